Context: an optimization exercise on an open-source flow, tuned for small area, a short achievable clock period and few clock cycles. The choices shown serve that exercise and are no tape-out recipe.
Where RTL was checked, it was by simulation tests only, not by an equivalence proof against the original.
Runs are listed by start time; runs that overlapped did not see each other's results, and the first one shown may already differ from the original design.
The series may have gaps, and a smaller design here may also do less where the tests do not look.
For runs 5, 6, 8, 9, 16, 23, 25 and 26, only the layout was checked, not whether the RTL still works.
Power and IR drop assume default switching activity.

==> flow/design.v <==
`timescale 1ns/10ps
module  ATCONV(
	input		clk,
	input		reset,
	output	reg	busy,	
	input		ready,	
	output reg	[11:0]	iaddr,
	input signed [12:0]	idata,
	output	reg 	cwr,
	output  reg	[11:0]	caddr_wr,
	output reg 	[12:0] 	cdata_wr,
	output	reg 	crd,
	output reg	[11:0] 	caddr_rd,
	input 	[12:0] 	cdata_rd,
	output reg 	csel
	);
localparam Padding = 0;
localparam Atrous_conv = 2;
localparam ReLU = 3;
localparam Readmem1 = 4;
localparam Stop = 5;
localparam Row_major = 6;
localparam Maxpooling = 7;
localparam Readmem2 = 8;
localparam Maxpooling_addr = 9;
localparam Writemem = 10;
localparam Max = 11;
localparam Writemem2 = 12;
reg [4:0] state;
reg [4:0] nextstate;
reg [6:0] i,j,i_begin,j_begin;
reg [6:0] ii,jj,k,right,down;
reg [12:0] temp,times,data,now,out1,out2,mem_addr,mem_addr2;
reg [12:0] kernel [8:0];
reg [12:0] bias;
reg [12:0] maxpooling_matrix [3:0];
reg [1:0] maxpooling_index,sel;
always @(*)begin
	nextstate = state;
	case(state)
		Padding:begin
			if(right == 2)
				nextstate = Padding;
			else
				nextstate = Row_major;
		end
		Row_major:begin
			nextstate = Readmem1;
		end
		Readmem1:begin
			nextstate = Atrous_conv;
		end
		Atrous_conv:begin
			if(k == 8)begin
				nextstate = ReLU;
			end
			else
				nextstate = Padding;
		end
		ReLU:begin
			nextstate = Writemem;
		end
		Writemem:begin
			if(times == 4095)
				nextstate = Maxpooling_addr;
			else
				nextstate = Padding;
		end
		Maxpooling_addr:begin
			nextstate = Readmem2;
		end
		Readmem2:begin
			if(maxpooling_index == 3) begin
				nextstate = Maxpooling;
			end
			else
				nextstate = Maxpooling_addr;
		end
		Maxpooling:begin
			nextstate = Max;
		end
		Max:begin
			nextstate = Writemem2;
		end
		Writemem2:begin
			if(now ==4030)
				nextstate = Stop;
			else
				nextstate = Maxpooling_addr;
		end
		default:begin
		end
	endcase
end
always @(posedge clk)begin
	if(reset)
		state <= Padding;
	else
		state <= nextstate;
end
always @(posedge clk)begin
	if(reset)begin
	kernel[0] <=13'h1FFF;
	kernel[1] <=13'h1FFE;
	kernel[2] <=13'h1FFF;
	kernel[3] <=13'h1FFC;
	kernel[4] <=13'h0010;
	kernel[5] <=13'h1FFC;
	kernel[6] <=13'h1FFF;
	kernel[7] <=13'h1FFE;
	kernel[8] <=13'h1FFF;
	bias <= 13'h1FF4;
	maxpooling_matrix[0] <= 0;
	maxpooling_matrix[1] <= 0;
	maxpooling_matrix[2] <= 0;
	maxpooling_matrix[3] <= 0;
	busy <= 0;
	i <= 0;
	j <= 0;
	k <= 0;
	ii <= 0;
	jj <= 0;
	temp <= 0;
	right <= 0;
	down <= 0;
	mem_addr <= 0;
	mem_addr2 <= 0;
	i_begin <= 0;
	j_begin <= 0;
	times <= 0;
	maxpooling_index <= 0;
	now <= 0;
	sel <= 0;
	cwr <= 0;
	crd <= 0;
	csel <= 0;
	iaddr <= 0;
	end
	else begin
		if(ready == 1)
			busy <= 1;
		case(state)
			Padding:begin
				cwr <= 0;
				csel <= 0;
				if(down < 3)begin
					if(right < 3)begin
						if (i < 2) 
							ii <= 0;
						else if (i-2 >= 63)
							ii <= 63;
						else
							ii <= i - 2;
						if (j < 2) 
							jj <= 0;
						else if (j-2 >= 63) 
							jj <= 63;
						else
							jj <= j-2;
						right <= right + 1;
						j <= j + 2;
					end
					else begin
						down <= down + 1;
						right <= 0;
						i <= i + 2;
						j <= j_begin;
					end
				end
				else begin
					right <= 0;
					down <= 0;
				end
			end
			Row_major:begin
				iaddr <= ii * 64 + jj;
			end
			Readmem1:begin
				data <= idata>>4;
			end
			Atrous_conv:begin
				if(k == 8) begin
					temp <= temp + data * kernel[k] + bias;
					k <= 0;
				end
				else begin
					temp <= temp + data * kernel[k];
					k <= k + 1;
				end
			end
			ReLU:begin
				if(j_begin == 63) begin
					i_begin <= i_begin + 1;
					j_begin <= 0;
					end
				else 
					j_begin <= j_begin + 1;
				caddr_wr <= mem_addr;
				mem_addr <= mem_addr + 1;
				down <= 0;
				right <= 0;
				if(temp >= 4096)
					cdata_wr <= 0;
				else
					cdata_wr <= temp;
			end
			Writemem:begin
				cwr <= 1;
				csel <= 0;
				i <= i_begin;
				j <= j_begin;
				if(times == 4095) begin
					times <= 0;
				end
				else begin
					times <= times+1;
					temp <= 0;
				end
			end
			Maxpooling_addr:begin
				cwr <= 0;
				csel <= 0;
				crd <= 1;
				times <= times+1;
				case(sel)
					0:caddr_rd <= now;
					1:caddr_rd <= now+1;
					2:caddr_rd <= now+64;
					3:caddr_rd <= now+65;
				endcase
				sel <= sel+1;
			end
			Readmem2:begin
				maxpooling_matrix[maxpooling_index] <= cdata_rd;
				maxpooling_index <= maxpooling_index + 1;
			end
			Maxpooling:begin
				if(maxpooling_matrix[maxpooling_index]<maxpooling_matrix[maxpooling_index+1])
					out1 <= maxpooling_matrix[maxpooling_index+1];
				else
					out1 <= maxpooling_matrix[maxpooling_index];
				if(maxpooling_matrix[maxpooling_index+2]<maxpooling_matrix[maxpooling_index+3])
					out2 <= maxpooling_matrix[maxpooling_index+3];
				else
					out2 <= maxpooling_matrix[maxpooling_index+2];	
				caddr_wr <=  mem_addr2;
				mem_addr2 <= mem_addr2 + 1;
			end
			Max:begin
				cwr <= 1;
				csel <= 1;
				if(out1<out2) begin
					if(out2<<9 >= 13'b0001000000000)begin
						cdata_wr <=((out2>>4)+1)<<4;
					end
					else begin
						cdata_wr <= (out2>>4)<<4;
					end
				end
				else begin
					if(out1<<9 >= 13'b0001000000000)begin
						cdata_wr <= ((out1>>4)+1)<<4;
					end
					else begin
						cdata_wr <= (out1>>4)<<4;
					end
				end
			end
			Writemem2:begin
				if(mem_addr2%32==0 && now!=0)
					now <= now + 66;
				else
					now <= now + 2;
			end
			Stop:begin
				busy <= 0;
			end
			default:begin
			end
		endcase
	end
end
endmodule
==> flow/run.sh <==
#!/bin/bash
# synth_recipe.tcl (not shown) runs the flow's synth.tcl, then flattens the netlist and writes it again
# the make line also repeats each setting of config.mk as NAME=value (left out here)
make -C /OpenROAD-flow-scripts/flow DESIGN_CONFIG=/design/flow/config.mk WORK_HOME=/design/flow/orfs CLKGATE_MAP_FILE= SYNTH_SCRIPT=/design/flow/synth_recipe.tcl finish
==> flow/config.mk <==
export PLATFORM = sky130hd
export DESIGN_NAME = ATCONV
export DESIGN_NICKNAME = ATCONV
export VERILOG_FILES = /design/flow/design.v
export SDC_FILE = /design/flow/constraint.sdc
export NUM_CORES = 4
export LEC_CHECK = 0
export CAP_MARGIN = 20
export CORE_MARGIN = 2
export CORE_UTILIZATION = 40
export SLEW_MARGIN = 20
==> flow/constraint.sdc <==
create_clock -name core_clock -period 8.0 [get_ports {clk}]
set_input_delay 1.6000 -clock core_clock [delete_from_list [all_inputs] [get_ports {clk}]]
set_output_delay 1.6000 -clock core_clock [all_outputs]
set_load 0.01 [all_outputs]
==> results of run 1 <==
==> state kept, by name, indices dropped and copies added, names as in the netlist, 13 cells and up, named ones only <==
signal             flops
times                 13
temp                  13
cdata_wr              13
out2                  13
maxpooling_matrix     52
out1                  13
==> worst max-delay path by stage <==
stage / to / depth (start not counted) / slack [ns] / startpoint
3_5_place_dp: temp[12] / 22 / 1.52 / k[0]
6_report: temp[12] / 22 / 1.49 / k[0]
3_3_place_gp: temp[12] / 22 / 1.57 / k[0]
5_1_grt: temp[12] / 22 / 1.07 / k[0]
2_1_floorplan: temp[12] / 24 / 2.28 / k[1]
4_1_cts: temp[12] / 22 / 1.47 / k[0]
==> metal layers <==
metal / wire, um / GRT usage / vias to the layer above
met1: 19300 / 0.225 / 6572
li1: - / - / 6861
met2: 19900 / 0.290 / 222
met4: 1050 / 0.0473 / 0
met5: 0 / 0 / -
met3: 1420 / 0.0215 / 67
==> cells in the final DEF, fill, tap and decap left out, drive strengths merged, types with 18 or more instances in the layout <==
cell type,Yosys,routed
inv,193,195
and3,20,20
mux2i,28,28
a21oi,106,106
nand2b,19,19
a211oi,24,24
nor2,171,171
dfxtp,150,150
buf,27,20
nand3,32,32
clkbuf,66,50
o21ai,107,107
nor3,39,39
xnor2,68,68
nand2,191,191
mux4,26,26
clkdlybuf4s50,0,76
edfxtp,124,124
and2,70,70
fa,91,91
ha,132,132
xor2,49,49
o31ai,29,29
nand4,18,18
o41ai,26,26
==> critical path, delay by kind of cell, from the launching register on <==
kind / cells / cell delay (ns)
flip-flops: 1 / 0.35
XOR/XNOR: 1 / 0.14
buffers and inverters: 4 / 0.29
AND/OR/NAND/NOR: 1 / 0.25
adder cells (fa/ha/maj): 7 / 2.74
AO/OA/AOI/OAI: 9 / 2.55
==> cell usage after synthesis (5+ instances only) <==
cell type and count:
a211o_1 5, a211oi_1 24, a21o_1 15, a21oi_1 106, a22oi_1 14, a31oi_1 8
and2_1 70, and3_1 20, buf_1 5, buf_2 20, clkbuf_1 66, dfxtp_1 150
edfxtp_1 124, fa_1 91, ha_1 132, inv_1 189, mux2_2 15, mux2i_1 28
mux4_2 26, nand2_1 191, nand2b_1 19, nand3_1 32, nand3b_1 9, nand4_1 18
nor2_1 170, nor2b_1 8, nor3_1 37, nor3b_1 11, nor4_1 7, o21ai_0 77
o21ai_1 30, o21bai_1 6, o31ai_1 15, o31ai_2 14, o41ai_2 22, or3_1 11
xnor2_1 67, xor2_1 48
==> metrics by stage <==
stage | util | setup slack [ns] | std cells | cell area [um^2]
global route | 0.456 | 1.07 | 2630 | 21300
finish | 0.456 | 1.49 | 2630 | 21300
CTS | 0.456 | 1.47 | 2630 | 21300
detailed placement | 0.435 | 1.52 | 2573 | 20300
floorplan | - | 2.28 | 1963 | 19000
global placement | 0.434 | 1.57 | 2573 | 20300
==> logic make-up after synthesis <==
| logic type | share of synthesized area |
|---|---|
| and+or+nand+nor | 0.157 |
| AOI/OAI and AO/OA | 0.134 |
| buffers and inverters | 0.0588 |
| DFF | 0.355 |
| adders and majority gates | 0.184 |
| xor gates and xnor gates | 0.0572 |
| muxes | 0.0546 |
==> final cells by class <==
class	instances	area, um^2	area share
sequential	274	6730	0.316
multi-input combinational	1403	11200	0.524
clock buffer	50	958	0.0450
timing repair buffer	96	911	0.0428
clock inverter	7	42.5	0.00200
inverter	193	724	0.0340
tap	607	759	0.0357
==> run notes, run 1 <==
synth top area cells=edfxtp_1 (20%), dfxtp_1 (16%), fa_1 (9.6%); Congestion Overflow GR=0; ys flop type=dfxtp_1; die height=222 um; WS Path Type=flop to flop; Synth Register Bits=274; clk slew on worst S/H paths=0.06 ns; Core Box Area=0.0467 mm^2; EDFF count, synth=124; Cell Chain, Critical Path=inv_1 -> ha_1 -> inv_1 -> o21ai_1 -> o21bai_1 -> and2_1 -> fa_1 -> ha_1 -> ha_1 -> inv_1 -> fa_1 -> inv_1 -> fa_1 -> fa_1 -> a21o_1 -> a21oi_1 -> o21ai_1 -> a31oi_1 -> o21ai_0 -> xnor2_1 -> a22oi_1 -> a21oi_1; antenna violations before repair=0; crit start category=flop; FF-to-FF End=temp[12]; TritonCTS Buffers=31; Worst R2R Start=k[0]; Final Hold Slack=0.449 ns; Crit path arrival time=6.91 ns; minimum clock period after layout=6.51 ns; Hold-fix buffers, CTS=0; CTS sink cnt=274; die width=222 um; CP required=8.40 ns; RSZ-0062 raised after global routing=false; Rel. slew slack=0.288; Critical Path Max Stage Delay=0.73 ns; CTS tree=done; largest net degree at the start of global routing=99; asr flop ratio synth=0; worst min-delay path category=flop to flop; Post-DP HPWL=31300 um; Min-Delay Endpoint=iaddr[1]; worst skew pair latency=0.57 ns; antenna cells=0; register area share after synthesis=0.355; synth unique cells=70; Final Hold Fails=0; Synth top area share=0.196; vias in the first global route=13654; number of max-cap violations=0; Slew @ Worst Pin=1.06 ns; Die Area=0.0491 mm^2; Synth Cell Area=0.0190 mm^2; FF-to-FF path depth=22; final setup fails=0; Cell Rows=79; Critical Path End Type=flop; Hold Path Cell Cnt=2; Slowest-stage cell, CP=o21ai_1; Net Count, Synth=2215; first-pass GRT wire length=69300 um; first-pass iteration count of the detailed router=16; Yosys warning count=2; Initial Util=0.406; clk root buf=clkbuf_16; fillers=4455; setup slack, reg-to-reg=1.49 ns; Wirelength per Cell=15.8 um; Fin Setup TNS=0 ns; I/O Pins=82; drc violations=0; HP Start=jj[1]; leading area contributor after synthesis=edfxtp_1; Setup Skew=0.0132 ns; Total GRT Usage=0.169; Vias=13722; Area Overhead vs Synth=12.3%; DRT iter0 DRCs=683; H-tree lvl count=1; worst-case clock buffer depth=3; layout cells sized above 1=0.0850; Max Freq=0.154 GHz; mean post-synth cell area=9.65 um^2; RD Place Congestion=0.827; Worst Path Max Fanout=10; final wirelength=41600 um; port bufs=77; status=complete, no violations; Layout Nets=2251; Post-CTS Setup Bufs=0; fin crit share=0.814; CTS resizes=0; synthesized instance count=1963; Final Slew Violations=0; Post-DRT Antenna Nets=0; Vias/cell=5.22
Testbench counts, summed over its fixed seeds: cycles 2,150,412.
Power of run 1 is not shown: default switching activity piles up to over one toggle a cycle in this logic, so the estimate is an artifact.
==> run 2: changes to the inputs <==
==> flow/design.v (replaced) <==
`timescale 1ns/10ps
module  ATCONV(
	input		clk,
	input		reset,
	output	reg	busy,
	input		ready,
	output reg	[11:0]	iaddr,
	input signed [12:0]	idata,
	output	reg 	cwr,
	output  	[11:0]	caddr_wr,
	output reg 	[12:0] 	cdata_wr,
	output	reg 	crd,
	output  	[11:0] 	caddr_rd,
	input 	[12:0] 	cdata_rd,
	output reg 	csel
	);
localparam [12:0] BIAS = 13'h1FF4;
reg [6:0] r;         
reg [1:0] ph;        
reg       half;      
reg       fin;
wire [5:0] x = iaddr[5:0];
reg [9:0]  A;        
reg [8:0]  M;        
reg        vld;      
reg        spA;      
reg [12:0] Xa, Xb;   
reg [5:0]  ro, xo;   
wire [8:0] d = idata[12:4];
reg [5:0] x_n;
reg       half_n;
reg [6:0] r_n;
always @(*) begin
	x_n = x; half_n = half; r_n = r;
	if (!half) begin
		if (x == 6'd62) begin x_n = 6'd63; half_n = 1'b1; end
		else x_n = x + 6'd2;
	end else if (x == 6'd1) x_n = 6'd0;
	else if (x == 6'd0) begin half_n = 1'b0; r_n = r + 7'd1; end
	else x_n = x - 6'd2;
end
wire [6:0] rt_n = (r_n < 7'd2) ? 7'd0 : r_n - 7'd2;
wire [6:0] rb   = (r > 7'd61) ? 7'd63 : r + 7'd2;
wire [12:0] P  = 13'd0 - {3'b0, A} - {2'b0, M, 2'b0};
wire [12:0] Q  = {M, 4'b0} - {2'b0, A, 1'b0};
wire [12:0] so = Xa + P;
wire [12:0] l0 = so[12] ? 13'd0 : so;
reg [5:0] xo_n, ro_n;
always @(*) begin
	xo_n = xo; ro_n = ro;
	if (!xo[0]) xo_n = (xo == 6'd62) ? 6'd63 : xo + 6'd2;
	else if (xo == 6'd1) begin xo_n = 6'd0; ro_n = ro + 6'd1; end
	else xo_n = xo - 6'd2;
end
wire [12:0] mx = (cdata_rd > cdata_wr) ? cdata_rd : cdata_wr;
wire [12:0] mr = (mx[3:0] == 4'd0) ? mx : {mx[12:4] + 9'd1, 4'd0};
assign caddr_wr = csel ? {2'b00, ro[5:1], xo[5:1]} : {ro, xo};
assign caddr_rd = csel ? {2'b00, ro[5:1], xo[5:1]} : {ro[5:1], 1'b0, xo};
always @(posedge clk) begin
	if (reset) begin
		busy <= 1'b0;
		fin <= 1'b0;
		r <= 7'd0;
		ph <= 2'd0;
		half <= 1'b0;
		iaddr <= 12'd0;
		vld <= 1'b0;
		ro <= 6'h3f;
		xo <= 6'd1;
		cwr <= 1'b0;
		crd <= 1'b0;
		csel <= 1'b0;
	end else if (!fin) begin
		if (ready) busy <= 1'b1;
		case (ph)
		2'd0: begin
			A <= {1'b0, d};
			iaddr[11:6] <= rb[5:0];
			ph <= 2'd1;
			Xa <= (spA ? P : Xb) + Q + BIAS;
			Xb <= P;
			if (vld) begin
				cdata_wr <= l0;
				cwr <= 1'b1;
				csel <= 1'b0;
				crd <= ro_n[0];
				ro <= ro_n;
				xo <= xo_n;
			end else begin
				cwr <= 1'b0;
				crd <= 1'b0;
			end
			if (r[6] && !half && x == 6'd2) begin
				busy <= 1'b0;
				fin <= 1'b1;
				cwr <= 1'b0;
			end
		end
		2'd1: begin
			A <= A + {1'b0, d};
			iaddr[11:6] <= r[5:0];
			ph <= 2'd2;
			if (crd) begin
				cdata_wr <= mx;
				csel <= 1'b1;
				cwr <= ~xo[0];
				crd <= xo[0];
			end else
				cwr <= 1'b0;
		end
		default: begin
			M <= d;
			iaddr <= {rt_n[5:0], x_n};
			half <= half_n;
			r <= r_n;
			ph <= 2'd0;
			vld <= !(x == 6'd0 && !half) && !r[6];
			spA <= (x == 6'd0 && !half) || (x == 6'd63 && half);
			if (crd) begin
				cdata_wr <= mr;
				cwr <= 1'b1;
			end else
				cwr <= 1'b0;
			crd <= 1'b0;
		end
		endcase
	end
end
endmodule
==> run notes, run 2 <==
status=complete, no violations; power per cell area=213 mW/mm^2; synthesized instance count=881; most frequent cells in the layout=nor2_1 (90), nand2_1 (82), ha_1 (80); RSZ-0062 raised after global routing=false; most common cell after layout, fill and taps aside=nor2_1; largest family of logic cells by synthesized area=simple AND/OR/NAND/NOR gates; Post-CTS Setup Bufs=0; FF-to-FF End=cdata_wr[9]; clk slew on worst S/H paths=0.08 ns; Rel. slew slack=0.331; leak pwr=3.59 nW; Crit path arrival time=4.98 ns; asr flop ratio synth=0; CTS tree=done; setup slack, reg-to-reg=3.07 ns; leading area contributor after synthesis=edfxtp_1; final setup fails=0; xor/xnor cell area share of the yosys netlist=0.0808; Slew @ Worst Pin=1.00 ns; Placed Instances=1179; Synth Area in Adders=0.159; Core Box Area=0.0193 mm^2; RD Place Congestion=0.824; Post-DP HPWL=13400 um; CP required=8.05 ns; clk root buf=clkbuf_16; Hold-fix buffers, CTS=0; minimum clock period after layout=4.93 ns; Final Hold Fails=0; Yosys warning count=1; mean post-synth cell area=8.85 um^2; Min-Delay Endpoint=iaddr[7]; synth top area cells=edfxtp_1 (23%), ha_1 (13%), dfxtp_1 (10%); Area Overhead vs Synth=15.6%; Wirelength per Cell=14.7 um; post-route insts no fill=1195; largest net degree at the start of global routing=31; WS Path Type=flop to flop; Gate power share=0.423; Fin Setup TNS=0 ns; Congestion Overflow GR=0; Cell Chain, Critical Path=inv_1 -> ha_1 -> nand3_1 -> nor3_1 -> xnor2_1 -> ha_1 -> o21ai_0 -> nand2b_1 -> o41ai_1 -> a31oi_1 -> xor2_1 -> ha_1 -> a21oi_1 -> nand2_1 -> o21ai_0 -> o21ai_0 -> xnor2_1 -> nand2b_1 -> o221ai_1; clock group share of total power=0.228; VDD IR max=0.121 mV; TritonCTS Buffers=9; Post-DRT Antenna Nets=0; worst skew pair latency=0.35 ns; Synth Cell Area=0.00779 mm^2; critical path's top delay family=compound AO/OA/AOI/OAI gates; CTS sink cnt=99; Worst R2R Start=A[0]; I/O Pins=82; first-pass GRT wire length=28800 um; Core Util, Final=0.467; Vias/cell=5.21; layout cells sized above 1=0.0591; synth unique cells=67; post-synthesis simple-gate area fraction=0.173; Final Slew Violations=0; DRT iter0 DRCs=314; CTS resizes=0; switch share=0.361; sequential fraction of design power=0.348; Slowest-stage cell, CP=edfxtp_1; Worst Path Max Fanout=10; Synth top area share=0.227; post-synthesis mux area share=0.0430; Critical Path Max Stage Delay=0.50 ns; antenna violations before repair=0; CP Buf/Inv Count=1; die height=144 um; Critical Path End Type=flop; Initial Util=0.404; Die Area=0.0206 mm^2; Net Count, Synth=1002; port bufs=77; Vias=6229; FF-to-FF path depth=19; worst-case clock buffer depth=2; Switch Pwr=0.693 mW; number of max-cap violations=0; vias in the first global route=5864; Commonest cells post-synth=nor2_1 (90), nand2_1 (82), ha_1 (80), inv_1 (73), edfxtp_1 (59); Synth Register Bits=99; post-synthesis compound-gate area fraction=0.149; worst min-delay path category=flop to flop; drc violations=0; H-tree lvl count=3; Total GRT Usage=0.174; HP Start=iaddr[7]; Cell Rows=51; Top Registers=Xa (13), Xb (13), cdata_wr (13); final wirelength=17500 um; die width=144 um; crit start category=flop; EDFF count, synth=59; antenna cells=0; Setup Skew=0.00790 ns; Layout Nets=1046; fin crit share=0.616; most common cell in the netlist=nor2_1; ys flop type=edfxtp_1; register area share after synthesis=0.330; first-pass iteration count of the detailed router=5; Max Freq=0.203 GHz; Pint=1.23 mW; Hold Path Cell Cnt=2
run 2: cell count changes after synthesis, sizes merged, moves of 26 or more:
| cell | previous run | this run |
|---|---|---|
| inv | 193 | 73 |
| dfxtp | 150 | 40 |
| nand2 | 191 | 82 |
| nor2 | 171 | 90 |
| fa | 91 | 12 |
| and2 | 70 | 4 |
| edfxtp | 124 | 59 |
| o21ai | 107 | 53 |
| a21oi | 106 | 54 |
| ha | 132 | 80 |
| clkbuf | 66 | 30 |
| xnor2 | 68 | 41 |
| mux4 | 26 | 0 |
run 2: logic make-up (layout without fill, tap and decap cells):
kind of cell | Yosys count | after routing
muxes | 31 | 31
DFF | 99 | 99
xor gates and xnor gates | 71 | 71
and+or+nand+nor | 281 | 281
buffers and inverters | 121 | 170
adders and majority gates | 92 | 92
AOI/OAI and AO/OA | 186 | 186
run 2: power by group through the flow:
| stage | combinational [mW] | sequential [mW] | clock [mW] |
|---|---|---|---|
| after global routing | 0.927 | 0.678 | 0.467 |
| after floorplan | 0.627 | 0.668 | 0 |
| after global placement | 0.812 | 0.679 | 0 |
| after detailed placement | 0.822 | 0.682 | 0 |
| after CTS | 0.830 | 0.670 | 0.450 |
| final | 0.814 | 0.669 | 0.439 |
run 2: stage by stage:
| step | setup WS (ns) | cell area [um^2] | hold WS [ns] | power, mW |
|---|---|---|---|---|
| finish | 3.07 | 9010 | 0.476 | 1.92 |
| global route | 2.56 | 9010 | 0.523 | 2.07 |
| CTS | 2.92 | 9000 | 0.481 | 1.95 |
| detailed placement | 2.79 | 8710 | 0.466 | 1.50 |
| global placement | 2.81 | 8710 | 0.467 | 1.49 |
| floorplan | 3.56 | 7790 | 0.468 | 1.29 |
run 2: worst max path at each step:
stage	start	endpoint	slack, ns	cells after the start
floorplan	cdata_rd[2]	cdata_wr[10]	3.56	14
global placement	cdata_rd[2]	cdata_wr[10]	2.81	14
detailed placement	cdata_rd[2]	cdata_wr[10]	2.79	14
CTS	A[0]	cdata_wr[9]	2.92	19
global route	A[0]	cdata_wr[9]	2.56	19
finish	A[0]	cdata_wr[9]	3.07	19
run 2: final cells by class:
cell class                      count  area, um^2
Fill cell                        1889       10300
Multi-Input combinational cell    661        4740
Sequential cell                    99        2570
Timing Repair Buffer               81         801
Tap cell                          265         332
Inverter                           73         274
Clock buffer                       10         250
Clock inverter                      6        42.5
run 2: layer usage:
| metal | routed length [um] | vias to the layer above | track usage |
|---|---|---|---|
| met2 | 8130 | 99 | 0.287 |
| met3 | 797 | 10 | 0.0310 |
| met4 | 177 | 0 | 0.0444 |
| li1 | - | 3186 | - |
| met5 | 0 | - | 0 |
| met1 | 8440 | 2934 | 0.236 |
run 2: worst register-to-register path, stage by stage (launching register included):
cell      delay [ns]
edfxtp_1        0.50
inv_1           0.16
ha_1            0.24
nand3_1         0.16
nor3_1          0.24
xnor2_1         0.11
ha_1            0.36
o21ai_0         0.14
nand2b_1        0.09
o41ai_1         0.06
a31oi_1         0.23
xor2_1          0.40
ha_1            0.34
a21oi_1         0.18
nand2_1         0.06
o21ai_0         0.28
o21ai_0         0.17
xnor2_1         0.31
nand2b_1        0.41
o221ai_1        0.19
Testbench counts for the RTL of run 2, summed over its fixed seeds: cycles 149,808.
==> run 3: changes to the inputs <==
==> flow/design.v (replaced) <==
`timescale 1ns/10ps
module  ATCONV(
	input		clk,
	input		reset,
	output	reg	busy,
	input		ready,
	output  	[11:0]	iaddr,
	input signed [12:0]	idata,
	output	reg 	cwr,
	output  	[11:0]	caddr_wr,
	output reg 	[12:0] 	cdata_wr,
	output	reg 	crd,
	output  	[11:0] 	caddr_rd,
	input 	[12:0] 	cdata_rd,
	output reg 	csel
	);
reg        fin;
reg [1:0]  ph;         
reg [6:0]  r;          
reg [6:0]  n;          
reg [5:0]  irow;       
reg [8:0]  D;          
reg [11:0] T;          
reg [12:0] U;          
reg [12:0] Xa;         
reg [11:0] Xb;         
reg        colv;       
reg        colsp;      
reg [11:0] pos;        
reg        pw;         
reg [12:0] RD;         
wire [5:0] x  = {n[4:0] ^ {5{n[5]}}, n[5]};
assign iaddr  = {irow, x};
wire [5:0] ro = pos[11:6];
wire [5:0] o  = pos[5:0];
wire [4:0] oc = o[4:0] ^ {5{o[5]}};           
assign caddr_wr = csel ? {2'b00, ro[5:1], oc} : {ro, oc, o[5]};
assign caddr_rd = csel ? {2'b00, ro[5:1], oc - 5'd1} : {ro[5:1], 1'b0, oc, o[5]};
wire       nlast = (n == 7'd64);
wire [6:0] r_n   = r + {6'd0, nlast};
wire [5:0] rtop  = (r < 7'd2) ? 6'd0 : r[5:0] - 6'd2;
wire [5:0] rbot  = (r > 7'd61) ? 6'd63 : r[5:0] + 6'd2;
wire [12:0] so  = Xa + ~{1'b0, T};
wire [12:0] l0  = so[12] ? 13'd0 : so;
wire [11:0] sel = colsp ? T : Xb;
wire [12:0] mx  = (RD > cdata_wr) ? RD : cdata_wr;
wire [12:0] mr  = (mx[3:0] == 4'd0) ? mx : {mx[12:4] + 9'd1, 4'd0};
always @(posedge clk) begin
	D  <= idata[12:4];
	RD <= cdata_rd;
	if (reset) begin
		busy <= 1'b0;
		fin <= 1'b0;
		ph <= 2'd0;
		r <= 7'd0;
		n <= 7'd0;
		irow <= 6'd0;
		colv <= 1'b0;
		pos <= 12'hfff;
		pw <= 1'b0;
		cwr <= 1'b0;
		crd <= 1'b0;
		csel <= 1'b0;
	end else if (!fin) begin
		if (ready) busy <= 1'b1;
		case (ph)
		2'd0: begin
			T <= T + {3'd0, D};
			U <= U + {4'b1111, ~D};
			irow <= rtop;
			ph <= 2'd1;
			if (pw) cdata_wr <= o[5] ? mr : mx;
			cwr <= pw;
			csel <= 1'b1;
			crd <= colv & ro[0] & o[5] & (o != 6'd63);
		end
		2'd1: begin
			T <= {1'b0, D, 2'b11};
			U <= {1'b0, D, 3'b000};
			irow <= rbot;
			ph <= 2'd2;
			Xa <= {U[11:0], 1'b0} + ~{1'b0, sel};
			Xb <= T;
			colv <= (n != 7'd0) && !r[6];
			colsp <= (n == 7'd0) || (n == 7'd32);
			if (colv & ro[0] & (o == 6'd31))
				RD <= cdata_wr;
			if (colv) begin
				cdata_wr <= l0;
				pos <= pos + 12'd1;
			end
			cwr <= colv;
			csel <= 1'b0;
			crd <= colv & (ro[0] ^ (o == 6'd63));
			pw <= colv & (ro[0] ^ (o == 6'd63));
			if (r[6] && n == 7'd1) begin
				busy <= 1'b0;
				fin <= 1'b1;
				cwr <= 1'b0;
				crd <= 1'b0;
			end
		end
		default: begin
			T <= T + {3'd0, D};
			U <= U + {4'b1111, ~D};
			irow <= r_n[5:0];
			r <= r_n;
			n <= nlast ? 7'd0 : n + 7'd1;
			ph <= 2'd0;
			if (pw & o[5]) cdata_wr <= mx;
			cwr <= 1'b0;
			crd <= 1'b0;
		end
		endcase
	end
end
endmodule
==> run notes, run 3 <==
Synth Register Bits=126; final setup fails=0; clk root buf=clkbuf_16; H-tree lvl count=4; Final Slew Violations=0; Yosys warning count=1; fillers=1923; Crit path arrival time=3.30 ns; Die Area=0.0216 mm^2; Slew @ Worst Pin=0.915 ns; Post-DP HPWL=12400 um; Wirelength per Cell=13.9 um; register area share after synthesis=0.385; ys flop type=edfxtp_1; Fin Setup TNS=0 ns; Rel. slew slack=0.389; Area Overhead vs Synth=19.6%; Worst Path Max Fanout=23; Cell Chain, Critical Path=inv_1 -> ha_1 -> nand2b_1 -> o22ai_1 -> a2111oi_0 -> clkdlybuf4s50_1; Core Util, Final=0.486; worst skew pair latency=0.42 ns; Congestion Overflow GR=0; fin crit share=0.612; FF-to-FF path depth=15; layout cells sized above 1=0.0766; antenna cells=0; vias in the first global route=5806; Min-Delay Endpoint=irow[4]; Commonest cells post-synth=nor2_1 (79), nand2_1 (76), a21oi_1 (70), ha_1 (70); number of max-cap violations=0; worst-case clock buffer depth=2; mean post-synth cell area=9.19 um^2; first-pass GRT wire length=28400 um; Worst R2R Start=cdata_wr[3]; FF/Latch Area=0.00315 mm^2; synth unique cells=64; leak pwr=3.97 nW; leading area contributor after synthesis=edfxtp_1; status=complete, no violations; HP Start=irow[4]; Critical Path End Type=primary output; setup slack, reg-to-reg=4.42 ns; most frequent cells in the layout=nor2_1 (77), clkdlybuf4s50_1 (77), nand2_1 (76); asr flop ratio synth=0; Post-DRT Antenna Nets=0; die width=147 um; power per cell area=234 mW/mm^2; synthesized instance count=892; EDFF count, synth=63; CTS tree=done; Post-CTS Setup Bufs=0; RSZ-0062 raised after global routing=false; crit start category=flop; port bufs=77; Max Freq=0.204 GHz; VDD IR max=0.147 mV; WS Path Type=flop to primary output; synth top area cells=edfxtp_1 (23%), dfxtp_1 (15%), ha_1 (11%); CP required=6.40 ns; Core Box Area=0.0202 mm^2; TritonCTS Buffers=17; RD Place Congestion=0.816; Vias/cell=5.12; Critical Path Max Stage Delay=0.92 ns; clk slew on worst S/H paths=0.06 ns; Initial Util=0.406; minimum clock period after layout=4.90 ns; Placed Instances=1204; dpl ws=3.56 ns; DRT iter0 DRCs=269; most common cell in the netlist=nor2_1; Total GRT Usage=0.161; largest net degree at the start of global routing=41; Top Registers=RD (13), Xa (13), cdata_wr (13); die height=147 um; post-route insts no fill=1236; Final Hold Fails=0; drc violations=0; worst setup margin=3.10 ns; area of the multi-input gates=0.00465 mm^2; Hold Path Cell Cnt=2; post-route cell area=0.00980 mm^2; CTS sink cnt=126; FF-to-FF End=cdata_wr[10]; worst min-delay path category=flop to flop; antenna violations before repair=0; placed instance area=0.00918 mm^2; final wirelength=17200 um; Cell Rows=52; Slowest-stage cell, CP=dfxtp_1; first-pass iteration count of the detailed router=4; Vias=6327; Layout Nets=1056; Setup Skew=0.0104 ns; Synth top area share=0.231; Synth Cell Area=0.00820 mm^2; CTS resizes=0; Hold-fix buffers, CTS=0; I/O Pins=82; Net Count, Synth=995
==> run 3: cell types whose count changed after synthesis, sizes merged, moves of 8 or more <==
cell and delta:
inv -14, mux2i +16, nor2 -11, ha -10, dfxtp +23, a21oi +17, fa -8
==> run 3: report_power, final <==
| group | switching (mW) | internal, mW |
|---|---|---|
| registers | 0.0623 | 0.777 |
| logic | 0.341 | 0.315 |
| clock network | 0.290 | 0.508 |
==> run 3: layout make-up <==
| type | instances | share of cell area |
|---|---|---|
| sequential | 126 | 0.322 |
| tap | 270 | 0.0345 |
| timing repair buffer | 85 | 0.0847 |
| clock buffer | 20 | 0.0466 |
| multi-input combinational | 664 | 0.474 |
| inverter | 59 | 0.0226 |
| clock inverter | 12 | 0.0162 |
==> run 3: cell families (layout without fill, tap and decap cells) <==
logic type | Yosys count | in the layout | share of synthesized area
muxes | 49 | 49 | 0.0632
and+or+nand+nor | 272 | 272 | 0.158
xor gates and xnor gates | 73 | 73 | 0.0780
buffers and inverters | 102 | 176 | 0.0514
AOI/OAI and AO/OA | 196 | 196 | 0.148
DFF | 126 | 126 | 0.385
adders and majority gates | 74 | 74 | 0.117
==> run 3: metal layers <==
layer	global-route usage	wire [um]	vias up
met1	0.221	8660	2913
met5	0	0	-
met2	0.256	7690	107
met4	0.0490	244	0
met3	0.0348	612	16
li1	-	-	3291
==> run 3: worst max-delay path, delay by kind of cell (launching register included) <==
family | cells | cell delay [ns]
fa+ha+maj | 1 | 0.44
compound gates | 2 | 0.49
buf+inv | 2 | 0.88
simple gates | 1 | 0.14
flops | 1 | 0.92
==> run 3: worst max path at each step <==
| stage | cells after the start | start | to |
|---|---|---|---|
| detailed placement | 6 | pos[5] | caddr_rd[4] |
| floorplan | 8 | pos[5] | caddr_rd[4] |
| global route | 6 | pos[5] | caddr_rd[4] |
| global placement | 6 | pos[5] | caddr_rd[4] |
| CTS | 6 | pos[5] | caddr_rd[4] |
| finish | 6 | pos[5] | caddr_rd[4] |
==> run 3: through the flow <==
step | total power, mW | hold WS [ns]
finish | 2.29 | 0.462
global route | 2.43 | 0.503
CTS | 2.32 | 0.461
detailed placement | 1.51 | 0.452
global placement | 1.50 | 0.452
floorplan | 1.35 | 0.450
Testbench counts for the RTL of run 3, summed over its fixed seeds: cycles 149,820.
==> run 4: changes to the inputs <==
--- a/flow/config.mk
+++ b/flow/config.mk
@@ -5,7 +5,9 @@
 export SDC_FILE = /design/flow/constraint.sdc
 export NUM_CORES = 4
 export LEC_CHECK = 0
+export ABC_CLOCK_PERIOD_IN_PS = 2500
 export CAP_MARGIN = 20
 export CORE_MARGIN = 2
 export CORE_UTILIZATION = 40
+export SETUP_SLACK_MARGIN = 4.5
 export SLEW_MARGIN = 20
==> run notes, run 4 <==
Wirelength per Cell=14.2 um; CTS tree=done; crit start category=flop; Post-DRT Antenna Nets=0; DRT iter0 DRCs=330; final wirelength=17900 um; mean post-synth cell area=9.19 um^2; most common cell after layout, fill and taps aside=nor2_1; Yosys warning count=1; Critical Path Max Stage Delay=0.43 ns; Hold-fix buffers, CTS=0; final setup fails=0; TritonCTS Buffers=17; leak pwr=4.11 nW; RD Place Congestion=0.814; Cell Rows=52; leading area contributor after synthesis=edfxtp_1; setup slack, reg-to-reg=4.69 ns; Rel. slew slack=0.464; Hold Path Cell Cnt=2; H-tree lvl count=4; synth unique cells=64; largest net degree at the start of global routing=41; synth top area cells=edfxtp_1 (23%), dfxtp_1 (15%), ha_1 (11%); asr flop ratio synth=0; worst min-delay path category=flop to flop; power per cell area=224 mW/mm^2; most common cell in the netlist=nor2_1; Net Count, Synth=995; Initial Util=0.406; most frequent cells in the layout=nor2_1 (77), nand2_1 (76), a21oi_1 (69); worst skew pair latency=0.43 ns; Max Freq=0.280 GHz; CP required=6.40 ns; first-pass GRT wire length=29600 um; worst-case clock buffer depth=2; ys flop type=edfxtp_1; VDD IR max=0.159 mV; Vias/cell=5.13; Total GRT Usage=0.169; FF-to-FF End=cdata_wr[10]; minimum clock period after layout=3.57 ns; Post-DP HPWL=12500 um; Core Util, Final=0.498; antenna cells=0; layout cells sized above 1=0.116; clk root buf=clkbuf_16; Synth Register Bits=126; Synth top area share=0.231; Final Hold Fails=0; clk slew on worst S/H paths=0.05 ns; register area share after synthesis=0.385; status=complete, no violations; Vias=6436; CTS sink cnt=126; Slew @ Worst Pin=0.803 ns; Setup Skew=0.0117 ns; Cell Chain, Critical Path=clkinvlp_4 -> ha_4 -> nand2b_4 -> o22ai_1 -> a2111oi_2 -> buf_2; Final Slew Violations=0; die height=147 um; fin crit share=0.447; Slowest-stage cell, CP=dfxtp_4; drc violations=0; Critical Path End Type=primary output; Fin Setup TNS=0 ns; Top Registers=RD (13), Xa (13), cdata_wr (13); EDFF count, synth=63; FF-to-FF path depth=16; Synth Cell Area=0.00820 mm^2; Congestion Overflow GR=0; HP Start=irow[4]; Worst Path Max Fanout=5; RSZ-0062 raised after global routing=true; I/O Pins=82; Layout Nets=1075; die width=147 um; antenna violations before repair=0; synthesized instance count=892; vias in the first global route=6052; number of max-cap violations=0; Min-Delay Endpoint=irow[4]; Core Box Area=0.0202 mm^2; port bufs=77; Worst R2R Start=cdata_wr[3]; Area Overhead vs Synth=22.6%; Die Area=0.0216 mm^2; Crit path arrival time=1.97 ns; first-pass iteration count of the detailed router=4; WS Path Type=flop to primary output; Commonest cells post-synth=nor2_1 (79), nand2_1 (76), a21oi_1 (70), ha_1 (70)
run 4: cell counts after synthesis:
No cell type changed its count.
run 4: how the worst max path moves through the flow:
stage / startpoint / end / slack (ns) / cells after the start
2_1_floorplan: pos[5] / caddr_rd[4] / 4.55 / 8
3_3_place_gp: pos[5] / caddr_rd[4] / 3.59 / 6
3_5_place_dp: pos[5] / caddr_rd[4] / 3.55 / 6
4_1_cts: pos[5] / caddr_wr[4] / 4.38 / 5
5_1_grt: pos[5] / caddr_rd[4] / 4.32 / 7
6_report: pos[5] / caddr_rd[4] / 4.43 / 6
run 4: cell type report:
class / instances / area (um^2)
fillers: 1905 / 10100
well taps: 270 / 338
clock buffers: 23 / 500
flip-flops and latches: 126 / 3170
clock inverters: 9 / 85.1
repair buffers: 104 / 970
inverters: 59 / 225
multi-input cells: 664 / 4760
run 4: critical path, delay by kind of cell, from the launching register on:
family	cells	cell delay [ns]
buf+inv	2	0.32
flops	1	0.43
simple gates	1	0.12
compound gates	2	0.36
fa+ha+maj	1	0.31
run 4: metrics by stage:
step           power, mW  setup slack [ns]  hold WS, ns  instances  area [um^2]
4_1_cts             2.27              4.38        0.461       1240         9850
6_report            2.26              4.43        0.459       1255        10000
5_1_grt             2.39              4.32        0.489       1255        10000
2_1_floorplan       1.35              4.55        0.450        892         8210
3_3_place_gp        1.49              3.59        0.452       1204         9190
3_5_place_dp        1.51              3.55        0.453       1204         9190
run 4: layer usage:
layer / GRT usage / up-vias / wire length (um) / part of all wire
met4: 0.0543 / 0 / 244 / 0.014
li1: - / 3328 / - / -
met5: 0 / - / 0 / 0
met3: 0.0401 / 18 / 578 / 0.032
met2: 0.271 / 96 / 8240 / 0.46
met1: 0.228 / 2994 / 8800 / 0.49
run 4: logic make-up (layout without fill, tap and decap cells):
logic type,count (synthesis),in the layout,synth area share
adder cells (fa/ha/maj),74,74,0.117
flip-flops,126,126,0.385
buffers and inverters,102,195,0.0514
AO/OA/AOI/OAI,196,196,0.148
AND/OR/NAND/NOR,272,272,0.158
XOR/XNOR,73,73,0.0780
multiplexers,49,49,0.0632
run 4: what timing repair did:
action	in CTS	in global routing
endpoints found under the setup margin	27	12
pin swaps	0	8
gates resized for setup	26	22
setup buffers	4	15
run 4: where the power goes:
part	internal, mW	total, mW	leakage, nW	switching (mW)
combinational	0.316	0.659	2.72	0.342
clock	0.471	0.759	0.279	0.288
sequential	0.777	0.837	1.11	0.0608
==> run 5: changes to the inputs <==
==> flow/design.v (replaced) <==
`timescale 1ns/10ps
module  ATCONV(
	input		clk,
	input		reset,
	output	reg	busy,
	input		ready,
	output reg	[11:0]	iaddr,
	input signed [12:0]	idata,
	output	reg 	cwr,
	output reg	[11:0]	caddr_wr,
	output reg 	[12:0] 	cdata_wr,
	output	reg 	crd,
	output reg	[11:0] 	caddr_rd,
	input 	[12:0] 	cdata_rd,
	output reg 	csel
	);
reg        fin;
reg [1:0]  ph;         
reg [6:0]  r;          
reg        ex;         
reg [8:0]  D;          
reg [11:0] T;          
reg [12:0] U;          
reg [12:0] Xa;         
reg [11:0] Xb;         
reg        colv;       
reg        colsp;      
reg [11:0] pos;        
reg        pw;         
reg [12:0] RD;         
wire [5:0] x  = iaddr[5:0];
wire [5:0] n  = {x[0], x[5:1] ^ {5{x[0]}}};
wire       n0 = (x == 6'd0) & ~ex;
wire [5:0] n1 = n + 6'd1;
wire       wrap = (x == 6'd1);           
wire [5:0] xn = ex ? 6'd0 : wrap ? 6'd0 : {n1[4:0] ^ {5{n1[5]}}, n1[5]};
wire [6:0] r_n = r + {6'd0, ex};
wire [5:0] rtop = (r < 7'd2) ? 6'd0 : r[5:0] - 6'd2;
wire [5:0] rbot = (r > 7'd61) ? 6'd63 : r[5:0] + 6'd2;
wire [5:0]  ro = pos[11:6];
wire [5:0]  o  = pos[5:0];
wire [11:0] pn = pos + 12'd1;
wire [4:0]  cn = pn[4:0] ^ {5{pn[5]}};
wire [4:0]  co = o[4:0] ^ {5{o[5]}};
wire [12:0] so  = Xa + ~{1'b0, T};
wire [12:0] l0  = so[12] ? 13'd0 : so;
wire [11:0] sel = colsp ? T : Xb;
wire        gt  = RD > cdata_wr;
wire [12:0] mx  = gt ? RD : cdata_wr;
wire [12:0] rr  = (RD[3:0] == 4'd0) ? RD : {RD[12:4] + 9'd1, 4'd0};
wire [12:0] rc  = (cdata_wr[3:0] == 4'd0) ? cdata_wr : {cdata_wr[12:4] + 9'd1, 4'd0};
wire [12:0] mr  = gt ? rr : rc;
always @(posedge clk) begin
	D  <= idata[12:4];
	RD <= cdata_rd;
	if (reset) begin
		busy <= 1'b0;
		fin <= 1'b0;
		ph <= 2'd0;
		r <= 7'd0;
		ex <= 1'b0;
		iaddr <= 12'd0;
		colv <= 1'b0;
		pos <= 12'hfff;
		pw <= 1'b0;
		cwr <= 1'b0;
		crd <= 1'b0;
		csel <= 1'b0;
	end else if (!fin) begin
		if (ready) busy <= 1'b1;
		case (ph)
		2'd0: begin
			T <= T + {3'd0, D};
			U <= U + {4'b1111, ~D};
			iaddr[11:6] <= rtop;
			ph <= 2'd1;
			if (pw) cdata_wr <= o[5] ? mr : mx;
			cwr <= pw;
			csel <= 1'b1;
			crd <= 1'b0;
			caddr_wr <= {2'b00, ro[5:1], co};
		end
		2'd1: begin
			T <= {1'b0, D, 2'b11};
			U <= {1'b0, D, 3'b000};
			iaddr[11:6] <= rbot;
			ph <= 2'd2;
			Xa <= {U[11:0], 1'b0} + ~{1'b0, sel};
			Xb <= T;
			colv <= !n0 && !r[6];
			colsp <= n0 || (x == 6'd63);
			if (colv & ro[0] & (o == 6'd31))
				RD <= cdata_wr;
			if (colv) begin
				cdata_wr <= l0;
				pos <= pn;
			end
			caddr_wr <= {pn[11:6], cn, pn[5]};
			caddr_rd <= {pn[11:7], 1'b0, cn, pn[5]};
			cwr <= colv;
			csel <= 1'b0;
			crd <= colv & pn[6];
			pw <= colv & pn[6];
			if (r[6] && !ex && x == 6'd2) begin
				busy <= 1'b0;
				fin <= 1'b1;
				cwr <= 1'b0;
				crd <= 1'b0;
			end
		end
		default: begin
			T <= T + {3'd0, D};
			U <= U + {4'b1111, ~D};
			iaddr <= {r_n[5:0], xn};
			ex <= wrap;
			r <= r_n;
			ph <= 2'd0;
			if (pw & o[5]) cdata_wr <= mx;
			cwr <= 1'b0;
			csel <= 1'b1;
			crd <= pw & o[5] & (o != 6'd63);
			caddr_rd <= {2'b00, ro[5:1], cn};
		end
		endcase
	end
end
endmodule
--- a/flow/config.mk
+++ b/flow/config.mk
@@ -9,5 +9,5 @@
 export CAP_MARGIN = 20
 export CORE_MARGIN = 2
 export CORE_UTILIZATION = 40
-export SETUP_SLACK_MARGIN = 4.5
+export SETUP_SLACK_MARGIN = 5
 export SLEW_MARGIN = 20
==> run notes, run 5 <==
worst-case clock buffer depth=2; Yosys warning count=1; RSZ-0062 raised after global routing=false; asr flop ratio synth=0; Min-Delay Endpoint=iaddr[8]; Crit path arrival time=1.36 ns; Vias=7460; layout cells sized above 1=0.104; worst skew pair latency=0.43 ns; post-route insts no fill=1387; Total GRT Usage=0.190; setup slack, reg-to-reg=5.18 ns; Critical Path Max Stage Delay=0.56 ns; synth top area cells=edfxtp_1 (28%), dfxtp_1 (13%), ha_1 (9.2%); most common cell in the netlist=edfxtp_1; synthesized instance count=981; clock group share of total power=0.320; FF-to-FF path depth=9; VDD IR max=0.113 mV; FF-to-FF End=cdata_wr[0]; Pint=1.70 mW; fin crit share=0.369; clk slew on worst S/H paths=0.06 ns; CTS tree=done; drc violations=0; RD Place Congestion=0.845; final setup fails=0; I/O Pins=82; first-pass GRT wire length=37200 um; CP required=6.40 ns; Final Slew Violations=0; Worst R2R Start=T[0]; Vias/cell=5.38; H-tree lvl count=4; final wirelength=22400 um; Critical Path End Type=primary output; CP Buf/Inv Count=1; most common cell after layout, fill and taps aside=edfxtp_1; minimum clock period after layout=2.96 ns; Gate power share=0.287; placed instance area=0.0105 mm^2; Hold Path Cell Cnt=2; clk root buf=clkbuf_16; Placed Instances=1338; antenna cells=0; port bufs=77; Slew @ Worst Pin=0.955 ns; Worst Path Max Fanout=2; Core Box Area=0.0233 mm^2; Net Count, Synth=1083; power per cell area=221 mW/mm^2; Synth Cell Area=0.00937 mm^2; first-pass iteration count of the detailed router=5; Post-DP HPWL=15400 um; mean post-synth cell area=9.55 um^2; ys flop type=edfxtp_1; CTS sink cnt=150; DRT iter0 DRCs=344; Cell Chain, Critical Path=clkdlybuf4s50_1; most frequent cells in the layout=edfxtp_1 (87), nand2_1 (76), a21oi_1 (71); fillers=2233; Wirelength per Cell=16.1 um; TritonCTS Buffers=17; register area share after synthesis=0.413; status=complete, no violations; Synth Register Bits=150; Cell Rows=56; WS Path Type=flop to primary output; die height=157 um; Rel. slew slack=0.362; Fin Setup TNS=0 ns; number of max-cap violations=0; die width=157 um; Max Freq=0.338 GHz; Final Hold Fails=0; worst min-delay path category=flop to flop; Initial Util=0.403; largest net degree at the start of global routing=52; crit start category=flop; EDFF count, synth=87; antenna violations before repair=0; Post-DRT Antenna Nets=0; Die Area=0.0247 mm^2; vias in the first global route=7324; Commonest cells post-synth=edfxtp_1 (87), nand2_1 (76), a21oi_1 (71), ha_1 (69), nor2_1 (67); Slowest-stage cell, CP=clkdlybuf4s50_1; leak pwr=4.54 nW; synth unique cells=68; Area Overhead vs Synth=20.2%; Synth top area share=0.279; Congestion Overflow GR=0; leading area contributor after synthesis=edfxtp_1; Layout Nets=1157; post-route cell area=0.0113 mm^2; Top Registers=RD (13), Xa (13), cdata_wr (13); switch share=0.315; Switch Pwr=0.784 mW; sequential fraction of design power=0.393; critical path's top delay family=buffers and inverters; Setup Skew=0.0124 ns; HP Start=iaddr[8]
## run 5: how the worst max path moves through the flow
stage	end	from	slack, ns	cells after the start
after floorplan	cdata_wr[0]	reset	4.93	4
after global placement	cdata_wr[2]	reset	4.22	5
after detailed placement	cdata_wr[1]	reset	4.21	5
after CTS	iaddr[0]	iaddr[0]	4.83	1
after global routing	cdata_wr[5]	T[0]	5.00	9
final	cdata_wr[6]	cdata_wr[6]	5.04	1
## run 5: logic make-up (layout without fill, tap and decap cells)
group,count (synthesis),count (layout),share of synthesized area
AND/OR/NAND/NOR,288,289,0.153
AO/OA/AOI/OAI,244,244,0.168
flip-flops,150,150,0.413
buffers and inverters,104,190,0.0433
XOR/XNOR,80,80,0.0748
adder cells (fa/ha/maj),73,73,0.101
multiplexers,42,42,0.0470
## run 5: what timing repair did
action / 4_1_cts / 5_1_grt
pin swaps: 2 / 0
gates cloned: 1 / 0
resized for setup: 15 / 16
hold buffers: 0 / 0
buffers inserted: 14 / 1
endpoints found under the setup margin: 69 / 23
endpoints found under the hold margin: 0 / 0
## run 5: layout make-up
type	count	area, um^2	area share
repair buffers	98	955	0.0848
multi-input cells	728	5210	0.462
flip-flops and latches	150	3890	0.346
inverters	60	229	0.0203
well taps	319	399	0.0354
clock buffers	22	485	0.0431
clock inverters	10	93.8	0.00833
## run 5: stage by stage
| stage | power [mW] | worst slack, ns | utilization | hold WS, ns |
|---|---|---|---|---|
| global route | 2.64 | 5.00 | 0.484 | 0.499 |
| finish | 2.49 | 5.04 | 0.484 | 0.465 |
| floorplan | 1.51 | 4.93 | - | 0.473 |
| CTS | 2.49 | 4.83 | 0.481 | 0.468 |
| detailed placement | 1.69 | 4.21 | 0.450 | 0.458 |
| global placement | 1.68 | 4.22 | 0.450 | 0.460 |
## run 5: power groups by stage
stage | sequential (mW) | clock [mW] | combinational (mW)
final | 0.978 | 0.797 | 0.713
after CTS | 0.981 | 0.815 | 0.697
after global placement | 0.999 | 0 | 0.677
after global routing | 0.989 | 0.843 | 0.811
after detailed placement | 0.999 | 0 | 0.687
after floorplan | 0.977 | 0 | 0.533
## run 5: layer usage
layer | vias to the layer above | GRT usage | routed length [um]
met5 | - | 0 | 0
met4 | 0 | 0.0636 | 493
met3 | 33 | 0.0352 | 836
met2 | 153 | 0.315 | 10500
met1 | 3540 | 0.250 | 10500
li1 | 3734 | - | -
==> run 6: changes to the inputs <==
--- a/flow/config.mk
+++ b/flow/config.mk
@@ -5,7 +5,7 @@
 export SDC_FILE = /design/flow/constraint.sdc
 export NUM_CORES = 4
 export LEC_CHECK = 0
-export ABC_CLOCK_PERIOD_IN_PS = 2500
+export ABC_AREA = 1
 export CAP_MARGIN = 20
 export CORE_MARGIN = 2
 export CORE_UTILIZATION = 40
==> run notes, run 6 <==
Wirelength per Cell=14.9 um; fin crit share=0.372; Initial Util=0.407; clk root buf=clkbuf_16; worst-case clock buffer depth=2; layout cells sized above 1=0.0669; Max Freq=0.336 GHz; total power=2.61 mW; FF-to-FF path depth=15; largest net degree at the start of global routing=45; die height=159 um; Synth Area in Adders=0.0988; antenna violations before repair=0; Critical Path Max Stage Delay=0.56 ns; H-tree lvl count=4; CTS tree=done; xor/xnor cell area share of the yosys netlist=0.0486; Critical Path Start=cdata_wr[0]; post-synthesis compound-gate area fraction=0.126; worst skew pair latency=0.43 ns; Total GRT Usage=0.201; DRT iter0 DRCs=529; met2 global-route usage=0.333; Rel. slew slack=0.391; most common cell in the netlist=nand2_1; Synth Register Bits=150; post-synthesis simple-gate area fraction=0.242; Net Count, Synth=1336; final wirelength=24600 um; post-route cell area=0.0115 mm^2; Cell Chain, Critical Path=clkdlybuf4s50_1; Commonest cells post-synth=nand2_1 (311), inv_1 (145), nand3_1 (115), o21ai_0 (96), edfxtp_1 (87); synth top area cells=edfxtp_1 (27%), dfxtp_1 (13%), nand2_1 (12%); synthesized instance count=1234; status=complete, no violations; Layout Nets=1420; crit start category=flop; port bufs=77; register area share after synthesis=0.406; Cell Rows=56; asr flop ratio synth=0; Core Util, Final=0.490; GRT Max-Usage Layer=met2; post-route insts no fill=1650; number of max-cap violations=0; Critical Path End=cdata_wr[0]; Slew @ Worst Pin=0.910 ns; worst min-delay path category=flop to flop; Global Route met3 Usage=0.0422; drc violations=0; mean post-synth cell area=7.74 um^2; Final Hold Fails=0; Synth top area share=0.274; antenna cells=0; RSZ-0062 raised after global routing=true; first-pass GRT wire length=39300 um; critical path depth in cells=1; most frequent cells in the layout=nand2_1 (310), inv_1 (144), nand3_1 (114); Slowest-stage cell, CP=clkdlybuf4s50_1; Area Overhead vs Synth=20.4%; area of the multi-input gates=0.00507 mm^2; ys flop type=edfxtp_1; RD Place Congestion=0.868; GR Layer Usage met1=0.269; critical path's top delay family=buffers and inverters; Die Area=0.0251 mm^2; Fin Setup TNS=0 ns; Synth Cell Area=0.00955 mm^2; fillers=2310; clk slew on worst S/H paths=0.06 ns; most common cell after layout, fill and taps aside=nand2_1; Vias/cell=5.05; setup slack, reg-to-reg=5.17 ns; Worst Path Max Fanout=2; CP required=6.40 ns; FF-to-FF End=cdata_wr[8]; leak pwr=5.32 nW; CTS sink cnt=150; first-pass iteration count of the detailed router=6; VDD IR max=0.102 mV; Worst R2R Start=cdata_wr[4]; FF/Latch Area=0.00388 mm^2; post-synthesis mux area share=0.00223; placed instance area=0.0106 mm^2; Post-DP HPWL=17600 um; EDFF count, synth=87; minimum clock period after layout=2.98 ns; Top Registers=RD (13), Xa (13), cdata_wr (13); Vias=8332; vias in the first global route=7857; Yosys warning count=1; synth unique cells=44; Critical Path End Type=primary output; TritonCTS Buffers=17; leading area contributor after synthesis=edfxtp_1; I/O Pins=82; Setup Skew=0.0152 ns; die width=159 um; Crit path arrival time=1.38 ns; largest family of logic cells by synthesized area=simple AND/OR/NAND/NOR gates; Congestion Overflow GR=0; final setup fails=0; power per cell area=227 mW/mm^2; Post-DRT Antenna Nets=0; Placed Instances=1598; Hold-fix buffers, CTS=0; WS Path Type=flop to primary output; CP Buf/Inv Count=1; Final Slew Violations=0; Core Box Area=0.0235 mm^2
run 6: worst min path at each step:
stage	start	to	cells past startpoint
final	T[11]	Xb[11]	0
after global placement	T[11]	Xb[11]	0
after detailed placement	T[11]	Xb[11]	0
after floorplan	T[11]	Xb[11]	0
after CTS	T[11]	Xb[11]	0
after global routing	T[11]	Xb[11]	0
run 6: logic make-up (layout without fill, tap and decap cells):
family          Yosys count  count (layout)
compound gates          221             221
simple gates            550             553
buf+inv                 185             279
flops                   150             150
xor+xnor                 53              53
mux                       2               2
fa+ha+maj                73              73
run 6: metal layers:
layer,wire (um),part of all wire,vias to the layer above
met3,1300,0.053,25
met4,321,0.013,0
li1,-,-,4299
met1,11500,0.47,3797
met2,11500,0.47,211
met5,0,0,-
run 6: layout make-up:
cell class / count / share of cell area
multi-input combinational: 902 / 0.441
timing repair buffer: 99 / 0.0858
tap: 319 / 0.0347
clock buffer: 20 / 0.0398
inverter: 148 / 0.0487
sequential: 150 / 0.338
clock inverter: 12 / 0.0122
run 6: power by group:
part           total (mW)  switching [mW]  internal, mW  leakage [nW]
Clock               0.826           0.341         0.484         0.297
Combinational       0.797           0.486         0.311          3.68
Sequential          0.990          0.0594         0.931          1.34
Total                2.61           0.887          1.73          5.32
run 6: what timing repair did:
| item | in CTS | in global routing |
|---|---|---|
| pin swaps | 3 | 2 |
| setup buffers | 11 | 6 |
| hold endpoints to repair | 0 | 0 |
| resized for setup | 22 | 20 |
| endpoints found under the setup margin | 54 | 38 |
| gates cloned | 1 | 2 |
run 6: per-stage QoR:
stage	hold WS (ns)	worst slack, ns
finish	0.450	5.02
global route	0.471	4.98
CTS	0.453	5.01
detailed placement	0.437	3.77
global placement	0.429	3.80
floorplan	0.426	4.87
==> run 7: changes to the inputs <==
--- a/flow/design.v
+++ b/flow/design.v
@@ -10,7 +10,7 @@
 	output reg	[11:0]	caddr_wr,
 	output reg 	[12:0] 	cdata_wr,
 	output	reg 	crd,
-	output reg	[11:0] 	caddr_rd,
+	output  	[11:0] 	caddr_rd,
 	input 	[12:0] 	cdata_rd,
 	output reg 	csel
 	);
@@ -28,6 +28,8 @@
 reg [11:0] pos;        
 reg        pw;         
 reg [12:0] RD;         
+reg        cr6;        
+assign caddr_rd = {caddr_wr[11:7], cr6, caddr_wr[5:0]};
 wire [5:0] x  = iaddr[5:0];
 wire [5:0] n  = {x[0], x[5:1] ^ {5{x[0]}}};
 wire       n0 = (x == 6'd0) & ~ex;
@@ -96,7 +98,7 @@
 				pos <= pn;
 			end
 			caddr_wr <= {pn[11:6], cn, pn[5]};
-			caddr_rd <= {pn[11:7], 1'b0, cn, pn[5]};
+			cr6 <= 1'b0;
 			cwr <= colv;
 			csel <= 1'b0;
 			crd <= colv & pn[6];
@@ -119,7 +121,8 @@
 			cwr <= 1'b0;
 			csel <= 1'b1;
 			crd <= pw & o[5] & (o != 6'd63);
-			caddr_rd <= {2'b00, ro[5:1], cn};
+			caddr_wr <= {2'b00, ro[5:1], cn};
+			cr6 <= ro[2];
 		end
 		endcase
 	end
--- a/flow/config.mk
+++ b/flow/config.mk
@@ -5,7 +5,7 @@
 export SDC_FILE = /design/flow/constraint.sdc
 export NUM_CORES = 4
 export LEC_CHECK = 0
-export ABC_AREA = 1
+export ABC_CLOCK_PERIOD_IN_PS = 2500
 export CAP_MARGIN = 20
 export CORE_MARGIN = 2
 export CORE_UTILIZATION = 40
==> run notes, run 7 <==
drc violations=0; worst-case clock buffer depth=2; number of max-cap violations=0; TritonCTS Buffers=17; Vias/cell=5.30; Max Freq=0.337 GHz; dpl ws=4.61 ns; post-synthesis compound-gate area fraction=0.165; worst setup margin=5.03 ns; Setup Skew=0.00811 ns; Commonest cells post-synth=nor2_1 (83), a21oi_1 (80), edfxtp_1 (76), ha_1 (69), nand2_1 (64); Yosys warning count=1; most common cell in the netlist=nor2_1; area of the multi-input gates=0.00482 mm^2; fillers=2012; synth unique cells=64; Hold-fix buffers, CTS=0; Die Area=0.0230 mm^2; final wirelength=20300 um; crit start category=flop; post-route insts no fill=1290; Final Hold Fails=0; Wirelength per Cell=15.7 um; RD Place Congestion=0.819; Cell Rows=53; Initial Util=0.410; Area Overhead vs Synth=21.2%; synthesized instance count=924; power per cell area=230 mW/mm^2; Synth Register Bits=139; Post-DP HPWL=14300 um; CTS tree=done; Synth Area in Adders=0.108; largest family of logic cells by synthesized area=compound AO/OA/AOI/OAI gates; Net Count, Synth=1026; layout cells sized above 1=0.104; Placed Instances=1234; die width=152 um; antenna cells=0; minimum clock period after layout=2.97 ns; Synth Cell Area=0.00871 mm^2; first-pass GRT wire length=32700 um; xor/xnor cell area share of the yosys netlist=0.0825; most common cell after layout, fill and taps aside=nor2_1; Crit path arrival time=3.13 ns; post-route cell area=0.0106 mm^2; VDD IR max=0.135 mV; clk slew on worst S/H paths=0.06 ns; synth top area cells=edfxtp_1 (26%), dfxtp_1 (14%), ha_1 (9.9%); Fin Setup TNS=0 ns; post-synthesis mux area share=0.0471; post-synthesis simple-gate area fraction=0.140; RSZ-0062 raised after global routing=true; vias in the first global route=6507; fin crit share=0.371; register area share after synthesis=0.407; asr flop ratio synth=0; leak pwr=4.32 nW; leading area contributor after synthesis=edfxtp_1; Post-DRT Antenna Nets=0; die height=152 um; Final Hold Slack=0.481 ns; Total GRT Usage=0.181; Vias=6835; Congestion Overflow GR=0; Slew @ Worst Pin=1.07 ns; Rel. slew slack=0.284; Top Registers=RD (13), Xa (13), cdata_wr (13); first-pass iteration count of the detailed router=5; worst min-delay path category=flop to flop; I/O Pins=82; antenna violations before repair=0; mean post-synth cell area=9.43 um^2; Final Slew Violations=0; CP required=8.16 ns; H-tree lvl count=4; total power=2.43 mW; port bufs=77; status=complete, no violations; Critical Path End Type=flop; placed instance area=0.00967 mm^2; Worst Path Max Fanout=3; Core Util, Final=0.498; clk root buf=clkbuf_16; worst skew pair latency=0.42 ns; final setup fails=0; Layout Nets=1104; DRT iter0 DRCs=465; EDFF count, synth=76; largest net degree at the start of global routing=47; Synth top area share=0.262; CTS sink cnt=139; FF/Latch Area=0.00355 mm^2; ys flop type=edfxtp_1; Core Box Area=0.0212 mm^2; most frequent cells in the layout=nor2_1 (79), a21oi_1 (78), edfxtp_1 (76); WS Path Type=flop to flop
[run 7: cell types whose count changed in the layout (fill, tap and decap cells not counted), sizes merged, moves of 10 or more]
| cell | before | now |
|---|---|---|
| edfxtp | 87 | 76 |
| nand3 | 116 | 28 |
| inv | 152 | 58 |
| nor3 | 12 | 22 |
| xnor2 | 12 | 48 |
| nand2 | 315 | 65 |
| o21ai | 99 | 53 |
| mux2i | 1 | 23 |
| mux2 | 1 | 16 |
[run 7: final timing paths]
kind                            startpoint  endpoint  slack [ns]  cells after the start
worst max register to register       colsp    Xa[12]        5.03                      9
worst max-delay path                 colsp    Xa[12]        5.03                      9
worst min register to register        csel      csel        0.48                      2
worst min-delay path                  csel      csel        0.48                      2
[run 7: area by class of cell]
| cell class | count | share of cell area |
|---|---|---|
| clock buffers | 17 | 0.0403 |
| clock inverters | 15 | 0.0166 |
| inverters | 59 | 0.0210 |
| multi-input cells | 681 | 0.457 |
| flip-flops and latches | 139 | 0.336 |
| well taps | 275 | 0.0326 |
| repair buffers | 104 | 0.0964 |
[run 7: timing repair]
item                       CTS  global route
buffers inserted            13             9
pin swaps                    1            12
resized for setup           15            24
setup endpoints to repair   35            30
cloned                       0             1
[run 7: cell families (layout without fill, tap and decap cells)]
logic type                 Yosys count  count (layout)
DFF                                139             139
and+or+nand+nor                    258             259
buffers and inverters              105             195
adders and majority gates           73              73
AOI/OAI and AO/OA                  228             228
muxes                               39              39
xor gates and xnor gates            82              82
[run 7: routing by layer]
metal / part of all wire / up-vias / GRT usage
met3: 0.047 / 27 / 0.0290
met2: 0.45 / 173 / 0.291
met4: 0.019 / 0 / 0.0565
li1: - / 3483 / -
met1: 0.48 / 3152 / 0.250
met5: 0 / - / 0
[run 7: where the power goes]
part           internal, mW  total [mW]  switching (mW)
Sequential            0.855       0.917          0.0620
Combinational         0.325       0.711           0.386
Clock                 0.489       0.803           0.313
Total                  1.67        2.43           0.762
[run 7: critical path, stage by stage (launching register included)]
cell       delay (ns)
edfxtp_1         0.51
mux2i_2          0.31
ha_1             0.27
a21o_1           0.16
a21o_1           0.21
a2111oi_4        0.36
nor4b_2          0.09
a2111o_1         0.41
o31ai_2          0.29
xor2_1           0.11
Testbench counts for the RTL of run 7, summed over its fixed seeds: cycles 149,820.
==> run 8: changes to the inputs <==
==> flow/design.v (replaced) <==
`timescale 1ns/10ps
module  ATCONV(
	input		clk,
	input		reset,
	output	reg	busy,
	input		ready,
	output reg	[11:0]	iaddr,
	input signed [12:0]	idata,
	output	reg 	cwr,
	output reg	[11:0]	caddr_wr,
	output reg 	[12:0] 	cdata_wr,
	output	reg 	crd,
	output reg	[11:0] 	caddr_rd,
	input 	[12:0] 	cdata_rd,
	output reg 	csel
	);
reg        fin;
reg [1:0]  ph;         
reg [5:0]  B;          
reg        ex;         
reg        dup;        
reg [8:0]  D;          
reg [11:0] Ta, Tb;     
reg [12:0] Va, Vb;     
reg [12:0] Xa, Xb;     
reg        colv;       
reg [10:0] pos;        
reg        ov;         
reg [12:0] RD;         
wire ph0 = (ph == 2'd0);
wire ph1 = (ph == 2'd1);
wire ph2 = (ph == 2'd2);
wire ph3 = (ph == 2'd3);
wire [5:0] x  = iaddr[5:0];
wire [5:0] n  = {x[0], x[5:1] ^ {5{x[0]}}};
wire       n0 = (x == 6'd0) & ~ex;
wire [5:0] n1 = n + 6'd1;
wire       wrap = (x == 6'd1) & ~dup;
wire [5:0] xn = (ex | wrap) ? 6'd0 : dup ? x : {n1[4:0] ^ {5{n1[5]}}, n1[5]};
wire       dupn = ex | ((x == 6'd62) & ~dup);
wire       cv = !n0 && !((x == 6'd63) && !dup) && !B[5];
wire [5:0] B_n = B + {5'd0, ex};
wire [3:0] q   = B[4:1];
wire       p   = B[0];
wire [3:0] qn  = B_n[4:1];
wire [5:0] rtopn = (qn == 4'd0) ? 6'd0 : {qn - 4'd1, 1'b1, B_n[0]};
wire [5:0] rbot  = (q == 4'd15) ? 6'd63 : {q + 4'd1, 1'b0, p};
wire [4:0]  pq = pos[10:7];
wire        pp = pos[6];
wire [5:0]  o  = pos[5:0];
wire [10:0] pn = pos + 11'd1;
wire [4:0]  co = o[4:0] ^ {5{o[5]}};
wire [4:0]  cn = pn[4:0] ^ {5{pn[5]}};
wire        pool = pp | o[5];
wire [11:0] tw = {3'd0, D};
wire [11:0] t4 = {1'b0, D, 2'b00};
wire [12:0] vw = {3'b111, ~D, 1'b0};
wire [12:0] v8 = {D, 4'b0000};
wire [11:0] Ta_n = (ph1 ? 12'd3 : Ta) + (ph2 ? t4 : tw);
wire [12:0] Va_n = (ph1 ? ~{1'b0, Ta} : Va) + (ph2 ? v8 : vw);
wire [11:0] Tb_n = (ph2 ? 12'd3 : Tb) + (ph3 ? t4 : tw);
wire [12:0] Vb_n = (ph2 ? ~{1'b0, Tb} : Vb) + (ph3 ? v8 : vw);
wire [12:0] so  = ph0 ? Xa + ~{1'b0, Ta} : Xb + ~{1'b0, Tb};
wire [12:0] l0  = so[12] ? 13'd0 : so;
wire        gt  = RD > cdata_wr;
wire [12:0] mx  = gt ? RD : cdata_wr;
wire [12:0] rr  = (RD[3:0] == 4'd0) ? RD : {RD[12:4] + 9'd1, 4'd0};
wire [12:0] rc  = (cdata_wr[3:0] == 4'd0) ? cdata_wr : {cdata_wr[12:4] + 9'd1, 4'd0};
wire [12:0] mr  = gt ? rr : rc;
wire [12:0] mg  = (pp & o[5]) ? mr : mx;
always @(posedge clk) begin
	D  <= idata[12:4];
	RD <= cdata_rd;
	if (!ph0) Ta <= Ta_n;
	Va <= Va_n;
	if (!ph1) begin
		Tb <= Tb_n;
		Vb <= Vb_n;
	end
	if (ph0) Xa <= Va;
	if (ph2) Xb <= Vb;
	if (reset) begin
		busy <= 1'b0;
		fin <= 1'b0;
		ph <= 2'd0;
		B <= 6'd0;
		ex <= 1'b0;
		dup <= 1'b1;
		iaddr <= 12'd0;
		colv <= 1'b0;
		ov <= 1'b0;
		pos <= 11'h7ff;
		cwr <= 1'b0;
		crd <= 1'b0;
		csel <= 1'b0;
	end else if (!fin) begin
		if (ready) busy <= 1'b1;
		ph <= ph + 2'd1;
		case (ph)
		2'd0: begin
			iaddr[11:6] <= {q, 1'b0, p};
			ov <= colv;
			if (colv) begin
				cdata_wr <= l0;
				pos <= pn;
			end
			cwr <= colv;
			csel <= 1'b0;
			caddr_wr <= {pn[10:7], 1'b0, pn[6], cn, pn[5]};
			crd <= colv & ~pn[6] & pn[5];
			caddr_rd <= {pn[10:7], 1'b1, pn[6], cn, 1'b0};
			if (B[5] && n0 && !dup) begin
				busy <= 1'b0;
				fin <= 1'b1;
				cwr <= 1'b0;
				crd <= 1'b0;
			end
		end
		2'd1: begin
			iaddr[11:6] <= {q, 1'b1, p};
			if (ov & pool) cdata_wr <= mg;
			cwr <= ov & pool;
			csel <= 1'b1;
			caddr_wr <= {2'b00, pq, 1'b0, co};
			crd <= ov & pp;
			caddr_rd <= {2'b00, pq, 1'b1, co};
		end
		2'd2: begin
			colv <= cv;
			iaddr[11:6] <= rbot;
			if (ov) cdata_wr <= l0;
			cwr <= ov;
			csel <= 1'b0;
			caddr_wr <= {pq, 1'b1, pp, co, o[5]};
			crd <= cv & ~pn[6] & pn[5];
			caddr_rd <= {pn[10:7], 1'b0, pn[6], cn, 1'b0};
		end
		default: begin
			iaddr <= {rtopn, xn};
			ex <= wrap;
			dup <= dupn;
			B <= B_n;
			if (ov & pool) cdata_wr <= mg;
			cwr <= ov & pool;
			csel <= 1'b1;
			caddr_wr <= {2'b00, pq, 1'b1, co};
			crd <= cv & pn[6];
			caddr_rd <= {2'b00, pn[10:7], 1'b0, cn};
		end
		endcase
	end
end
endmodule
==> run notes, run 8 <==
antenna violations before repair=0; clock group share of total power=0.174; Vias=9612; sequential fraction of design power=0.309; Placed Instances=1648; Net Count, Synth=1374; Gate power share=0.517; post-route cell area=0.0141 mm^2; number of max-cap violations=0; most frequent cells in the layout=nor2_1 (131), edfxtp_1 (101), a21oi_1 (101); fin crit share=0.386; most common cell after layout, fill and taps aside=nor2_1; CTS tree=done; RSZ-0062 raised after global routing=true; Layout Nets=1481; leak pwr=5.80 nW; total power=4.40 mW; TritonCTS Buffers=17; Congestion Overflow GR=0; Commonest cells post-synth=nor2_1 (134), a21oi_1 (117), edfxtp_1 (101), ha_1 (98), nand2_1 (83); Synth Cell Area=0.0114 mm^2; ys flop type=edfxtp_1; Synth top area share=0.267; Pint=2.70 mW; switch share=0.388; port bufs=77; Critical Path Max Stage Delay=0.50 ns; Top cell by count, worst path=a21o_1; VDD IR max=0.204 mV; antenna cells=0; asr flop ratio synth=0; area of the multi-input gates=0.00677 mm^2; synthesized instance count=1241; Area Overhead vs Synth=24.0%; FF/Latch Area=0.00453 mm^2; Die Area=0.0298 mm^2; Core Util, Final=0.506; critical path's top delay family=compound AO/OA/AOI/OAI gates; Hold-fix buffers, CTS=0; EDFF count, synth=101; CP Buf/Inv Count=2; clk root buf=clkbuf_16; synth top area cells=edfxtp_1 (27%), dfxtp_1 (13%), ha_1 (11%); placed instance area=0.0126 mm^2; Cell Rows=61; Cell Chain, Critical Path=inv_2 -> ha_4 -> buf_16 -> nor2_1 -> a21oi_2 -> ha_1 -> a21o_1 -> a21o_1 -> a2111oi_4 -> o311ai_4 -> a21o_1 -> a21oi_2 -> xnor2_1; Final Hold Slack=0.421 ns; Final Hold Fails=0; die height=173 um; mean post-synth cell area=9.16 um^2; first-pass iteration count of the detailed router=5; Rel. slew slack=0.382; Critical Path End Type=flop; post-route insts no fill=1739; final wirelength=31100 um; H-tree lvl count=4; worst setup margin=4.91 ns; Post-DRT Antenna Nets=0; Final Slew Violations=0; minimum clock period after layout=3.09 ns; I/O Pins=82; clk slew on worst S/H paths=0.07 ns; Worst Path Max Fanout=19; CP required=8.19 ns; worst min-delay path category=flop to flop; Synth Register Bits=175; Core Box Area=0.0279 mm^2; register area share after synthesis=0.397; Wirelength per Cell=17.9 um; fillers=2545; worst skew pair latency=0.44 ns; vias in the first global route=8991; Post-DP HPWL=20000 um; Slew @ Worst Pin=0.925 ns; final setup fails=0; worst-case clock buffer depth=2; DRT iter0 DRCs=864; synth unique cells=69; Switch Pwr=1.71 mW; Initial Util=0.408; crit start category=flop; drc violations=0; Max Freq=0.323 GHz; Crit path arrival time=3.28 ns; largest net degree at the start of global routing=43; most common cell in the netlist=nor2_1; Slowest-stage cell, CP=a2111oi_4; power per cell area=312 mW/mm^2; first-pass GRT wire length=48800 um; Setup Skew=0.0104 ns; WS Path Type=flop to flop; layout cells sized above 1=0.133; die width=173 um; Total GRT Usage=0.204; dpl ws=4.03 ns; Yosys warning count=1; Vias/cell=5.53; Fin Setup TNS=0 ns; status=complete, no violations; RD Place Congestion=0.838; CTS sink cnt=175; leading area contributor after synthesis=edfxtp_1
run 8: worst paths after layout:
check                           start  endpoint  slack [ns]  cells past startpoint
worst max register to register  ph[0]    Vb[12]        4.91                     13
worst min-delay path            Va[0]     Xa[0]        0.42                      0
worst min register to register  Va[0]     Xa[0]        0.42                      0
worst max-delay path            ph[0]    Vb[12]        4.91                     13
run 8: timing repair:
action,in CTS,in global routing
buffers inserted,32,18
endpoints found under the setup margin,72,52
pin swaps,22,37
gates resized for setup,62,43
cloned,7,2
run 8: routing by layer:
metal | vias up | GRT usage | share of wire
met5 | - | 0 | 0
met4 | 0 | 0.0570 | 0.017
met3 | 37 | 0.0358 | 0.060
met2 | 314 | 0.311 | 0.43
met1 | 4526 | 0.298 | 0.49
li1 | 4735 | - | -
run 8: cells by family after synthesis:
group	Yosys count	synth area share
AOI/OAI and AO/OA	353	0.201
xor gates and xnor gates	97	0.0748
adders and majority gates	104	0.118
buffers and inverters	136	0.0460
DFF	175	0.397
muxes	12	0.0109
and+or+nand+nor	364	0.152
run 8: area by class of cell:
| class | instances | share of cell area |
|---|---|---|
| flip-flops and latches | 175 | 0.322 |
| inverters | 81 | 0.0224 |
| multi-input cells | 932 | 0.480 |
| repair buffers | 140 | 0.105 |
| repair inverters | 1 | 0.000355 |
| clock buffers | 19 | 0.0307 |
| clock inverters | 13 | 0.00639 |
| well taps | 378 | 0.0336 |
run 8: power by group through the flow:
stage,Clock (mW),Sequential (mW),Combinational [mW]
5_1_grt,0.815,1.38,2.51
3_3_place_gp,0,1.38,1.86
6_report,0.766,1.36,2.28
2_1_floorplan,0,1.35,1.50
4_1_cts,0.779,1.36,2.13
3_5_place_dp,0,1.38,1.90
run 8: worst reg2reg max path, delay by kind of cell, from the launching register on:
family | cells | cell delay, ns
xor+xnor | 1 | 0.09
fa+ha+maj | 2 | 0.45
buf+inv | 2 | 0.25
compound gates | 7 | 1.60
flops | 1 | 0.37
simple gates | 1 | 0.10
==> run 9: changes to the inputs <==
==> flow/design.v (replaced) <==
`timescale 1ns/10ps
module  ATCONV(
	input		clk,
	input		reset,
	output	reg	busy,
	input		ready,
	output reg	[11:0]	iaddr,
	input signed [12:0]	idata,
	output	reg 	cwr,
	output reg	[11:0]	caddr_wr,
	output reg 	[12:0] 	cdata_wr,
	output	reg 	crd,
	output  	[11:0] 	caddr_rd,
	input 	[12:0] 	cdata_rd,
	output reg 	csel
	);
reg        fin;
reg [2:0]  ph;         
reg [6:0]  r;          
reg        ex;         
reg        dup;        
reg [8:0]  D;          
reg [11:0] T;          
reg [12:0] V;          
reg [12:0] Xa;         
reg        colv;       
reg [11:0] pos;        
reg        ov;         
reg [12:0] RD;         
assign caddr_rd = caddr_wr;
wire ph0 = ph[0];
wire ph1 = ph[1];
wire ph2 = ph[2];
wire [5:0] x  = iaddr[5:0];
wire [5:0] n  = {x[0], x[5:1] ^ {5{x[0]}}};
wire       n0 = (x == 6'd0) & ~ex;
wire [5:0] n1 = n + 6'd1;
wire       wrap = (x == 6'd1) & ~dup;
wire [5:0] xn = (ex | wrap) ? 6'd0 : dup ? x : {n1[4:0] ^ {5{n1[5]}}, n1[5]};
wire       dupn = ex | ((x == 6'd62) & ~dup);
wire       cv = !n0 && !((x == 6'd63) && !dup) && !r[6];
wire [6:0] r_n = r + {6'd0, ex};
wire [5:0] rtop = (r < 7'd2) ? 6'd0 : r[5:0] - 6'd2;
wire [5:0] rbot = (r > 7'd61) ? 6'd63 : r[5:0] + 6'd2;
wire [5:0]  ro = pos[11:6];
wire [5:0]  o  = pos[5:0];
wire [11:0] pn = pos + 12'd1;
wire [4:0]  co = o[4:0] ^ {5{o[5]}};
wire [4:0]  cn = pn[4:0] ^ {5{pn[5]}};
wire        pool  = ro[0] | o[5];
wire        pooln = pn[6] | pn[5];
wire [11:0] T_n = (ph1 ? 12'd3 : T) + (ph1 ? {1'b0, D, 2'b00} : {3'd0, D});
wire [12:0] V_n = (ph1 ? ~{1'b0, T} : V) + (ph1 ? {D, 4'b0000} : {3'b111, ~D, 1'b0});
wire [12:0] so  = Xa + ~{1'b0, T};
wire [12:0] l0  = so[12] ? 13'd0 : so;
wire        gt  = RD > cdata_wr;
wire [12:0] mx  = gt ? RD : cdata_wr;
wire [12:0] rr  = (RD[3:0] == 4'd0) ? RD : {RD[12:4] + 9'd1, 4'd0};
wire [12:0] rc  = (cdata_wr[3:0] == 4'd0) ? cdata_wr : {cdata_wr[12:4] + 9'd1, 4'd0};
wire [12:0] mr  = gt ? rr : rc;
always @(posedge clk) begin
	D  <= idata[12:4];
	RD <= cdata_rd;
	T  <= T_n;
	V  <= V_n;
	if (ph1) Xa <= V;
	cdata_wr <= ph1 ? l0 : (ro[0] & o[5]) ? mr : mx;
	if (reset) begin
		busy <= 1'b0;
		fin <= 1'b0;
		ph <= 3'b001;
		r <= 7'd0;
		ex <= 1'b0;
		dup <= 1'b1;
		iaddr <= 12'd0;
		colv <= 1'b0;
		ov <= 1'b0;
		pos <= 12'hfff;
		cwr <= 1'b0;
		crd <= 1'b0;
		csel <= 1'b0;
	end else begin
		if (ready && !fin) busy <= 1'b1;
		ph <= {ph[1:0], ph[2]};
		case (1'b1)
		ph0: begin
			iaddr[11:6] <= rtop;
			cwr <= 1'b0;
			crd <= colv & pooln & ~fin;
			csel <= pn[6];
			caddr_wr <= pn[6] ? {2'b00, pn[11:7], cn} : {pn[11:6], cn, 1'b0};
			if (r[6] && n0 && !dup) begin
				busy <= 1'b0;
				fin <= 1'b1;
			end
		end
		ph1: begin
			iaddr[11:6] <= rbot;
			ov <= colv;
			if (colv) pos <= pn;
			cwr <= colv & ~fin;
			crd <= 1'b0;
			csel <= 1'b0;
			caddr_wr <= {pn[11:6], cn, pn[5]};
		end
		default: begin
			iaddr <= {r_n[5:0], xn};
			ex <= wrap;
			dup <= dupn;
			r <= r_n;
			colv <= cv;
			cwr <= ov & pool & ~fin;
			csel <= 1'b1;
			caddr_wr <= {2'b00, ro[5:1], co};
		end
		endcase
	end
end
endmodule
==> run notes, run 9 <==
setup slack, reg-to-reg=5.12 ns; dpl ws=3.23 ns; minimum clock period after layout=2.95 ns; die width=143 um; Crit path arrival time=1.35 ns; Max Freq=0.339 GHz; FF-to-FF path depth=10; TritonCTS Buffers=17; Cell Chain, Critical Path=clkdlybuf4s50_1; Setup Skew=0.00857 ns; antenna violations before repair=0; Post-DP HPWL=12200 um; Wirelength per Cell=14.7 um; post-route insts no fill=1164; clk slew on worst S/H paths=0.06 ns; synthesized instance count=856; CTS tree=done; worst setup margin=5.05 ns; Die Area=0.0203 mm^2; final setup fails=0; Hold Path Cell Cnt=1; Critical Path End Type=primary output; H-tree lvl count=4; layout cells sized above 1=0.0860; first-pass GRT wire length=28800 um; Final Slew Violations=0; Slowest-stage cell, CP=clkdlybuf4s50_1; synth top area cells=dfxtp_1 (23%), edfxtp_1 (15%), ha_1 (9.6%); Vias/cell=5.31; DRT iter0 DRCs=411; die height=143 um; clk root buf=clkbuf_16; Synth Cell Area=0.00768 mm^2; Congestion Overflow GR=0; leading area contributor after synthesis=dfxtp_1; antenna cells=0; Worst R2R Start=ph[1]; Vias=6184; Layout Nets=1008; Fin Setup TNS=0 ns; Area Overhead vs Synth=20.9%; critical path's top delay family=buffers and inverters; synth unique cells=74; Critical Path Max Stage Delay=0.55 ns; RD Place Congestion=0.860; Post-DRT Antenna Nets=0; Net Count, Synth=947; status=complete, no violations; worst-case clock buffer depth=2; EDFF count, synth=39; ys flop type=dfxtp_1; worst min-delay path category=flop to flop; Slew @ Worst Pin=0.759 ns; most frequent cells in the layout=nand2_1 (82), dfxtp_1 (81), nor2_1 (75); Total GRT Usage=0.177; most common cell after layout, fill and taps aside=nand2_1; mean post-synth cell area=8.97 um^2; worst skew pair latency=0.42 ns; Placed Instances=1122; power per cell area=307 mW/mm^2; number of max-cap violations=0; FF-to-FF End=V[11]; Worst Path Max Fanout=3; CTS sink cnt=128; Yosys warning count=1; asr flop ratio synth=0; Synth top area share=0.232; WS Path Type=flop to primary output; Rel. slew slack=0.492; CP Buf/Inv Count=1; Cell Rows=50; port bufs=77; Final Hold Fails=0; Core Box Area=0.0188 mm^2; largest net degree at the start of global routing=49; fin crit share=0.369; VDD IR max=0.146 mV; register area share after synthesis=0.385; RSZ-0062 raised after global routing=false; I/O Pins=82; vias in the first global route=5939; HP Start=ph[2]; CP required=6.40 ns; drc violations=0; crit start category=flop; Commonest cells post-synth=dfxtp_1 (89), nand2_1 (82), nor2_1 (75), ha_1 (59), a21oi_1 (56); final wirelength=17100 um; most common cell in the netlist=dfxtp_1; first-pass iteration count of the detailed router=4; total power=2.85 mW; Min-Delay Endpoint=ph[0]; leak pwr=3.87 nW; Synth Register Bits=128; Initial Util=0.409
[run 9: cell types whose count changed in the layout (fill, tap and decap cells not counted), sizes merged, moves of 9 or more]
cell           delta
o21a             -14
o21ai            -32
dfxtp            +15
a21oi            -61
inv              -34
clkdlybuf4s50     +9
buf              -44
o21bai           -10
xnor2            -19
a21o             -11
ha               -39
and3             -14
edfxtp           -62
nor2             -59
[run 9: how the worst max path moves through the flow]
stage                 from          end  slack [ns]  depth (start not counted)
6_report       cdata_wr[3]  cdata_wr[3]        5.05                          1
5_1_grt        cdata_wr[0]  cdata_wr[0]        5.00                          1
4_1_cts           iaddr[3]     iaddr[3]        5.01                          1
3_5_place_dp         reset     iaddr[4]        3.23                          5
3_3_place_gp         reset     iaddr[4]        3.31                          5
2_1_floorplan        ph[1]        V[11]        5.01                         12
[run 9: metrics by stage]
step	cell area [um^2]	hold WS, ns	util
after floorplan	7700	0.389	-
after global placement	8520	0.392	0.454
after detailed placement	8520	0.392	0.454
after CTS	9220	0.406	0.491
after global routing	9280	0.423	0.495
final	9280	0.405	0.495
[run 9: area by class of cell]
class	count	area, um^2
fill	1750	9480
multi-input combinational	631	4320
sequential	128	2970
timing repair buffer	90	883
clock buffer	24	493
tap	234	293
inverter	49	201
clock inverter	8	124
[run 9: kinds of logic after synthesis]
group,after synthesis,share of synthesized area
flops,128,0.385
mux,19,0.0262
xor+xnor,73,0.0833
compound gates,201,0.177
buf+inv,97,0.0562
simple gates,276,0.169
fa+ha+maj,62,0.104
[run 9: repair_timing]
item                                    4_1_cts  5_1_grt
resized for setup                            19       14
pin swaps                                     0        1
endpoints found under the setup margin       45       30
hold buffers                                  0        0
hold endpoints to repair                      0        0
setup buffers                                 7        3
[run 9: routing by layer]
layer / vias up / track usage / share of wire
met3: 20 / 0.0353 / 0.036
met4: 0 / 0.0584 / 0.013
met2: 124 / 0.276 / 0.45
li1: 3176 / - / -
met5: - / 0 / 0
met1: 2864 / 0.246 / 0.50
[run 9: power by group]
| group | internal, mW | switching, mW | total, mW |
|---|---|---|---|
| combinational | 0.525 | 0.607 | 1.13 |
| clock | 0.526 | 0.282 | 0.807 |
| sequential | 0.828 | 0.0807 | 0.909 |
==> run 10: changes to the inputs <==
==> flow/design.v (replaced) <==
`timescale 1ns/10ps
module  ATCONV(
	input		clk,
	input		reset,
	output	reg	busy,
	input		ready,
	output reg	[11:0]	iaddr,
	input signed [12:0]	idata,
	output	reg 	cwr,
	output reg	[11:0]	caddr_wr,
	output reg 	[12:0] 	cdata_wr,
	output	reg 	crd,
	output reg	[11:0] 	caddr_rd,
	input 	[12:0] 	cdata_rd,
	output reg 	csel
	);
reg        fin;
reg [3:0]  ph;         
reg [5:0]  B;          
reg        ex;         
reg        dup;        
reg [8:0]  D;          
reg [11:0] Ta, Tb;     
reg [12:0] Va, Vb;     
reg [12:0] Xa, Xb;     
reg        colv;       
reg [10:0] pos;        
reg        ov;         
reg [12:0] RD;         
wire ph0 = ph[0];
wire ph1 = ph[1];
wire ph2 = ph[2];
wire ph3 = ph[3];
wire [5:0] x  = iaddr[5:0];
wire [5:0] n  = {x[0], x[5:1] ^ {5{x[0]}}};
wire       n0 = (x == 6'd0) & ~ex;
wire [5:0] n1 = n + 6'd1;
wire       wrap = (x == 6'd1) & ~dup;
wire [5:0] xn = (ex | wrap) ? 6'd0 : dup ? x : {n1[4:0] ^ {5{n1[5]}}, n1[5]};
wire       dupn = ex | ((x == 6'd62) & ~dup);
wire       cv = !n0 && !((x == 6'd63) && !dup) && !B[5];
wire [5:0] B_n = B + {5'd0, ex};
wire [3:0] q   = B[4:1];
wire       p   = B[0];
wire [3:0] qn  = B_n[4:1];
wire [5:0] rtopn = (qn == 4'd0) ? 6'd0 : {qn - 4'd1, 1'b1, B_n[0]};
wire [5:0] rbot  = (q == 4'd15) ? 6'd63 : {q + 4'd1, 1'b0, p};
wire [4:0]  pq = pos[10:7];
wire        pp = pos[6];
wire [5:0]  o  = pos[5:0];
wire [10:0] pn = pos + 11'd1;
wire [4:0]  co = o[4:0] ^ {5{o[5]}};
wire [4:0]  cn = pn[4:0] ^ {5{pn[5]}};
wire        pool = pp | o[5];
wire [11:0] tw = {3'd0, D};
wire [11:0] t4 = {1'b0, D, 2'b00};
wire [12:0] vw = {3'b111, ~D, 1'b0};
wire [12:0] v8 = {D, 4'b0000};
wire [11:0] Ta_n = (ph1 ? 12'd3 : Ta) + (ph2 ? t4 : tw);
wire [12:0] Va_n = (ph0 ? ~{1'b0, Ta} : Va) + (ph0 ? 13'd0 : ph2 ? v8 : vw);
wire [11:0] Tb_n = (ph2 ? 12'd3 : Tb) + (ph3 ? t4 : tw);
wire [12:0] Vb_n = (ph2 ? ~{1'b0, Tb} : Vb) + (ph3 ? v8 : vw);
wire [12:0] so  = ph0 ? Xa + ~{1'b0, Ta} : Xb + ~{1'b0, Tb};
wire [12:0] l0  = so[12] ? 13'd0 : so;
wire        gt  = RD > cdata_wr;
wire [12:0] mx  = gt ? RD : cdata_wr;
wire [12:0] rr  = (RD[3:0] == 4'd0) ? RD : {RD[12:4] + 9'd1, 4'd0};
wire [12:0] rc  = (cdata_wr[3:0] == 4'd0) ? cdata_wr : {cdata_wr[12:4] + 9'd1, 4'd0};
wire [12:0] mr  = gt ? rr : rc;
wire [12:0] mg  = (pp & o[5]) ? mr : mx;
always @(posedge clk) begin
	D  <= idata[12:4];
	RD <= cdata_rd;
	Ta <= Ta_n;
	Va <= Va_n;
	if (!ph1) begin
		Tb <= Tb_n;
		Vb <= Vb_n;
	end
	if (ph0) Xa <= Va;
	if (ph2) Xb <= Vb;
	cdata_wr <= (ph0 | ph2) ? l0 : mg;
	if (reset) begin
		busy <= 1'b0;
		fin <= 1'b0;
		ph <= 4'b0001;
		B <= 6'd0;
		ex <= 1'b0;
		dup <= 1'b1;
		iaddr <= 12'd0;
		colv <= 1'b0;
		ov <= 1'b0;
		pos <= 11'h7ff;
		cwr <= 1'b0;
		crd <= 1'b0;
		csel <= 1'b0;
	end else begin
		if (ready && !fin) busy <= 1'b1;
		ph <= {ph[2:0], ph[3]};
		case (1'b1)
		ph0: begin
			iaddr[11:6] <= {q, 1'b0, p};
			ov <= colv;
			if (colv) pos <= pn;
			cwr <= colv & ~fin;
			csel <= 1'b0;
			caddr_wr <= {pn[10:7], 1'b0, pn[6], cn, pn[5]};
			crd <= colv & ~pn[6] & pn[5];
			caddr_rd <= {pn[10:7], 1'b1, pn[6], cn, 1'b0};
			if (B[5] && n0 && !dup) begin
				busy <= 1'b0;
				fin <= 1'b1;
				cwr <= 1'b0;
				crd <= 1'b0;
			end
		end
		ph1: begin
			iaddr[11:6] <= {q, 1'b1, p};
			cwr <= ov & pool & ~fin;
			csel <= 1'b1;
			caddr_wr <= {2'b00, pq, 1'b0, co};
			crd <= ov & pp;
			caddr_rd <= {2'b00, pq, 1'b1, co};
		end
		ph2: begin
			colv <= cv;
			iaddr[11:6] <= rbot;
			cwr <= ov & ~fin;
			csel <= 1'b0;
			caddr_wr <= {pq, 1'b1, pp, co, o[5]};
			crd <= cv & ~pn[6] & pn[5];
			caddr_rd <= {pn[10:7], 1'b0, pn[6], cn, 1'b0};
		end
		default: begin
			iaddr <= {rtopn, xn};
			ex <= wrap;
			dup <= dupn;
			B <= B_n;
			cwr <= ov & pool & ~fin;
			csel <= 1'b1;
			caddr_wr <= {2'b00, pq, 1'b1, co};
			crd <= cv & pn[6];
			caddr_rd <= {2'b00, pn[10:7], 1'b0, cn};
		end
		endcase
	end
end
endmodule
==> run notes, run 10 <==
Crit path arrival time=1.36 ns; mean post-synth cell area=9.05 um^2; Yosys warning count=1; clk slew on worst S/H paths=0.08 ns; synthesized instance count=1199; power per cell area=321 mW/mm^2; port bufs=77; final setup fails=0; fin crit share=0.370; Vias=8914; DRT iter0 DRCs=638; register area share after synthesis=0.409; ys flop type=edfxtp_1; leak pwr=5.32 nW; worst skew pair latency=0.44 ns; FF-to-FF path depth=14; I/O Pins=82; Vias/cell=5.47; synth unique cells=73; most common cell in the netlist=a21oi_1; CP Buf/Inv Count=1; WS Path Type=flop to primary output; FF/Latch Area=0.00446 mm^2; placed instance area=0.0119 mm^2; die width=169 um; worst min-delay path category=flop to flop; number of max-cap violations=0; H-tree lvl count=4; status=complete, no violations; Core Box Area=0.0268 mm^2; Hold Path Cell Cnt=0; clk root buf=clkbuf_16; Setup Skew=0.0154 ns; setup slack, reg-to-reg=5.05 ns; HP Start=Va[0]; Fin Setup TNS=0 ns; fillers=2548; Congestion Overflow GR=0; Critical Path End Type=primary output; first-pass GRT wire length=44500 um; synth top area cells=edfxtp_1 (25%), dfxtp_1 (16%), ha_1 (11%); Layout Nets=1404; Initial Util=0.405; Final Hold Fails=0; RSZ-0062 raised after global routing=true; worst-case clock buffer depth=2; Max Freq=0.338 GHz; Min-Delay Endpoint=Xa[0]; RD Place Congestion=0.854; Post-DP HPWL=18800 um; Post-DRT Antenna Nets=0; drc violations=0; EDFF count, synth=89; area of the multi-input gates=0.00607 mm^2; Commonest cells post-synth=a21oi_1 (124), nor2_1 (123), nand2_1 (111), ha_1 (93), edfxtp_1 (89); post-route cell area=0.0128 mm^2; Final Slew Violations=0; Synth Register Bits=177; CP required=6.40 ns; asr flop ratio synth=0; FF-to-FF End=Va[11]; Net Count, Synth=1327; Wirelength per Cell=17.1 um; Area Overhead vs Synth=18.4%; Cell Chain, Critical Path=clkdlybuf4s50_1; Rel. slew slack=0.549; Worst Path Max Fanout=3; Synth Cell Area=0.0108 mm^2; Slew @ Worst Pin=0.672 ns; antenna violations before repair=1; TritonCTS Buffers=17; Synth top area share=0.246; most frequent cells in the layout=nor2_1 (123), a21oi_1 (116), nand2_1 (110); Total GRT Usage=0.198; Cell Rows=60; CTS tree=done; critical path's top delay family=buffers and inverters; layout cells sized above 1=0.0861; antenna cells=0; CTS sink cnt=177; minimum clock period after layout=2.96 ns; Die Area=0.0284 mm^2; leading area contributor after synthesis=edfxtp_1; largest net degree at the start of global routing=37; die height=169 um; final wirelength=27900 um; first-pass iteration count of the detailed router=5; VDD IR max=0.155 mV; most common cell after layout, fill and taps aside=nor2_1; Worst R2R Start=ph[0]; Critical Path Max Stage Delay=0.54 ns; crit start category=flop; vias in the first global route=8566; Slowest-stage cell, CP=clkdlybuf4s50_1
run 10: worst max-delay path by stage:
stage	startpoint	endpoint	slack [ns]	cells past startpoint
global route	ph[0]	Va[11]	4.91	14
finish	iaddr[0]	iaddr[0]	5.04	1
CTS	ph[0]	Va[11]	4.96	14
detailed placement	ph[0]	Va[11]	3.93	14
floorplan	ph[0]	Va[11]	4.93	15
global placement	ph[0]	Va[11]	4.01	14
run 10: repair_timing:
| action | in CTS | in global routing |
|---|---|---|
| hold buffers | 0 | 0 |
| endpoints found under the setup margin | 49 | 23 |
| resized for setup | 37 | 25 |
| cloned | 4 | 0 |
| pin swaps | 3 | 7 |
| setup buffers | 14 | 3 |
run 10: layout make-up:
| type | count | area share |
|---|---|---|
| Sequential cell | 177 | 0.347 |
| Clock inverter | 15 | 0.0114 |
| Timing Repair inverter | 2 | 0.000780 |
| Multi-Input combinational cell | 908 | 0.473 |
| Tap cell | 341 | 0.0332 |
| Clock buffer | 17 | 0.0331 |
| Timing Repair Buffer | 103 | 0.0809 |
| Inverter | 67 | 0.0202 |
run 10: routing by layer:
layer / routed length [um] / track usage / vias to the layer above / part of all wire
li1: - / - / 4421 / -
met1: 12700 / 0.261 / 4169 / 0.45
met2: 12700 / 0.323 / 279 / 0.45
met3: 1900 / 0.0449 / 43 / 0.068
met4: 648 / 0.0626 / 2 / 0.023
met5: 12 / 0 / - / 0.00043
run 10: logic make-up (layout without fill, tap and decap cells):
group / after synthesis / in the layout / synth area share
flip-flops: 177 / 177 / 0.409
adder cells (fa/ha/maj): 99 / 99 / 0.118
buffers and inverters: 115 / 204 / 0.0419
AO/OA/AOI/OAI: 317 / 318 / 0.175
XOR/XNOR: 101 / 101 / 0.0816
multiplexers: 13 / 13 / 0.0128
AND/OR/NAND/NOR: 377 / 377 / 0.162
run 10: through the flow:
| stage | util | power [mW] | std cells | hold WS [ns] | worst slack [ns] |
|---|---|---|---|---|---|
| global placement | 0.444 | 3.15 | 1577 | 0.402 | 4.01 |
| detailed placement | 0.444 | 3.19 | 1577 | 0.407 | 3.93 |
| global route | 0.479 | 4.42 | 1630 | 0.438 | 4.91 |
| finish | 0.479 | 4.12 | 1630 | 0.425 | 5.04 |
| floorplan | - | 2.72 | 1199 | 0.400 | 4.93 |
| CTS | 0.475 | 4.07 | 1627 | 0.426 | 4.96 |
run 10: where the power goes:
group	switching (mW)	internal, mW
logic	1.07	0.866
registers	0.119	1.24
clock network	0.405	0.415
Testbench counts for the RTL of run 10, summed over its fixed seeds: cycles 102,972.
==> run 11: changes to the inputs <==
--- a/flow/design.v
+++ b/flow/design.v
@@ -64,9 +64,7 @@
 wire [12:0] l0  = so[12] ? 13'd0 : so;
 wire        gt  = RD > cdata_wr;
 wire [12:0] mx  = gt ? RD : cdata_wr;
-wire [12:0] rr  = (RD[3:0] == 4'd0) ? RD : {RD[12:4] + 9'd1, 4'd0};
-wire [12:0] rc  = (cdata_wr[3:0] == 4'd0) ? cdata_wr : {cdata_wr[12:4] + 9'd1, 4'd0};
-wire [12:0] mr  = gt ? rr : rc;
+wire [12:0] mr  = (mx[3:0] == 4'd0) ? mx : {mx[12:4] + 9'd1, 4'd0};
 wire [12:0] mg  = (pp & o[5]) ? mr : mx;
 always @(posedge clk) begin
 	D  <= idata[12:4];
@@ -93,7 +91,6 @@
 		pos <= 11'h7ff;
 		cwr <= 1'b0;
 		crd <= 1'b0;
-		csel <= 1'b0;
 	end else begin
 		if (ready && !fin) busy <= 1'b1;
 		ph <= {ph[2:0], ph[3]};
@@ -103,10 +100,7 @@
 			ov <= colv;
 			if (colv) pos <= pn;
 			cwr <= colv & ~fin;
-			csel <= 1'b0;
-			caddr_wr <= {pn[10:7], 1'b0, pn[6], cn, pn[5]};
 			crd <= colv & ~pn[6] & pn[5];
-			caddr_rd <= {pn[10:7], 1'b1, pn[6], cn, 1'b0};
 			if (B[5] && n0 && !dup) begin
 				busy <= 1'b0;
 				fin <= 1'b1;
@@ -117,19 +111,13 @@
 		ph1: begin
 			iaddr[11:6] <= {q, 1'b1, p};
 			cwr <= ov & pool & ~fin;
-			csel <= 1'b1;
-			caddr_wr <= {2'b00, pq, 1'b0, co};
 			crd <= ov & pp;
-			caddr_rd <= {2'b00, pq, 1'b1, co};
 		end
 		ph2: begin
 			colv <= cv;
 			iaddr[11:6] <= rbot;
 			cwr <= ov & ~fin;
-			csel <= 1'b0;
-			caddr_wr <= {pq, 1'b1, pp, co, o[5]};
 			crd <= cv & ~pn[6] & pn[5];
-			caddr_rd <= {pn[10:7], 1'b0, pn[6], cn, 1'b0};
 		end
 		default: begin
 			iaddr <= {rtopn, xn};
@@ -137,12 +125,33 @@
 			dup <= dupn;
 			B <= B_n;
 			cwr <= ov & pool & ~fin;
-			csel <= 1'b1;
-			caddr_wr <= {2'b00, pq, 1'b1, co};
 			crd <= cv & pn[6];
-			caddr_rd <= {2'b00, pn[10:7], 1'b0, cn};
 		end
 		endcase
 	end
 end
+always @(posedge clk) begin
+	case (1'b1)
+	ph0: begin
+		csel <= 1'b0;
+		caddr_wr <= {pn[10:7], 1'b0, pn[6], cn, pn[5]};
+		caddr_rd <= {pn[10:7], 1'b1, pn[6], cn, 1'b0};
+	end
+	ph1: begin
+		csel <= 1'b1;
+		caddr_wr <= {2'b00, pq, 1'b0, co};
+		caddr_rd <= {2'b00, pq, 1'b1, co};
+	end
+	ph2: begin
+		csel <= 1'b0;
+		caddr_wr <= {pq, 1'b1, pp, co, o[5]};
+		caddr_rd <= {pn[10:7], 1'b0, pn[6], cn, 1'b0};
+	end
+	default: begin
+		csel <= 1'b1;
+		caddr_wr <= {2'b00, pq, 1'b1, co};
+		caddr_rd <= {2'b00, pn[10:7], 1'b0, cn};
+	end
+	endcase
+end
 endmodule
==> run notes, run 11 <==
most common cell after layout, fill and taps aside=nor2_1; Total GRT Usage=0.195; final wirelength=26900 um; Placed Instances=1580; Net Count, Synth=1334; Final Hold Slack=0.427 ns; Critical Path Start=cdata_wr[6]; most frequent cells in the layout=nor2_1 (141), dfxtp_1 (113), a21oi_1 (113); Commonest cells post-synth=nor2_1 (141), a21oi_1 (126), dfxtp_1 (125), nand2_1 (100), ha_1 (92); most common cell in the netlist=nor2_1; largest family of logic cells by synthesized area=compound AO/OA/AOI/OAI gates; xor/xnor cell area share of the yosys netlist=0.0814; CP required=6.40 ns; met2 global-route usage=0.308; placed instance area=0.0116 mm^2; number of max-cap violations=0; RD Place Congestion=0.850; fillers=2516; post-synthesis mux area share=0.0166; antenna violations before repair=0; port bufs=77; TritonCTS Buffers=17; Slowest-stage cell, CP=clkdlybuf4s50_1; setup slack, reg-to-reg=5.12 ns; RSZ-0062 raised after global routing=true; Post-DP HPWL=18500 um; EDFF count, synth=52; Post-DRT Antenna Nets=0; Worst R2R Start=ph[2]; post-route insts no fill=1626; Initial Util=0.406; Die Area=0.0277 mm^2; post-synthesis simple-gate area fraction=0.174; Critical Path Max Stage Delay=0.54 ns; die height=166 um; largest net degree at the start of global routing=73; Yosys warning count=1; HP Start=Va[1]; Vias/cell=5.43; Core Box Area=0.0260 mm^2; layout cells sized above 1=0.0999; leading area contributor after synthesis=dfxtp_1; antenna cells=0; Wirelength per Cell=16.5 um; Hold-fix buffers, CTS=0; Cell Rows=59; synthesized instance count=1207; Rel. slew slack=0.448; register area share after synthesis=0.385; Final Slew Violations=0; leak pwr=5.22 nW; mean post-synth cell area=8.74 um^2; post-synthesis compound-gate area fraction=0.178; GR Layer Usage met1=0.273; clk slew on worst S/H paths=0.07 ns; minimum clock period after layout=2.97 ns; asr flop ratio synth=0; clk root buf=clkbuf_16; Synth Register Bits=177; Slew @ Worst Pin=0.807 ns; post-route cell area=0.0126 mm^2; Area Overhead vs Synth=19.5%; Crit path arrival time=1.37 ns; Global Route met3 Usage=0.0336; final setup fails=0; crit start category=flop; Congestion Overflow GR=0; Fin Setup TNS=0 ns; CTS sink cnt=177; synth unique cells=76; first-pass iteration count of the detailed router=5; fin crit share=0.372; Layout Nets=1405; die width=166 um; vias in the first global route=8366; Setup Skew=0.0159 ns; first-pass GRT wire length=43800 um; Synth Cell Area=0.0105 mm^2; Worst Path Max Fanout=6; drc violations=0; worst min-delay path category=flop to flop; Synth Area in Adders=0.121; DRT iter0 DRCs=771; synth top area cells=dfxtp_1 (24%), edfxtp_1 (15%), ha_1 (11%); worst-case clock buffer depth=2; critical path's top delay family=buffers and inverters; VDD IR max=0.192 mV; Final Hold Fails=0; Core Util, Final=0.485; power per cell area=324 mW/mm^2; GRT Max-Usage Layer=met2; Critical Path End Type=primary output; worst skew pair latency=0.45 ns; CP Buf/Inv Count=1; ys flop type=dfxtp_1; status=complete, no violations; Vias=8830; WS Path Type=flop to primary output; H-tree lvl count=4; CTS tree=done; I/O Pins=82; Synth top area share=0.237; Max Freq=0.336 GHz; Cell Chain, Critical Path=clkdlybuf4s50_1
[run 11: cell types whose count changed after synthesis, sizes merged, moves of 8 or more]
cell / delta
dfxtp: +37
edfxtp: -37
nor2: +21
nand2: -11
o21ai: -11
nand3: -9
or3: -8
[run 11: cells by family (layout without fill, tap and decap cells)]
| family | Yosys count | after routing |
|---|---|---|
| buf+inv | 119 | 202 |
| flops | 177 | 177 |
| simple gates | 393 | 393 |
| compound gates | 306 | 307 |
| xor+xnor | 98 | 98 |
| mux | 16 | 16 |
| fa+ha+maj | 98 | 98 |
[run 11: final timing paths]
kind	end	depth (start not counted)
max	cdata_wr[6]	1
min	Xa[1]	0
max reg2reg	Tb[10]	13
min reg2reg	Xa[1]	0
[run 11: per-layer routing]
layer,wire [um],vias up,part of all wire
li1,-,4420,-
met1,13000,4150,0.48
met2,12100,225,0.45
met3,1310,35,0.049
met4,483,0,0.018
met5,0,-,0
[run 11: final cells by class]
type	instances	area, um^2	area share
Timing Repair Buffer	98	1020	0.0813
Sequential cell	177	4090	0.324
Tap cell	335	419	0.0332
Multi-Input combinational cell	912	6200	0.492
Clock inverter	15	166	0.0132
Inverter	72	282	0.0223
Clock buffer	17	425	0.0337
[run 11: report_power, final]
part           switching [mW]  internal (mW)  leakage, nW  total (mW)
combinational            1.06          0.850         3.37        1.91
sequential              0.119           1.19         1.55        1.31
clock                   0.395          0.470        0.298       0.866
total                    1.57           2.51         5.22        4.08
[run 11: repair_timing]
action / in CTS / in global routing
setup buffers: 6 / 5
resized for setup: 43 / 29
cloned: 2 / 1
pin swaps: 1 / 7
endpoints found under the setup margin: 37 / 26
[run 11: per-stage QoR]
stage / setup WS [ns] / total power, mW
floorplan: 4.98 / 2.65
global placement: 4.42 / 3.06
detailed placement: 4.42 / 3.10
CTS: 5.00 / 4.03
global route: 4.98 / 4.39
finish: 5.03 / 4.08
Testbench counts for the RTL of run 11, summed over its fixed seeds: cycles 102,972.
==> run 12: changes to the inputs <==
--- a/flow/config.mk
+++ b/flow/config.mk
@@ -8,6 +8,6 @@
 export ABC_CLOCK_PERIOD_IN_PS = 2500
 export CAP_MARGIN = 20
 export CORE_MARGIN = 2
-export CORE_UTILIZATION = 40
+export CORE_UTILIZATION = 60
 export SETUP_SLACK_MARGIN = 5
 export SLEW_MARGIN = 20
==> run notes, run 12 <==
synth unique cells=76; synth top area cells=dfxtp_1 (24%), edfxtp_1 (15%), ha_1 (11%); Initial Util=0.612; antenna cells=0; most frequent cells in the layout=nor2_1 (141), a21oi_1 (117), dfxtp_1 (115); Die Area=0.0187 mm^2; Total GRT Usage=0.271; post-synthesis compound-gate area fraction=0.178; CTS tree=done; CP required=6.40 ns; VDD IR max=0.246 mV; antenna violations before repair=0; Net Count, Synth=1334; number of max-cap violations=0; Fin Setup TNS=0 ns; post-synthesis simple-gate area fraction=0.174; worst setup margin=5.02 ns; Layout Nets=1405; port bufs=77; DRT iter0 DRCs=718; largest family of logic cells by synthesized area=compound AO/OA/AOI/OAI gates; worst skew pair latency=0.45 ns; Post-DRT Antenna Nets=0; layout cells sized above 1=0.0937; Commonest cells post-synth=nor2_1 (141), a21oi_1 (126), dfxtp_1 (125), nand2_1 (100), ha_1 (92); first-pass iteration count of the detailed router=7; fillers=1375; Yosys warning count=1; Core Box Area=0.0172 mm^2; final setup fails=0; most common cell in the netlist=nor2_1; most common cell after layout, fill and taps aside=nor2_1; fin crit share=0.372; Vias=8822; power per cell area=326 mW/mm^2; Rel. slew slack=0.429; die height=137 um; critical path's top delay family=buffers and inverters; Setup Skew=0.0146 ns; Slew @ Worst Pin=0.855 ns; leading area contributor after synthesis=dfxtp_1; Cell Chain, Critical Path=clkdlybuf4s50_1; status=complete, no violations; TritonCTS Buffers=17; Max Freq=0.336 GHz; register area share after synthesis=0.385; CTS sink cnt=177; Cell Rows=48; clk slew on worst S/H paths=0.07 ns; mean post-synth cell area=8.74 um^2; synthesized instance count=1207; worst min-delay path category=flop to flop; Synth Area in Adders=0.121; WS Path Type=flop to primary output; Critical Path Max Stage Delay=0.56 ns; final wirelength=25300 um; Congestion Overflow GR=0; Slowest-stage cell, CP=clkdlybuf4s50_1; Synth Register Bits=177; Worst Path Max Fanout=4; minimum clock period after layout=2.98 ns; xor/xnor cell area share of the yosys netlist=0.0814; vias in the first global route=8047; asr flop ratio synth=0; Wirelength per Cell=16.7 um; CP Buf/Inv Count=1; drc violations=0; EDFF count, synth=52; Area Overhead vs Synth=17.9%; Vias/cell=5.82; ys flop type=dfxtp_1; RSZ-0062 raised after global routing=true; worst-case clock buffer depth=2; Post-DP HPWL=17100 um; die width=137 um; crit start category=flop; Critical Path End Type=primary output; post-synthesis mux area share=0.0166; RD Place Congestion=0.876; Crit path arrival time=1.38 ns; clk root buf=clkbuf_16; leak pwr=5.30 nW; first-pass GRT wire length=39900 um; largest net degree at the start of global routing=78; Synth top area share=0.237; Final Slew Violations=0; dpl ws=4.43 ns; Hold-fix buffers, CTS=0; Synth Cell Area=0.0105 mm^2; Final Hold Fails=0; H-tree lvl count=4; I/O Pins=82
==> run 12: cell counts after synthesis <==
Identical to the previous run, type by type.
==> run 12: layout make-up <==
| class | instances | area, um^2 | area share |
|---|---|---|---|
| clock inverters | 10 | 71.3 | 0.00574 |
| well taps | 225 | 282 | 0.0226 |
| multi-input cells | 912 | 6170 | 0.496 |
| repair buffers | 98 | 1040 | 0.0838 |
| clock buffers | 22 | 507 | 0.0408 |
| inverters | 72 | 278 | 0.0223 |
| flip-flops and latches | 177 | 4080 | 0.329 |
==> run 12: per-layer routing <==
metal	track usage	wire length, um
met1	0.380	11900
met4	0.0822	449
met3	0.0452	1210
met2	0.429	11700
met5	0	0
==> run 12: path summary, 6_finish.rpt <==
check               from     endpoint  slack (ns)  cells past startpoint
max reg2reg        ph[0]       Va[10]        5.09                     11
min                Va[0]        Xa[0]        0.43                      0
max          cdata_wr[4]  cdata_wr[4]        5.02                      1
min reg2reg        Va[0]        Xa[0]        0.43                      0
==> run 12: timing repair <==
action	4_1_cts	5_1_grt
resized for setup	29	39
pin swaps	3	7
cloned	1	2
setup endpoints to repair	37	33
setup buffers	6	5
==> run 12: cell families after synthesis <==
logic type,Yosys count
simple gates,393
fa+ha+maj,98
compound gates,306
flops,177
xor+xnor,98
mux,16
buf+inv,119
==> run 12: metrics by stage <==
stage / util / cell area (um^2) / instances / power [mW] / hold slack (ns)
2_1_floorplan: - / 10600 / 1207 / 2.65 / 0.400
3_3_place_gp: 0.666 / 11500 / 1470 / 3.05 / 0.404
3_5_place_dp: 0.666 / 11500 / 1470 / 3.09 / 0.410
4_1_cts: 0.708 / 12200 / 1509 / 3.97 / 0.430
5_1_grt: 0.721 / 12400 / 1516 / 4.33 / 0.442
6_report: 0.721 / 12400 / 1516 / 4.05 / 0.428
==> run 12: where the power goes <==
| group | internal [mW] | total (mW) | switching (mW) |
|---|---|---|---|
| combinational | 0.858 | 1.92 | 1.07 |
| clock | 0.453 | 0.821 | 0.368 |
| sequential | 1.19 | 1.31 | 0.118 |
| total | 2.50 | 4.05 | 1.55 |
==> run 12: worst register-to-register path, delay by kind of cell (launching register included) <==
kind	cells	cell delay, ns
multiplexers	1	0.29
AND/OR/NAND/NOR	3	0.45
buffers and inverters	2	0.42
flip-flops	1	0.47
XOR/XNOR	1	0.14
AO/OA/AOI/OAI	3	0.73
adder cells (fa/ha/maj)	1	0.33
==> run 13: changes to the inputs <==
--- a/flow/config.mk
+++ b/flow/config.mk
@@ -8,6 +8,7 @@
 export ABC_CLOCK_PERIOD_IN_PS = 2500
 export CAP_MARGIN = 20
 export CORE_MARGIN = 2
-export CORE_UTILIZATION = 60
+export CORE_UTILIZATION = 40
+export CTS_BUF_LIST = sky130_fd_sc_hd__clkbuf_8
 export SETUP_SLACK_MARGIN = 5
 export SLEW_MARGIN = 20
==> run notes, run 13 <==
first-pass GRT wire length=43800 um; vias in the first global route=8349; worst setup margin=5.07 ns; final setup fails=0; Synth Register Bits=177; drc violations=0; Core Util, Final=0.480; worst-case clock buffer depth=2; final wirelength=26700 um; Slew @ Worst Pin=0.792 ns; mean post-synth cell area=8.74 um^2; TritonCTS Buffers=17; Vias/cell=5.40; leak pwr=5.48 nW; die height=166 um; Post-DRT Antenna Nets=0; CP Buf/Inv Count=1; port bufs=77; EDFF count, synth=52; Layout Nets=1408; Final Hold Fails=0; RD Place Congestion=0.850; I/O Pins=82; Initial Util=0.406; Max Freq=0.341 GHz; number of max-cap violations=0; Slowest-stage cell, CP=clkdlybuf4s50_1; H-tree lvl count=4; Vias=8802; clk root buf=clkbuf_8; Core Box Area=0.0260 mm^2; Synth Cell Area=0.0105 mm^2; Hold-fix buffers, CTS=0; first-pass iteration count of the detailed router=9; worst min-delay path category=flop to flop; RSZ-0062 raised after global routing=true; Yosys warning count=1; Rel. slew slack=0.458; Cell Chain, Critical Path=clkdlybuf4s50_1; Synth top area share=0.237; Worst Path Max Fanout=1; Setup Skew=0.0223 ns; Commonest cells post-synth=nor2_1 (141), a21oi_1 (126), dfxtp_1 (125), nand2_1 (100), ha_1 (92); largest net degree at the start of global routing=73; Critical Path Max Stage Delay=0.53 ns; antenna violations before repair=0; most frequent cells in the layout=nor2_1 (141), dfxtp_1 (113), a21oi_1 (113); Post-DP HPWL=18500 um; DRT iter0 DRCs=724; Net Count, Synth=1334; most common cell after layout, fill and taps aside=nor2_1; most common cell in the netlist=nor2_1; minimum clock period after layout=2.93 ns; synth unique cells=76; synthesized instance count=1207; Crit path arrival time=1.33 ns; Critical Path Start=caddr_wr[6]; Fin Setup TNS=0 ns; Die Area=0.0277 mm^2; Critical Path End Type=primary output; layout cells sized above 1=0.102; clk slew on worst S/H paths=0.10 ns; antenna cells=0; WS Path Type=flop to primary output; ys flop type=dfxtp_1; Cell Rows=59; Wirelength per Cell=16.4 um; Congestion Overflow GR=0; fin crit share=0.367; CTS sink cnt=177; worst skew pair latency=0.48 ns; Final Slew Violations=0; Total GRT Usage=0.195; VDD IR max=0.135 mV; crit start category=flop; HP Start=Va[1]; CTS tree=done; fillers=2544; Worst R2R Start=ph[2]; synth top area cells=dfxtp_1 (24%), edfxtp_1 (15%), ha_1 (11%); critical path's top delay family=buffers and inverters; CP required=6.40 ns; leading area contributor after synthesis=dfxtp_1; register area share after synthesis=0.385; asr flop ratio synth=0; power per cell area=309 mW/mm^2; status=complete, no violations; dpl ws=4.42 ns; die width=166 um; Area Overhead vs Synth=18.2%
==> run 13: changes by cell type in the layout (fill, tap and decap cells not counted), moves of 5 or more <==
cell / before / now
clkdlybuf4s50_1: 65 / 39
clkbuf_16: 21 / 0
clkbuf_8: 2 / 17
dlygate4sd2_1: 2 / 15
dlymetal6s2s_1: 10 / 23
inv_6: 0 / 6
dfxtp_4: 3 / 8
==> run 13: worst paths after layout <==
| check | endpoint | slack (ns) | cells after the start |
|---|---|---|---|
| setup / recovery | caddr_wr[6] | 5.07 | 1 |
| hold / removal | Xa[1] | 0.43 | 0 |
| setup reg to reg | Tb[10] | 5.11 | 13 |
| hold reg to reg | Xa[1] | 0.43 | 0 |
==> run 13: repair_timing <==
| action | CTS | global route |
|---|---|---|
| endpoints found under the hold margin | 0 | 0 |
| pin swaps | 1 | 7 |
| buffers inserted | 6 | 9 |
| gates resized for setup | 59 | 47 |
| gates cloned | 2 | 0 |
| endpoints found under the setup margin | 45 | 43 |
==> run 13: stage by stage <==
| stage | instance area (um^2) | total power [mW] | instances | hold slack [ns] |
|---|---|---|---|---|
| 6_report | 12500 | 3.85 | 1629 | 0.431 |
| 5_1_grt | 12500 | 4.16 | 1629 | 0.444 |
| 4_1_cts | 12200 | 3.80 | 1620 | 0.424 |
| 3_5_place_dp | 11600 | 3.10 | 1580 | 0.405 |
| 3_3_place_gp | 11600 | 3.06 | 1580 | 0.403 |
| 2_1_floorplan | 10600 | 2.65 | 1207 | 0.400 |
==> run 13: power by group <==
group | switching [mW] | internal, mW
registers | 0.117 | 1.19
clock network | 0.362 | 0.287
logic | 1.06 | 0.842
==> run 13: final cells by class <==
class | instances | area [um^2] | share of cell area
well taps | 335 | 419 | 0.0336
flip-flops and latches | 177 | 4100 | 0.329
inverters | 72 | 274 | 0.0220
multi-input cells | 912 | 6190 | 0.497
clock buffers | 17 | 234 | 0.0188
repair buffers | 101 | 1080 | 0.0863
clock inverters | 15 | 166 | 0.0134
==> run 13: cells by family after synthesis <==
logic type	synth area share
multiplexers	0.0166
AO/OA/AOI/OAI	0.178
flip-flops	0.385
buffers and inverters	0.0435
adder cells (fa/ha/maj)	0.121
XOR/XNOR	0.0814
AND/OR/NAND/NOR	0.174
==> run 13: routing by layer <==
| layer | GRT usage | wire length (um) | up-vias |
|---|---|---|---|
| li1 | - | - | 4411 |
| met1 | 0.273 | 12900 | 4132 |
| met2 | 0.308 | 12100 | 226 |
| met3 | 0.0327 | 1270 | 33 |
| met4 | 0.0588 | 509 | 0 |
| met5 | 0 | 0 | - |
==> run 14: changes to the inputs <==
==> flow/flow/run.sh (new file) <==
#!/bin/bash
# The standard layout, with plain buf_1 cells as the port buffers
# (buffer_ports otherwise picks a delay buffer of twice the area).
set -euo pipefail
export BUFFER_PORTS_ARGS="-buffer_cell sky130_fd_sc_hd__buf_1"
bash standard.sh "$@" > standard.log 2>&1
==> flow/standard.sh (new file) <==
#!/bin/bash
# synth_recipe.tcl (not shown) runs the flow's synth.tcl, then flattens the netlist and writes it again
# the make line also repeats each setting of config.mk as NAME=value (left out here)
make -C /OpenROAD-flow-scripts/flow DESIGN_CONFIG=/design/flow/config.mk WORK_HOME=/design/flow/orfs CLKGATE_MAP_FILE= SYNTH_SCRIPT=/design/flow/synth_recipe.tcl "${@:-finish}"
--- a/flow/config.mk
+++ b/flow/config.mk
@@ -9,6 +9,5 @@
 export CAP_MARGIN = 20
 export CORE_MARGIN = 2
 export CORE_UTILIZATION = 40
-export CTS_BUF_LIST = sky130_fd_sc_hd__clkbuf_8
 export SETUP_SLACK_MARGIN = 5
 export SLEW_MARGIN = 20
removed: flow/run.sh
==> run notes, run 14 <==
status=complete, no violations; clk root buf=clkbuf_16; Area Overhead vs Synth=15.1%; Fin Setup TNS=0 ns; Congestion Overflow GR=0; largest net degree at the start of global routing=69; register area share after synthesis=0.385; number of max-cap violations=0; synthesized instance count=1207; Core Box Area=0.0260 mm^2; Final Slew Violations=0; Placed Instances=1580; vias in the first global route=8424; fin crit share=0.361; xor/xnor cell area share of the yosys netlist=0.0814; Cell Rows=59; FF-to-FF End=cdata_wr[8]; Synth top area share=0.237; Die Area=0.0277 mm^2; worst-case clock buffer depth=2; Max Freq=0.346 GHz; minimum clock period after layout=2.89 ns; largest family of logic cells by synthesized area=compound AO/OA/AOI/OAI gates; I/O Pins=82; Critical Path Start=cdata_wr[4]; Critical Path End=cdata_wr[8]; WS Path Type=flop to flop; VDD IR max=0.203 mV; Worst R2R Start=cdata_wr[4]; Net Count, Synth=1334; Crit path arrival time=3.23 ns; RSZ-0062 raised after global routing=false; worst min-delay path category=flop to flop; worst skew pair latency=0.44 ns; final setup fails=0; synth top area cells=dfxtp_1 (24%), edfxtp_1 (15%), ha_1 (11%); Yosys warning count=1; Synth Area in Adders=0.121; die width=166 um; leading area contributor after synthesis=dfxtp_1; TritonCTS Buffers=17; most common cell in the netlist=nor2_1; EDFF count, synth=52; crit start category=flop; Synth Register Bits=177; Final Hold Fails=0; drc violations=0; Setup Skew=0.0184 ns; antenna violations before repair=0; post-synthesis mux area share=0.0166; Total GRT Usage=0.190; most frequent cells in the layout=nor2_1 (141), dfxtp_1 (122), a21oi_1 (116); Worst Path Max Fanout=9; RD Place Congestion=0.868; post-synthesis simple-gate area fraction=0.174; leak pwr=4.98 nW; DRT iter0 DRCs=581; first-pass iteration count of the detailed router=5; power per cell area=333 mW/mm^2; Critical Path End Type=flop; Initial Util=0.406; Hold Path Cell Cnt=0; die height=166 um; Rel. slew slack=0.390; synth unique cells=76; Vias/cell=5.37; FF-to-FF path depth=11; Slew @ Worst Pin=0.891 ns; Post-DRT Antenna Nets=0; Layout Nets=1406; port bufs=77; ys flop type=dfxtp_1; setup slack, reg-to-reg=5.11 ns; CTS tree=done; Commonest cells post-synth=nor2_1 (141), a21oi_1 (126), dfxtp_1 (125), nand2_1 (100), ha_1 (92); CP required=8.35 ns; Synth Cell Area=0.0105 mm^2; antenna cells=0; asr flop ratio synth=0; H-tree lvl count=4; Wirelength per Cell=16.3 um; Vias=8738; first-pass GRT wire length=42900 um; layout cells sized above 1=0.0913; Post-DP HPWL=18300 um; most common cell after layout, fill and taps aside=nor2_1; CTS sink cnt=177; final wirelength=26500 um; clk slew on worst S/H paths=0.07 ns; mean post-synth cell area=8.74 um^2; post-route insts no fill=1627; post-synthesis compound-gate area fraction=0.178
## run 14: per-layer routing
layer | global-route usage | vias up | share of wire
met1 | 0.258 | 4067 | 0.48
met5 | 0 | - | 0
li1 | - | 4403 | -
met4 | 0.0540 | 0 | 0.015
met3 | 0.0315 | 35 | 0.045
met2 | 0.313 | 233 | 0.46
## run 14: critical path, cell delays in order (launching register included)
cell      delay, ns
dfxtp_1        0.39
inv_1          0.09
ha_1           0.30
nand4_1        0.21
o221ai_2       0.31
a221oi_4       0.12
a21oi_4        0.24
buf_4          0.24
mux2i_1        0.33
nor3b_2        0.12
a2111o_1       0.40
o31ai_1        0.06
## run 14: logic make-up after synthesis
family,Yosys count
buffers and inverters,119
AOI/OAI and AO/OA,306
xor gates and xnor gates,98
muxes,16
adders and majority gates,98
and+or+nand+nor,393
DFF,177
## run 14: worst min-delay path by stage
stage               startpoint  endpoint  slack [ns]
finish                   Vb[0]     Xb[0]        0.42
CTS                      Vb[0]     Xb[0]        0.43
floorplan                Va[0]     Xa[0]        0.40
global placement         Vb[0]     Xb[0]        0.40
global route             Va[2]     Xa[2]        0.44
detailed placement       Vb[0]     Xb[0]        0.41
## run 14: per-stage QoR
stage	hold WS (ns)	util	power (mW)	setup WS, ns	instance area, um^2
floorplan	0.400	-	2.65	4.98	10600
global placement	0.405	0.429	3.01	4.47	11100
detailed placement	0.410	0.429	3.04	4.45	11100
CTS	0.426	0.462	4.00	5.00	12000
global route	0.437	0.467	4.34	5.00	12100
finish	0.424	0.467	4.04	5.11	12100
## run 14: timing repair
item | in CTS | in global routing
gates cloned | 2 | 1
setup endpoints to repair | 28 | 18
pin swaps | 2 | 4
resized for setup | 30 | 22
hold buffers | 0 | 0
setup buffers | 8 | 4
## run 14: where the power goes
group / total (mW) / internal (mW) / switching, mW
clock network: 0.892 / 0.500 / 0.392
registers: 1.30 / 1.19 / 0.118
logic: 1.85 / 0.798 / 1.05
total: 4.04 / 2.48 / 1.56
## run 14: area by class of cell
class	instances	area (um^2)
fillers	2567	13800
multi-input cells	912	6190
flip-flops and latches	177	4070
repair buffers	99	566
clock buffers	19	464
well taps	335	419
inverters	72	274
clock inverters	13	156
==> run 15: changes to the inputs <==
==> flow/flow/run.sh (replaced) <==
#!/bin/bash
set -euo pipefail
export BUFFER_PORTS_ARGS="-buffer_cell sky130_fd_sc_hd__buf_1"
bash standard.sh SETUP_SLACK_MARGIN=5.3 finish > standard.log 2>&1
==> run notes, run 15 <==
status=complete, no violations; drc violations=0; Area Overhead vs Synth=21.9%; Vias=8932; fin crit share=0.336; synth unique cells=76; Synth Cell Area=0.0105 mm^2; most common cell after layout, fill and taps aside=nor2_1; Final Hold Fails=0; number of max-cap violations=0; Total GRT Usage=0.190; Worst R2R Start=ph[2]; Post-DP HPWL=18200 um; asr flop ratio synth=0; Synth Register Bits=177; vias in the first global route=8268; register area share after synthesis=0.385; Max Freq=0.373 GHz; mean post-synth cell area=8.74 um^2; first-pass GRT wire length=42800 um; minimum clock period after layout=2.68 ns; power per cell area=330 mW/mm^2; Net Count, Synth=1334; Vias/cell=5.36; Wirelength per Cell=16.6 um; Cell Rows=59; worst-case clock buffer depth=2; ys flop type=dfxtp_1; Synth top area share=0.237; layout cells sized above 1=0.165; clk slew on worst S/H paths=0.08 ns; crit start category=flop; clk root buf=clkbuf_16; Hold-fix buffers, CTS=0; first-pass iteration count of the detailed router=5; Post-DRT Antenna Nets=0; final wirelength=27600 um; FF-to-FF End=Vb[11]; RSZ-0062 raised after global routing=true; Core Box Area=0.0260 mm^2; Setup Skew=0.0116 ns; largest net degree at the start of global routing=76; most frequent cells in the layout=nor2_1 (138), a21oi_1 (108), dfxtp_1 (104); synth top area cells=dfxtp_1 (24%), edfxtp_1 (15%), ha_1 (11%); I/O Pins=82; Fin Setup TNS=0 ns; Commonest cells post-synth=nor2_1 (141), a21oi_1 (126), dfxtp_1 (125), nand2_1 (100), ha_1 (92); die width=166 um; Initial Util=0.406; RD Place Congestion=0.836; Congestion Overflow GR=0; Worst Path Max Fanout=13; TritonCTS Buffers=17; setup slack, reg-to-reg=5.32 ns; VDD IR max=0.190 mV; synthesized instance count=1207; EDFF count, synth=52; Critical Path Start=ph[2]; Top cell by count, worst path=a21oi_2; Yosys warning count=1; area of the multi-input gates=0.00648 mm^2; antenna cells=0; worst min-delay path category=flop to flop; CTS sink cnt=177; Critical Path End=Vb[11]; HP Start=Va[6]; DRT iter0 DRCs=627; WS Path Type=flop to flop; Critical Path Max Stage Delay=0.40 ns; FF-to-FF path depth=13; port bufs=77; final setup fails=0; Rel. slew slack=0.490; leading area contributor after synthesis=dfxtp_1; Die Area=0.0277 mm^2; CP required=8.19 ns; Layout Nets=1446; die height=166 um; Final Hold Slack=0.426 ns; fillers=2422; most common cell in the netlist=nor2_1; antenna violations before repair=0; Critical Path End Type=flop; worst skew pair latency=0.43 ns; Slew @ Worst Pin=0.762 ns; Slowest-stage cell, CP=dfxtp_4; FF/Latch Area=0.00410 mm^2; Final Slew Violations=0; H-tree lvl count=4; CTS tree=done; Crit path arrival time=2.88 ns; leak pwr=5.26 nW; Cell Chain, Critical Path=buf_16 -> nor2_1 -> a21oi_1 -> ha_2 -> fa_2 -> a21o_1 -> a21oi_2 -> o21bai_1 -> a21oi_2 -> o21ai_2 -> a21o_1 -> a21oi_2 -> xnor2_1
-- run 15: metrics by stage --
| step | utilization | total power, mW | setup WS [ns] | instance area (um^2) | instances |
|---|---|---|---|---|---|
| global route | 0.495 | 4.53 | 5.20 | 12900 | 1667 |
| floorplan | - | 2.69 | 5.23 | 10800 | 1207 |
| global placement | 0.432 | 3.06 | 4.74 | 11200 | 1579 |
| finish | 0.495 | 4.25 | 5.32 | 12900 | 1667 |
| detailed placement | 0.432 | 3.09 | 4.71 | 11200 | 1579 |
| CTS | 0.471 | 4.08 | 5.29 | 12200 | 1628 |
-- run 15: where the power goes --
part,leakage (nW),switching (mW),total [mW],internal [mW]
clock,0.301,0.381,0.864,0.483
combinational,3.41,1.15,2.07,0.920
sequential,1.55,0.126,1.32,1.19
total,5.26,1.65,4.25,2.60
-- run 15: layout make-up --
| cell class | count | share of cell area |
|---|---|---|
| multi-input cells | 913 | 0.504 |
| flip-flops and latches | 177 | 0.319 |
| repair buffers | 138 | 0.0757 |
| clock buffers | 21 | 0.0383 |
| well taps | 335 | 0.0326 |
| inverters | 72 | 0.0220 |
| clock inverters | 11 | 0.00876 |
-- run 15: logic make-up (layout without fill, tap and decap cells) --
| kind of cell | after synthesis | after routing | share of synthesized area |
|---|---|---|---|
| XOR/XNOR | 98 | 98 | 0.0814 |
| AND/OR/NAND/NOR | 393 | 393 | 0.174 |
| flip-flops | 177 | 177 | 0.385 |
| adder cells (fa/ha/maj) | 98 | 98 | 0.121 |
| multiplexers | 16 | 16 | 0.0166 |
| buffers and inverters | 119 | 242 | 0.0435 |
| AO/OA/AOI/OAI | 306 | 308 | 0.178 |
-- run 15: repair_timing --
action / 4_1_cts / 5_1_grt
pin swaps: 13 / 47
gates cloned: 3 / 6
endpoints found under the setup margin: 46 / 28
resized for setup: 49 / 55
buffers inserted: 14 / 33
-- run 15: per-layer routing --
layer | part of all wire | wire length, um | global-route usage
met5 | 0 | 0 | 0
met4 | 0.019 | 521 | 0.0562
met3 | 0.045 | 1250 | 0.0265
met2 | 0.46 | 12700 | 0.301
met1 | 0.48 | 13200 | 0.270
-- run 15: worst min path at each step --
stage,to,slack [ns],cells past startpoint
floorplan,Xa[0],0.40,0
global route,Xa[0],0.42,0
finish,Xa[6],0.43,0
detailed placement,Xa[6],0.41,0
global placement,Xa[6],0.41,0
CTS,Xa[0],0.42,0
-- run 15: critical path, delay by kind of cell, from the launching register on --
kind | cells | cell delay (ns)
buffers and inverters | 1 | 0.16
xor gates and xnor gates | 1 | 0.07
and+or+nand+nor | 1 | 0.11
DFF | 1 | 0.40
adders and majority gates | 2 | 0.57
AOI/OAI and AO/OA | 8 | 1.13
==> run 16: changes to the inputs <==
--- a/flow/design.v
+++ b/flow/design.v
@@ -19,7 +19,6 @@
 reg [5:0]  B;          
 reg        ex;         
 reg        dup;        
-reg [8:0]  D;          
 reg [11:0] Ta, Tb;     
 reg [12:0] Va, Vb;     
 reg [12:0] Xa, Xb;     
@@ -52,6 +51,7 @@
 wire [4:0]  co = o[4:0] ^ {5{o[5]}};
 wire [4:0]  cn = pn[4:0] ^ {5{pn[5]}};
 wire        pool = pp | o[5];
+wire [8:0]  D  = idata[12:4];
 wire [11:0] tw = {3'd0, D};
 wire [11:0] t4 = {1'b0, D, 2'b00};
 wire [12:0] vw = {3'b111, ~D, 1'b0};
@@ -67,7 +67,6 @@
 wire [12:0] mr  = (mx[3:0] == 4'd0) ? mx : {mx[12:4] + 9'd1, 4'd0};
 wire [12:0] mg  = (pp & o[5]) ? mr : mx;
 always @(posedge clk) begin
-	D  <= idata[12:4];
 	RD <= cdata_rd;
 	Ta <= Ta_n;
 	Va <= Va_n;
@@ -82,9 +81,9 @@
 		busy <= 1'b0;
 		fin <= 1'b0;
 		ph <= 4'b0001;
-		B <= 6'd0;
-		ex <= 1'b0;
-		dup <= 1'b1;
+		B <= 6'h3f;
+		ex <= 1'b1;
+		dup <= 1'b0;
 		iaddr <= 12'd0;
 		colv <= 1'b0;
 		ov <= 1'b0;
@@ -96,12 +95,15 @@
 		ph <= {ph[2:0], ph[3]};
 		case (1'b1)
 		ph0: begin
-			iaddr[11:6] <= {q, 1'b0, p};
+			iaddr <= {rtopn, xn};
+			ex <= wrap;
+			dup <= dupn;
+			B <= B_n;
 			ov <= colv;
 			if (colv) pos <= pn;
 			cwr <= colv & ~fin;
 			crd <= colv & ~pn[6] & pn[5];
-			if (B[5] && n0 && !dup) begin
+			if (B[5] && (x == 6'd0) && dup && !ex) begin
 				busy <= 1'b0;
 				fin <= 1'b1;
 				cwr <= 1'b0;
@@ -109,21 +111,18 @@
 			end
 		end
 		ph1: begin
-			iaddr[11:6] <= {q, 1'b1, p};
+			iaddr[11:6] <= {q, 1'b0, p};
 			cwr <= ov & pool & ~fin;
 			crd <= ov & pp;
 		end
 		ph2: begin
 			colv <= cv;
-			iaddr[11:6] <= rbot;
+			iaddr[11:6] <= {q, 1'b1, p};
 			cwr <= ov & ~fin;
 			crd <= cv & ~pn[6] & pn[5];
 		end
 		default: begin
-			iaddr <= {rtopn, xn};
-			ex <= wrap;
-			dup <= dupn;
-			B <= B_n;
+			iaddr[11:6] <= rbot;
 			cwr <= ov & pool & ~fin;
 			crd <= cv & pn[6];
 		end
==> run notes, run 16 <==
synth unique cells=74; Total GRT Usage=0.198; minimum clock period after layout=3.46 ns; Core Box Area=0.0262 mm^2; CTS sink cnt=168; Final Hold Fails=0; Slew @ Worst Pin=0.783 ns; number of max-cap violations=0; Commonest cells post-synth=nor2_1 (139), a21oi_1 (119), dfxtp_1 (116), ha_1 (92), nand2_1 (85); Synth Register Bits=168; WS Path Type=primary input to flop; first-pass GRT wire length=45000 um; FF-to-FF path depth=13; dpl ws=3.55 ns; fillers=2391; Congestion Overflow GR=0; most frequent cells in the layout=nor2_1 (129), a21oi_1 (95), dfxtp_1 (91); drc violations=0; fin crit share=0.433; die width=168 um; final setup fails=0; antenna cells=0; power per cell area=345 mW/mm^2; port bufs=77; Critical Path End=Tb[10]; Layout Nets=1513; largest net degree at the start of global routing=54; Yosys warning count=1; Synth Cell Area=0.0107 mm^2; Post-DRT Antenna Nets=0; status=complete, no violations; leak pwr=5.53 nW; Fin Setup TNS=0 ns; Area Overhead vs Synth=25.2%; CP required=8.20 ns; layout cells sized above 1=0.219; die height=168 um; crit start category=primary input; Rel. slew slack=0.473; most common cell after layout, fill and taps aside=nor2_1; synthesized instance count=1250; FF-to-FF End=Ta[10]; final wirelength=28300 um; Crit path arrival time=3.66 ns; clk root buf=clkbuf_16; CTS tree=done; worst skew pair latency=0.44 ns; Initial Util=0.409; Vias=9365; ys flop type=dfxtp_1; leading area contributor after synthesis=dfxtp_1; Die Area=0.0281 mm^2; Cell Rows=59; Max Freq=0.289 GHz; Post-DP HPWL=18900 um; H-tree lvl count=4; Net Count, Synth=1377; Critical Path End Type=flop; worst-case clock buffer depth=2; EDFF count, synth=52; Worst Path Max Fanout=4; I/O Pins=82; VDD IR max=0.210 mV; asr flop ratio synth=0; clk slew on worst S/H paths=0.07 ns; worst setup margin=4.54 ns; RD Place Congestion=0.810; TritonCTS Buffers=17; first-pass iteration count of the detailed router=7; Wirelength per Cell=16.3 um; Synth top area share=0.217; register area share after synthesis=0.363; Final Slew Violations=0; DRT iter0 DRCs=541; mean post-synth cell area=8.57 um^2; Worst R2R Start=ph[1]; RSZ-0062 raised after global routing=true; worst min-delay path category=flop to flop; Vias/cell=5.40; most common cell in the netlist=nor2_1; Setup Skew=0.0128 ns; antenna violations before repair=0; Critical Path Start=idata[4]; synth top area cells=dfxtp_1 (22%), edfxtp_1 (15%), ha_1 (11%); setup slack, reg-to-reg=4.68 ns; vias in the first global route=8936
-- run 16: layout make-up --
class | instances | area [um^2] | area share
clock inverters | 15 | 179 | 0.0133
clock buffers | 17 | 425 | 0.0317
flip-flops and latches | 168 | 3920 | 0.293
multi-input cells | 949 | 7040 | 0.525
well taps | 335 | 419 | 0.0313
inverters | 80 | 300 | 0.0224
repair buffers | 170 | 1120 | 0.0834
-- run 16: timing repair --
action	in CTS	in global routing
resized for setup	86	74
endpoints found under the setup margin	63	63
gates cloned	2	0
hold buffers	0	0
pin swaps	74	61
setup buffers	54	27
-- run 16: critical path, cell delays in order --
cell and delay, ns:
buf_12 0.11, nor2b_4 0.13, ha_4 0.18, fa_2 0.35
a21o_1 0.20, a21oi_2 0.15, o21bai_1 0.10, a21oi_2 0.19
o21ai_2 0.08, a21oi_2 0.19, nor3_1 0.07, a311o_1 0.31
-- run 16: where the power goes --
group          internal, mW  leakage, nW  switching [mW]
Combinational          1.15         3.75            1.33
Clock                 0.450        0.296           0.403
Sequential             1.16         1.48           0.130
-- run 16: per-layer routing --
metal  global-route usage  up-vias  routed length [um]
li1                     -     4721                   -
met1                0.264     4423               13400
met2                0.334      192               13400
met3               0.0317       29                1170
met4               0.0552        0                 336
met5                    0        -                   0
-- run 16: cells by family after synthesis --
family,share of synthesized area
simple gates,0.189
xor+xnor,0.0777
mux,0.0147
compound gates,0.188
fa+ha+maj,0.119
buf+inv,0.0486
flops,0.363
-- run 16: worst min-delay path by stage --
stage / startpoint / to / slack [ns] / depth (start not counted)
CTS: Va[0] / Xa[0] / 0.43 / 0
global placement: Va[6] / Xa[6] / 0.40 / 0
global route: Va[0] / Xa[0] / 0.44 / 0
detailed placement: Vb[0] / Xb[0] / 0.41 / 0
finish: Va[0] / Xa[0] / 0.43 / 0
floorplan: Va[0] / Xa[0] / 0.40 / 0
-- run 16: stage by stage --
step	cell area [um^2]	hold slack, ns	std cells	power (mW)	utilization
floorplan	11000	0.400	1250	2.81	-
global placement	11500	0.405	1619	3.22	0.440
detailed placement	11500	0.408	1619	3.26	0.440
CTS	12900	0.433	1707	4.40	0.492
global route	13400	0.445	1734	4.95	0.512
finish	13400	0.430	1734	4.62	0.512
==> run 17: changes to the inputs <==
--- a/flow/design.v
+++ b/flow/design.v
@@ -19,6 +19,7 @@
 reg [5:0]  B;          
 reg        ex;         
 reg        dup;        
+reg [8:0]  D;          
 reg [11:0] Ta, Tb;     
 reg [12:0] Va, Vb;     
 reg [12:0] Xa, Xb;     
@@ -51,7 +52,6 @@
 wire [4:0]  co = o[4:0] ^ {5{o[5]}};
 wire [4:0]  cn = pn[4:0] ^ {5{pn[5]}};
 wire        pool = pp | o[5];
-wire [8:0]  D  = idata[12:4];
 wire [11:0] tw = {3'd0, D};
 wire [11:0] t4 = {1'b0, D, 2'b00};
 wire [12:0] vw = {3'b111, ~D, 1'b0};
@@ -67,6 +67,7 @@
 wire [12:0] mr  = (mx[3:0] == 4'd0) ? mx : {mx[12:4] + 9'd1, 4'd0};
 wire [12:0] mg  = (pp & o[5]) ? mr : mx;
 always @(posedge clk) begin
+	D  <= idata[12:4];
 	RD <= cdata_rd;
 	Ta <= Ta_n;
 	Va <= Va_n;
@@ -81,9 +82,9 @@
 		busy <= 1'b0;
 		fin <= 1'b0;
 		ph <= 4'b0001;
-		B <= 6'h3f;
-		ex <= 1'b1;
-		dup <= 1'b0;
+		B <= 6'd0;
+		ex <= 1'b0;
+		dup <= 1'b1;
 		iaddr <= 12'd0;
 		colv <= 1'b0;
 		ov <= 1'b0;
@@ -95,15 +96,12 @@
 		ph <= {ph[2:0], ph[3]};
 		case (1'b1)
 		ph0: begin
-			iaddr <= {rtopn, xn};
-			ex <= wrap;
-			dup <= dupn;
-			B <= B_n;
+			iaddr[11:6] <= {q, 1'b0, p};
 			ov <= colv;
 			if (colv) pos <= pn;
 			cwr <= colv & ~fin;
 			crd <= colv & ~pn[6] & pn[5];
-			if (B[5] && (x == 6'd0) && dup && !ex) begin
+			if (B[5] && n0 && !dup) begin
 				busy <= 1'b0;
 				fin <= 1'b1;
 				cwr <= 1'b0;
@@ -111,18 +109,21 @@
 			end
 		end
 		ph1: begin
-			iaddr[11:6] <= {q, 1'b0, p};
+			iaddr[11:6] <= {q, 1'b1, p};
 			cwr <= ov & pool & ~fin;
 			crd <= ov & pp;
 		end
 		ph2: begin
 			colv <= cv;
-			iaddr[11:6] <= {q, 1'b1, p};
+			iaddr[11:6] <= rbot;
 			cwr <= ov & ~fin;
 			crd <= cv & ~pn[6] & pn[5];
 		end
 		default: begin
-			iaddr[11:6] <= rbot;
+			iaddr <= {rtopn, xn};
+			ex <= wrap;
+			dup <= dupn;
+			B <= B_n;
 			cwr <= ov & pool & ~fin;
 			crd <= cv & pn[6];
 		end
==> flow/flow/run.sh (replaced) <==
#!/bin/bash
# The standard layout, with plain buf_1 cells as the port buffers
# (buffer_ports otherwise picks a delay buffer of twice the area).
set -euo pipefail
export BUFFER_PORTS_ARGS="-buffer_cell sky130_fd_sc_hd__buf_1"
bash standard.sh "$@" > standard.log 2>&1
--- a/flow/config.mk
+++ b/flow/config.mk
@@ -9,5 +9,6 @@
 export CAP_MARGIN = 20
 export CORE_MARGIN = 2
 export CORE_UTILIZATION = 40
+export CTS_BUF_LIST = sky130_fd_sc_hd__clkbuf_8
 export SETUP_SLACK_MARGIN = 5
 export SLEW_MARGIN = 20
==> run notes, run 17 <==
placed instance area=0.0111 mm^2; Total GRT Usage=0.190; Initial Util=0.406; TritonCTS Buffers=17; Wirelength per Cell=16.3 um; setup slack, reg-to-reg=5.11 ns; Critical Path End Type=flop; antenna cells=0; register area share after synthesis=0.385; worst-case clock buffer depth=2; Post-DRT Antenna Nets=0; Yosys warning count=1; layout cells sized above 1=0.0921; Vias/cell=5.35; Core Box Area=0.0260 mm^2; Vias=8698; CP required=8.39 ns; Final Slew Violations=0; Max Freq=0.346 GHz; ys flop type=dfxtp_1; post-route cell area=0.0120 mm^2; Final Hold Fails=0; number of max-cap violations=0; RD Place Congestion=0.868; final wirelength=26500 um; leading area contributor after synthesis=dfxtp_1; worst min-delay path category=flop to flop; synthesized instance count=1207; asr flop ratio synth=0; port bufs=77; crit start category=flop; Commonest cells post-synth=nor2_1 (141), a21oi_1 (126), dfxtp_1 (125), nand2_1 (100), ha_1 (92); I/O Pins=82; leak pwr=4.90 nW; Crit path arrival time=3.28 ns; antenna violations before repair=0; die height=166 um; dpl ws=4.45 ns; most common cell after layout, fill and taps aside=nor2_1; Net Count, Synth=1334; vias in the first global route=8413; status=complete, no violations; worst setup margin=5.11 ns; worst skew pair latency=0.48 ns; WS Path Type=flop to flop; fin crit share=0.362; RSZ-0062 raised after global routing=false; Layout Nets=1406; Placed Instances=1580; Die Area=0.0277 mm^2; synth unique cells=76; minimum clock period after layout=2.89 ns; Synth Register Bits=177; drc violations=0; Final Hold Slack=0.431 ns; mean post-synth cell area=8.74 um^2; Area Overhead vs Synth=13.3%; VDD IR max=0.135 mV; Worst Path Max Fanout=9; H-tree lvl count=4; Congestion Overflow GR=0; post-route insts no fill=1627; Fin Setup TNS=0 ns; Cell Rows=59; clk root buf=clkbuf_8; final setup fails=0; die width=166 um; Rel. slew slack=0.412; Setup Skew=0.0319 ns; CTS sink cnt=177; Slew @ Worst Pin=0.860 ns; DRT iter0 DRCs=625; largest net degree at the start of global routing=69; first-pass iteration count of the detailed router=5; most frequent cells in the layout=nor2_1 (141), dfxtp_1 (121), a21oi_1 (116); Post-DP HPWL=18300 um; most common cell in the netlist=nor2_1; CTS tree=done; Hold-fix buffers, CTS=0; synth top area cells=dfxtp_1 (24%), edfxtp_1 (15%), ha_1 (11%); Synth Cell Area=0.0105 mm^2; Synth top area share=0.237; fillers=2598; first-pass GRT wire length=42600 um; EDFF count, synth=52; power per cell area=322 mW/mm^2; clk slew on worst S/H paths=0.10 ns
[run 17: cell count changes in the layout (fill, tap and decap cells not counted), moves of 18 or more]
cell      delta
clkbuf_8    +18
a21oi_1     +21
dfxtp_2     -20
buf_6       -20
nand2_1     +20
dfxtp_1     +30
buf_4       -56
[run 17: report_power, final]
group | switching [mW] | internal [mW]
Combinational | 1.05 | 0.797
Clock | 0.368 | 0.329
Sequential | 0.118 | 1.19
[run 17: logic make-up after synthesis]
| kind of cell | after synthesis | share of synthesized area |
|---|---|---|
| AOI/OAI and AO/OA | 306 | 0.178 |
| adders and majority gates | 98 | 0.121 |
| buffers and inverters | 119 | 0.0435 |
| muxes | 16 | 0.0166 |
| and+or+nand+nor | 393 | 0.174 |
| xor gates and xnor gates | 98 | 0.0814 |
| DFF | 177 | 0.385 |
[run 17: worst paths after layout]
path	start	to	cells after the start
min	Vb[0]	Xb[0]	0
max reg2reg	cdata_wr[4]	cdata_wr[8]	11
max	cdata_wr[4]	cdata_wr[8]	11
min reg2reg	Vb[0]	Xb[0]	0
[run 17: per-layer routing]
layer / GRT usage / vias up / share of wire / routed length, um
met1: 0.255 / 4049 / 0.48 / 12700
met2: 0.310 / 207 / 0.46 / 12200
met5: 0 / - / 0 / 0
met3: 0.0336 / 31 / 0.044 / 1160
li1: - / 4411 / - / -
met4: 0.0611 / 0 / 0.017 / 442
[run 17: layout make-up]
class                      instances  area (um^2)  area share
tap                              335          419      0.0351
sequential                       177         4070       0.341
clock buffer                      18          248      0.0207
multi-input combinational        912         6190       0.518
inverter                          72          274      0.0229
clock inverter                    14          186      0.0156
timing repair buffer              99          562      0.0470
[run 17: through the flow]
step,total power [mW],util
global placement,3.01,0.429
CTS,3.79,0.454
floorplan,2.65,-
finish,3.85,0.460
detailed placement,3.04,0.429
global route,4.14,0.460
[run 17: worst max-delay path, cell delays in order (launching register included)]
cell and delay, ns:
dfxtp_1 0.40, inv_1 0.09, ha_1 0.30, nand4_1 0.21, o221ai_2 0.31, a221oi_4 0.12, a21oi_4 0.24, buf_4 0.25
mux2i_1 0.33, nor3b_2 0.12, a2111o_1 0.40, o31ai_1 0.06
[run 17: what timing repair did]
item | 4_1_cts | 5_1_grt
cloned | 2 | 1
endpoints found under the hold margin | 0 | 0
gates resized for setup | 30 | 22
buffers inserted | 8 | 4
pin swaps | 3 | 5
setup endpoints to repair | 28 | 21
Testbench counts for the RTL of run 17, summed over its fixed seeds: cycles 102,972.
==> run 18: changes to the inputs <==
==> flow/flow/run.sh (replaced) <==
#!/bin/bash
set -euo pipefail
export BUFFER_PORTS_ARGS="-buffer_cell sky130_fd_sc_hd__buf_1"
bash standard.sh SETUP_SLACK_MARGIN=5.3 finish > standard.log 2>&1
--- a/flow/config.mk
+++ b/flow/config.mk
@@ -9,6 +9,7 @@
 export CAP_MARGIN = 20
 export CORE_MARGIN = 2
 export CORE_UTILIZATION = 40
-export CTS_BUF_LIST = sky130_fd_sc_hd__clkbuf_8
+export CTS_CLUSTER_DIAMETER = 150
+export CTS_CLUSTER_SIZE = 30
 export SETUP_SLACK_MARGIN = 5
 export SLEW_MARGIN = 20
==> run notes, run 18 <==
status=complete, no violations; H-tree lvl count=4; most common cell after layout, fill and taps aside=nor2_1; switch share=0.389; WS Path Type=flop to flop; TritonCTS Buffers=17; clk slew on worst S/H paths=0.08 ns; Metal-1 WL=13200 um; Pint=2.60 mW; final wirelength=27600 um; Core Util, Final=0.495; largest net degree at the start of global routing=76; Congestion Overflow GR=0; crit start category=flop; RSZ-0062 raised after global routing=true; Vias/cell=5.36; drc violations=0; Final Hold Fails=0; sequential fraction of design power=0.310; fin crit share=0.336; Layout Nets=1446; Setup Skew=0.0116 ns; ys flop type=dfxtp_1; most frequent cells in the layout=nor2_1 (138), a21oi_1 (108), dfxtp_1 (104); Top cell by count, worst path=a21oi_2; vias in the first global route=8268; clk root buf=clkbuf_16; Final Slew Violations=0; fillers=2422; Final Hold Slack=0.426 ns; Synth Cell Area=0.0105 mm^2; worst-case clock buffer depth=2; Synth top area share=0.237; Vias=8932; number of max-cap violations=0; I/O Pins=82; worst setup margin=5.32 ns; DRT iter0 DRCs=627; Slowest-stage cell, CP=dfxtp_4; synth unique cells=76; mean post-synth cell area=8.74 um^2; leak pwr=5.26 nW; Commonest cells post-synth=nor2_1 (141), a21oi_1 (126), dfxtp_1 (125), nand2_1 (100), ha_1 (92); Core Box Area=0.0260 mm^2; worst min-delay path category=flop to flop; antenna cells=0; antenna violations before repair=0; layout cells sized above 1=0.165; Switch Pwr=1.65 mW; CTS tree=done; DR WL met3=1250 um; Yosys warning count=1; leading area contributor after synthesis=dfxtp_1; RD Place Congestion=0.836; first-pass iteration count of the detailed router=5; Crit path arrival time=2.88 ns; Net Count, Synth=1334; Total GRT Usage=0.190; most common cell in the netlist=nor2_1; Slew @ Worst Pin=0.762 ns; Critical Path Max Stage Delay=0.40 ns; Cell Chain, Critical Path=buf_16 -> nor2_1 -> a21oi_1 -> ha_2 -> fa_2 -> a21o_1 -> a21oi_2 -> o21bai_1 -> a21oi_2 -> o21ai_2 -> a21o_1 -> a21oi_2 -> xnor2_1; max layer used=met4; synth top area cells=dfxtp_1 (24%), edfxtp_1 (15%), ha_1 (11%); die height=166 um; total power=4.25 mW; Gate power share=0.486; Post-DRT Antenna Nets=0; CTS sink cnt=177; port bufs=77; Critical Path End Type=flop; Worst Path Max Fanout=13; Routed met2 length=12700 um; Post-DP HPWL=18200 um; CP Buf/Inv Count=1; die width=166 um; power per cell area=330 mW/mm^2; clock group share of total power=0.203; dpl ws=4.71 ns; Fin Setup TNS=0 ns; minimum clock period after layout=2.68 ns; critical path's top delay family=compound AO/OA/AOI/OAI gates; Max Freq=0.373 GHz; Die Area=0.0277 mm^2; Cell Rows=59; CP required=8.19 ns; Rel. slew slack=0.490; VDD IR max=0.190 mV; synthesized instance count=1207; EDFF count, synth=52; asr flop ratio synth=0; Wirelength per Cell=16.6 um; Synth Register Bits=177; final setup fails=0; Initial Util=0.406; Area Overhead vs Synth=21.9%; worst skew pair latency=0.43 ns; register area share after synthesis=0.385; first-pass GRT wire length=42800 um
[run 18: cell families (layout without fill, tap and decap cells)]
logic type               Yosys count  after routing  share of synthesized area
adder cells (fa/ha/maj)           98             98                      0.121
multiplexers                      16             16                     0.0166
AO/OA/AOI/OAI                    306            308                      0.178
buffers and inverters            119            242                     0.0435
XOR/XNOR                          98             98                     0.0814
flip-flops                       177            177                      0.385
AND/OR/NAND/NOR                  393            393                      0.174
[run 18: through the flow]
stage                     area (um^2)  std cells
after floorplan                 10800       1207
after global placement          11200       1579
after detailed placement        11200       1579
after CTS                       12200       1628
after global routing            12900       1667
final                           12900       1667
[run 18: worst paths after layout]
check	slack [ns]	cells past startpoint	endpoint	start
max reg2reg	5.32	13	Vb[11]	ph[2]
min reg2reg	0.43	0	Xa[6]	Va[6]
min	0.43	0	Xa[6]	Va[6]
max	5.32	13	Vb[11]	ph[2]
[run 18: what timing repair did]
item                                   CTS  global route
endpoints found under the hold margin    0             0
hold buffers                             0             0
pin swaps                               13            47
gates cloned                             3             6
setup buffers                           14            33
gates resized for setup                 49            55
setup endpoints to repair               46            28
[run 18: cell type report]
class | count | area (um^2) | share of cell area
Clock buffer | 21 | 493 | 0.0383
Clock inverter | 11 | 113 | 0.00876
Multi-Input combinational cell | 913 | 6480 | 0.504
Sequential cell | 177 | 4100 | 0.319
Tap cell | 335 | 419 | 0.0326
Timing Repair Buffer | 138 | 973 | 0.0757
Inverter | 72 | 283 | 0.0220
[run 18: power by group through the flow]
| stage | registers, mW | logic (mW) | clock network (mW) |
|---|---|---|---|
| global route | 1.34 | 2.28 | 0.914 |
| floorplan | 1.31 | 1.39 | 0 |
| global placement | 1.33 | 1.73 | 0 |
| detailed placement | 1.33 | 1.76 | 0 |
| CTS | 1.31 | 1.89 | 0.877 |
| finish | 1.32 | 2.07 | 0.864 |
[run 18: metal layers]
layer	vias up	GRT usage
li1	4505	-
met1	4161	0.270
met2	233	0.301
met3	33	0.0265
met4	0	0.0562
met5	-	0
==> run 19: changes to the inputs <==
==> flow/flow/run.sh (replaced) <==
#!/bin/bash
set -euo pipefail
export BUFFER_PORTS_ARGS="-buffer_cell sky130_fd_sc_hd__buf_1"
bash standard.sh SETUP_SLACK_MARGIN=5.15 finish > standard.log 2>&1
--- a/flow/config.mk
+++ b/flow/config.mk
@@ -9,7 +9,6 @@
 export CAP_MARGIN = 20
 export CORE_MARGIN = 2
 export CORE_UTILIZATION = 40
-export CTS_CLUSTER_DIAMETER = 150
-export CTS_CLUSTER_SIZE = 30
+export CTS_BUF_LIST = sky130_fd_sc_hd__clkbuf_8
 export SETUP_SLACK_MARGIN = 5
 export SLEW_MARGIN = 20
==> run notes, run 19 <==
synth top area cells=dfxtp_1 (24%), edfxtp_1 (15%), ha_1 (11%); dpl ws=4.44 ns; total power=3.91 mW; Synth Register Bits=177; EDFF count, synth=52; Net Count, Synth=1334; RSZ-0062 raised after global routing=true; Layout Nets=1433; Post-DRT Antenna Nets=0; Commonest cells post-synth=nor2_1 (141), a21oi_1 (126), dfxtp_1 (125), nand2_1 (100), ha_1 (92); RD Place Congestion=0.848; final setup fails=0; synth unique cells=76; DRT iter0 DRCs=636; clk slew on worst S/H paths=0.10 ns; register area share after synthesis=0.385; H-tree lvl count=4; Cell Rows=59; worst min-delay path category=flop to flop; Congestion Overflow GR=0; sequential fraction of design power=0.334; leading area contributor after synthesis=dfxtp_1; met2 global-route usage=0.321; synthesized instance count=1207; die width=166 um; Core Util, Final=0.473; Critical Path End=cdata_wr[7]; most common cell after layout, fill and taps aside=nor2_1; worst skew pair latency=0.48 ns; Area Overhead vs Synth=16.5%; switch share=0.406; VDD IR max=0.135 mV; Rel. slew slack=0.337; asr flop ratio synth=0; largest net degree at the start of global routing=61; I/O Pins=82; Slew @ Worst Pin=0.969 ns; Critical Path Start=Tb[0]; first-pass iteration count of the detailed router=5; CTS tree=done; Synth top area share=0.237; Total GRT Usage=0.192; WS Path Type=flop to flop; fin crit share=0.347; Max Freq=0.360 GHz; clk root buf=clkbuf_8; Fin Setup TNS=0 ns; TritonCTS Buffers=17; Wirelength per Cell=16.6 um; power per cell area=318 mW/mm^2; Synth Cell Area=0.0105 mm^2; mean post-synth cell area=8.74 um^2; Vias/cell=5.38; setup slack, reg-to-reg=5.23 ns; Die Area=0.0277 mm^2; worst-case clock buffer depth=2; Final Hold Fails=0; die height=166 um; CTS sink cnt=177; crit start category=flop; worst setup margin=5.23 ns; Setup Skew=0.0244 ns; status=complete, no violations; CP required=8.35 ns; Global Route met3 Usage=0.0293; final wirelength=27500 um; layout cells sized above 1=0.130; FF-to-FF End=cdata_wr[7]; number of max-cap violations=0; Critical Path End Type=flop; Worst Path Max Fanout=3; Worst R2R Start=Tb[0]; Final Slew Violations=0; clock group share of total power=0.161; most common cell in the netlist=nor2_1; Vias=8903; Gate power share=0.505; Post-DP HPWL=18400 um; Yosys warning count=1; FF-to-FF path depth=12; GR Layer Usage met1=0.260; antenna violations before repair=0; leak pwr=5.04 nW; Crit path arrival time=3.12 ns; port bufs=77; first-pass GRT wire length=43300 um; Core Box Area=0.0260 mm^2; Switch Pwr=1.59 mW; drc violations=0; vias in the first global route=8416; antenna cells=0; Initial Util=0.406; Hold-fix buffers, CTS=0; ys flop type=dfxtp_1; minimum clock period after layout=2.77 ns; Pint=2.32 mW; most frequent cells in the layout=nor2_1 (139), dfxtp_1 (118), a21oi_1 (110); GRT Max-Usage Layer=met2
## run 19: cell counts after synthesis
Identical to the previous run, type by type.
## run 19: per-stage QoR
| step | cell area (um^2) | instances | hold slack (ns) |
|---|---|---|---|
| final | 12300 | 1654 | 0.429 |
| after global routing | 12300 | 1654 | 0.434 |
| after CTS | 11900 | 1630 | 0.432 |
| after detailed placement | 11200 | 1580 | 0.410 |
| after global placement | 11200 | 1580 | 0.406 |
| after floorplan | 10700 | 1207 | 0.400 |
## run 19: repair_timing
item                                    CTS  global route
resized for setup                        36            35
buffers inserted                         15            20
cloned                                    3             4
endpoints found under the setup margin   35            22
pin swaps                                 9            20
## run 19: cell families after synthesis
| logic type | share of synthesized area |
|---|---|
| DFF | 0.385 |
| AOI/OAI and AO/OA | 0.178 |
| xor gates and xnor gates | 0.0814 |
| and+or+nand+nor | 0.174 |
| buffers and inverters | 0.0435 |
| muxes | 0.0166 |
| adders and majority gates | 0.121 |
## run 19: layout make-up
| cell class | count | area, um^2 |
|---|---|---|
| multi-input combinational | 913 | 6310 |
| clock buffer | 18 | 248 |
| sequential | 177 | 4080 |
| fill | 2532 | 13700 |
| timing repair buffer | 125 | 817 |
| clock inverter | 14 | 140 |
| tap | 335 | 419 |
| inverter | 72 | 280 |
## run 19: power by group through the flow
stage / logic, mW / clock network [mW] / registers [mW]
floorplan: 1.36 / 0 / 1.30
global placement: 1.71 / 0 / 1.32
detailed placement: 1.74 / 0 / 1.33
CTS: 1.84 / 0.643 / 1.30
global route: 2.19 / 0.678 / 1.33
finish: 1.97 / 0.629 / 1.31
## run 19: metal layers
layer	wire length (um)	vias to the layer above
li1	-	4460
met1	13100	4201
met2	12700	210
met3	1210	32
met4	567	0
met5	0	-
## run 19: worst max-delay path, stage by stage (launching register included)
cell and delay (ns):
edfxtp_1 0.39, inv_2 0.13, ha_4 0.18, inv_1 0.05, fa_1 0.37, nand2b_2 0.24, a21oi_4 0.20, o211a_1 0.20
nand4b_1 0.16, o311ai_4 0.17, and2_4 0.25, a22oi_1 0.22, o21ai_0 0.11
## run 19: worst min path at each step
stage,startpoint,to,slack (ns),cells past startpoint
after CTS,Vb[0],Xb[0],0.43,0
after global placement,Vb[0],Xb[0],0.41,0
after global routing,Vb[0],Xb[0],0.43,0
after floorplan,Va[0],Xa[0],0.40,0
final,Vb[0],Xb[0],0.43,0
after detailed placement,Vb[0],Xb[0],0.41,0
==> run 20: changes to the inputs <==
==> flow/flow/run.sh (replaced) <==
#!/bin/bash
set -euo pipefail
export BUFFER_PORTS_ARGS="-buffer_cell sky130_fd_sc_hd__buf_1"
bash standard.sh SETUP_SLACK_MARGIN=5.7 finish > standard.log 2>&1
==> run notes, run 20 <==
I/O Pins=82; clk root buf=clkbuf_8; Slowest-stage cell, CP=a2111o_1; Commonest cells post-synth=nor2_1 (141), a21oi_1 (126), dfxtp_1 (125), nand2_1 (100), ha_1 (92); HP Start=Va[6]; Cell Chain, Critical Path=inv_2 -> ha_4 -> nand4_1 -> o221ai_2 -> a221oi_4 -> a21oi_4 -> o21ai_2 -> ha_2 -> buf_6 -> nor3b_4 -> a2111o_1 -> o31ai_1; Post-DP HPWL=18500 um; mean post-synth cell area=8.74 um^2; synth unique cells=76; most common cell after layout, fill and taps aside=nor2_1; synthesized instance count=1207; WS Path Type=flop to flop; final wirelength=30300 um; Setup Skew=0.0129 ns; Die Area=0.0277 mm^2; Gate power share=0.554; register area share after synthesis=0.385; antenna violations before repair=0; switch share=0.391; total power=4.55 mW; sequential fraction of design power=0.291; most common cell in the netlist=nor2_1; Layout Nets=1515; Vias=9432; layout cells sized above 1=0.311; first-pass GRT wire length=47600 um; Synth Register Bits=177; CP required=8.39 ns; CTS sink cnt=177; Hold Path Cell Cnt=0; Critical Path End Type=flop; post-route insts no fill=1736; Final Hold Fails=0; Congestion Overflow GR=0; synth top area cells=dfxtp_1 (24%), edfxtp_1 (15%), ha_1 (11%); fin crit share=0.334; critical path's top delay family=compound AO/OA/AOI/OAI gates; status=complete, no violations; RSZ-0062 raised after global routing=true; drc violations=0; placed instance area=0.0114 mm^2; number of max-cap violations=0; Total GRT Usage=0.213; Min-Delay Endpoint=Xa[6]; vias in the first global route=9128; Vias/cell=5.43; VDD IR max=0.187 mV; die height=166 um; Post-DRT Antenna Nets=0; Net Count, Synth=1334; Wirelength per Cell=17.4 um; worst skew pair latency=0.47 ns; first-pass iteration count of the detailed router=5; Switch Pwr=1.78 mW; Synth top area share=0.237; final setup fails=0; port bufs=77; Yosys warning count=1; Worst R2R Start=cdata_wr[2]; Placed Instances=1580; largest net degree at the start of global routing=64; Worst Path Max Fanout=7; Fin Setup TNS=0 ns; power per cell area=322 mW/mm^2; Area Overhead vs Synth=34.0%; H-tree lvl count=4; crit start category=flop; Rel. slew slack=0.427; FF-to-FF End=cdata_wr[8]; Critical Path Max Stage Delay=0.38 ns; leading area contributor after synthesis=dfxtp_1; CTS tree=done; worst min-delay path category=flop to flop; post-route cell area=0.0141 mm^2; RD Place Congestion=0.841; FF-to-FF path depth=12; Max Freq=0.374 GHz; fillers=2296; Cell Rows=59; Initial Util=0.406; Core Box Area=0.0260 mm^2; asr flop ratio synth=0; ys flop type=dfxtp_1; CP Buf/Inv Count=2; leak pwr=5.97 nW; Slew @ Worst Pin=0.856 ns; Pint=2.77 mW; worst-case clock buffer depth=2; most frequent cells in the layout=nor2_1 (132), a21oi_1 (92), nand2_1 (92); antenna cells=0; setup slack, reg-to-reg=5.33 ns; die width=166 um; Synth Cell Area=0.0105 mm^2; DRT iter0 DRCs=655; clk slew on worst S/H paths=0.10 ns; EDFF count, synth=52; Crit path arrival time=3.06 ns; TritonCTS Buffers=17; clock group share of total power=0.155; minimum clock period after layout=2.67 ns; Final Slew Violations=0
## run 20: area by class of cell
type / instances / area, um^2 / area share
Multi-Input combinational cell: 913 / 6920 / 0.489
Sequential cell: 177 / 4160 / 0.294
Timing Repair Buffer: 207 / 1910 / 0.135
Tap cell: 335 / 419 / 0.0297
Inverter: 72 / 285 / 0.0202
Clock buffer: 17 / 234 / 0.0166
Clock inverter: 15 / 205 / 0.0145
## run 20: layer usage
layer	global-route usage	up-vias	wire (um)	share of wire
li1	-	4629	-	-
met1	0.283	4489	13900	0.46
met2	0.346	247	14100	0.47
met3	0.0324	67	1340	0.044
met4	0.0885	0	903	0.030
met5	0	-	0	0
## run 20: worst max-delay path by stage
stage	startpoint	endpoint	slack [ns]	cells after the start
floorplan	ph[2]	Vb[11]	5.24	14
detailed placement	ph[2]	Vb[12]	4.69	12
global route	cdata_wr[2]	cdata_wr[12]	5.21	13
CTS	Ta[0]	cdata_wr[6]	5.32	11
global placement	ph[2]	Vb[12]	4.70	12
finish	cdata_wr[2]	cdata_wr[8]	5.33	12
## run 20: metrics by stage
step / util / setup WS, ns / hold slack, ns
detailed placement: 0.438 / 4.69 / 0.412
finish: 0.544 / 5.33 / 0.437
floorplan: - / 5.24 / 0.400
global route: 0.544 / 5.21 / 0.452
CTS: 0.517 / 5.32 / 0.436
global placement: 0.438 / 4.70 / 0.403
## run 20: power by group through the flow
stage	sequential, mW	clock (mW)	combinational [mW]
final	1.32	0.703	2.52
after global routing	1.35	0.751	2.74
after CTS	1.32	0.719	2.23
after detailed placement	1.34	0	1.81
after global placement	1.33	0	1.77
after floorplan	1.32	0	1.43
## run 20: kinds of logic (layout without fill, tap and decap cells)
| logic type | after synthesis | in the layout | share of synthesized area |
|---|---|---|---|
| compound gates | 306 | 308 | 0.178 |
| fa+ha+maj | 98 | 98 | 0.121 |
| simple gates | 393 | 393 | 0.174 |
| xor+xnor | 98 | 98 | 0.0814 |
| buf+inv | 119 | 311 | 0.0435 |
| flops | 177 | 177 | 0.385 |
| mux | 16 | 16 | 0.0166 |
## run 20: what timing repair did
item / CTS / global route
setup buffers: 84 / 32
hold endpoints to repair: 0 / 0
gates resized for setup: 210 / 105
gates cloned: 8 / 0
hold buffers: 0 / 0
setup endpoints to repair: 115 / 107
pin swaps: 70 / 57
==> run 21: changes to the inputs <==
==> flow/flow/run.sh (replaced) <==
#!/bin/bash
set -euo pipefail
export BUFFER_PORTS_ARGS="-buffer_cell sky130_fd_sc_hd__buf_1"
bash standard.sh SETUP_SLACK_MARGIN=5.5 finish > standard.log 2>&1
==> run notes, run 21 <==
status=complete, no violations; Post-DRT Antenna Nets=0; Top cell by count, worst path=buf_4; Synth top area share=0.237; antenna cells=0; ys flop type=dfxtp_1; Vias/cell=5.41; Rel. slew slack=0.473; largest net degree at the start of global routing=76; Max Freq=0.366 GHz; Synth Register Bits=177; Total GRT Usage=0.205; H-tree lvl count=4; asr flop ratio synth=0; CP Buf/Inv Count=3; Slew @ Worst Pin=0.788 ns; worst setup margin=5.26 ns; register area share after synthesis=0.385; critical path's top delay family=compound AO/OA/AOI/OAI gates; clk root buf=clkbuf_8; Post-DP HPWL=18200 um; final wirelength=29800 um; Core Box Area=0.0260 mm^2; EDFF count, synth=52; power per cell area=315 mW/mm^2; CTS sink cnt=177; number of max-cap violations=0; DRT iter0 DRCs=652; most frequent cells in the layout=nor2_1 (136), a21oi_1 (100), nand2_1 (96); Commonest cells post-synth=nor2_1 (141), a21oi_1 (126), dfxtp_1 (125), nand2_1 (100), ha_1 (92); Net Count, Synth=1334; synthesized instance count=1207; fin crit share=0.342; worst skew pair latency=0.47 ns; minimum clock period after layout=2.74 ns; WS Path Type=flop to flop; final setup fails=0; Final Hold Fails=0; Layout Nets=1493; Die Area=0.0277 mm^2; Setup Skew=0.0210 ns; clk slew on worst S/H paths=0.10 ns; crit start category=flop; Cell Chain, Critical Path=inv_1 -> ha_1 -> nand4_1 -> buf_4 -> nor4_4 -> a21oi_4 -> o21ai_2 -> ha_4 -> buf_4 -> a311oi_1 -> a2111o_1 -> o31ai_1; drc violations=0; RSZ-0062 raised after global routing=true; leak pwr=5.74 nW; Crit path arrival time=3.11 ns; Congestion Overflow GR=0; die height=166 um; die width=166 um; synth top area cells=dfxtp_1 (24%), edfxtp_1 (15%), ha_1 (11%); RD Place Congestion=0.850; worst-case clock buffer depth=2; Worst Path Max Fanout=6; Wirelength per Cell=17.4 um; synth unique cells=76; first-pass iteration count of the detailed router=6; first-pass GRT wire length=46200 um; Slowest-stage cell, CP=dfxtp_2; total power=4.31 mW; Fin Setup TNS=0 ns; mean post-synth cell area=8.74 um^2; Yosys warning count=1; CTS tree=done; dpl ws=4.70 ns; Final Slew Violations=0; Critical Path End Type=flop; Initial Util=0.406; Cell Rows=59; worst min-delay path category=flop to flop; I/O Pins=82; CP required=8.37 ns; Critical Path Max Stage Delay=0.39 ns; antenna violations before repair=0; VDD IR max=0.184 mV; leading area contributor after synthesis=dfxtp_1; vias in the first global route=8883; Vias=9267; most common cell in the netlist=nor2_1; TritonCTS Buffers=17; Synth Cell Area=0.0105 mm^2; most common cell after layout, fill and taps aside=nor2_1; Area Overhead vs Synth=29.8%; layout cells sized above 1=0.282; Hold-fix buffers, CTS=0; port bufs=77
run 21: cell count changes in the layout (fill, tap and decap cells not counted), sizes merged:
cell	delta
a21oi	-1
buf	-21
clkbuf	+3
bufinv	-3
bufbuf	-1
run 21: area by class of cell:
class	instances	area [um^2]
Clock buffer	19	262
Clock inverter	12	109
Fill cell	2340	12300
Inverter	72	282
Multi-Input combinational cell	912	6730
Sequential cell	177	4170
Tap cell	335	419
Timing Repair Buffer	186	1730
run 21: worst paths after layout:
| kind | end | cells after the start | slack [ns] | start |
|---|---|---|---|---|
| setup / recovery | cdata_wr[8] | 12 | 5.26 | cdata_wr[5] |
| hold / removal | Xa[1] | 0 | 0.43 | Va[1] |
| setup reg to reg | cdata_wr[8] | 12 | 5.26 | cdata_wr[5] |
| hold reg to reg | Xa[1] | 0 | 0.43 | Va[1] |
run 21: stage by stage:
stage / hold slack [ns] / util / cell area, um^2 / std cells
after floorplan: 0.400 / - / 10800 / 1207
after global placement: 0.406 / 0.435 / 11300 / 1580
after global routing: 0.450 / 0.527 / 13700 / 1713
final: 0.430 / 0.527 / 13700 / 1713
after CTS: 0.430 / 0.502 / 13000 / 1681
after detailed placement: 0.412 / 0.435 / 11300 / 1580
run 21: routing by layer:
metal | vias to the layer above | part of all wire | GRT usage
met5 | - | 0 | 0
met4 | 0 | 0.033 | 0.0791
met3 | 65 | 0.043 | 0.0377
met2 | 252 | 0.48 | 0.339
met1 | 4365 | 0.45 | 0.268
li1 | 4585 | - | -
run 21: timing repair:
item                                    4_1_cts  5_1_grt
gates cloned                                  7        1
endpoints found under the setup margin       99       83
setup buffers                                63       31
pin swaps                                    50       63
gates resized for setup                     182      100
run 21: kinds of logic (layout without fill, tap and decap cells):
logic type | count (synthesis) | in the layout | synth area share
AOI/OAI and AO/OA | 306 | 307 | 0.178
xor gates and xnor gates | 98 | 98 | 0.0814
adders and majority gates | 98 | 98 | 0.121
buffers and inverters | 119 | 289 | 0.0435
DFF | 177 | 177 | 0.385
muxes | 16 | 16 | 0.0166
and+or+nand+nor | 393 | 393 | 0.174
run 21: where the power goes:
group          internal, mW  switching, mW
Sequential             1.20          0.130
Combinational          1.14           1.24
Clock                 0.263          0.343
==> run 22: changes to the inputs <==
==> flow/flow/run.sh (replaced) <==
#!/bin/bash
set -euo pipefail
export BUFFER_PORTS_ARGS="-buffer_cell sky130_fd_sc_hd__buf_1"
bash standard.sh SETUP_SLACK_MARGIN=5.3 finish > standard.log 2>&1
==> run notes, run 22 <==
TritonCTS Buffers=17; Cell Chain, Critical Path=buf_4 -> buf_1; synth unique cells=76; most common cell after layout, fill and taps aside=nor2_1; layout cells sized above 1=0.153; Post-DP HPWL=18200 um; post-route cell area=0.0125 mm^2; first-pass iteration count of the detailed router=5; largest net degree at the start of global routing=76; Synth Area in Adders=0.121; port bufs=77; clk slew on worst S/H paths=0.10 ns; post-synthesis mux area share=0.0166; power per cell area=324 mW/mm^2; die height=166 um; H-tree lvl count=4; Setup Skew=0.0195 ns; register area share after synthesis=0.385; I/O Pins=82; Placed Instances=1579; number of max-cap violations=0; worst min-delay path category=flop to flop; crit start category=flop; CP required=6.40 ns; clk root buf=clkbuf_8; Congestion Overflow GR=0; most common cell in the netlist=nor2_1; Layout Nets=1428; synthesized instance count=1207; post-synthesis simple-gate area fraction=0.174; Commonest cells post-synth=nor2_1 (141), a21oi_1 (126), dfxtp_1 (125), nand2_1 (100), ha_1 (92); leading area contributor after synthesis=dfxtp_1; worst skew pair latency=0.47 ns; Total GRT Usage=0.189; leak pwr=5.07 nW; Net Count, Synth=1334; xor/xnor cell area share of the yosys netlist=0.0814; Yosys warning count=1; Die Area=0.0277 mm^2; dpl ws=4.71 ns; vias in the first global route=8196; Fin Setup TNS=0 ns; CTS sink cnt=177; Core Box Area=0.0260 mm^2; Slew @ Worst Pin=0.772 ns; minimum clock period after layout=2.69 ns; placed instance area=0.0112 mm^2; first-pass GRT wire length=42400 um; final setup fails=0; Post-DRT Antenna Nets=0; fin crit share=0.336; antenna violations before repair=0; Critical Path Max Stage Delay=0.37 ns; post-route insts no fill=1649; Max Freq=0.372 GHz; worst setup margin=5.31 ns; EDFF count, synth=52; Vias=8795; Initial Util=0.406; RSZ-0062 raised after global routing=true; drc violations=0; worst-case clock buffer depth=2; fillers=2498; Final Slew Violations=0; Synth Register Bits=177; Final Hold Slack=0.428 ns; Final Hold Fails=0; synth top area cells=dfxtp_1 (24%), edfxtp_1 (15%), ha_1 (11%); asr flop ratio synth=0; Synth top area share=0.237; antenna cells=0; most frequent cells in the layout=nor2_1 (139), a21oi_1 (107), dfxtp_1 (102); mean post-synth cell area=8.74 um^2; Core Util, Final=0.480; Cell Rows=59; status=complete, no violations; ys flop type=dfxtp_1; Rel. slew slack=0.484; RD Place Congestion=0.836; DRT iter0 DRCs=598; Wirelength per Cell=16.1 um; Slowest-stage cell, CP=dfxtp_2; WS Path Type=flop to primary output; total power=4.03 mW; final wirelength=26600 um; VDD IR max=0.145 mV; Area Overhead vs Synth=18.1%; Worst Path Max Fanout=4; Hold-fix buffers, CTS=0; CTS tree=done; largest family of logic cells by synthesized area=compound AO/OA/AOI/OAI gates; Crit path arrival time=1.09 ns; Synth Cell Area=0.0105 mm^2; Vias/cell=5.33; die width=166 um; post-synthesis compound-gate area fraction=0.178; Critical Path End Type=primary output
run 22: power breakdown:
group / switching [mW] / internal [mW]
Combinational: 1.13 / 0.907
Sequential: 0.127 / 1.19
Clock: 0.356 / 0.324
Total: 1.61 / 2.42
run 22: worst paths after layout:
| kind | startpoint | endpoint | slack (ns) | cells after the start |
|---|---|---|---|---|
| setup / recovery | cdata_wr[4] | cdata_wr[4] | 5.31 | 2 |
| hold / removal | Va[0] | Xa[0] | 0.43 | 0 |
| setup reg to reg | ph[2] | Vb[11] | 5.34 | 13 |
| hold reg to reg | Va[0] | Xa[0] | 0.43 | 0 |
run 22: logic make-up (layout without fill, tap and decap cells):
kind of cell	Yosys count	in the layout
buffers and inverters	119	224
flip-flops	177	177
AND/OR/NAND/NOR	393	393
XOR/XNOR	98	98
adder cells (fa/ha/maj)	98	98
multiplexers	16	16
AO/OA/AOI/OAI	306	308
run 22: routing by layer:
layer,part of all wire,up-vias,track usage
met5,0,-,0
met4,0.020,0,0.0570
met3,0.048,29,0.0315
met2,0.45,245,0.293
met1,0.48,4077,0.269
li1,-,4444,-
run 22: final cells by class:
type / count / area [um^2] / area share
inverter: 72 / 279 / 0.0224
clock inverter: 14 / 176 / 0.0142
multi-input combinational: 913 / 6440 / 0.517
tap: 335 / 419 / 0.0336
timing repair buffer: 120 / 779 / 0.0626
sequential: 177 / 4120 / 0.330
clock buffer: 18 / 248 / 0.0199
run 22: critical path, delay by kind of cell, from the launching register on:
family,cells,cell delay (ns)
buffers and inverters,2,0.25
DFF,1,0.37
run 22: what timing repair did:
action,CTS,global route
setup buffers,16,16
cloned,3,3
pin swaps,14,37
endpoints found under the setup margin,51,29
resized for setup,53,52
==> run 23: changes to the inputs <==
--- a/flow/design.v
+++ b/flow/design.v
@@ -64,7 +64,9 @@
 wire [12:0] l0  = so[12] ? 13'd0 : so;
 wire        gt  = RD > cdata_wr;
 wire [12:0] mx  = gt ? RD : cdata_wr;
-wire [12:0] mr  = (mx[3:0] == 4'd0) ? mx : {mx[12:4] + 9'd1, 4'd0};
+wire [12:0] rr  = (RD[3:0] == 4'd0) ? RD : {RD[12:4] + 9'd1, 4'd0};
+wire [12:0] rc  = (cdata_wr[3:0] == 4'd0) ? cdata_wr : {cdata_wr[12:4] + 9'd1, 4'd0};
+wire [12:0] mr  = gt ? rr : rc;       
 wire [12:0] mg  = (pp & o[5]) ? mr : mx;
 always @(posedge clk) begin
 	D  <= idata[12:4];
==> run notes, run 23 <==
status=complete, no violations; Slowest-stage cell, CP=edfxtp_1; Top cell by count, worst path=buf_6; Layout Nets=1479; Net Count, Synth=1363; clk root buf=clkbuf_8; mean post-synth cell area=8.82 um^2; CP required=6.40 ns; worst min-delay path category=flop to flop; Synth top area share=0.206; setup slack, reg-to-reg=5.26 ns; worst setup margin=5.25 ns; most frequent cells in the layout=nor2_1 (130), dfxtp_1 (99), a21oi_1 (98); Slew @ Worst Pin=0.885 ns; FF-to-FF path depth=10; Core Box Area=0.0269 mm^2; Max Freq=0.364 GHz; RSZ-0062 raised after global routing=true; Area Overhead vs Synth=18.9%; sequential fraction of design power=0.320; drc violations=0; Cell Chain, Critical Path=buf_6 -> buf_6; Post-DRT Antenna Nets=0; worst skew pair latency=0.48 ns; Total GRT Usage=0.196; Setup Skew=0.0191 ns; Gate power share=0.533; most common cell in the netlist=nor2_1; first-pass GRT wire length=45300 um; most common cell after layout, fill and taps aside=nor2_1; FF-to-FF End=cdata_wr[4]; RD Place Congestion=0.836; leak pwr=5.34 nW; Worst R2R Start=Xa[0]; synth top area cells=dfxtp_1 (21%), edfxtp_1 (18%), ha_1 (11%); first-pass iteration count of the detailed router=5; Congestion Overflow GR=0; EDFF count, synth=65; synthesized instance count=1235; CTS tree=done; worst-case clock buffer depth=2; Yosys warning count=1; Synth Cell Area=0.0109 mm^2; WS Path Type=flop to primary output; antenna violations before repair=0; Crit path arrival time=1.15 ns; final setup fails=0; total power=4.15 mW; ys flop type=dfxtp_1; Vias/cell=5.43; Post-DP HPWL=18500 um; power per cell area=320 mW/mm^2; synth unique cells=68; Switch Pwr=1.66 mW; port bufs=77; Rel. slew slack=0.410; Synth Register Bits=177; fin crit share=0.343; Cell Rows=60; CTS sink cnt=177; Fin Setup TNS=0 ns; I/O Pins=82; die width=169 um; Die Area=0.0286 mm^2; H-tree lvl count=4; Final Slew Violations=0; Pint=2.49 mW; clk slew on worst S/H paths=0.10 ns; dpl ws=4.49 ns; clock group share of total power=0.147; layout cells sized above 1=0.163; Initial Util=0.405; antenna cells=0; crit start category=flop; leading area contributor after synthesis=dfxtp_1; Final Hold Fails=0; asr flop ratio synth=0; Core Util, Final=0.482; TritonCTS Buffers=17; Wirelength per Cell=16.6 um; Critical Path Max Stage Delay=0.42 ns; switch share=0.401; register area share after synthesis=0.385; DRT iter0 DRCs=795; number of max-cap violations=0; Worst Path Max Fanout=2; Commonest cells post-synth=nor2_1 (132), a21oi_1 (114), dfxtp_1 (112), nand2_1 (98), ha_1 (93); die height=169 um; Critical Path End Type=primary output; vias in the first global route=8833; final wirelength=28400 um; largest net degree at the start of global routing=43; Critical Path End=cdata_wr[4]; Vias=9251; minimum clock period after layout=2.75 ns; VDD IR max=0.125 mV; Critical Path Start=cdata_wr[4]
[run 23: changes by cell type after synthesis, sizes merged, moves of 8 or more]
cell    change
a21oi      -15
nor3        -8
nor2       -12
o21a       +11
dfxtp      -13
clkbuf     +10
nand2b      +8
edfxtp     +13
o221ai      +8
[run 23: cell type report]
type,count,area (um^2)
clock inverters,15,130
multi-input cells,931,6650
repair buffers,148,1000
well taps,341,427
flip-flops and latches,177,4220
fillers,2589,13900
clock buffers,17,234
inverters,76,294
[run 23: logic make-up after synthesis]
group	share of synthesized area
AOI/OAI and AO/OA	0.185
and+or+nand+nor	0.173
adders and majority gates	0.118
buffers and inverters	0.0441
xor gates and xnor gates	0.0787
DFF	0.385
muxes	0.0165
[run 23: critical path: cells and delay by family (launching register included)]
kind	cells	cell delay, ns
buf+inv	2	0.25
flops	1	0.42
[run 23: repair_timing]
action / in CTS / in global routing
setup buffers: 35 / 27
hold buffers: 0 / 0
cloned: 3 / 1
resized for setup: 61 / 61
endpoints found under the setup margin: 76 / 50
pin swaps: 21 / 28
[run 23: power groups by stage]
stage | Sequential (mW) | Clock (mW) | Combinational (mW)
detailed placement | 1.36 | 0 | 1.78
floorplan | 1.34 | 0 | 1.41
CTS | 1.33 | 0.627 | 2.00
global placement | 1.36 | 0 | 1.75
global route | 1.35 | 0.661 | 2.43
finish | 1.33 | 0.610 | 2.21
[run 23: how the worst min path moves through the flow]
stage               startpoint    end  slack (ns)  cells after the start
detailed placement       Va[0]  Xa[0]        0.41                      0
floorplan                Va[0]  Xa[0]        0.40                      0
global route             Va[0]  Xa[0]        0.43                      0
CTS                      Va[0]  Xa[0]        0.42                      0
finish                   Va[0]  Xa[0]        0.42                      0
global placement         Va[0]  Xa[0]        0.40                      0
[run 23: metal layers]
layer  track usage  vias to the layer above  part of all wire
met4        0.0446                        0             0.011
met5             0                        -                 0
li1              -                     4658                 -
met1         0.265                     4354              0.47
met3        0.0255                       21             0.042
met2         0.336                      218              0.48
[run 23: per-stage QoR]
stage	hold WS [ns]	instance area, um^2	instances
finish	0.424	13000	1705
global route	0.431	13000	1705
CTS	0.419	12500	1677
detailed placement	0.406	11500	1607
global placement	0.401	11500	1607
floorplan	0.400	11000	1235
==> run 24: changes to the inputs <==
--- a/flow/design.v
+++ b/flow/design.v
@@ -64,9 +64,7 @@
 wire [12:0] l0  = so[12] ? 13'd0 : so;
 wire        gt  = RD > cdata_wr;
 wire [12:0] mx  = gt ? RD : cdata_wr;
-wire [12:0] rr  = (RD[3:0] == 4'd0) ? RD : {RD[12:4] + 9'd1, 4'd0};
-wire [12:0] rc  = (cdata_wr[3:0] == 4'd0) ? cdata_wr : {cdata_wr[12:4] + 9'd1, 4'd0};
-wire [12:0] mr  = gt ? rr : rc;       
+wire [12:0] mr  = (mx[3:0] == 4'd0) ? mx : {mx[12:4] + 9'd1, 4'd0};
 wire [12:0] mg  = (pp & o[5]) ? mr : mx;
 always @(posedge clk) begin
 	D  <= idata[12:4];
--- a/flow/config.mk
+++ b/flow/config.mk
@@ -5,7 +5,7 @@
 export SDC_FILE = /design/flow/constraint.sdc
 export NUM_CORES = 4
 export LEC_CHECK = 0
-export ABC_CLOCK_PERIOD_IN_PS = 2500
+export ABC_CLOCK_PERIOD_IN_PS = 1500
 export CAP_MARGIN = 20
 export CORE_MARGIN = 2
 export CORE_UTILIZATION = 40
==> run notes, run 24 <==
final setup fails=0; Critical Path Max Stage Delay=0.37 ns; Area Overhead vs Synth=18.1%; die height=166 um; drc violations=0; Synth Area in Adders=0.121; clk slew on worst S/H paths=0.10 ns; first-pass GRT wire length=42400 um; Final Hold Slack=0.428 ns; Rel. slew slack=0.484; Wirelength per Cell=16.1 um; Synth Register Bits=177; leading area contributor after synthesis=dfxtp_1; clock group share of total power=0.168; most common cell after layout, fill and taps aside=nor2_1; HP Start=Va[0]; Placed Instances=1579; CP Buf/Inv Count=2; antenna violations before repair=0; Commonest cells post-synth=nor2_1 (141), a21oi_1 (126), dfxtp_1 (125), nand2_1 (100), ha_1 (92); Critical Path End Type=primary output; final wirelength=26600 um; synth top area cells=dfxtp_1 (24%), edfxtp_1 (15%), ha_1 (11%); DRT iter0 DRCs=598; worst min-delay path category=flop to flop; Post-DRT Antenna Nets=0; EDFF count, synth=52; Synth top area share=0.237; port bufs=77; synth unique cells=76; clk root buf=clkbuf_8; Post-DP HPWL=18200 um; Slew @ Worst Pin=0.772 ns; worst-case clock buffer depth=2; FF-to-FF path depth=13; total power=4.03 mW; RSZ-0062 raised after global routing=true; most common cell in the netlist=nor2_1; sequential fraction of design power=0.326; Die Area=0.0277 mm^2; post-synthesis simple-gate area fraction=0.174; Net Count, Synth=1334; Initial Util=0.406; die width=166 um; xor/xnor cell area share of the yosys netlist=0.0814; post-route insts no fill=1649; I/O Pins=82; Final Hold Fails=0; Yosys warning count=1; setup slack, reg-to-reg=5.34 ns; WS Path Type=flop to primary output; Min-Delay Endpoint=Xa[0]; number of max-cap violations=0; register area share after synthesis=0.385; TritonCTS Buffers=17; vias in the first global route=8196; largest net degree at the start of global routing=76; fillers=2498; post-synthesis mux area share=0.0166; FF/Latch Area=0.00412 mm^2; switch share=0.400; minimum clock period after layout=2.69 ns; Vias=8795; leak pwr=5.07 nW; Vias/cell=5.33; largest family of logic cells by synthesized area=compound AO/OA/AOI/OAI gates; VDD IR max=0.145 mV; H-tree lvl count=4; Hold Path Cell Cnt=0; Congestion Overflow GR=0; Worst R2R Start=ph[2]; most frequent cells in the layout=nor2_1 (139), a21oi_1 (107), dfxtp_1 (102); mean post-synth cell area=8.74 um^2; first-pass iteration count of the detailed router=5; Max Freq=0.372 GHz; Gate power share=0.505; Core Box Area=0.0260 mm^2; Fin Setup TNS=0 ns; Slowest-stage cell, CP=dfxtp_2; layout cells sized above 1=0.153; Crit path arrival time=1.09 ns; crit start category=flop; power per cell area=324 mW/mm^2; asr flop ratio synth=0; RD Place Congestion=0.836; status=complete, no violations; Total GRT Usage=0.189; CP required=6.40 ns; fin crit share=0.336; post-synthesis compound-gate area fraction=0.178; Cell Chain, Critical Path=buf_4 -> buf_1; Switch Pwr=1.61 mW; worst skew pair latency=0.47 ns; antenna cells=0; Layout Nets=1428; CTS sink cnt=177; FF-to-FF End=Vb[11]; critical path depth in cells=2; critical path's top delay family=flip-flops; CTS tree=done; ys flop type=dfxtp_1; Final Slew Violations=0; area of the multi-input gates=0.00644 mm^2; synthesized instance count=1207; Worst Path Max Fanout=4; Setup Skew=0.0195 ns; Pint=2.42 mW; Synth Cell Area=0.0105 mm^2; Cell Rows=59
[run 24: changes by cell type in the layout (fill, tap and decap cells not counted), sizes merged, moves of 11 or more]
| cell | delta |
|---|---|
| a21oi | +17 |
| buf | -25 |
| dfxtp | +13 |
| edfxtp | -13 |
| nor2 | +12 |
| o21a | -11 |
[run 24: repair_timing]
action / CTS / global route
setup endpoints to repair: 51 / 29
pin swaps: 14 / 37
hold buffers: 0 / 0
resized for setup: 53 / 52
buffers inserted: 16 / 16
cloned: 3 / 3
[run 24: final cells by class]
class | instances | share of cell area
timing repair buffer | 120 | 0.0626
inverter | 72 | 0.0224
clock buffer | 18 | 0.0199
multi-input combinational | 913 | 0.517
clock inverter | 14 | 0.0142
sequential | 177 | 0.330
tap | 335 | 0.0336
[run 24: stage by stage]
stage | area [um^2] | util | setup WS [ns]
3_3_place_gp | 11200 | 0.432 | 4.74
2_1_floorplan | 10800 | - | 5.23
5_1_grt | 12500 | 0.480 | 5.18
3_5_place_dp | 11200 | 0.432 | 4.71
4_1_cts | 12100 | 0.464 | 5.29
6_report | 12500 | 0.480 | 5.31
[run 24: how the worst max path moves through the flow]
stage | to | start
floorplan | Vb[11] | ph[2]
global placement | Vb[11] | ph[2]
detailed placement | Va[10] | ph[0]
CTS | Va[10] | ph[0]
global route | Va[11] | ph[0]
finish | cdata_wr[4] | cdata_wr[4]
[run 24: worst register-to-register path, cell delays in order, from the launching register on]
cell      delay, ns
dfxtp_4        0.41
buf_16         0.17
nor2_1         0.11
a21oi_1        0.05
ha_2           0.19
fa_2           0.37
a21o_1         0.18
a21oi_2        0.15
o21bai_1       0.11
a21oi_2        0.21
o21ai_2        0.09
a21o_1         0.18
a21oi_2        0.14
xnor2_1        0.07
[run 24: cell families (layout without fill, tap and decap cells)]
family,Yosys count,count (layout)
XOR/XNOR,98,98
multiplexers,16,16
adder cells (fa/ha/maj),98,98
AND/OR/NAND/NOR,393,393
flip-flops,177,177
buffers and inverters,119,224
AO/OA/AOI/OAI,306,308
[run 24: per-layer routing]
layer	share of wire	routed length, um	global-route usage
met4	0.020	522	0.0570
met5	0	0	0
met1	0.48	12700	0.269
met2	0.45	12100	0.293
met3	0.048	1280	0.0315
[run 24: power groups by stage]
stage,Clock [mW],Sequential [mW],Combinational [mW]
final,0.679,1.32,2.04
after global routing,0.730,1.34,2.25
after CTS,0.694,1.31,1.89
after detailed placement,0,1.33,1.76
after global placement,0,1.33,1.73
after floorplan,0,1.31,1.39
Testbench counts for the RTL of run 24, summed over its fixed seeds: cycles 102,972.
==> run 25: changes to the inputs <==
--- a/flow/design.v
+++ b/flow/design.v
@@ -26,7 +26,7 @@
 reg        colv;       
 reg [10:0] pos;        
 reg        ov;         
-reg [12:0] RD;         
+reg [11:0] RD;         
 wire ph0 = ph[0];
 wire ph1 = ph[1];
 wire ph2 = ph[2];
@@ -58,23 +58,21 @@
 wire [12:0] v8 = {D, 4'b0000};
 wire [11:0] Ta_n = (ph1 ? 12'd3 : Ta) + (ph2 ? t4 : tw);
 wire [12:0] Va_n = (ph0 ? ~{1'b0, Ta} : Va) + (ph0 ? 13'd0 : ph2 ? v8 : vw);
-wire [11:0] Tb_n = (ph2 ? 12'd3 : Tb) + (ph3 ? t4 : tw);
-wire [12:0] Vb_n = (ph2 ? ~{1'b0, Tb} : Vb) + (ph3 ? v8 : vw);
+wire [11:0] Tb_n = (ph2 ? 12'd3 : Tb) + (ph1 ? 12'd0 : ph3 ? t4 : tw);
+wire [12:0] Vb_n = (ph2 ? ~{1'b0, Tb} : Vb) + (ph1 ? 13'd0 : ph3 ? v8 : vw);
 wire [12:0] so  = ph0 ? Xa + ~{1'b0, Ta} : Xb + ~{1'b0, Tb};
 wire [12:0] l0  = so[12] ? 13'd0 : so;
-wire        gt  = RD > cdata_wr;
-wire [12:0] mx  = gt ? RD : cdata_wr;
+wire        gt  = {1'b0, RD} > cdata_wr;
+wire [12:0] mx  = gt ? {1'b0, RD} : cdata_wr;
 wire [12:0] mr  = (mx[3:0] == 4'd0) ? mx : {mx[12:4] + 9'd1, 4'd0};
 wire [12:0] mg  = (pp & o[5]) ? mr : mx;
 always @(posedge clk) begin
 	D  <= idata[12:4];
-	RD <= cdata_rd;
+	RD <= cdata_rd[11:0];
 	Ta <= Ta_n;
 	Va <= Va_n;
-	if (!ph1) begin
-		Tb <= Tb_n;
-		Vb <= Vb_n;
-	end
+	Tb <= Tb_n;
+	Vb <= Vb_n;
 	if (ph0) Xa <= Va;
 	if (ph2) Xb <= Vb;
 	cdata_wr <= (ph0 | ph2) ? l0 : mg;
--- a/flow/config.mk
+++ b/flow/config.mk
@@ -5,7 +5,7 @@
 export SDC_FILE = /design/flow/constraint.sdc
 export NUM_CORES = 4
 export LEC_CHECK = 0
-export ABC_CLOCK_PERIOD_IN_PS = 1500
+export ABC_CLOCK_PERIOD_IN_PS = 2500
 export CAP_MARGIN = 20
 export CORE_MARGIN = 2
 export CORE_UTILIZATION = 40
==> run notes, run 25 <==
clk root buf=clkbuf_8; worst-case clock buffer depth=2; Synth top area share=0.282; CTS sink cnt=176; Switch Pwr=1.62 mW; antenna cells=0; most common cell after layout, fill and taps aside=nor2_1; Hold Path Cell Cnt=0; total power=4.00 mW; final setup fails=0; CP required=8.40 ns; Die Area=0.0276 mm^2; RSZ-0062 raised after global routing=true; die width=166 um; clk slew on worst S/H paths=0.10 ns; VDD IR max=0.160 mV; drc violations=0; FF-to-FF path depth=12; Net Count, Synth=1371; CTS tree=done; Yosys warning count=1; Synth Cell Area=0.0105 mm^2; RD Place Congestion=0.822; Hold-fix buffers, CTS=0; antenna violations before repair=0; Min-Delay Endpoint=Xa[0]; worst min-delay path category=flop to flop; synth top area cells=dfxtp_1 (28%), ha_1 (11%), edfxtp_1 (8.0%); Final Slew Violations=0; clock group share of total power=0.166; synthesized instance count=1245; HP Start=Va[0]; most common cell in the netlist=nor2_1; Layout Nets=1463; largest net degree at the start of global routing=66; layout cells sized above 1=0.160; switch share=0.404; first-pass GRT wire length=44300 um; worst skew pair latency=0.47 ns; vias in the first global route=8819; mean post-synth cell area=8.43 um^2; minimum clock period after layout=3.03 ns; fin crit share=0.379; asr flop ratio synth=0; DRT iter0 DRCs=624; Max Freq=0.330 GHz; Rel. slew slack=0.139; EDFF count, synth=28; most frequent cells in the layout=nor2_1 (149), a21oi_1 (127), dfxtp_1 (124); Wirelength per Cell=16.1 um; Critical Path End Type=flop; Worst R2R Start=RD[7]; Final Hold Fails=0; register area share after synthesis=0.362; Gate power share=0.519; Vias=9045; Cell Rows=59; Fin Setup TNS=0 ns; synth unique cells=75; leak pwr=5.14 nW; port bufs=76; FF-to-FF End=cdata_wr[12]; Post-DP HPWL=18300 um; Crit path arrival time=3.43 ns; TritonCTS Buffers=17; Total GRT Usage=0.194; number of max-cap violations=0; Post-DRT Antenna Nets=0; sequential fraction of design power=0.315; setup slack, reg-to-reg=4.97 ns; Commonest cells post-synth=nor2_1 (151), dfxtp_1 (148), a21oi_1 (142), ha_1 (91), inv_1 (88); Vias/cell=5.37; Setup Skew=0.0152 ns; Slew @ Worst Pin=1.28 ns; Core Box Area=0.0259 mm^2; status=complete, no violations; I/O Pins=82; H-tree lvl count=4; final wirelength=27000 um; ys flop type=dfxtp_1; Worst Path Max Fanout=4; Congestion Overflow GR=0; Synth Register Bits=176; WS Path Type=flop to flop; crit start category=flop; die height=166 um; power per cell area=321 mW/mm^2; first-pass iteration count of the detailed router=5; Pint=2.39 mW; Initial Util=0.405; leading area contributor after synthesis=dfxtp_1; Area Overhead vs Synth=18.7%
[run 25: changes by cell type in the layout (fill, tap and decap cells not counted), moves of 11 or more]
cell	delta
dfxtp_1	+22
edfxtp_1	-24
nand2_1	-33
inv_1	+11
a21oi_1	+20
xnor2_1	-11
[run 25: worst max-delay path: stages (launching register included)]
cell     delay [ns]
dfxtp_1        0.39
ha_4           0.30
nand4_1        0.20
nor4_4         0.39
a31o_1         0.22
nand2_4        0.10
o21ai_4        0.18
ha_4           0.17
nand3_4        0.11
nor4_4         0.20
mux2i_2        0.15
or4_1          0.42
a21oi_1        0.13
[run 25: cell families (layout without fill, tap and decap cells)]
kind of cell / count (synthesis) / count (layout) / synth area share
buffers and inverters: 144 / 248 / 0.0528
XOR/XNOR: 94 / 94 / 0.0784
adder cells (fa/ha/maj): 97 / 97 / 0.120
multiplexers: 21 / 21 / 0.0209
flip-flops: 176 / 176 / 0.362
AND/OR/NAND/NOR: 381 / 382 / 0.175
AO/OA/AOI/OAI: 332 / 332 / 0.191
[run 25: area by class of cell]
| class | count | area (um^2) |
|---|---|---|
| clock buffer | 17 | 234 |
| clock inverter | 15 | 179 |
| fill | 2488 | 13500 |
| inverter | 90 | 370 |
| multi-input combinational | 926 | 6620 |
| sequential | 176 | 3870 |
| tap | 335 | 419 |
| timing repair buffer | 126 | 774 |
[run 25: power groups by stage]
stage	Clock, mW	Combinational [mW]	Sequential, mW
2_1_floorplan	0	1.40	1.26
3_3_place_gp	0	1.72	1.28
3_5_place_dp	0	1.76	1.28
4_1_cts	0.674	1.91	1.26
5_1_grt	0.714	2.32	1.29
6_report	0.663	2.08	1.26
[run 25: through the flow]
step / area (um^2) / utilization / hold slack [ns] / instances / setup slack (ns)
global route: 12500 / 0.481 / 0.445 / 1685 / 4.82
floorplan: 10700 / - / 0.400 / 1245 / 5.05
global placement: 11200 / 0.431 / 0.401 / 1607 / 4.52
CTS: 12100 / 0.466 / 0.435 / 1668 / 4.97
detailed placement: 11200 / 0.431 / 0.406 / 1607 / 4.48
finish: 12500 / 0.481 / 0.431 / 1685 / 4.97
[run 25: what timing repair did]
action	4_1_cts	5_1_grt
setup buffers	27	17
pin swaps	15	28
gates resized for setup	60	70
setup endpoints to repair	54	41
gates cloned	2	0
[run 25: how the worst max path moves through the flow]
stage	start	to	slack, ns	cells after the start
after floorplan	cdata_wr[11]	cdata_wr[12]	5.05	14
after global placement	ph[1]	Ta[9]	4.52	11
after detailed placement	ph[1]	Ta[9]	4.48	11
after CTS	cdata_wr[6]	cdata_wr[12]	4.97	13
after global routing	cdata_wr[3]	cdata_wr[10]	4.82	16
final	RD[7]	cdata_wr[12]	4.97	12
[run 25: layer usage]
layer	up-vias	wire, um	track usage
met5	-	0	0
met4	0	540	0.0696
met3	32	1300	0.0255
met2	222	12400	0.313
met1	4227	12800	0.268
li1	4564	-	-
==> run 26: changes to the inputs <==
--- a/flow/design.v
+++ b/flow/design.v
@@ -26,7 +26,6 @@
 reg        colv;       
 reg [10:0] pos;        
 reg        ov;         
-reg [11:0] RD;         
 wire ph0 = ph[0];
 wire ph1 = ph[1];
 wire ph2 = ph[2];
@@ -58,21 +57,22 @@
 wire [12:0] v8 = {D, 4'b0000};
 wire [11:0] Ta_n = (ph1 ? 12'd3 : Ta) + (ph2 ? t4 : tw);
 wire [12:0] Va_n = (ph0 ? ~{1'b0, Ta} : Va) + (ph0 ? 13'd0 : ph2 ? v8 : vw);
-wire [11:0] Tb_n = (ph2 ? 12'd3 : Tb) + (ph1 ? 12'd0 : ph3 ? t4 : tw);
-wire [12:0] Vb_n = (ph2 ? ~{1'b0, Tb} : Vb) + (ph1 ? 13'd0 : ph3 ? v8 : vw);
+wire [11:0] Tb_n = (ph2 ? 12'd3 : Tb) + (ph3 ? t4 : tw);
+wire [12:0] Vb_n = (ph2 ? ~{1'b0, Tb} : Vb) + (ph3 ? v8 : vw);
 wire [12:0] so  = ph0 ? Xa + ~{1'b0, Ta} : Xb + ~{1'b0, Tb};
 wire [12:0] l0  = so[12] ? 13'd0 : so;
-wire        gt  = {1'b0, RD} > cdata_wr;
-wire [12:0] mx  = gt ? {1'b0, RD} : cdata_wr;
+wire        gt  = cdata_rd > cdata_wr;
+wire [12:0] mx  = gt ? cdata_rd : cdata_wr;
 wire [12:0] mr  = (mx[3:0] == 4'd0) ? mx : {mx[12:4] + 9'd1, 4'd0};
 wire [12:0] mg  = (pp & o[5]) ? mr : mx;
 always @(posedge clk) begin
 	D  <= idata[12:4];
-	RD <= cdata_rd[11:0];
 	Ta <= Ta_n;
 	Va <= Va_n;
-	Tb <= Tb_n;
-	Vb <= Vb_n;
+	if (!ph1) begin
+		Tb <= Tb_n;
+		Vb <= Vb_n;
+	end
 	if (ph0) Xa <= Va;
 	if (ph2) Xb <= Vb;
 	cdata_wr <= (ph0 | ph2) ? l0 : mg;
@@ -115,7 +115,7 @@
 			colv <= cv;
 			iaddr[11:6] <= rbot;
 			cwr <= ov & ~fin;
-			crd <= cv & ~pn[6] & pn[5];
+			crd <= ov & ~pp & o[5];
 		end
 		default: begin
 			iaddr <= {rtopn, xn};
@@ -133,7 +133,7 @@
 	ph0: begin
 		csel <= 1'b0;
 		caddr_wr <= {pn[10:7], 1'b0, pn[6], cn, pn[5]};
-		caddr_rd <= {pn[10:7], 1'b1, pn[6], cn, 1'b0};
+		caddr_rd <= {pn[10:7], 1'b0, pn[6], cn, 1'b0};    
 	end
 	ph1: begin
 		csel <= 1'b1;
@@ -143,7 +143,7 @@
 	ph2: begin
 		csel <= 1'b0;
 		caddr_wr <= {pq, 1'b1, pp, co, o[5]};
-		caddr_rd <= {pn[10:7], 1'b0, pn[6], cn, 1'b0};
+		caddr_rd <= {pq, 1'b1, pp, co, 1'b0};              
 	end
 	default: begin
 		csel <= 1'b1;
==> run notes, run 26 <==
status=complete, no violations; Synth Area in Adders=0.124; post-synthesis compound-gate area fraction=0.187; FF-to-FF End=cdata_wr[7]; Fin Setup TNS=0 ns; Critical Path End Type=flop; met2 global-route usage=0.327; Global Route met3 Usage=0.0290; Hold-fix buffers, CTS=0; Final Hold Fails=0; FF-to-FF path depth=12; Switch Pwr=1.55 mW; most frequent cells in the layout=nor2_1 (130), a21oi_1 (117), nand2_1 (98); Yosys warning count=1; first-pass GRT wire length=41700 um; Worst R2R Start=Tb[0]; post-route cell area=0.0125 mm^2; RD Place Congestion=0.843; Congestion Overflow GR=0; H-tree lvl count=4; Final Slew Violations=0; die width=164 um; register area share after synthesis=0.366; Vias/cell=5.31; worst setup margin=4.48 ns; WS Path Type=primary input to flop; Min-Delay Endpoint=Xa[6]; Die Area=0.0270 mm^2; DRT iter0 DRCs=578; sequential fraction of design power=0.317; CTS sink cnt=162; worst skew pair latency=0.47 ns; CP required=8.34 ns; Slew @ Worst Pin=0.780 ns; Max Freq=0.284 GHz; GR Layer Usage met1=0.264; Pint=2.35 mW; Area Overhead vs Synth=21.5%; Crit path arrival time=3.86 ns; antenna violations before repair=0; Layout Nets=1428; setup slack, reg-to-reg=5.19 ns; Rel. slew slack=0.478; EDFF count, synth=52; Commonest cells post-synth=a21oi_1 (138), nor2_1 (136), dfxtp_1 (110), nand2_1 (104), ha_1 (92); total power=3.89 mW; Post-DP HPWL=17800 um; worst-case clock buffer depth=2; VDD IR max=0.150 mV; die height=164 um; Core Box Area=0.0252 mm^2; FF/Latch Area=0.00380 mm^2; vias in the first global route=8240; Synth Cell Area=0.0103 mm^2; asr flop ratio synth=0; switch share=0.397; Cell Rows=58; Post-DRT Antenna Nets=0; antenna cells=0; clk root buf=clkbuf_8; Core Util, Final=0.496; first-pass iteration count of the detailed router=5; synth unique cells=77; Worst Path Max Fanout=6; Total GRT Usage=0.196; Wirelength per Cell=16.3 um; synth top area cells=dfxtp_1 (21%), edfxtp_1 (15%), ha_1 (11%); synthesized instance count=1193; GRT Max-Usage Layer=met2; leak pwr=5.07 nW; Gate power share=0.511; layout cells sized above 1=0.178; power per cell area=312 mW/mm^2; Vias=8735; worst min-delay path category=flop to flop; largest net degree at the start of global routing=80; most common cell after layout, fill and taps aside=nor2_1; placed instance area=0.0110 mm^2; drc violations=0; mean post-synth cell area=8.62 um^2; TritonCTS Buffers=17; minimum clock period after layout=3.52 ns; ys flop type=dfxtp_1; number of max-cap violations=0; HP Start=Va[6]; leading area contributor after synthesis=dfxtp_1; fillers=2385; crit start category=primary input; post-synthesis simple-gate area fraction=0.171; most common cell in the netlist=a21oi_1; fin crit share=0.440; final wirelength=26800 um; clock group share of total power=0.172; Setup Skew=0.0138 ns; Initial Util=0.408; xor/xnor cell area share of the yosys netlist=0.0859; Synth top area share=0.214; CTS tree=done; area of the multi-input gates=0.00647 mm^2; clk slew on worst S/H paths=0.09 ns; final setup fails=0; RSZ-0062 raised after global routing=true; largest family of logic cells by synthesized area=compound AO/OA/AOI/OAI gates; port bufs=77; Net Count, Synth=1320; Synth Register Bits=162; I/O Pins=82; Hold Path Cell Cnt=0; dpl ws=3.79 ns; post-synthesis mux area share=0.0175
[run 26: cell types whose count changed after synthesis, moves of 14 or more]
cell	before	now
inv_1	88	66
edfxtp_1	28	52
clkbuf_1	38	24
nor2_1	151	136
dfxtp_1	148	110
nand2_1	67	104
[run 26: cell families after synthesis]
kind of cell | after synthesis
adder cells (fa/ha/maj) | 98
AO/OA/AOI/OAI | 321
flip-flops | 162
AND/OR/NAND/NOR | 373
XOR/XNOR | 100
buffers and inverters | 122
multiplexers | 17
[run 26: layout make-up]
cell class	instances	share of cell area
clock inverters	14	0.0150
flip-flops and latches	162	0.305
repair inverters	1	0.000701
clock buffers	18	0.0198
repair buffers	142	0.0864
multi-input cells	909	0.518
inverters	68	0.0228
well taps	330	0.0330
[run 26: power by group through the flow]
| stage | clock network (mW) | logic [mW] | registers [mW] |
|---|---|---|---|
| floorplan | 0 | 1.36 | 1.22 |
| global placement | 0 | 1.70 | 1.24 |
| detailed placement | 0 | 1.73 | 1.25 |
| CTS | 0.691 | 1.90 | 1.23 |
| global route | 0.722 | 2.21 | 1.26 |
| finish | 0.671 | 1.99 | 1.23 |
[run 26: metal layers]
layer	wire length [um]	vias up
met5	0	-
met4	391	0
met3	1080	30
met2	12700	199
met1	12600	4101
li1	-	4405
[run 26: how the worst max path moves through the flow]
| stage | start | endpoint | slack [ns] | cells after the start |
|---|---|---|---|---|
| 2_1_floorplan | cdata_rd[8] | cdata_wr[10] | 4.33 | 15 |
| 3_3_place_gp | cdata_rd[8] | cdata_wr[10] | 3.87 | 15 |
| 3_5_place_dp | cdata_rd[8] | cdata_wr[10] | 3.79 | 15 |
| 4_1_cts | cdata_rd[12] | cdata_wr[8] | 4.58 | 15 |
| 5_1_grt | cdata_rd[2] | cdata_wr[8] | 4.39 | 15 |
| 6_report | cdata_rd[2] | cdata_wr[8] | 4.48 | 15 |
[run 26: per-stage QoR]
stage               hold WS (ns)  cells
floorplan                  0.400   1193
global placement           0.405   1553
detailed placement         0.409   1553
CTS                        0.430   1613
global route               0.439   1644
finish                     0.430   1644
[run 26: repair_timing]
| action | CTS | global route |
|---|---|---|
| gates cloned | 4 | 2 |
| pin swaps | 43 | 27 |
| endpoints found under the setup margin | 49 | 45 |
| buffers inserted | 24 | 29 |
| resized for setup | 90 | 53 |
[run 26: critical path, cell delays in order]
cell     delay (ns)
buf_2          0.14
ha_4           0.27
nand4_1        0.12
nor2_1         0.19
o31ai_2        0.12
a21oi_2        0.21
buf_12         0.15
mux2_4         0.32
ha_4           0.19
nand2_4        0.08
nor2_4         0.05
xnor2_2        0.16
nor2_1         0.06
a21oi_1        0.12
o22ai_1        0.08
==> run 27: changes to the inputs <==
--- a/flow/design.v
+++ b/flow/design.v
@@ -26,6 +26,7 @@
 reg        colv;       
 reg [10:0] pos;        
 reg        ov;         
+reg [12:0] RD;         
 wire ph0 = ph[0];
 wire ph1 = ph[1];
 wire ph2 = ph[2];
@@ -61,12 +62,13 @@
 wire [12:0] Vb_n = (ph2 ? ~{1'b0, Tb} : Vb) + (ph3 ? v8 : vw);
 wire [12:0] so  = ph0 ? Xa + ~{1'b0, Ta} : Xb + ~{1'b0, Tb};
 wire [12:0] l0  = so[12] ? 13'd0 : so;
-wire        gt  = cdata_rd > cdata_wr;
-wire [12:0] mx  = gt ? cdata_rd : cdata_wr;
+wire        gt  = RD > cdata_wr;
+wire [12:0] mx  = gt ? RD : cdata_wr;
 wire [12:0] mr  = (mx[3:0] == 4'd0) ? mx : {mx[12:4] + 9'd1, 4'd0};
 wire [12:0] mg  = (pp & o[5]) ? mr : mx;
 always @(posedge clk) begin
 	D  <= idata[12:4];
+	RD <= cdata_rd;
 	Ta <= Ta_n;
 	Va <= Va_n;
 	if (!ph1) begin
@@ -115,7 +117,7 @@
 			colv <= cv;
 			iaddr[11:6] <= rbot;
 			cwr <= ov & ~fin;
-			crd <= ov & ~pp & o[5];
+			crd <= cv & ~pn[6] & pn[5];
 		end
 		default: begin
 			iaddr <= {rtopn, xn};
@@ -133,7 +135,7 @@
 	ph0: begin
 		csel <= 1'b0;
 		caddr_wr <= {pn[10:7], 1'b0, pn[6], cn, pn[5]};
-		caddr_rd <= {pn[10:7], 1'b0, pn[6], cn, 1'b0};    
+		caddr_rd <= {pn[10:7], 1'b1, pn[6], cn, 1'b0};
 	end
 	ph1: begin
 		csel <= 1'b1;
@@ -143,7 +145,7 @@
 	ph2: begin
 		csel <= 1'b0;
 		caddr_wr <= {pq, 1'b1, pp, co, o[5]};
-		caddr_rd <= {pq, 1'b1, pp, co, 1'b0};              
+		caddr_rd <= {pn[10:7], 1'b0, pn[6], cn, 1'b0};
 	end
 	default: begin
 		csel <= 1'b1;
--- a/flow/config.mk
+++ b/flow/config.mk
@@ -9,6 +9,6 @@
 export CAP_MARGIN = 20
 export CORE_MARGIN = 2
 export CORE_UTILIZATION = 40
-export CTS_BUF_LIST = sky130_fd_sc_hd__clkbuf_8
+export CTS_BUF_LIST = sky130_fd_sc_hd__clkbuf_8 sky130_fd_sc_hd__clkbuf_16
 export SETUP_SLACK_MARGIN = 5
 export SLEW_MARGIN = 20
==> run notes, run 27 <==
status=complete, no violations; antenna violations before repair=0; Worst R2R Start=ph[2]; die width=166 um; Hold Path Cell Cnt=0; RD Place Congestion=0.836; first-pass iteration count of the detailed router=5; CTS sink cnt=177; Synth Register Bits=177; ys flop type=dfxtp_1; Core Util, Final=0.495; crit start category=flop; switch share=0.389; I/O Pins=82; worst-case clock buffer depth=2; met2 global-route usage=0.301; worst min-delay path category=flop to flop; asr flop ratio synth=0; Global Route met3 Usage=0.0265; synth unique cells=76; Final Hold Fails=0; minimum clock period after layout=2.68 ns; TritonCTS Buffers=17; total power=4.25 mW; Area Overhead vs Synth=21.9%; worst skew pair latency=0.43 ns; most common cell in the netlist=nor2_1; Crit path arrival time=2.87 ns; port bufs=77; Top cell by count, worst path=a21oi_2; HP Start=Va[6]; Hold-fix buffers, CTS=0; leak pwr=5.27 nW; Final Slew Violations=0; clk slew on worst S/H paths=0.08 ns; Rel. slew slack=0.474; Worst Path Max Fanout=13; VDD IR max=0.189 mV; Die Area=0.0277 mm^2; EDFF count, synth=52; vias in the first global route=8268; FF-to-FF End=Vb[11]; Critical Path Max Stage Delay=0.40 ns; Slowest-stage cell, CP=dfxtp_4; Total GRT Usage=0.190; most common cell after layout, fill and taps aside=nor2_1; CP required=8.19 ns; setup slack, reg-to-reg=5.32 ns; CTS tree=done; synth top area cells=dfxtp_1 (24%), edfxtp_1 (15%), ha_1 (11%); synthesized instance count=1207; Vias=8939; Layout Nets=1446; DRT iter0 DRCs=628; Critical Path End Type=flop; die height=166 um; clock group share of total power=0.203; Critical Path Start=ph[2]; Yosys warning count=1; Commonest cells post-synth=nor2_1 (141), a21oi_1 (126), dfxtp_1 (125), nand2_1 (100), ha_1 (92); Max Freq=0.373 GHz; Gate power share=0.487; first-pass GRT wire length=42800 um; critical path's top delay family=compound AO/OA/AOI/OAI gates; sequential fraction of design power=0.310; area of the multi-input gates=0.00648 mm^2; leading area contributor after synthesis=dfxtp_1; clk root buf=clkbuf_16; Vias/cell=5.36; Synth Cell Area=0.0105 mm^2; Slew @ Worst Pin=0.786 ns; layout cells sized above 1=0.165; register area share after synthesis=0.385; Cell Rows=59; final wirelength=27600 um; power per cell area=330 mW/mm^2; fin crit share=0.335; fillers=2422; Core Box Area=0.0260 mm^2; FF/Latch Area=0.00410 mm^2; Post-DP HPWL=18200 um; most frequent cells in the layout=nor2_1 (138), a21oi_1 (108), dfxtp_1 (104); mean post-synth cell area=8.74 um^2; Net Count, Synth=1334; Pint=2.59 mW; Post-DRT Antenna Nets=0; largest net degree at the start of global routing=76; drc violations=0; Min-Delay Endpoint=Xa[6]; Synth top area share=0.237; Cell Chain, Critical Path=buf_16 -> nor2_1 -> a21oi_1 -> ha_2 -> fa_2 -> a21o_1 -> a21oi_2 -> o21bai_1 -> a21oi_2 -> o21ai_2 -> a21o_1 -> a21oi_2 -> xnor2_1; number of max-cap violations=0; Initial Util=0.406; final setup fails=0; antenna cells=0; CP Buf/Inv Count=1; WS Path Type=flop to flop; H-tree lvl count=4; Switch Pwr=1.65 mW; GRT Max-Usage Layer=met2; Wirelength per Cell=16.6 um; Congestion Overflow GR=0; GR Layer Usage met1=0.270; Fin Setup TNS=0 ns; Setup Skew=0.0115 ns; RSZ-0062 raised after global routing=true; FF-to-FF path depth=13
-- run 27: cells by family (layout without fill, tap and decap cells) --
kind of cell               Yosys count  in the layout  synth area share
adders and majority gates           98             98             0.121
DFF                                177            177             0.385
muxes                               16             16            0.0166
xor gates and xnor gates            98             98            0.0814
and+or+nand+nor                    393            393             0.174
AOI/OAI and AO/OA                  306            308             0.178
buffers and inverters              119            242            0.0435
-- run 27: what timing repair did --
item	CTS	global route
hold endpoints to repair	0	0
cloned	3	6
pin swaps	13	47
resized for setup	49	55
buffers inserted	14	33
setup endpoints to repair	46	28
-- run 27: worst max path at each step --
stage | to | slack (ns) | cells past startpoint
after CTS | Va[12] | 5.29 | 13
after floorplan | Vb[11] | 5.23 | 15
final | Vb[11] | 5.32 | 13
after global routing | Vb[11] | 5.20 | 13
after detailed placement | Va[10] | 4.71 | 13
after global placement | Vb[11] | 4.74 | 12
-- run 27: routing by layer --
layer / vias up / routed length (um)
met5: - / 0
met2: 239 / 12700
li1: 4505 / -
met3: 33 / 1280
met4: 0 / 521
met1: 4162 / 13100
-- run 27: power by group through the flow --
stage               sequential (mW)  clock [mW]  combinational, mW
detailed placement             1.33           0               1.76
floorplan                      1.31           0               1.39
finish                         1.32       0.862               2.07
global placement               1.33           0               1.73
global route                   1.34       0.913               2.28
CTS                            1.31       0.876               1.89
-- run 27: through the flow --
| step | area, um^2 | worst slack (ns) | hold WS, ns | std cells |
|---|---|---|---|---|
| floorplan | 10800 | 5.23 | 0.400 | 1207 |
| global placement | 11200 | 4.74 | 0.408 | 1579 |
| detailed placement | 11200 | 4.71 | 0.411 | 1579 |
| CTS | 12200 | 5.29 | 0.419 | 1628 |
| global route | 12900 | 5.20 | 0.416 | 1667 |
| finish | 12900 | 5.32 | 0.426 | 1667 |
-- run 27: layout make-up --
cell class | instances | area share
multi-input combinational | 913 | 0.504
clock buffer | 20 | 0.0380
inverter | 72 | 0.0220
timing repair buffer | 138 | 0.0757
sequential | 177 | 0.319
tap | 335 | 0.0326
clock inverter | 12 | 0.00905
Testbench counts for the RTL of run 27, summed over its fixed seeds: cycles 102,972.
==> run 28: changes to the inputs <==
==> flow/flow/run.sh (replaced) <==
#!/bin/bash
set -euo pipefail
export BUFFER_PORTS_ARGS="-buffer_cell sky130_fd_sc_hd__buf_1"
bash standard.sh SETUP_SLACK_MARGIN=5.4 finish > standard.log 2>&1
--- a/flow/config.mk
+++ b/flow/config.mk
@@ -9,6 +9,6 @@
 export CAP_MARGIN = 20
 export CORE_MARGIN = 2
 export CORE_UTILIZATION = 40
-export CTS_BUF_LIST = sky130_fd_sc_hd__clkbuf_8 sky130_fd_sc_hd__clkbuf_16
+export CTS_BUF_LIST = sky130_fd_sc_hd__clkbuf_8
 export SETUP_SLACK_MARGIN = 5
 export SLEW_MARGIN = 20
==> run notes, run 28 <==
Synth Register Bits=177; number of max-cap violations=0; RD Place Congestion=0.837; FF-to-FF End=cdata_wr[8]; CTS sink cnt=177; most common cell after layout, fill and taps aside=nor2_1; Final Hold Slack=0.427 ns; leak pwr=5.42 nW; worst skew pair latency=0.47 ns; worst min-delay path category=flop to flop; Area Overhead vs Synth=22.6%; Slowest-stage cell, CP=a2111o_1; layout cells sized above 1=0.218; Synth Cell Area=0.0105 mm^2; Die Area=0.0277 mm^2; leading area contributor after synthesis=dfxtp_1; final setup fails=0; Worst Path Max Fanout=6; Post-DP HPWL=18200 um; EDFF count, synth=52; clk slew on worst S/H paths=0.10 ns; Net Count, Synth=1334; asr flop ratio synth=0; die width=166 um; Vias/cell=5.40; placed instance area=0.0113 mm^2; die height=166 um; FF/Latch Area=0.00413 mm^2; Final Slew Violations=0; CP Buf/Inv Count=2; sequential fraction of design power=0.322; minimum clock period after layout=2.71 ns; Switch Pwr=1.64 mW; vias in the first global route=8930; switch share=0.400; Congestion Overflow GR=0; FF-to-FF path depth=12; DRT iter0 DRCs=766; Wirelength per Cell=16.9 um; CP required=8.38 ns; Max Freq=0.369 GHz; CTS tree=done; Vias=9089; total power=4.09 mW; Critical Path Max Stage Delay=0.43 ns; Pint=2.45 mW; power per cell area=316 mW/mm^2; area of the multi-input gates=0.00650 mm^2; Synth top area share=0.237; ys flop type=dfxtp_1; first-pass iteration count of the detailed router=6; VDD IR max=0.163 mV; post-route cell area=0.0129 mm^2; Fin Setup TNS=0 ns; port bufs=77; clk root buf=clkbuf_8; Min-Delay Endpoint=Xb[0]; Slew @ Worst Pin=0.770 ns; worst-case clock buffer depth=2; Crit path arrival time=3.09 ns; critical path depth in cells=12; Critical Path Start=cdata_wr[5]; critical path's top delay family=compound AO/OA/AOI/OAI gates; antenna cells=0; most common cell in the netlist=nor2_1; Worst R2R Start=cdata_wr[5]; largest net degree at the start of global routing=71; most frequent cells in the layout=nor2_1 (138), a21oi_1 (105), nand2_1 (99); Cell Rows=59; synth unique cells=76; Initial Util=0.406; H-tree lvl count=4; Gate power share=0.533; status=complete, no violations; crit start category=flop; dpl ws=4.67 ns; Final Hold Fails=0; final wirelength=28500 um; fin crit share=0.339; Hold-fix buffers, CTS=0; Hold Path Cell Cnt=0; synthesized instance count=1207; Rel. slew slack=0.485; antenna violations before repair=0; Setup Skew=0.0140 ns; fillers=2442; Core Box Area=0.0260 mm^2; Layout Nets=1465; WS Path Type=flop to flop; drc violations=0; Total GRT Usage=0.206; first-pass GRT wire length=46200 um; TritonCTS Buffers=17; synth top area cells=dfxtp_1 (24%), edfxtp_1 (15%), ha_1 (11%); I/O Pins=82; RSZ-0062 raised after global routing=true; clock group share of total power=0.145; Commonest cells post-synth=nor2_1 (141), a21oi_1 (126), dfxtp_1 (125), nand2_1 (100), ha_1 (92); Critical Path End Type=flop; register area share after synthesis=0.385; HP Start=Vb[0]; worst setup margin=5.29 ns; mean post-synth cell area=8.74 um^2; setup slack, reg-to-reg=5.29 ns; Yosys warning count=1; Cell Chain, Critical Path=inv_1 -> ha_1 -> nand4_1 -> nor2_2 -> a221oi_4 -> a21oi_4 -> buf_6 -> o21ai_4 -> ha_4 -> a41oi_2 -> a2111o_1 -> o31ai_1; Post-DRT Antenna Nets=0
-- run 28: area by class of cell --
cell class | count | share of cell area
Timing Repair Buffer | 157 | 0.0961
Inverter | 72 | 0.0215
Clock inverter | 12 | 0.00842
Clock buffer | 18 | 0.0192
Sequential cell | 177 | 0.319
Multi-Input combinational cell | 913 | 0.503
Tap cell | 335 | 0.0324
-- run 28: repair_timing --
item | 4_1_cts | 5_1_grt
endpoints found under the setup margin | 58 | 66
pin swaps | 36 | 48
gates cloned | 6 | 1
gates resized for setup | 94 | 79
setup buffers | 45 | 23
-- run 28: worst max-delay path by stage --
stage / endpoint / slack (ns)
floorplan: Vb[11] / 5.24
global placement: Tb[10] / 4.68
detailed placement: Tb[10] / 4.67
CTS: cdata_wr[8] / 5.34
global route: cdata_wr[6] / 5.15
finish: cdata_wr[8] / 5.29
-- run 28: logic make-up after synthesis --
group / after synthesis / share of synthesized area
buffers and inverters: 119 / 0.0435
adder cells (fa/ha/maj): 98 / 0.121
AO/OA/AOI/OAI: 306 / 0.178
flip-flops: 177 / 0.385
multiplexers: 16 / 0.0166
XOR/XNOR: 98 / 0.0814
AND/OR/NAND/NOR: 393 / 0.174
-- run 28: power by group through the flow --
stage / logic, mW / registers (mW) / clock network [mW]
after floorplan: 1.40 / 1.31 / 0
after global placement: 1.73 / 1.33 / 0
after detailed placement: 1.77 / 1.34 / 0
after CTS: 2.01 / 1.31 / 0.607
after global routing: 2.41 / 1.34 / 0.646
final: 2.18 / 1.32 / 0.591
-- run 28: routing by layer --
| layer | track usage | part of all wire |
|---|---|---|
| met2 | 0.333 | 0.46 |
| met3 | 0.0348 | 0.045 |
| met5 | 0 | 0 |
| met4 | 0.0783 | 0.027 |
| met1 | 0.275 | 0.47 |
-- run 28: stage by stage --
step	utilization	cells
2_1_floorplan	-	1207
3_3_place_gp	0.434	1579
3_5_place_dp	0.434	1579
4_1_cts	0.480	1660
5_1_grt	0.498	1684
6_report	0.498	1684
==> run 29: changes to the inputs <==
==> flow/flow/run.sh (replaced) <==
#!/bin/bash
set -euo pipefail
export BUFFER_PORTS_ARGS="-buffer_cell sky130_fd_sc_hd__buf_1"
bash standard.sh SETUP_SLACK_MARGIN=5.25 finish > standard.log 2>&1
==> run notes, run 29 <==
Post-DP HPWL=18100 um; Max Freq=0.373 GHz; mean post-synth cell area=8.74 um^2; antenna violations before repair=0; Net Count, Synth=1334; H-tree lvl count=4; I/O Pins=82; die height=166 um; Commonest cells post-synth=nor2_1 (141), a21oi_1 (126), dfxtp_1 (125), nand2_1 (100), ha_1 (92); Final Slew Violations=0; most frequent cells in the layout=nor2_1 (137), a21oi_1 (107), dfxtp_1 (103); leading area contributor after synthesis=dfxtp_1; synth top area cells=dfxtp_1 (24%), edfxtp_1 (15%), ha_1 (11%); Vias/cell=5.36; Synth top area share=0.237; DRT iter0 DRCs=622; most common cell after layout, fill and taps aside=nor2_1; synthesized instance count=1207; leak pwr=5.11 nW; Rel. slew slack=0.443; Die Area=0.0277 mm^2; Wirelength per Cell=16.4 um; Final Hold Slack=0.425 ns; Core Util, Final=0.483; Worst Path Max Fanout=6; clk slew on worst S/H paths=0.10 ns; final wirelength=27200 um; Slowest-stage cell, CP=nor4_4; RSZ-0062 raised after global routing=true; final setup fails=0; Vias=8898; number of max-cap violations=0; Cell Chain, Critical Path=inv_1 -> ha_1 -> nand4_1 -> buf_4 -> nor4_4 -> a21oi_4 -> nand2_1 -> o21ai_2 -> ha_4 -> nor3b_2 -> a2111o_1 -> o31ai_1; Congestion Overflow GR=0; worst-case clock buffer depth=2; die width=166 um; critical path's top delay family=simple AND/OR/NAND/NOR gates; drc violations=0; worst skew pair latency=0.46 ns; Critical Path End Type=flop; Critical Path Max Stage Delay=0.40 ns; worst setup margin=5.32 ns; GR Layer Usage met1=0.266; CTS tree=done; Layout Nets=1438; power per cell area=322 mW/mm^2; antenna cells=0; layout cells sized above 1=0.156; Slew @ Worst Pin=0.832 ns; CP required=8.37 ns; EDFF count, synth=52; TritonCTS Buffers=17; Synth Cell Area=0.0105 mm^2; status=complete, no violations; Core Box Area=0.0260 mm^2; ys flop type=dfxtp_1; GRT Max-Usage Layer=met2; CTS sink cnt=177; met2 global-route usage=0.304; vias in the first global route=8194; crit start category=flop; port bufs=77; clk root buf=clkbuf_8; CP Buf/Inv Count=2; Initial Util=0.406; Final Hold Fails=0; Fin Setup TNS=0 ns; Setup Skew=0.0192 ns; VDD IR max=0.147 mV; fin crit share=0.335; Area Overhead vs Synth=18.9%; minimum clock period after layout=2.68 ns; Synth Register Bits=177; fillers=2423; WS Path Type=flop to flop; Post-DRT Antenna Nets=0; RD Place Congestion=0.850; first-pass GRT wire length=42800 um; Cell Rows=59; worst min-delay path category=flop to flop; Global Route met3 Usage=0.0291; synth unique cells=76; most common cell in the netlist=nor2_1; largest net degree at the start of global routing=73; dpl ws=4.22 ns; register area share after synthesis=0.385; Total GRT Usage=0.190; first-pass iteration count of the detailed router=5; Yosys warning count=1; Crit path arrival time=3.05 ns; asr flop ratio synth=0
[run 29: cell count changes in the layout (fill, tap and decap cells not counted), sizes merged]
cell / before / now
clkbuf: 40 / 21
bufinv: 1 / 3
clkinvlp: 1 / 3
inv: 79 / 77
buf: 130 / 124
clkinv: 3 / 4
bufbuf: 5 / 2
[run 29: kinds of logic after synthesis]
group,Yosys count,synth area share
AO/OA/AOI/OAI,306,0.178
XOR/XNOR,98,0.0814
adder cells (fa/ha/maj),98,0.121
buffers and inverters,119,0.0435
flip-flops,177,0.385
multiplexers,16,0.0166
AND/OR/NAND/NOR,393,0.174
[run 29: final cells by class]
class                      instances  area (um^2)  share of cell area
timing repair buffer             129          867              0.0691
sequential                       177         4100               0.327
inverter                          72          285              0.0227
clock buffer                      18          248              0.0198
clock inverter                    14          178              0.0142
tap                              335          419              0.0334
timing repair inverter             1         5.00            0.000399
multi-input combinational        913         6430               0.513
[run 29: path summary, 6_finish.rpt]
| path | start | end | slack (ns) | depth (start not counted) |
|---|---|---|---|---|
| worst max-delay path | cdata_wr[11] | cdata_wr[8] | 5.32 | 12 |
| worst min-delay path | Vb[0] | Xb[0] | 0.43 | 0 |
| worst max register to register | cdata_wr[11] | cdata_wr[8] | 5.32 | 12 |
| worst min register to register | Vb[0] | Xb[0] | 0.43 | 0 |
[run 29: report_power, final]
| part | internal [mW] | switching [mW] |
|---|---|---|
| Combinational | 0.911 | 1.12 |
| Sequential | 1.19 | 0.133 |
| Clock | 0.324 | 0.355 |
| Total | 2.43 | 1.61 |
[run 29: timing repair]
action                     CTS  global route
gates cloned                 4             4
hold buffers                 0             0
setup buffers               18            22
pin swaps                    7            41
setup endpoints to repair   49            29
gates resized for setup     38            69
[run 29: through the flow]
stage | area, um^2 | total power, mW | instances
after floorplan | 10700 | 2.68 | 1207
after global routing | 12500 | 4.32 | 1659
after detailed placement | 11200 | 3.09 | 1579
after global placement | 11200 | 3.05 | 1579
after CTS | 12000 | 3.86 | 1633
final | 12500 | 4.03 | 1659
[run 29: layer usage]
layer | part of all wire | vias to the layer above | routed length (um)
met5 | 0 | - | 0
met4 | 0.018 | 0 | 492
met3 | 0.047 | 27 | 1270
met2 | 0.46 | 219 | 12500
met1 | 0.48 | 4184 | 12900
li1 | - | 4468 | -
==> run 30: changes to the inputs <==
==> flow/flow/run.sh (replaced) <==
#!/bin/bash
set -euo pipefail
export BUFFER_PORTS_ARGS="-buffer_cell sky130_fd_sc_hd__buf_1"
bash standard.sh SETUP_SLACK_MARGIN=5.35 finish > standard.log 2>&1
==> run notes, run 30 <==
status=complete, no violations; Final Hold Fails=0; Final Slew Violations=0; final wirelength=28900 um; drc violations=0; worst setup margin=5.33 ns; layout cells sized above 1=0.193; Post-DP HPWL=18300 um; vias in the first global route=8675; synth unique cells=76; antenna violations before repair=0; Routed met2 length=13500 um; mean post-synth cell area=8.74 um^2; RD Place Congestion=0.860; fin crit share=0.334; Min-Delay Endpoint=Xa[6]; Commonest cells post-synth=nor2_1 (141), a21oi_1 (126), dfxtp_1 (125), nand2_1 (100), ha_1 (92); CP required=8.38 ns; Rel. slew slack=0.448; Area Overhead vs Synth=22.2%; Hold Path Cell Cnt=0; power per cell area=316 mW/mm^2; FF/Latch Area=0.00413 mm^2; Metal-1 WL=13400 um; worst-case clock buffer depth=2; Vias/cell=5.42; FF-to-FF path depth=11; Worst Path Max Fanout=6; area of the multi-input gates=0.00655 mm^2; synth top area cells=dfxtp_1 (24%), edfxtp_1 (15%), ha_1 (11%); most common cell after layout, fill and taps aside=nor2_1; Max Freq=0.375 GHz; Synth Area in Adders=0.121; H-tree lvl count=4; HP Start=Va[6]; post-route insts no fill=1686; Worst R2R Start=cdata_wr[4]; max layer used=met4; post-synthesis mux area share=0.0166; clk slew on worst S/H paths=0.09 ns; RSZ-0062 raised after global routing=true; CTS tree=done; die height=166 um; Vias=9135; WS Path Type=flop to flop; asr flop ratio synth=0; worst min-delay path category=flop to flop; Yosys warning count=1; Critical Path End Type=flop; largest family of logic cells by synthesized area=compound AO/OA/AOI/OAI gates; register area share after synthesis=0.385; first-pass GRT wire length=45000 um; TritonCTS Buffers=17; Synth Cell Area=0.0105 mm^2; Die Area=0.0277 mm^2; VDD IR max=0.147 mV; leading area contributor after synthesis=dfxtp_1; antenna cells=0; first-pass iteration count of the detailed router=5; Wirelength per Cell=17.1 um; DRT iter0 DRCs=611; post-synthesis compound-gate area fraction=0.178; Total GRT Usage=0.201; ys flop type=dfxtp_1; FF-to-FF End=cdata_wr[8]; Crit path arrival time=3.05 ns; post-synthesis simple-gate area fraction=0.174; Synth Register Bits=177; die width=166 um; Cell Rows=59; CTS sink cnt=177; setup slack, reg-to-reg=5.33 ns; Core Box Area=0.0260 mm^2; port bufs=77; DR WL met3=1160 um; Net Count, Synth=1334; final setup fails=0; worst skew pair latency=0.48 ns; Congestion Overflow GR=0; Initial Util=0.406; EDFF count, synth=52; Placed Instances=1580; Slew @ Worst Pin=0.825 ns; crit start category=flop; clk root buf=clkbuf_8; synthesized instance count=1207; Fin Setup TNS=0 ns; Setup Skew=0.0279 ns; number of max-cap violations=0; leak pwr=5.28 nW; minimum clock period after layout=2.67 ns; largest net degree at the start of global routing=63; Post-DRT Antenna Nets=0; I/O Pins=82; most frequent cells in the layout=nor2_1 (136), a21oi_1 (105), dfxtp_1 (100); most common cell in the netlist=nor2_1; Synth top area share=0.237; fillers=2439; Layout Nets=1465; dpl ws=4.54 ns; xor/xnor cell area share of the yosys netlist=0.0814
[run 30: cell counts after synthesis]
No cell type changed its count.
[run 30: per-layer routing]
metal / GRT usage / up-vias
li1: - / 4528
met5: 0 / -
met1: 0.272 / 4306
met4: 0.0753 / 0
met3: 0.0272 / 56
met2: 0.327 / 245
[run 30: cell families (layout without fill, tap and decap cells)]
group	after synthesis	count (layout)
adders and majority gates	98	98
AOI/OAI and AO/OA	306	308
DFF	177	177
buffers and inverters	119	261
and+or+nand+nor	393	393
xor gates and xnor gates	98	98
muxes	16	16
[run 30: worst max-delay path by stage]
| stage | start | end | slack [ns] | depth (start not counted) |
|---|---|---|---|---|
| after global placement | ph[0] | Va[11] | 4.68 | 14 |
| after CTS | cdata_wr[4] | cdata_wr[8] | 5.31 | 11 |
| after global routing | cdata_wr[3] | cdata_wr[8] | 5.22 | 12 |
| after floorplan | ph[2] | Vb[11] | 5.24 | 14 |
| after detailed placement | Tb[0] | cdata_wr[8] | 4.54 | 11 |
| final | cdata_wr[4] | cdata_wr[8] | 5.33 | 11 |
[run 30: what timing repair did]
| action | in CTS | in global routing |
|---|---|---|
| hold buffers | 0 | 0 |
| gates resized for setup | 73 | 59 |
| setup buffers | 33 | 33 |
| hold endpoints to repair | 0 | 0 |
| setup endpoints to repair | 52 | 35 |
| cloned | 5 | 3 |
| pin swaps | 23 | 53 |
[run 30: final cells by class]
type	instances	area share
tap	335	0.0325
sequential	177	0.320
clock buffer	21	0.0224
multi-input combinational	913	0.509
timing repair buffer	157	0.0877
clock inverter	11	0.00631
inverter	72	0.0221
[run 30: where the power goes]
| group | internal [mW] | switching [mW] |
|---|---|---|
| sequential | 1.19 | 0.125 |
| clock | 0.250 | 0.344 |
| combinational | 0.990 | 1.17 |
[run 30: metrics by stage]
step	hold WS [ns]	cell area [um^2]	total power, mW	util
after detailed placement	0.408	11300	3.10	0.434
final	0.433	12900	4.08	0.496
after CTS	0.435	12300	3.88	0.475
after floorplan	0.400	10800	2.71	-
after global routing	0.442	12900	4.36	0.496
after global placement	0.405	11300	3.06	0.434
[run 30: worst max-delay path: stages, from the launching register on]
cell,delay (ns)
dfxtp_4,0.38
inv_4,0.05
ha_4,0.25
nand4_1,0.14
o221ai_2,0.32
a221oi_4,0.12
a21oi_4,0.33
buf_6,0.19
mux2i_4,0.28
nor3b_4,0.08
a2111o_1,0.36
o31ai_1,0.07
==> run 31: changes to the inputs <==
==> flow/flow/run.sh (replaced) <==
#!/bin/bash
set -euo pipefail
export BUFFER_PORTS_ARGS="-buffer_cell sky130_fd_sc_hd__buf_1"
bash standard.sh SETUP_SLACK_MARGIN=5.3 finish > standard.log 2>&1
--- a/flow/config.mk
+++ b/flow/config.mk
@@ -12,3 +12,4 @@
 export CTS_BUF_LIST = sky130_fd_sc_hd__clkbuf_8
 export SETUP_SLACK_MARGIN = 5
 export SLEW_MARGIN = 20
+export TNS_END_PERCENT = 50
==> run notes, run 31 <==
status=complete, no violations; Wirelength per Cell=16.3 um; RD Place Congestion=0.841; leak pwr=5.13 nW; vias in the first global route=8174; placed instance area=0.0112 mm^2; WS Path Type=flop to primary output; Vias/cell=5.33; Final Hold Fails=0; FF-to-FF End=Vb[11]; Slowest-stage cell, CP=dfxtp_1; VDD IR max=0.144 mV; RSZ-0062 raised after global routing=true; Post-DRT Antenna Nets=0; CTS sink cnt=177; Crit path arrival time=1.14 ns; Worst R2R Start=ph[2]; final wirelength=27200 um; Cell Rows=59; critical path depth in cells=1; CTS tree=done; Synth Register Bits=177; DRT iter0 DRCs=569; Core Box Area=0.0260 mm^2; die width=166 um; drc violations=0; first-pass iteration count of the detailed router=5; synthesized instance count=1207; Vias=8890; Total GRT Usage=0.186; Max Freq=0.365 GHz; mean post-synth cell area=8.74 um^2; ys flop type=dfxtp_1; leading area contributor after synthesis=dfxtp_1; synth top area cells=dfxtp_1 (24%), edfxtp_1 (15%), ha_1 (11%); Critical Path Start=iaddr[5]; Fin Setup TNS=0 ns; FF-to-FF path depth=13; Final Slew Violations=0; Setup Skew=0.0172 ns; total power=3.97 mW; Critical Path End Type=primary output; Layout Nets=1447; Post-DP HPWL=18200 um; I/O Pins=82; crit start category=flop; largest net degree at the start of global routing=74; post-route cell area=0.0126 mm^2; antenna violations before repair=0; critical path's top delay family=flip-flops; Congestion Overflow GR=0; minimum clock period after layout=2.74 ns; Initial Util=0.406; final setup fails=0; Synth Cell Area=0.0105 mm^2; Net Count, Synth=1334; TritonCTS Buffers=17; Die Area=0.0277 mm^2; fin crit share=0.342; EDFF count, synth=52; worst-case clock buffer depth=2; worst min-delay path category=flop to flop; die height=166 um; port bufs=77; asr flop ratio synth=0; Critical Path Max Stage Delay=0.47 ns; antenna cells=0; setup slack, reg-to-reg=5.32 ns; Slew @ Worst Pin=0.784 ns; CP Buf/Inv Count=1; Commonest cells post-synth=nor2_1 (141), a21oi_1 (126), dfxtp_1 (125), nand2_1 (100), ha_1 (92); clk root buf=clkbuf_8; Rel. slew slack=0.464; Worst Path Max Fanout=8; Yosys warning count=1; layout cells sized above 1=0.158; worst skew pair latency=0.48 ns; first-pass GRT wire length=41800 um; number of max-cap violations=0; most common cell in the netlist=nor2_1; CP required=6.40 ns; H-tree lvl count=4; power per cell area=315 mW/mm^2; register area share after synthesis=0.385; most frequent cells in the layout=nor2_1 (138), dfxtp_1 (109), a21oi_1 (108); most common cell after layout, fill and taps aside=nor2_1; Critical Path End=iaddr[5]; Synth top area share=0.237; Area Overhead vs Synth=19.3%; Cell Chain, Critical Path=buf_1; synth unique cells=76; clk slew on worst S/H paths=0.11 ns
-- run 31: cell counts after synthesis --
Identical to the previous run, type by type.
-- run 31: kinds of logic (layout without fill, tap and decap cells) --
kind of cell    Yosys count  in the layout  share of synthesized area
flops                   177            177                      0.385
buf+inv                 119            243                     0.0435
fa+ha+maj                98             98                      0.121
xor+xnor                 98             98                     0.0814
simple gates            393            393                      0.174
mux                      16             16                     0.0166
compound gates          306            308                      0.178
-- run 31: per-stage QoR --
step | utilization | cells | hold WS [ns] | setup slack (ns)
2_1_floorplan | - | 1207 | 0.400 | 5.23
3_3_place_gp | 0.432 | 1580 | 0.408 | 4.73
3_5_place_dp | 0.432 | 1580 | 0.411 | 4.71
4_1_cts | 0.461 | 1631 | 0.429 | 5.24
5_1_grt | 0.484 | 1668 | 0.449 | 5.19
6_report | 0.484 | 1668 | 0.430 | 5.26
-- run 31: repair_timing --
action	in CTS	in global routing
gates resized for setup	41	62
endpoints found under the hold margin	0	0
cloned	3	4
hold buffers	0	0
endpoints found under the setup margin	43	39
pin swaps	14	50
buffers inserted	16	33
-- run 31: cell type report --
type                       instances  area, um^2
multi-input combinational        913        6480
clock inverter                    15         144
timing repair buffer             139         927
fill                            2476       13400
sequential                       177        4100
tap                              335         419
clock buffer                      17         234
inverter                          72         279
-- run 31: routing by layer --
metal | part of all wire | GRT usage | up-vias | wire [um]
met1 | 0.47 | 0.260 | 4141 | 12900
met5 | 0 | 0 | - | 0
met3 | 0.050 | 0.0300 | 34 | 1350
met4 | 0.024 | 0.0588 | 0 | 648
li1 | - | - | 4490 | -
met2 | 0.45 | 0.293 | 225 | 12300
-- run 31: how the worst min path moves through the flow --
stage,startpoint,end,slack [ns],depth (start not counted)
after floorplan,Va[0],Xa[0],0.40,0
after global placement,Vb[0],Xb[0],0.41,0
after detailed placement,Va[0],Xa[0],0.41,0
after CTS,Vb[0],Xb[0],0.43,0
after global routing,Vb[0],Xb[0],0.45,0
final,Vb[0],Xb[0],0.43,0
-- run 31: where the power goes --
part           internal [mW]  switching [mW]
Combinational          0.912            1.12
Sequential              1.19           0.130
Clock                  0.231           0.380
==> run 32: changes to the inputs <==
--- a/flow/config.mk
+++ b/flow/config.mk
@@ -12,4 +12,4 @@
 export CTS_BUF_LIST = sky130_fd_sc_hd__clkbuf_8
 export SETUP_SLACK_MARGIN = 5
 export SLEW_MARGIN = 20
-export TNS_END_PERCENT = 50
+export TNS_END_PERCENT = 0
==> run notes, run 32 <==
status=complete, no violations; Fin Setup TNS=0 ns; asr flop ratio synth=0; Synth Register Bits=177; most common cell in the netlist=nor2_1; most common cell after layout, fill and taps aside=nor2_1; Post-DRT Antenna Nets=0; fin crit share=0.346; worst-case clock buffer depth=2; Cell Rows=59; Congestion Overflow GR=0; first-pass iteration count of the detailed router=6; FF-to-FF path depth=13; switch share=0.399; Synth Cell Area=0.0105 mm^2; Total GRT Usage=0.193; Gate power share=0.497; register area share after synthesis=0.385; Post-DP HPWL=18300 um; area of the multi-input gates=0.00637 mm^2; clk root buf=clkbuf_8; Pint=2.42 mW; I/O Pins=82; power per cell area=323 mW/mm^2; post-synthesis simple-gate area fraction=0.174; Net Count, Synth=1334; first-pass GRT wire length=43100 um; Synth Area in Adders=0.121; most frequent cells in the layout=nor2_1 (140), dfxtp_1 (113), a21oi_1 (112); worst min-delay path category=flop to flop; Yosys warning count=1; layout cells sized above 1=0.135; EDFF count, synth=52; post-synthesis mux area share=0.0166; Crit path arrival time=2.99 ns; WS Path Type=flop to flop; Hold-fix buffers, CTS=0; HP Start=Vb[0]; antenna violations before repair=0; vias in the first global route=8251; Critical Path End Type=flop; Critical Path Start=ph[2]; drc violations=0; Initial Util=0.406; Core Box Area=0.0260 mm^2; TritonCTS Buffers=17; CP required=8.22 ns; Vias=8845; clock group share of total power=0.174; H-tree lvl count=4; largest family of logic cells by synthesized area=compound AO/OA/AOI/OAI gates; crit start category=flop; Setup Skew=0.0198 ns; Worst Path Max Fanout=5; CTS tree=done; Core Util, Final=0.479; final wirelength=27400 um; synth top area cells=dfxtp_1 (24%), edfxtp_1 (15%), ha_1 (11%); port bufs=77; Switch Pwr=1.61 mW; VDD IR max=0.140 mV; Worst R2R Start=ph[2]; worst skew pair latency=0.47 ns; Die Area=0.0277 mm^2; final setup fails=0; die height=166 um; ys flop type=dfxtp_1; clk slew on worst S/H paths=0.10 ns; Slew @ Worst Pin=0.779 ns; mean post-synth cell area=8.74 um^2; RSZ-0062 raised after global routing=true; Layout Nets=1431; setup slack, reg-to-reg=5.23 ns; Critical Path End=Tb[10]; largest net degree at the start of global routing=73; Rel. slew slack=0.467; fillers=2490; synth unique cells=76; Synth top area share=0.237; leading area contributor after synthesis=dfxtp_1; leak pwr=5.08 nW; synthesized instance count=1207; RD Place Congestion=0.847; Area Overhead vs Synth=18.1%; Final Hold Fails=0; CTS sink cnt=177; Commonest cells post-synth=nor2_1 (141), a21oi_1 (126), dfxtp_1 (125), nand2_1 (100), ha_1 (92); antenna cells=0; DRT iter0 DRCs=721; Vias/cell=5.35; post-synthesis compound-gate area fraction=0.178; minimum clock period after layout=2.77 ns; sequential fraction of design power=0.329; die width=166 um; FF-to-FF End=Tb[10]; Max Freq=0.362 GHz; xor/xnor cell area share of the yosys netlist=0.0814; number of max-cap violations=0; Wirelength per Cell=16.6 um; FF/Latch Area=0.00409 mm^2; Final Slew Violations=0
-- run 32: cell types whose count changed in the layout (fill, tap and decap cells not counted), moves of 4 or more --
cell	previous run	this run
dfxtp_2	10	6
dfxtp_1	109	113
a21oi_1	108	112
buf_4	49	32
a21oi_2	20	15
-- run 32: logic make-up (layout without fill, tap and decap cells) --
kind of cell	Yosys count	in the layout
mux	16	16
fa+ha+maj	98	98
buf+inv	119	228
xor+xnor	98	98
flops	177	177
compound gates	306	307
simple gates	393	393
-- run 32: stage by stage --
step | cell area, um^2 | setup WS, ns | cells | hold slack [ns] | total power [mW]
after floorplan | 10700 | 5.23 | 1207 | 0.400 | 2.68
after global placement | 11200 | 4.71 | 1579 | 0.406 | 3.05
after detailed placement | 11200 | 4.65 | 1579 | 0.411 | 3.08
after CTS | 12000 | 5.24 | 1627 | 0.431 | 3.88
after global routing | 12500 | 5.15 | 1652 | 0.439 | 4.31
final | 12500 | 5.23 | 1652 | 0.419 | 4.03
-- run 32: power by group through the flow --
stage          clock [mW]  sequential, mW  combinational, mW
3_5_place_dp            0            1.34               1.74
3_3_place_gp            0            1.34               1.71
5_1_grt             0.747            1.35               2.21
6_report            0.700            1.33               2.00
2_1_floorplan           0            1.31               1.38
4_1_cts             0.718            1.32               1.85
-- run 32: critical path: stages, from the launching register on --
cell and delay, ns:
dfxtp_4 0.40, clkinvlp_4 0.15, buf_12 0.12, nand2_1 0.05, ha_1 0.22, fa_2 0.36, a21o_1 0.19, a21oi_2 0.14
o21bai_1 0.13, a21oi_2 0.18, o21ai_1 0.11, a21o_1 0.20, a21oi_1 0.17, xnor2_1 0.08
-- run 32: timing repair --
item	in CTS	in global routing
setup buffers	12	23
cloned	4	2
pin swaps	6	29
endpoints found under the setup margin	45	35
resized for setup	37	48
-- run 32: routing by layer --
metal / part of all wire / track usage / routed length, um / vias up
met3: 0.055 / 0.0329 / 1500 / 28
met2: 0.45 / 0.300 / 12300 / 237
met5: 0 / 0 / 0 / -
li1: - / - / - / 4448
met4: 0.019 / 0.0675 / 531 / 0
met1: 0.48 / 0.270 / 13100 / 4132
-- run 32: cell type report --
class,instances,area share
Multi-Input combinational cell,912,0.512
Timing Repair Buffer,124,0.0679
Tap cell,335,0.0337
Clock inverter,14,0.0154
Clock buffer,18,0.0199
Sequential cell,177,0.329
Inverter,72,0.0228
-- run 32: how the worst min path moves through the flow --
stage	endpoint	cells past startpoint	slack, ns
2_1_floorplan	Xa[0]	0	0.40
3_3_place_gp	Xa[0]	0	0.41
3_5_place_dp	Xa[6]	0	0.41
4_1_cts	Xb[0]	0	0.43
5_1_grt	Xa[6]	0	0.44
6_report	Xb[0]	0	0.42
==> run 33: changes to the inputs <==
==> flow/flow/run.sh (replaced) <==
#!/bin/bash
set -euo pipefail
export BUFFER_PORTS_ARGS="-buffer_cell sky130_fd_sc_hd__buf_1"
bash standard.sh SETUP_SLACK_MARGIN=5.45 finish > standard.log 2>&1
--- a/flow/config.mk
+++ b/flow/config.mk
@@ -12,4 +12,4 @@
 export CTS_BUF_LIST = sky130_fd_sc_hd__clkbuf_8
 export SETUP_SLACK_MARGIN = 5
 export SLEW_MARGIN = 20
-export TNS_END_PERCENT = 0
+export TNS_END_PERCENT = 10
==> run notes, run 33 <==
fillers=2406; status=complete, no violations; Vias/cell=5.29; register area share after synthesis=0.385; Final Hold Fails=0; FF-to-FF End=Tb[10]; antenna violations before repair=0; number of max-cap violations=0; most common cell in the netlist=nor2_1; synthesized instance count=1207; most frequent cells in the layout=nor2_1 (138), a21oi_1 (107), dfxtp_1 (98); largest net degree at the start of global routing=74; H-tree lvl count=4; post-route insts no fill=1672; Area Overhead vs Synth=21.4%; Yosys warning count=1; Synth Cell Area=0.0105 mm^2; Min-Delay Endpoint=Xa[3]; die height=166 um; fin crit share=0.335; DRT iter0 DRCs=719; Fin Setup TNS=0 ns; Initial Util=0.406; Total GRT Usage=0.193; most common cell after layout, fill and taps aside=nor2_1; Crit path arrival time=1.08 ns; RSZ-0062 raised after global routing=true; Critical Path End Type=primary output; Post-DP HPWL=18100 um; Wirelength per Cell=16.1 um; HP Start=Va[3]; worst-case clock buffer depth=2; CP required=6.40 ns; Hold-fix buffers, CTS=0; Final Hold Slack=0.435 ns; final setup fails=0; Hold Path Cell Cnt=0; Rel. slew slack=0.491; EDFF count, synth=52; VDD IR max=0.163 mV; first-pass iteration count of the detailed router=5; TritonCTS Buffers=17; FF-to-FF path depth=13; antenna cells=0; total power=4.17 mW; Synth top area share=0.237; vias in the first global route=8436; Setup Skew=0.0246 ns; setup slack, reg-to-reg=5.36 ns; Core Box Area=0.0260 mm^2; crit start category=flop; drc violations=0; Synth Register Bits=177; Slew @ Worst Pin=0.763 ns; Max Freq=0.373 GHz; ys flop type=dfxtp_1; Final Slew Violations=0; clk slew on worst S/H paths=0.09 ns; leak pwr=5.27 nW; layout cells sized above 1=0.200; CTS tree=done; synth unique cells=76; Vias=8838; Net Count, Synth=1334; WS Path Type=flop to primary output; power per cell area=326 mW/mm^2; first-pass GRT wire length=43400 um; Layout Nets=1451; worst min-delay path category=flop to flop; worst skew pair latency=0.47 ns; port bufs=77; Worst R2R Start=ph[2]; Worst Path Max Fanout=3; Congestion Overflow GR=0; Post-DRT Antenna Nets=0; mean post-synth cell area=8.74 um^2; synth top area cells=dfxtp_1 (24%), edfxtp_1 (15%), ha_1 (11%); clk root buf=clkbuf_8; Cell Rows=59; leading area contributor after synthesis=dfxtp_1; RD Place Congestion=0.849; Placed Instances=1579; CTS sink cnt=177; asr flop ratio synth=0; die width=166 um; minimum clock period after layout=2.68 ns; I/O Pins=82; Commonest cells post-synth=nor2_1 (141), a21oi_1 (126), dfxtp_1 (125), nand2_1 (100), ha_1 (92); final wirelength=26900 um; Die Area=0.0277 mm^2
==> run 33: cell counts after synthesis <==
No cell type changed its count.
==> run 33: timing repair <==
action,in CTS,in global routing
gates resized for setup,114,38
hold endpoints to repair,0,0
endpoints found under the setup margin,97,88
pin swaps,34,18
buffers inserted,39,17
gates cloned,5,0
==> run 33: logic make-up after synthesis <==
| group | share of synthesized area |
|---|---|
| flip-flops | 0.385 |
| AND/OR/NAND/NOR | 0.174 |
| XOR/XNOR | 0.0814 |
| multiplexers | 0.0166 |
| buffers and inverters | 0.0435 |
| AO/OA/AOI/OAI | 0.178 |
| adder cells (fa/ha/maj) | 0.121 |
==> run 33: critical path, stage by stage, from the launching register on <==
cell	delay, ns
dfxtp_2	0.35
buf_4	0.14
buf_2	0.14
==> run 33: routing by layer <==
metal,wire length (um),vias up,track usage,part of all wire
li1,-,4500,-,-
met1,13000,4095,0.269,0.48
met2,12000,202,0.299,0.45
met3,1210,41,0.0348,0.045
met4,714,0,0.0720,0.027
met5,0,-,0,0
==> run 33: report_power, final <==
group | total (mW) | switching [mW] | leakage, nW | internal, mW
combinational | 2.18 | 1.17 | 3.49 | 1.01
clock | 0.674 | 0.350 | 0.219 | 0.324
sequential | 1.32 | 0.131 | 1.56 | 1.19
==> run 33: worst max path at each step <==
stage / from / end
4_1_cts: Xa[0] / cdata_wr[6]
6_report: cdata_wr[5] / cdata_wr[5]
3_3_place_gp: ph[3] / Tb[10]
5_1_grt: cdata_wr[3] / cdata_wr[9]
3_5_place_dp: ph[3] / Tb[10]
2_1_floorplan: ph[2] / Vb[11]
==> run 33: stage by stage <==
step	setup WS, ns	area [um^2]	utilization
after detailed placement	4.80	11200	0.432
after global placement	4.81	11200	0.432
after global routing	5.26	12800	0.493
after floorplan	5.24	10800	-
after CTS	5.40	12500	0.481
final	5.32	12800	0.493
==> run 33: area by class of cell <==
cell class	count	area, um^2	share of cell area
tap	335	419	0.0327
clock inverter	14	178	0.0139
inverter	72	285	0.0223
timing repair buffer	143	981	0.0766
sequential	177	4120	0.322
multi-input combinational	913	6580	0.513
clock buffer	18	248	0.0193
==> run 34: changes to the inputs <==
==> flow/flow/run.sh (replaced) <==
#!/bin/bash
set -euo pipefail
export BUFFER_PORTS_ARGS="-buffer_cell sky130_fd_sc_hd__buf_1"
bash standard.sh SETUP_SLACK_MARGIN=5.3 finish > standard.log 2>&1
==> run notes, run 34 <==
Final Slew Violations=0; power per cell area=320 mW/mm^2; GRT Max-Usage Layer=met2; port bufs=77; Final Hold Fails=0; Hold Path Cell Cnt=0; Initial Util=0.406; CP Buf/Inv Count=1; clk root buf=clkbuf_8; RD Place Congestion=0.832; H-tree lvl count=4; antenna cells=0; Post-DRT Antenna Nets=0; VDD IR max=0.144 mV; EDFF count, synth=52; critical path's top delay family=flip-flops; Slowest-stage cell, CP=dfxtp_1; fillers=2506; most common cell in the netlist=nor2_1; ys flop type=dfxtp_1; vias in the first global route=8445; total power=3.87 mW; Post-DP HPWL=18100 um; Yosys warning count=1; Min-Delay Endpoint=Xa[3]; GR Layer Usage met1=0.266; FF-to-FF path depth=10; mean post-synth cell area=8.74 um^2; Vias=8726; synth unique cells=76; Slew @ Worst Pin=0.802 ns; asr flop ratio synth=0; die width=166 um; Commonest cells post-synth=nor2_1 (141), a21oi_1 (126), dfxtp_1 (125), nand2_1 (100), ha_1 (92); register area share after synthesis=0.385; Synth top area share=0.237; most frequent cells in the layout=nor2_1 (139), a21oi_1 (112), dfxtp_1 (110); CTS tree=done; leak pwr=4.90 nW; Rel. slew slack=0.465; Layout Nets=1412; met2 global-route usage=0.310; Worst Path Max Fanout=8; DRT iter0 DRCs=623; status=complete, no violations; RSZ-0062 raised after global routing=true; worst skew pair latency=0.47 ns; first-pass iteration count of the detailed router=5; Core Box Area=0.0260 mm^2; synthesized instance count=1207; Max Freq=0.369 GHz; I/O Pins=82; Global Route met3 Usage=0.0315; final wirelength=26300 um; Critical Path End Type=primary output; synth top area cells=dfxtp_1 (24%), edfxtp_1 (15%), ha_1 (11%); HP Start=Va[3]; WS Path Type=flop to primary output; Core Util, Final=0.465; Net Count, Synth=1334; Cell Chain, Critical Path=buf_1; largest net degree at the start of global routing=59; antenna violations before repair=0; Cell Rows=59; Synth Register Bits=177; Setup Skew=0.0192 ns; CTS sink cnt=177; leading area contributor after synthesis=dfxtp_1; Final Hold Slack=0.424 ns; final setup fails=0; Total GRT Usage=0.192; layout cells sized above 1=0.122; number of max-cap violations=0; Area Overhead vs Synth=14.6%; setup slack, reg-to-reg=5.29 ns; Die Area=0.0277 mm^2; Synth Cell Area=0.0105 mm^2; worst-case clock buffer depth=2; fin crit share=0.339; crit start category=flop; die height=166 um; clk slew on worst S/H paths=0.10 ns; minimum clock period after layout=2.71 ns; Congestion Overflow GR=0; worst min-delay path category=flop to flop; Fin Setup TNS=0 ns; FF-to-FF End=cdata_wr[6]; Wirelength per Cell=16.1 um; Hold-fix buffers, CTS=0; Crit path arrival time=1.11 ns; Critical Path Max Stage Delay=0.47 ns; Worst R2R Start=Ta[2]; first-pass GRT wire length=43400 um; CP required=6.40 ns; drc violations=0; TritonCTS Buffers=17; Vias/cell=5.34; most common cell after layout, fill and taps aside=nor2_1
[run 34: cell families after synthesis]
logic type,share of synthesized area
xor+xnor,0.0814
compound gates,0.178
fa+ha+maj,0.121
buf+inv,0.0435
simple gates,0.174
flops,0.385
mux,0.0166
[run 34: cell type report]
class	count	area, um^2	area share
Multi-Input combinational cell	912	6330	0.524
Timing Repair Buffer	104	572	0.0473
Timing Repair inverter	1	5.00	0.000414
Sequential cell	177	4090	0.339
Clock inverter	15	164	0.0136
Inverter	72	274	0.0227
Clock buffer	17	234	0.0194
Tap cell	335	419	0.0347
[run 34: report_power, final]
part           total, mW  switching (mW)  internal, mW
sequential          1.31           0.124          1.19
clock              0.630           0.392         0.237
combinational       1.93            1.09         0.842
total               3.87            1.60          2.27
[run 34: through the flow]
| stage | cell area (um^2) | instances | worst slack, ns |
|---|---|---|---|
| 2_1_floorplan | 10700 | 1207 | 5.23 |
| 3_3_place_gp | 11200 | 1577 | 3.66 |
| 3_5_place_dp | 11200 | 1577 | 3.59 |
| 4_1_cts | 11900 | 1631 | 5.25 |
| 5_1_grt | 12100 | 1633 | 5.18 |
| 6_report | 12100 | 1633 | 5.29 |
[run 34: worst max-delay path by stage]
stage                   to        start  cells after the start  slack, ns
6_report          iaddr[3]     iaddr[3]                      1       5.29
5_1_grt        cdata_wr[7]  cdata_wr[4]                     11       5.18
4_1_cts        cdata_wr[7]        Tb[0]                     13       5.25
3_5_place_dp        Va[10]        ph[2]                     12       3.59
3_3_place_gp        Va[12]        ph[2]                     12       3.66
2_1_floorplan       Vb[11]        ph[2]                     15       5.23
[run 34: what timing repair did]
item                                    in CTS  in global routing
buffers inserted                            20                  2
gates resized for setup                     31                 33
endpoints found under the setup margin      66                 37
pin swaps                                   10                 13
cloned                                       2                  0
[run 34: per-layer routing]
metal	part of all wire	up-vias
li1	-	4413
met1	0.48	4073
met2	0.46	216
met3	0.045	24
met4	0.013	0
met5	0	-
==> run 35: changes to the inputs <==
--- a/flow/config.mk
+++ b/flow/config.mk
@@ -8,7 +8,7 @@
 export ABC_CLOCK_PERIOD_IN_PS = 2500
 export CAP_MARGIN = 20
 export CORE_MARGIN = 2
-export CORE_UTILIZATION = 40
+export CORE_UTILIZATION = 55
 export CTS_BUF_LIST = sky130_fd_sc_hd__clkbuf_8
 export SETUP_SLACK_MARGIN = 5
 export SLEW_MARGIN = 20
==> run notes, run 35 <==
Vias=8842; Switch Pwr=1.59 mW; EDFF count, synth=52; DRT iter0 DRCs=475; mean post-synth cell area=8.74 um^2; most frequent cells in the layout=nor2_1 (139), a21oi_1 (110), dfxtp_1 (109); Final Hold Fails=0; I/O Pins=82; Core Box Area=0.0188 mm^2; minimum clock period after layout=2.71 ns; layout cells sized above 1=0.140; Cell Chain, Critical Path=buf_1; Congestion Overflow GR=0; clock group share of total power=0.153; worst skew pair latency=0.48 ns; status=complete, no violations; Vias/cell=5.69; worst min-delay path category=flop to flop; synthesized instance count=1207; Core Util, Final=0.650; critical path's top delay family=flip-flops; Synth top area share=0.237; vias in the first global route=7961; most common cell after layout, fill and taps aside=nor2_1; Fin Setup TNS=0 ns; Cell Rows=50; Total GRT Usage=0.256; switch share=0.405; HP Start=Va[0]; port bufs=77; Gate power share=0.512; clk root buf=clkbuf_8; dpl ws=4.51 ns; GR Layer Usage met1=0.361; Initial Util=0.562; drc violations=0; clk slew on worst S/H paths=0.10 ns; CP required=6.40 ns; Slowest-stage cell, CP=dfxtp_1; total power=3.93 mW; Worst Path Max Fanout=7; crit start category=flop; met2 global-route usage=0.403; CP Buf/Inv Count=1; Global Route met3 Usage=0.0441; Post-DRT Antenna Nets=0; RSZ-0062 raised after global routing=true; TritonCTS Buffers=17; sequential fraction of design power=0.334; Critical Path Start=iaddr[1]; Slew @ Worst Pin=0.802 ns; Final Slew Violations=0; Pint=2.34 mW; RD Place Congestion=0.871; VDD IR max=0.165 mV; die height=142 um; Die Area=0.0203 mm^2; Max Freq=0.369 GHz; Yosys warning count=1; leak pwr=5.04 nW; leading area contributor after synthesis=dfxtp_1; H-tree lvl count=4; Rel. slew slack=0.465; most common cell in the netlist=nor2_1; GRT Max-Usage Layer=met2; Setup Skew=0.0138 ns; register area share after synthesis=0.385; Commonest cells post-synth=nor2_1 (141), a21oi_1 (126), dfxtp_1 (125), nand2_1 (100), ha_1 (92); fin crit share=0.339; final wirelength=26200 um; power per cell area=322 mW/mm^2; CTS sink cnt=177; Layout Nets=1432; Area Overhead vs Synth=15.7%; final setup fails=0; first-pass GRT wire length=41000 um; Synth Cell Area=0.0105 mm^2; Hold-fix buffers, CTS=0; CTS tree=done; Crit path arrival time=1.11 ns; Post-DP HPWL=17200 um; number of max-cap violations=0; fillers=1641; Wirelength per Cell=16.9 um; synth top area cells=dfxtp_1 (24%), edfxtp_1 (15%), ha_1 (11%); worst-case clock buffer depth=2; Final Hold Slack=0.426 ns; asr flop ratio synth=0; first-pass iteration count of the detailed router=5; antenna violations before repair=0; Net Count, Synth=1334; Critical Path End Type=primary output; die width=142 um; worst setup margin=5.29 ns; ys flop type=dfxtp_1; largest net degree at the start of global routing=78; Worst R2R Start=Xa[0]; Critical Path Max Stage Delay=0.45 ns; Synth Register Bits=177; WS Path Type=flop to primary output; synth unique cells=76
## run 35: final timing paths
path / slack [ns] / cells past startpoint / endpoint
worst min register to register: 0.43 / 0 / Xa[0]
worst max-delay path: 5.29 / 1 / iaddr[1]
worst max register to register: 5.31 / 11 / cdata_wr[6]
worst min-delay path: 0.43 / 0 / Xa[0]
## run 35: what timing repair did
item | CTS | global route
buffers inserted | 17 | 20
resized for setup | 35 | 48
gates cloned | 2 | 3
pin swaps | 12 | 36
endpoints found under the setup margin | 52 | 34
## run 35: through the flow
step / area [um^2] / cells
floorplan: 10700 / 1207
global placement: 11100 / 1478
detailed placement: 11100 / 1478
CTS: 11800 / 1529
global route: 12200 / 1552
finish: 12200 / 1553
## run 35: power groups by stage
| stage | sequential, mW | clock [mW] | combinational (mW) |
|---|---|---|---|
| floorplan | 1.31 | 0 | 1.38 |
| detailed placement | 1.33 | 0 | 1.75 |
| CTS | 1.30 | 0.619 | 1.89 |
| global route | 1.34 | 0.657 | 2.22 |
| finish | 1.31 | 0.602 | 2.01 |
| global placement | 1.32 | 0 | 1.73 |
## run 35: area by class of cell
cell class	instances	area (um^2)	area share
clock inverters	15	135	0.0111
flip-flops and latches	177	4090	0.335
repair buffers	124	801	0.0656
diodes	1	2.50	0.000205
clock buffers	17	234	0.0192
inverters	72	277	0.0227
well taps	234	293	0.0240
multi-input cells	913	6370	0.522
## run 35: logic make-up after synthesis
family | share of synthesized area
buffers and inverters | 0.0435
xor gates and xnor gates | 0.0814
DFF | 0.385
muxes | 0.0166
and+or+nand+nor | 0.174
AOI/OAI and AO/OA | 0.178
adders and majority gates | 0.121
## run 35: routing by layer
metal	up-vias	share of wire	wire, um
li1	4476	-	-
met1	4101	0.49	12800
met2	218	0.44	11700
met3	47	0.045	1180
met4	0	0.024	620
met5	-	0	0
==> run 36: changes to the inputs <==
--- a/flow/config.mk
+++ b/flow/config.mk
@@ -6,10 +6,10 @@
 export NUM_CORES = 4
 export LEC_CHECK = 0
 export ABC_CLOCK_PERIOD_IN_PS = 2500
-export CAP_MARGIN = 20
+export CAP_MARGIN = 5
 export CORE_MARGIN = 2
-export CORE_UTILIZATION = 55
+export CORE_UTILIZATION = 40
 export CTS_BUF_LIST = sky130_fd_sc_hd__clkbuf_8
 export SETUP_SLACK_MARGIN = 5
-export SLEW_MARGIN = 20
+export SLEW_MARGIN = 5
 export TNS_END_PERCENT = 10
==> run notes, run 36 <==
worst-case clock buffer depth=2; Worst Path Max Fanout=8; synth top area cells=dfxtp_1 (24%), edfxtp_1 (15%), ha_1 (11%); Layout Nets=1412; number of max-cap violations=0; Wirelength per Cell=16.1 um; worst min-delay path category=flop to flop; critical path's top delay family=flip-flops; Vias=8726; largest net degree at the start of global routing=59; die width=166 um; Rel. slew slack=0.465; CTS sink cnt=177; Congestion Overflow GR=0; DRT iter0 DRCs=623; Net Count, Synth=1334; Critical Path End Type=primary output; post-synthesis simple-gate area fraction=0.174; Post-DRT Antenna Nets=0; Core Util, Final=0.465; Min-Delay Endpoint=Xa[3]; I/O Pins=82; Synth Register Bits=177; final setup fails=0; Setup Skew=0.0192 ns; Slowest-stage cell, CP=dfxtp_1; leak pwr=4.90 nW; Max Freq=0.369 GHz; Critical Path Start=iaddr[3]; CP Buf/Inv Count=1; minimum clock period after layout=2.71 ns; largest family of logic cells by synthesized area=compound AO/OA/AOI/OAI gates; xor/xnor cell area share of the yosys netlist=0.0814; Final Hold Slack=0.424 ns; Die Area=0.0277 mm^2; Vias/cell=5.34; Crit path arrival time=1.11 ns; final wirelength=26300 um; dpl ws=3.59 ns; register area share after synthesis=0.385; Slew @ Worst Pin=0.802 ns; VDD IR max=0.144 mV; port bufs=77; antenna cells=0; Synth Cell Area=0.0105 mm^2; asr flop ratio synth=0; post-synthesis compound-gate area fraction=0.178; Initial Util=0.406; FF-to-FF path depth=10; Core Box Area=0.0260 mm^2; RSZ-0062 raised after global routing=true; synthesized instance count=1207; Cell Chain, Critical Path=buf_1; CP required=6.40 ns; leading area contributor after synthesis=dfxtp_1; most frequent cells in the layout=nor2_1 (139), a21oi_1 (112), dfxtp_1 (110); TritonCTS Buffers=17; post-route cell area=0.0121 mm^2; most common cell after layout, fill and taps aside=nor2_1; first-pass iteration count of the detailed router=5; Cell Rows=59; worst setup margin=5.29 ns; Hold Path Cell Cnt=0; setup slack, reg-to-reg=5.29 ns; total power=3.87 mW; antenna violations before repair=0; crit start category=flop; Area Overhead vs Synth=14.6%; clk root buf=clkbuf_8; EDFF count, synth=52; Fin Setup TNS=0 ns; Placed Instances=1577; Worst R2R Start=Ta[2]; post-route insts no fill=1633; CTS tree=done; most common cell in the netlist=nor2_1; H-tree lvl count=4; FF-to-FF End=cdata_wr[6]; placed instance area=0.0112 mm^2; first-pass GRT wire length=43400 um; synth unique cells=76; layout cells sized above 1=0.122; worst skew pair latency=0.47 ns; Total GRT Usage=0.192; fin crit share=0.339; mean post-synth cell area=8.74 um^2; die height=166 um; Final Slew Violations=0; Synth top area share=0.237; Commonest cells post-synth=nor2_1 (141), a21oi_1 (126), dfxtp_1 (125), nand2_1 (100), ha_1 (92); RD Place Congestion=0.832; clk slew on worst S/H paths=0.10 ns; post-synthesis mux area share=0.0166; vias in the first global route=8445; Synth Area in Adders=0.121; ys flop type=dfxtp_1; Critical Path Max Stage Delay=0.47 ns; power per cell area=320 mW/mm^2; Post-DP HPWL=18100 um; status=complete, no violations; Final Hold Fails=0; drc violations=0; WS Path Type=flop to primary output; HP Start=Va[3]; Yosys warning count=1
-- run 36: changes by cell type in the layout (fill, tap and decap cells not counted), moves of 3 or more --
cell | before | now
buf_4 | 34 | 18
inv_8 | 1 | 4
clkinv_2 | 3 | 0
buf_6 | 1 | 4
clkinv_8 | 0 | 3
-- run 36: power by group --
| group | leakage [nW] | switching, mW | internal, mW |
|---|---|---|---|
| logic | 3.15 | 1.09 | 0.842 |
| registers | 1.55 | 0.124 | 1.19 |
| clock network | 0.197 | 0.392 | 0.237 |
| total | 4.90 | 1.60 | 2.27 |
-- run 36: cell type report --
cell class,instances,area (um^2)
clock buffers,17,234
clock inverters,15,164
fillers,2506,13900
inverters,72,274
multi-input cells,912,6330
flip-flops and latches,177,4090
well taps,335,419
repair buffers,104,572
repair inverters,1,5.00
-- run 36: cells by family (layout without fill, tap and decap cells) --
kind of cell | count (synthesis) | in the layout
AO/OA/AOI/OAI | 306 | 307
flip-flops | 177 | 177
adder cells (fa/ha/maj) | 98 | 98
XOR/XNOR | 98 | 98
multiplexers | 16 | 16
buffers and inverters | 119 | 209
AND/OR/NAND/NOR | 393 | 393
-- run 36: worst max-delay path by stage --
stage | to | slack [ns] | cells past startpoint
detailed placement | Va[10] | 3.59 | 12
floorplan | Vb[11] | 5.23 | 15
CTS | cdata_wr[7] | 5.25 | 13
global placement | Va[12] | 3.66 | 12
global route | cdata_wr[7] | 5.18 | 11
finish | iaddr[3] | 5.29 | 1
-- run 36: repair_timing --
| action | 4_1_cts | 5_1_grt |
|---|---|---|
| gates cloned | 2 | 0 |
| pin swaps | 10 | 13 |
| hold buffers | 0 | 0 |
| setup endpoints to repair | 66 | 37 |
| resized for setup | 31 | 33 |
| setup buffers | 20 | 2 |
-- run 36: layer usage --
layer,GRT usage,wire length (um),up-vias
li1,-,-,4413
met1,0.266,12600,4073
met2,0.310,12100,216
met3,0.0315,1190,24
met4,0.0506,344,0
met5,0,0,-

afterwards: timing with drivers on the ports:
Ports are ideal in the flow. The routed layouts listed here were re-timed in OpenROAD.
Step 1 (the two cells are an assumption about what drives the block):
set clk [get_ports {clk}]
set_driving_cell -lib_cell sky130_fd_sc_hd__clkbuf_16 $clk
set_driving_cell -lib_cell sky130_fd_sc_hd__buf_2 [delete_from_list [all_inputs] $clk]
Step 2 times the ports against the registers' clock, not the clock port: input delays grow and output delays shrink by t, the midpoint of the rising clock arrivals with the driver on.
Three values: ideal, step 1, step 2; two values: the first two.
run	shift t [ns]	setup WS [ns]	latest minus earliest clock arrival (ns)	pins driven straight from the clock port
run 1	0.619	1.492 / 1.492 / 1.492	0.017 / 0.018	1
run 2	0.394	3.073 / 3.073 / 2.755	0.008 / 0.008	1
run 3	0.462	3.102 / 3.057 / 3.519	0.011 / 0.010	1
run 4	0.470	4.427 / 4.384 / 4.634	0.012 / 0.012	1
run 5	0.468	5.044 / 4.998 / 4.861	0.015 / 0.015	1
run 6	0.471	5.025 / 4.978 / 4.627	0.015 / 0.015	1
run 7	0.460	5.034 / 4.990 / 4.826	0.008 / 0.009	1
run 8	0.480	4.909 / 4.909 / 4.747	0.011 / 0.011	1
run 9	0.455	5.051 / 5.012 / 4.775	0.010 / 0.010	1
run 10	0.478	5.042 / 4.995 / 4.753	0.016 / 0.016	1
run 11	0.484	5.025 / 4.981 / 5.075	0.016 / 0.016	1
run 12	0.486	5.023 / 4.975 / 5.069	0.015 / 0.015	1
run 13	0.509	5.066 / 5.024 / 5.080	0.023 / 0.022	1
run 14	0.477	5.113 / 5.098 / 5.113	0.020 / 0.019	1
run 15	0.475	5.316 / 5.306 / 5.316	0.012 / 0.012	1
run 16	0.480	4.539 / 4.539 / 4.058	0.016 / 0.015	1
run 17	0.506	5.107 / 5.107 / 5.107	0.032 / 0.032	1
run 18	0.475	5.316 / 5.306 / 5.316	0.012 / 0.012	1
run 19	0.508	5.225 / 5.208 / 5.225	0.025 / 0.025	1
run 20	0.507	5.330 / 5.289 / 5.330	0.014 / 0.014	1
run 21	0.500	5.264 / 5.264 / 5.264	0.021 / 0.022	1
run 22	0.503	5.312 / 5.272 / 5.341	0.021 / 0.020	1
run 23	0.514	5.252 / 5.207 / 5.127	0.020 / 0.019	1
run 24	0.503	5.312 / 5.272 / 5.341	0.021 / 0.020	1
run 25	0.504	4.967 / 4.967 / 4.967	0.017 / 0.017	1
run 26	0.508	4.482 / 4.502 / 3.993	0.017 / 0.017	1
run 27	0.475	5.316 / 5.307 / 5.316	0.012 / 0.012	1
run 28	0.502	5.290 / 5.290 / 5.290	0.015 / 0.015	1
run 29	0.493	5.319 / 5.296 / 5.319	0.020 / 0.019	1
run 30	0.510	5.330 / 5.302 / 5.330	0.029 / 0.028	1
run 31	0.512	5.260 / 5.221 / 5.316	0.019 / 0.019	1
run 32	0.504	5.234 / 5.234 / 5.234	0.023 / 0.023	1
run 33	0.499	5.321 / 5.279 / 5.360	0.025 / 0.025	1
run 34	0.506	5.290 / 5.246 / 5.293	0.020 / 0.021	1
run 35	0.511	5.288 / 5.249 / 5.306	0.016 / 0.016	1
run 36	0.506	5.290 / 5.246 / 5.293	0.020 / 0.021	1
After both steps setup and hold are still met in every run listed. For run 26, which loses most, drivers alone change the setup slack by +0.020 ns; drivers and shift together by -0.489 ns.
